From an optimization exercise on the open Yosys and OpenROAD flow, aimed at small area; shortcuts taken in it are not production practice. At most, simulation tests tie the RTL to the original design; equivalence was not proved. Order is by start time. A run may have started before the one above it ended, and the first run may already hold edits. The series may have gaps, and a smaller design here may also do less where the tests do not look. Only the layout flow was run in runs 3 and 11; the RTL was not checked for function there. In runs 15 and 16 the design's own scripts or RTL, not TritonCTS, make the clock network. The clock port is modelled as an ideal driver, which makes a skipped or thinned clock tree look cheaper than it is; a real chip needs a root buffer or a tree. No activity file was given, so power comes from the tool's default toggle rates.

**config.mk**
```make
export PLATFORM = sky130hd
export DESIGN_NAME = top_control
export DESIGN_NICKNAME = top_control
export VERILOG_FILES = /design/flow/design.v
export SDC_FILE = /design/flow/constraint.sdc
export NUM_CORES = 4
export LEC_CHECK = 0
export CAP_MARGIN = 20
export CORE_MARGIN = 2
export CORE_UTILIZATION = 40
export SLEW_MARGIN = 20
```
**constraint.sdc**
```tcl
create_clock -name core_clock -period 10.0 [get_ports {clk}]
set_input_delay 2.0000 -clock core_clock [delete_from_list [all_inputs] [get_ports {clk}]]
set_output_delay 2.0000 -clock core_clock [all_outputs]
set_load 0.01 [all_outputs]
```
**run.sh**
```bash
#!/bin/bash
# synth_recipe.tcl (not shown) runs the flow's synth.tcl, then flattens the netlist and writes it again
# the make line also repeats each setting of config.mk as NAME=value (left out here)
make -C /OpenROAD-flow-scripts/flow DESIGN_CONFIG=/design/flow/config.mk WORK_HOME=/design/flow/orfs CLKGATE_MAP_FILE= SYNTH_SCRIPT=/design/flow/synth_recipe.tcl finish
```
**design.v**
```verilog
`timescale 1ns / 1ps
module clkdiv(
    input wire clk,
    input wire clr,
    output wire ce25
    );
	 reg [24:0] count;
	 always @(posedge clk or posedge clr)
		begin
			if(clr == 1)
				count <= 0;
			else
				count <= count + 1;
		end
	assign ce25 = ~count[0];
endmodule
`timescale 1ns / 1ps
module key_ctrl(
    input wire clk,
    input wire ce25,
    input wire clr,
    input wire kbClk,
    input wire kbData,
    output reg [7:0] val1,
    output reg [7:0] val2
		);
	 reg kbClkF, kbDataF;
	 reg [3:0] kbClk_filter, kbData_filter;
	 reg [10:0] sh1, sh2, sh3;
	 reg [3:0] bCount;
	 reg [4:0] state;
	 reg [7:0]  val3;
	 parameter 	start = 	4'b0000,		 
					clk1Lo = 4'b0001,
					clk1Hi = 4'b0010,
					clk2Lo = 4'b0100,
					clk2Hi = 4'b0101,
					clk3Lo = 4'b1000,
					clk3Hi = 4'b1001,
					getK1  = 4'b0011,
					getK2  = 4'b0110,
					getK3  = 4'b1010,
					upKey  = 4'b0111,
					bitMax = 4'b1011;
	 always @(posedge clk or posedge clr)
		begin 
			if(clr == 1)
				begin
					kbClk_filter <= 1;
					kbData_filter <= 1;
					kbClkF <= 1;
					kbDataF <= 1;
				end
			else if (ce25)
				begin
					kbClk_filter[3] <= kbClk;	 
					kbClk_filter[2:0] <= kbClk_filter[3:1];
					kbData_filter[3] <= kbData; 
					kbData_filter[2:0] <= kbData_filter[3:1];
					if(kbClk_filter == 4'b1111)	 
						kbClkF <= 1;
					else
						if(kbClk_filter == 4'b0000)
							kbClkF <= 0;
					if(kbData_filter == 4'b1111)  
						kbDataF <= 1;
					else
						if(kbData_filter == 4'b0000)
							kbDataF <= 0;
		end
	end
always @(posedge clk or posedge clr)
	begin
		if(clr == 1)	 
			begin
				state <= start;
				bCount <= 0;
				sh1 <= 0;
				sh2 <= 0;
				sh3 <= 0;
				val1 <= 0;
				val2 <= 0;
				val3 <= 0;
			end
		else if (ce25)
			case(state)
				start:
					if (kbDataF == 1) 
						state <= start;
					else
						state <= clk1Lo;
				clk1Lo: 
					if (bCount < bitMax)
						if (kbClkF == 1)	 
							state <= clk1Lo;
						else
							begin
								state <= clk1Hi;
								sh1 <= {kbDataF, sh1[10:1]};	 
							end
					else
						state <= getK1;
				clk1Hi:
					if (kbClkF == 0)	 
						state <= clk1Hi;
					else
						begin
							state <= clk1Lo;
							bCount <= bCount + 1;
						end
				getK1:
					begin
						val1 <= sh1[8:1];	 
						state <= clk2Lo;	 
						bCount <= 0;
					end
				clk2Lo:
					if (bCount < bitMax)
						if (kbClkF == 1)	 
							state <= clk2Lo;
						else
							begin
								state <= clk2Hi;
								sh2 <= {kbDataF, sh2[10:1]};	 
							end
					else
						state <= getK2;
				clk2Hi:
					if (kbClkF == 0)	 
						state <= clk2Hi;
					else
						begin
							state <= clk2Lo;
							bCount <= bCount + 1;
						end
				getK2:
					begin
						val2 <= sh2[8:1];	 
						state <= upKey;	 
						bCount <= 0;
					end
				upKey:
					if (val2 == 8'hF0)	 
						state <= clk3Lo;	 
					else
						if(val1 == 8'hE0)
							state <= clk1Lo;
						else
							state <= clk2Lo;
				clk3Lo:
					if (bCount < bitMax)
						if (kbClkF == 1)	 
							state <= clk3Lo;
						else
							begin
								state <= clk3Hi;
								sh3 <= {kbDataF, sh3[10:1]};	 
							end 
					else
						state <= getK3;
				clk3Hi:
					if ( kbClkF == 0)	  
						state <= clk3Hi;
					else
						begin 
							state <= clk3Lo;
							bCount <= bCount + 1;
						end
				getK3:
					begin
						val3 <= sh3[8:1];	 
						state <= clk1Lo;	 
						bCount <= 0;
					end
				default ;
			endcase
		end
endmodule
`timescale 1ns / 1ps
module sev_seg(
    input clock,
    input reset,
    input [3:0] digit3,
    input [3:0] digit2,
    input [3:0] digit1,
    input [3:0] digit0,
    output [7:0] s,
    output dp,
    output [3:0] an
    );
localparam N = 18;
reg [N-1:0]count;  
always @ (posedge clock or posedge reset)	 
 begin
  if (reset)
   count <= 0;
  else
   count <= count + 1;
 end
reg [3:0]seg;  
reg [3:0]tempAnode;  
reg dec;	 
always @ (*)
 begin
  case(count[N-1:N-2])
   2'b00 :	 
    begin
     seg = digit0;
     tempAnode = 4'b1110;
     dec = 1'b1;
    end
   2'b01:	 
    begin
     seg = digit1;
     tempAnode = 4'b1101;
     dec = 1'b1;
    end
   2'b10:	 
    begin
     seg = digit2;
     tempAnode = 4'b1011;
     dec = 1'b1;
    end
   2'b11:	 
    begin
     seg = digit3;
     tempAnode = 4'b0111;
     dec = 1'b0;
    end
  endcase
 end
assign an = tempAnode;	 
reg [6:0] temp;
always @ (*)
 begin
  case(seg)
   4'd0 : temp = 7'b1000000;  
   4'd1 : temp = 7'b1111001;  
   4'd2 : temp = 7'b0100100;  
   4'd3 : temp = 7'b0110000;  
   4'd4 : temp = 7'b0011001;  
   4'd5 : temp = 7'b0010010;  
   4'd6 : temp = 7'b0000010;  
   4'd7 : temp = 7'b1111000;  
   4'd8 : temp = 7'b0000000;  
   4'd9 : temp = 7'b0010000;  
   default : temp = 7'b0111111; 
  endcase
 end
assign s = temp;
assign dp = dec;
endmodule
`timescale 1ns / 1ps
module top_control(
    input kbClk,
    input kbData,
    input clk,
    input clr,
    output [7:0] seg,
    output [3:0] anode,
    output dec
    );
wire [7:0] key,key2;
wire keyCe;
reg [3:0] d3, d2, d1, d0;
clkdiv U1 (.clk(clk),
		.clr(clr),
		.ce25(keyCe)
		);
key_ctrl U2 (.clk(clk),
		.ce25(keyCe),
		.clr(clr),
		.kbClk(kbClk),
		.kbData(kbData),
		.val1(key),
		.val2(key2)
	 );
sev_seg U3 (.clock(clk),
		.reset(clr),
		.digit0(d0),
		.digit1(d1),
		.digit2(d2),
		.digit3(d3),
		.s(seg),
		.dp(dec),
		.an(anode)
		);
	reg [3:0] count0, count1, count2, count3;  
	reg [1:0] sel, selNext;
	localparam [1:0] idle = 2'b00;			
	localparam [1:0] incrementing = 2'b01;	
   localparam [1:0] timeStart = 2'b10;		
   localparam [1:0] done = 2'b11;	
	reg [1:0] current, next;
	reg [28:0] currentCount, nextCount;
	always @ (posedge clk or posedge clr)
	begin
		if(clr)
		begin
			current <= idle;
			currentCount <= 0;
			sel <=0;
		end
		else if(key == 8'h1D)	 
		begin
			current <= idle;
			currentCount <= 0;
			sel <=0;
		end		
		else	 
		begin
			current <= next;
			currentCount <= nextCount;
			sel <= selNext;
		end
	end
	reg startTimer;
	always @ (*)
	begin
		next = current; 
		nextCount = currentCount;
		selNext = sel;
	case(current)
		idle:
		begin
		selNext = 2'b00;		 
			if(key == 8'h1C)	 
			begin
				next = timeStart;  
			end
			if(key == 8'h23 && key2 == 8'hF0)	 
			begin
				selNext = 2'b11;
				next = incrementing;  
			end
		end
		incrementing:			 
		begin
				selNext = 2'b11; 
				next = done;
		end
		timeStart:
		begin
			selNext = 2'b01;  
			next = done;    
		end
		done:		 
		begin
			if(key == 8'h1B)
			begin
				selNext = 2'b10; 
			end
			else if (key == 8'h1C)
			begin
				selNext = 2'b01;
			end
		end
	endcase
    end
	reg [18:0] ticker;  
	wire click;
	always @ (posedge clk or posedge clr)
	begin
		if(clr)
			ticker <= 0;
		else if(key == 8'h1D)
			ticker <= 0;
 		else if(ticker == 100000)
			ticker <= 0;
		else if(startTimer)
			ticker <= ticker + 1;
	end
	assign click = ((ticker == 100000) ? 1'b1 : 1'b0);  
	always @ (posedge clk or posedge clr)
	begin
		if (clr)
		begin
			count0 <= 0;
			count1 <= 0;
			count2 <= 0;
			count3 <= 0;
		end
		else if (key == 8'h1D)
		begin
			count0 <= 0;
			count1 <= 0;
			count2 <= 0;
			count3 <= 0;
		end
		else if (key == 8'h23 && key2 == 8'hF0)  
		begin
			if(count0 == 9)
			begin  
				count0 <= 0;
				if (count1 == 9)
				begin  
					count1 <= 0;
					if (count2 == 9)
					begin  
						count2 <= 0;
						if(count3 == 9 && count2 == 9 && d1 == 9 && d0 == 9)
						begin
							count3 <= 0;
						end
						else	 
							count3 <= count3 + 1;
					end
					else  
						count2 <= count2 + 1;
				end
				else  
					count1 <= count1 + 1;
			end
			else  
				count0 <= count0 + 1;
		end
		else if (click)  
		begin
			if(count0 == 9)
			begin  
				count0 <= 0;
				if (count1 == 9)
				begin  
					count1 <= 0;
					if (count2 == 9)
					begin  
						count2 <= 0;
						if(count3 == 9 && count2 == 9 && d1 == 9 && d0 == 9)
						begin
							count3 <= 0;
						end
						else	 
							count3 <= count3 + 1;
					end
					else  
						count2 <= count2 + 1;
				end
				else  
					count1 <= count1 + 1;
			end
			else  
				count0 <= count0 + 1;
		end
	end
	always@ (*)
	begin
	case(selNext) 
		2'b00:
		begin
			startTimer = 0;  
			d0 = 4'd0;	
			d1 = 4'd0;
			d2 = 4'd0;
			d3 = 4'd0;
		end
		2'b01:  
		begin
			startTimer = 1'b1;  
			d0 = count0;
			d1 = count1;
			d2 = count2;
			d3 = count3;
		end
		2'b10:  
		begin
			startTimer = 1'b0;
			d0 = count0;
			d1 = count1;
			d2 = count2;
			d3 = count3;
		end
		2'b11: 	 
		begin
			startTimer = 1'b0;
			d0 = count0;
			d1 = count1;
			d2 = count2;
			d3 = count3;
		end
		default:
		begin
			d0 = 4'd0;
			d1 = 4'd0;
			d2 = 4'd0;
			d3 = 4'd0;
			startTimer = 1'b0;
		end
	endcase  
	end
endmodule
```
==> qor_table.md, run 1 <==
| Item | Value |
|---|---|
| Status | no timing/DRC/antenna violations |
| Highest attainable clock frequency | 172 MHz |
| Area of all sequential standard cells | 0.00281 mm2 |
| Worst-case register-to-register setup slack | 7.13 ns |
| Total number of yosys warnings | 4 |
| Antenna violations before repair | 0 |
| Post-Route Skew | 0.00863 ns |
| Relative slew margins | 0.303 |
| Number of levels in the clock H-tree | 3 |
| Cell area after synthesis | 0.00583 mm2 |
| Flip-flop cell with the highest count after synthesis | sky130_fd_sc_hd__dfrtp_1 |
| Delay of the slowest critical-path stage | 0.91 ns |
| Number of nets in the layout | 587 |
| Hold_ws | 0.468 ns |
| DR vias | 4,110 |
| Initial cell density of the core | 0.406 |
| N_diodes | 0 |
| Most frequent cells after synthesis | 108 x sky130_fd_sc_hd__dfrtp_1, 45 x sky130_fd_sc_hd__nor2_1, 44 x sky130_fd_sc_hd__mux2_2, 42 x sky130_fd_sc_hd__nand2_1, 31 x sky130_fd_sc_hd__xnor2_1 |
| Crit. End Element | output port |
| Setup TNS after final layout | 0 ns |
| Static leakage | 2.87 nW |
| CP Launch Point | U2.val2[1] |
| Clock slew at reported path FFs | 0.08 ns |
| Pre-antenna DRT Iters | 4 |
| Vias/cell | 5.43 |
| Clock latency reported for the late side of the worst-skew pair | 0.36 ns |
| Reg-to-reg endpoint | ticker[18] |
| Share of cells above drive strength 1 | 0.147 |
| Worst IR Drop VDD | 0.113 mV |
| Final standard cell area without fillers | 0.00647 mm2 |
| Post-place instance area | 0.00615 mm2 |
| Area taken by multi-input logic gates | 0.00285 mm2 |
| Final setup violation count | 0 |
| Remaining number of nets flagged by the antenna check after routing | 0 |
| Cts-stage hold buffer count | 0 |
| Clock buffer depth | 2 |
| CTS tree | done |
| CTS Buf Count | 9 |
| Worst Tran Pin Value | 1.03 ns |
| Max-capacitance violation count | 0 |
| First-pass GRT wire length | 19,300 um |
| Horiz. Die Dim | 125 um |
| Num Clock Sinks | 112 |
| Num ports | 17 |
| Arrival time at the worst endpoint | 3.80 ns |
| Post-route DRC | 0 |
| Cell-by-cell listing of the critical path | nor4_1 -> nand4_1 -> o22ai_1 -> nor3_1 -> nor2_1 -> a2bb2oi_1 -> clkdlybuf4s50_1 |
| Count of pins over their slew limit | 0 |
| Worst r2r path cells | 6 |
| Number of buffer cells added on primary ports | 15 |
| Placeable core area | 0.0144 mm2 |
| DIE AREA | 0.0155 mm2 |
| Flip-flop and latch count after synthesis | 112 |
| First-iteration detailed-routing DRC count | 269 |
| Worst path slowest cell | sky130_fd_sc_hd__o22ai_1 |
| Unrepaired setup endpoints after global routing | false |
| Share of async-settable or async-resettable flops after synthesis | 1.00 |
| Critical Setup Path Class | reg -> out |
| Post-CTS setup-driven buffer insertion count | 0 |
| Library cell used as clock root buffer | sky130_fd_sc_hd__clkbuf_16 |
| Avg Synthesized Cell Area | 10.5 um2 |
| Final total power | 0.968 mW |
| Largest net degree at the start of global routing | 72 |
| Standard-cell row count | 44 |
| Number of synthesized flops with an enable pin | 0 |
| Number of instances resized during post-cts repair | 0 |
| Number of global-route vias before repair | 4,149 |
| Layout overhead on the synthesized area | 11.1% |
| Final hold vios | 0 |
| Maximum fanout along the worst path | 11 |
| Post-route fraction of the period consumed by the critical path | 0.580 |
| Post-Synthesis Net Count | 575 |
| Required time at the worst-slack endpoint | 8.00 ns |
| Sum of routed wire length over all layers | 10,900 um |
| Routability congestion estimate from global placement | 0.772 |
| Global route total overflow | 0 |
| Class of the worst hold path | reg -> reg |
| Filler cells | 1,340 |
| Vertical extent of the die | 125 um |
| Part of the Yosys area used for sequential elements | 0.482 |
| Post-Place Cells | 741 |
| Largest cells by area after synthesis | sky130_fd_sc_hd__dfrtp_1 46%, sky130_fd_sc_hd__mux2_2 8.5%, sky130_fd_sc_hd__xnor2_1 4.7%, sky130_fd_sc_hd__ha_1 3.2%, sky130_fd_sc_hd__nor2_1 2.9% |
| Post-route insts no fill | 757 |
| Average detailed-routed wire length per instance | 14.4 um |
| Final critical delay including setup and external delays | 5.80 ns |
| Cell taking the most area after synthesis | sky130_fd_sc_hd__dfrtp_1 |
| GRT Overall Usage | 0.148 |
| Pwr Density | 150 mW/mm2 |
| Cell count after synthesis | 556 |
| Last element of the critical path | seg[5] |
| Cell with the most instances after synthesis | sky130_fd_sc_hd__dfrtp_1 |
| Post-DP HPWL | 7460 um |
| Count of cell types in the netlist | 65 |
| Fraction of post-synthesis cell area in the top cell type by area | 0.464 |
| Crit path launch type | flip-flop |
| Start of the worst register-to-register path | U2.val2[1] |
[registers in the layout (all words and copies together) (netlist names), 2 cells and up]
signal	count
ticker	19
U3.count	18
U2.sh1	10
U2.sh2	10
U2.val1	8
U2.val2	8
U2.bCount	4
U2.kbClk_filter	4
U2.kbData_filter	4
U2.state	4
count0	4
count1	4
count2	4
count3	4
current	2
sel	2
[critical path: cells and delay by family (launching register included)]
kind / cells / cell delay [ns]
and+or+nand+nor: 4 / 1.37
AOI/OAI and AO/OA: 2 / 1.11
buffers and inverters: 1 / 0.56
DFF: 1 / 0.39
[worst min-delay path by stage]
stage | startpoint | to | slack, ns | depth (start not counted)
global placement | U3.count[4] | U3.count[4] | 0.45 | 1
floorplan | U3.count[4] | U3.count[4] | 0.44 | 1
finish | U3.count[4] | U3.count[4] | 0.47 | 1
global route | U3.count[4] | U3.count[4] | 0.48 | 1
detailed placement | U3.count[4] | U3.count[4] | 0.46 | 1
CTS | U3.count[4] | U3.count[4] | 0.47 | 1
[power by group]
| group | internal (mW) | leakage, nW | switching, mW |
|---|---|---|---|
| sequential | 0.471 | 1.50 | 0.0325 |
| combinational | 0.0346 | 1.21 | 0.0452 |
| clock | 0.203 | 0.157 | 0.183 |
| total | 0.708 | 2.87 | 0.260 |
[layout make-up]
cell class	instances	share of cell area
sequential	112	0.434
inverter	25	0.0149
tap	184	0.0356
clock buffer	9	0.0348
clock inverter	7	0.0147
multi-input combinational	402	0.440
timing repair buffer	18	0.0267
[cells by family (layout without fill, tap and decap cells)]
logic type,Yosys count,after routing,synth area share
and+or+nand+nor,210,210,0.198
DFF,112,112,0.482
AOI/OAI and AO/OA,87,87,0.0960
muxes,49,49,0.102
buffers and inverters,42,59,0.0294
xor gates and xnor gates,40,40,0.0601
adders and majority gates,15,15,0.0322
other,1,1,0.000644
[stage by stage]
| step | utilization | setup WS (ns) |
|---|---|---|
| 6_report | 0.451 | 4.20 |
| 2_1_floorplan | - | 5.05 |
| 3_3_place_gp | 0.428 | 4.75 |
| 5_1_grt | 0.451 | 3.88 |
| 3_5_place_dp | 0.428 | 4.59 |
| 4_1_cts | 0.451 | 4.17 |
[layout by cell type (no fill, tap or decap), types with 5 or more instances in the layout]
| master | count |
|---|---|
| sky130_fd_sc_hd__clkdlybuf4s50_1 | 15 |
| sky130_fd_sc_hd__inv_1 | 24 |
| sky130_fd_sc_hd__ha_1 | 15 |
| sky130_fd_sc_hd__nor3_1 | 8 |
| sky130_fd_sc_hd__nor2b_1 | 12 |
| sky130_fd_sc_hd__nand2b_1 | 5 |
| sky130_fd_sc_hd__a21oi_1 | 22 |
| sky130_fd_sc_hd__xor2_1 | 9 |
| sky130_fd_sc_hd__nor2_1 | 45 |
| sky130_fd_sc_hd__mux2_2 | 44 |
| sky130_fd_sc_hd__or3_1 | 5 |
| sky130_fd_sc_hd__nor4_1 | 18 |
| sky130_fd_sc_hd__xnor2_1 | 31 |
| sky130_fd_sc_hd__and4b_1 | 5 |
| sky130_fd_sc_hd__nand3_1 | 24 |
| sky130_fd_sc_hd__a31oi_1 | 6 |
| sky130_fd_sc_hd__nand2_1 | 42 |
| sky130_fd_sc_hd__nand4_1 | 12 |
| sky130_fd_sc_hd__o21ai_0 | 28 |
| sky130_fd_sc_hd__and3_1 | 5 |
| sky130_fd_sc_hd__dfrtp_1 | 108 |
| sky130_fd_sc_hd__clkbuf_16 | 9 |
[metal layers]
layer  GRT usage  vias to the layer above  share of wire
met5           0                        -              0
met4      0.0344                        0         0.0077
met3      0.0442                        6          0.029
met2       0.245                       47           0.48
met1       0.193                     2034           0.48
li1            -                     2023              -
==> run 2: changes to the inputs <==
==> design.v (replaced) <==
`timescale 1ns / 1ps
module clkdiv(
    input wire clk,
    input wire clr,
    output wire ce25
    );
	reg t;
	always @(posedge clk or posedge clr)
		if (clr)
			t <= 1'b0;
		else
			t <= ~t;
	assign ce25 = ~t;
endmodule
`timescale 1ns / 1ps
module key_ctrl(
    input wire clk,
    input wire ce25,
    input wire clr,
    input wire kbClk,
    input wire kbData,
    output reg [2:0] k1,
    output reg k2f0
    );
	reg [3:0] cfl, dfl;
	reg cF, dF;
	always @(posedge clk or posedge clr)
		if (clr) begin
			cfl <= 4'b0001;
			dfl <= 4'b0001;
			cF <= 1'b1;
			dF <= 1'b1;
		end else if (ce25) begin
			cfl <= {kbClk, cfl[3:1]};
			dfl <= {kbData, dfl[3:1]};
			if (cfl == 4'b1111) cF <= 1'b1;
			else if (cfl == 4'b0000) cF <= 1'b0;
			if (dfl == 4'b1111) dF <= 1'b1;
			else if (dfl == 4'b0000) dF <= 1'b0;
		end
	reg [1:0] fr;
	reg hi;
	reg [3:0] bc;
	reg [7:0] sh;
	always @(posedge clk)
		if (ce25 && fr != 2'd0 && !hi && !cF && bc <= 4'd8)
			sh <= {dF, sh[7:1]};
	reg [2:0] cls;
	always @(*)
		case (sh)
			8'h1D: cls = 3'd1;
			8'h1C: cls = 3'd2;
			8'h1B: cls = 3'd3;
			8'h23: cls = 3'd4;
			8'hE0: cls = 3'd5;
			default: cls = 3'd0;
		endcase
	always @(posedge clk or posedge clr)
		if (clr) begin
			fr <= 2'd0;
			hi <= 1'b0;
			bc <= 4'd0;
			k1 <= 3'd0;
			k2f0 <= 1'b0;
		end else if (ce25) begin
			if (fr == 2'd0) begin
				if (!dF) fr <= 2'd1;
			end else if (hi) begin
				if (cF) begin
					hi <= 1'b0;
					bc <= bc + 4'd1;
				end
			end else if (bc < 4'd11) begin
				if (!cF) hi <= 1'b1;
			end else if (bc == 4'd11) begin
				bc <= 4'd12;
			end else if (bc == 4'd12) begin
				if (fr == 2'd2) begin
					k2f0 <= (sh == 8'hF0);
					bc <= 4'd13;
				end else begin
					if (fr == 2'd1) k1 <= cls;
					fr <= (fr == 2'd1) ? 2'd2 : 2'd1;
					bc <= 4'd0;
				end
			end else begin
				bc <= 4'd0;
				if (k2f0) fr <= 2'd3;
				else if (k1 == 3'd5) fr <= 2'd1;
				else fr <= 2'd2;
			end
		end
endmodule
`timescale 1ns / 1ps
module sev_seg(
    input clock,
    input reset,
    input [3:0] digit3,
    input [3:0] digit2,
    input [3:0] digit1,
    input [3:0] digit0,
    input blank,             
    output [7:0] s,
    output dp,
    output [3:0] an
    );
	reg [15:0] lf;
	reg [1:0] q;
	wire z = ~|lf[14:0];
	wire fb = lf[15] ^ lf[13] ^ lf[12] ^ lf[10] ^ z;
	wire wrap = lf[15] & z;
	always @(posedge clock or posedge reset)
		if (reset) begin
			lf <= 16'd0;
			q <= 2'd0;
		end else begin
			lf <= {lf[14:0], fb};
			if (wrap) q <= q + 2'd1;
		end
	reg [3:0] dg;
	always @(*)
		case (q)
			2'd0: dg = digit0;
			2'd1: dg = digit1;
			2'd2: dg = digit2;
			default: dg = digit3;
		endcase
	wire [3:0] v = blank ? 4'd0 : dg;
	reg [6:0] temp;
	always @(*)
		case (v)
			4'd0 : temp = 7'b1000000;
			4'd1 : temp = 7'b1111001;
			4'd2 : temp = 7'b0100100;
			4'd3 : temp = 7'b0110000;
			4'd4 : temp = 7'b0011001;
			4'd5 : temp = 7'b0010010;
			4'd6 : temp = 7'b0000010;
			4'd7 : temp = 7'b1111000;
			4'd8 : temp = 7'b0000000;
			4'd9 : temp = 7'b0010000;
			default : temp = 7'b0111111;
		endcase
	assign s = {1'b0, temp};
	assign an = ~(4'b0001 << q);
	assign dp = ~(q == 2'd3);
endmodule
`timescale 1ns / 1ps
module top_control(
    input kbClk,
    input kbData,
    input clk,
    input clr,
    output [7:0] seg,
    output [3:0] anode,
    output dec
    );
wire keyCe;
wire [2:0] k1;
wire k2f0;
clkdiv U1 (.clk(clk), .clr(clr), .ce25(keyCe));
key_ctrl U2 (.clk(clk), .ce25(keyCe), .clr(clr), .kbClk(kbClk), .kbData(kbData),
		.k1(k1), .k2f0(k2f0));
	wire kW = (k1 == 3'd1);		 
	wire kA = (k1 == 3'd2);		 
	wire kS = (k1 == 3'd3);		 
	wire kD = (k1 == 3'd4) & k2f0;	 
	localparam [2:0] IDLE = 3'd0, INC = 3'd1, TSTART = 3'd2, RUN = 3'd3, STOP = 3'd4;
	reg [2:0] st, stn;
	always @(*)
		case (st)
			IDLE:    stn = kD ? INC : (kA ? TSTART : IDLE);
			INC:     stn = STOP;
			TSTART:  stn = RUN;
			RUN:     stn = kS ? STOP : RUN;
			default: stn = kA ? RUN : STOP;
		endcase
	always @(posedge clk or posedge clr)
		if (clr)
			st <= IDLE;
		else if (kW)
			st <= IDLE;
		else
			st <= stn;
	wire blank = (st == IDLE) & ~kD;
	wire run = (st == TSTART) | ((st == RUN) & ~kS) | ((st == STOP) & kA);
	localparam [16:0] TEND = 17'd43223;
	reg [16:0] tk;
	wire click = (tk == TEND);
	always @(posedge clk or posedge clr)
		if (clr)
			tk <= 17'd0;
		else if (kW | click)
			tk <= 17'd0;
		else if (run)
			tk <= {tk[15:0], ~(tk[16] ^ tk[13])};
	reg [3:0] c0, c1, c2, c3;
	wire n0 = (c0 == 4'd9);
	wire n1 = (c1 == 4'd9);
	wire n2 = (c2 == 4'd9);
	wire n3 = (c3 == 4'd9);
	always @(posedge clk or posedge clr)
		if (clr) begin
			c0 <= 4'd0; c1 <= 4'd0; c2 <= 4'd0; c3 <= 4'd0;
		end else if (kW) begin
			c0 <= 4'd0; c1 <= 4'd0; c2 <= 4'd0; c3 <= 4'd0;
		end else if (kD | click) begin
			c0 <= n0 ? 4'd0 : c0 + 4'd1;
			if (n0) begin
				c1 <= n1 ? 4'd0 : c1 + 4'd1;
				if (n1) begin
					c2 <= n2 ? 4'd0 : c2 + 4'd1;
					if (n2)
						c3 <= n3 ? 4'd0 : c3 + 4'd1;
				end
			end
		end
sev_seg U3 (.clock(clk), .reset(clr), .digit0(c0), .digit1(c1), .digit2(c2), .digit3(c3),
		.blank(blank), .s(seg), .dp(dec), .an(anode));
endmodule
==> qor_table.md, run 2 <==
| Item | Value | Change |
|---|---|---|
| Antenna violations before repair | 0 | unchanged |
| Final standard cell area without fillers | 0.00477 mm2 | -26% |
| Post-Place Cells | 547 | -26% |
| Number of nets in the layout | 447 | -24% |
| CP Buf/Inv Count | 1 | unchanged |
| Total number of yosys warnings | 4 | unchanged |
| Worst path slowest cell | sky130_fd_sc_hd__clkdlybuf4s50_1 |  |
| Clock latency reported for the late side of the worst-skew pair | 0.36 ns | about the same |
| Post-place instance area | 0.00455 mm2 | -26% |
| Unrepaired setup endpoints after global routing | false |  |
| Remaining number of nets flagged by the antenna check after routing | 0 | unchanged |
| Share of cells above drive strength 1 | 0.105 | -0.0415 |
| Maximum fanout along the worst path | 9 | -2 |
| Cts-stage hold buffer count | 0 | unchanged |
| Sum of routed wire length over all layers | 7660 um | -30% |
| Final setup violation count | 0 | unchanged |
| Flip-flop count of the largest register, all copies and words added | 17 | -2 |
| Crit path launch type | flip-flop |  |
| Arrival time at the worst endpoint | 3.00 ns | -0.80 ns |
| Worst Tran Pin Value | 0.920 ns | -0.110 ns |
| Clock buffer depth | 2 | unchanged |
| Fraction of post-synthesis cell area in the top cell type by area | 0.420 | -0.0434 |
| Max-capacitance violation count | 0 | unchanged |
| Pre-antenna DRT Iters | 4 | unchanged |
| First-iteration detailed-routing DRC count | 106 | -61% |
| DR vias | 2,995 | -27% |
| Final core utilization | 0.460 | +0.00968 |
| Reg with most FFs | tk |  |
| Most frequent cells after synthesis | 72 x sky130_fd_sc_hd__dfrtp_1, 35 x sky130_fd_sc_hd__nand2_1, 34 x sky130_fd_sc_hd__nor2_1, 25 x sky130_fd_sc_hd__mux2i_1, 24 x sky130_fd_sc_hd__o21ai_1 |  |
| Placeable core area | 0.0104 mm2 | -28% |
| Final hold vios | 0 | unchanged |
| Required time at the worst-slack endpoint | 8.00 ns | about the same |
| Standard-cell row count | 37 | -16% |
| Part of the Yosys area used for sequential elements | 0.501 | +0.0192 |
| Average detailed-routed wire length per instance | 13.6 um | -5.5% |
| Layout overhead on the synthesized area | 11.4% |  |
| Post-route insts no fill | 564 | -25% |
| Post-Synthesis Net Count | 432 | -25% |
| Leading cell types in the layout, fill and taps excluded | 72 x sky130_fd_sc_hd__dfrtp_1, 35 x sky130_fd_sc_hd__nand2_1, 34 x sky130_fd_sc_hd__nor2_1 |  |
| N_diodes | 0 | unchanged |
| Hold_ws | 0.385 ns | -0.0832 ns |
| Leading cell type in the layout, fill and taps excluded | sky130_fd_sc_hd__dfrtp_1 |  |
| Count of pins over their slew limit | 0 | unchanged |
| Top flop regs | tk x17, U3.lf x16, U2.sh x8 |  |
| Post-CTS setup-driven buffer insertion count | 0 | unchanged |
| Final total power | 0.656 mW | -32% |
| First-pass GRT wire length | 13,300 um | -31% |
| DIE AREA | 0.0116 mm2 | -26% |
| GRT Overall Usage | 0.144 | -0.00442 |
| Post-DP HPWL | 5270 um | -29% |
| Status | no timing/DRC/antenna violations |  |
| Num ports | 17 | unchanged |
| Delay of the slowest critical-path stage | 0.56 ns | -0.35 ns |
| Critical Setup Path Class | reg -> out |  |
| Routability congestion estimate from global placement | 0.798 | +3.4% |
| Number of global-route vias before repair | 2,865 | -31% |
| Clock slew at reported path FFs | 0.09 ns | about the same |
| Post-route fraction of the period consumed by the critical path | 0.500 | -0.0802 |
| Class of the worst hold path | reg -> reg |  |
| Static leakage | 2.03 nW | -29% |
| Crit. End Element | output port |  |
| Number of synthesized flops with an enable pin | 8 | +8 |
| Cell with the most instances after synthesis | sky130_fd_sc_hd__dfrtp_1 |  |
| Number of instances resized during post-cts repair | 0 | unchanged |
| Flip-flop cell with the highest count after synthesis | sky130_fd_sc_hd__dfrtp_1 |  |
| Setup slack after placement | 5.37 ns | +0.778 ns |
| Avg Synthesized Cell Area | 10.5 um2 | +0.22% |
| Number of levels in the clock H-tree | 3 | unchanged |
| Cell-by-cell listing of the critical path | and4bb_1 -> or4_1 -> nor2b_1 -> ha_1 -> or2_1 -> a32oi_1 -> clkdlybuf4s50_1 |  |
| Global route total overflow | 0 | unchanged |
| Post-route DRC | 0 | unchanged |
| Post-Route Skew | 0.0125 ns | +0.00391 ns |
| Vertical extent of the die | 108 um | -14% |
| Worst IR Drop VDD | 0.125 mV | +10% |
| Vias/cell | 5.31 | -2.2% |
| Library cell used as clock root buffer | sky130_fd_sc_hd__clkbuf_8 |  |
| Cell count after synthesis | 408 | -27% |
| Relative slew margins | 0.387 | +0.0840 |
| Flip-flop and latch count after synthesis | 84 | -25% |
| Filler cells | 983 | -27% |
| Cell family with the largest share of critical-path delay | simple AND/OR/NAND/NOR gates |  |
| Num Clock Sinks | 84 | -25% |
| Number of buffer cells added on primary ports | 15 | unchanged |
| Area of all sequential standard cells | 0.00215 mm2 | -24% |
| Final critical delay including setup and external delays | 5.00 ns | -0.802 ns |
| Final worst setup slack | 5.00 ns | +0.802 ns |
| Count of cell types in the netlist | 58 | -11% |
| Horiz. Die Dim | 108 um | -14% |
| Initial cell density of the core | 0.413 | +0.00773 |
| Largest net degree at the start of global routing | 77 | +6.9% |
| Setup TNS after final layout | 0 ns | unchanged |
| Highest attainable clock frequency | 200 MHz | +16% |
| CTS tree | done |  |
| Cell taking the most area after synthesis | sky130_fd_sc_hd__dfrtp_1 |  |
| CTS Buf Count | 9 | unchanged |
| Area taken by multi-input logic gates | 0.00198 mm2 | -30% |
| Share of async-settable or async-resettable flops after synthesis | 0.905 | -0.0952 |
| Cell area after synthesis | 0.00429 mm2 | -26% |
| Largest cells by area after synthesis | sky130_fd_sc_hd__dfrtp_1 42%, sky130_fd_sc_hd__ha_1 5.8%, sky130_fd_sc_hd__mux2i_1 5.8%, sky130_fd_sc_hd__edfxtp_1 5.6%, sky130_fd_sc_hd__nand2_1 3.1% |  |
| Pwr Density | 137 mW/mm2 | -8.1% |
run 2: cell types whose count changed after synthesis, sizes merged, moves of 6 or more:
cell,change
mux2,-33
o21ai,+6
nand3,-13
nand2,-7
dfrtp,-36
nor2,-11
a21oi,-7
edfxtp,+8
mux2i,+24
xnor2,-29
xor2,-7
nor2b,-7
nor4,-12
nand4,-13
run 2: cell type report:
class	instances	share of cell area
flip-flops and latches	84	0.450
clock buffers	10	0.0288
well taps	136	0.0356
clock inverters	6	0.0152
inverters	23	0.0181
repair buffers	18	0.0370
multi-input cells	287	0.415
run 2: final timing paths:
path                           from        end  slack (ns)  cells after the start
hold / removal             U3.lf[8]   U3.lf[9]        0.38                      0
setup / recovery           U2.k1[1]     seg[4]        5.00                      7
min in group asynchronous       clr  U2.dfl[1]        2.25                      3
hold reg to reg            U3.lf[8]   U3.lf[9]        0.38                      0
max in group asynchronous       clr      tk[1]        7.16                      3
setup reg to reg              tk[8]      c3[3]        7.61                      6
run 2: worst reg2reg max path, delay by kind of cell, from the launching register on:
family,cells,cell delay (ns)
AOI/OAI and AO/OA,2,0.34
buffers and inverters,1,0.22
DFF,1,0.40
and+or+nand+nor,3,1.34
run 2: cell families (layout without fill, tap and decap cells):
kind of cell               count (synthesis)  count (layout)  synth area share
buffers and inverters                     37              57            0.0371
DFF                                       84              84             0.501
and+or+nand+nor                          142             142             0.180
muxes                                     36              36            0.0873
adders and majority gates                 20              20            0.0584
other                                      1               1          0.000875
AOI/OAI and AO/OA                         84              84             0.127
xor gates and xnor gates                   4               4           0.00818
run 2: metal layers:
| layer | vias up | track usage | share of wire |
|---|---|---|---|
| met2 | 36 | 0.217 | 0.45 |
| met3 | 7 | 0.0387 | 0.027 |
| met1 | 1459 | 0.203 | 0.51 |
| met4 | 0 | 0.0440 | 0.010 |
| li1 | 1493 | - | - |
| met5 | - | 0 | 0 |
run 2: report_power, final:
group / internal [mW] / total, mW / leakage (nW) / switching [mW]
clock: 0.125 / 0.252 / 0.108 / 0.128
sequential: 0.353 / 0.365 / 1.04 / 0.0122
combinational: 0.0168 / 0.0383 / 0.876 / 0.0215
==> run 3: changes to the inputs <==
--- a/design.v
+++ b/design.v
@@ -187,33 +187,38 @@
 	localparam [16:0] TEND = 17'd43223;
 	reg [16:0] tk;
 	wire click = (tk == TEND);
+	wire tkeep = ~kW & ~click;
+	wire tstep = tkeep & run;
+	wire thold = tkeep & ~run;
+	wire [16:0] tnx = {tk[15:0], ~(tk[16] ^ tk[13])};
 	always @(posedge clk or posedge clr)
 		if (clr)
 			tk <= 17'd0;
-		else if (kW | click)
-			tk <= 17'd0;
-		else if (run)
-			tk <= {tk[15:0], ~(tk[16] ^ tk[13])};
+		else
+			tk <= ({17{tstep}} & tnx) | ({17{thold}} & tk);
+	function [3:0] bcdnext(input [3:0] d, input ci, input w);
+		reg [3:0] t;
+		begin
+			t[0] = ci;
+			t[1] = ci & d[0] & ~d[3];
+			t[2] = ci & d[0] & d[1];
+			t[3] = ci & d[0] & (d[3] | (d[2] & d[1]));
+			bcdnext = (d ^ t) & {4{~w}};
+		end
+	endfunction
 	reg [3:0] c0, c1, c2, c3;
-	wire n0 = (c0 == 4'd9);
-	wire n1 = (c1 == 4'd9);
-	wire n2 = (c2 == 4'd9);
-	wire n3 = (c3 == 4'd9);
+	wire i0 = kD | click;
+	wire i1 = i0 & c0[3] & c0[0];
+	wire i2 = i1 & c1[3] & c1[0];
+	wire i3 = i2 & c2[3] & c2[0];
 	always @(posedge clk or posedge clr)
 		if (clr) begin
 			c0 <= 4'd0; c1 <= 4'd0; c2 <= 4'd0; c3 <= 4'd0;
-		end else if (kW) begin
-			c0 <= 4'd0; c1 <= 4'd0; c2 <= 4'd0; c3 <= 4'd0;
-		end else if (kD | click) begin
-			c0 <= n0 ? 4'd0 : c0 + 4'd1;
-			if (n0) begin
-				c1 <= n1 ? 4'd0 : c1 + 4'd1;
-				if (n1) begin
-					c2 <= n2 ? 4'd0 : c2 + 4'd1;
-					if (n2)
-						c3 <= n3 ? 4'd0 : c3 + 4'd1;
-				end
-			end
+		end else begin
+			c0 <= bcdnext(c0, i0, kW);
+			c1 <= bcdnext(c1, i1, kW);
+			c2 <= bcdnext(c2, i2, kW);
+			c3 <= bcdnext(c3, i3, kW);
 		end
 sev_seg U3 (.clock(clk), .reset(clr), .digit0(c0), .digit1(c1), .digit2(c2), .digit3(c3),
 		.blank(blank), .s(seg), .dp(dec), .an(anode));
==> flow/run.sh (new file) <==
#!/bin/bash
# Standard ORFS flow with an area-oriented synthesis: no adder extraction,
# and an ABC script of our own (flow/abc_area.script). Port buffers use buf_1.
set -euo pipefail
W=$(pwd)
rm -rf "$W/scripts_mod"
cp -r "$FLOW_HOME/scripts" "$W/scripts_mod"
cp "$W/flow/abc_area.script" "$W/scripts_mod/abc_area.script"
bash standard.sh ADDER_MAP_FILE= ABC_AREA=1 SCRIPTS_DIR="$W/scripts_mod" \
  "BUFFER_PORTS_ARGS=-buffer_cell sky130_fd_sc_hd__buf_1" finish > "$W/flow_make.log" 2>&1
==> flow/abc_area.script (new file) <==
&get -n
&st
&dch -f
&nf -R 1000
&put
topo
==> standard.sh (new file) <==
#!/bin/bash
# synth_recipe.tcl (not shown) runs the flow's synth.tcl, then flattens the netlist and writes it again
# the make line also repeats each setting of config.mk as NAME=value (left out here)
make -C /OpenROAD-flow-scripts/flow DESIGN_CONFIG=/design/flow/config.mk WORK_HOME=/design/flow/orfs CLKGATE_MAP_FILE= SYNTH_SCRIPT=/design/flow/synth_recipe.tcl "${@:-finish}"
removed: run.sh
==> qor_table.md, run 3 <==
| Item | Value | Change |
|---|---|---|
| Status | no timing/DRC/antenna violations |  |
| Top flop regs | tk x17, U3.lf x16, U2.sh x8 |  |
| Antenna violations before repair | 0 | unchanged |
| Highest attainable clock frequency | 229 MHz | +15% |
| Number of levels in the clock H-tree | 3 | unchanged |
| Final core utilization | 0.457 | -0.00363 |
| Xor and xnor fraction of the mapped netlist area | 0.0243 | +0.0162 |
| Num Clock Sinks | 84 | unchanged |
| CTS tree | done |  |
| Critical Path Most Common Cell | sky130_fd_sc_hd__nand2_1 |  |
| Pre-antenna DRT Iters | 4 | unchanged |
| Count of pins over their slew limit | 0 | unchanged |
| Post-place instance area | 0.00379 mm2 | -17% |
| Flip-flop cell with the highest count after synthesis | sky130_fd_sc_hd__dfrtp_1 |  |
| Total number of yosys warnings | 4 | unchanged |
| Maximum fanout along the worst path | 6 | -3 |
| Cell area after synthesis | 0.00360 mm2 | -16% |
| Flip-flop count of the largest register, all copies and words added | 17 | unchanged |
| CP Launch Point | U2.k1[1] |  |
| Post-route fraction of the period consumed by the critical path | 0.437 | -0.0634 |
| Required time at the worst-slack endpoint | 8.00 ns | about the same |
| Vias/cell | 5.35 | +0.78% |
| Remaining number of nets flagged by the antenna check after routing | 0 | unchanged |
| Clock slew at reported path FFs | 0.09 ns | about the same |
| Worst r2r path cells | 10 | +4 |
| Number of nets in the layout | 357 | -20% |
| Num ports | 17 | unchanged |
| Most frequent cells after synthesis | 72 x sky130_fd_sc_hd__dfrtp_1, 34 x sky130_fd_sc_hd__nor2_1, 31 x sky130_fd_sc_hd__nand2_1, 24 x sky130_fd_sc_hd__a21oi_1, 17 x sky130_fd_sc_hd__a22o_1 |  |
| Leading cell type in the layout, fill and taps excluded | sky130_fd_sc_hd__dfrtp_1 |  |
| Switching power share of the total | 0.308 | +0.0619 |
| Flip-flop and latch count after synthesis | 84 | unchanged |
| Worst path slowest cell | sky130_fd_sc_hd__dfrtp_1 |  |
| Share of synthesized area spent on multiplexers | 0.0376 | -0.0497 |
| CTS Buf Count | 9 | unchanged |
| First-pass GRT wire length | 11,300 um | -16% |
| Post-Synthesis Net Count | 331 | -23% |
| Average detailed-routed wire length per instance | 13.5 um | -0.29% |
| Worst IR Drop VDD | 0.0816 mV | -35% |
| Cell taking the most area after synthesis | sky130_fd_sc_hd__dfrtp_1 |  |
| Standard-cell row count | 34 | -8.1% |
| Static leakage | 1.68 nW | -17% |
| Post-CTS setup-driven buffer insertion count | 0 | unchanged |
| Pwr Density | 189 mW/mm2 | +37% |
| Cts-stage hold buffer count | 0 | unchanged |
| Clock network fraction of design power | 0.298 | -0.087 |
| Clock buffer depth | 2 | unchanged |
| Number of synthesized flops with an enable pin | 8 | unchanged |
| Final critical delay including setup and external delays | 4.37 ns | -0.634 ns |
| Final hold vios | 0 | unchanged |
| Relative slew margins | 0.315 | -0.0718 |
| DR vias | 2,494 | -17% |
| Largest cells by area after synthesis | sky130_fd_sc_hd__dfrtp_1 50%, sky130_fd_sc_hd__edfxtp_1 6.7%, sky130_fd_sc_hd__a22o_1 4.1%, sky130_fd_sc_hd__mux2_1 3.8%, sky130_fd_sc_hd__nor2_1 3.5% |  |
| Worst Tran Pin Value | 1.02 ns | +0.104 ns |
| Last element of the critical path | seg[4] |  |
| Internal power contribution | 0.520 mW | +5.2% |
| Largest family of logic cells by synthesized area | simple AND/OR/NAND/NOR gates |  |
| Number of instances resized during post-cts repair | 0 | unchanged |
| Critical Setup Path Class | reg -> out |  |
| Number of global-route vias before repair | 2,425 | -15% |
| Cell count after synthesis | 327 | -20% |
| Crit path launch type | flip-flop |  |
| Post-synthesis adder-cell area fraction | 0 | -0.0584 |
| Post-DP HPWL | 4180 um | -21% |
| Synthesized-area fraction occupied by ao, oa, aoi and oai cells | 0.141 | +0.0138 |
| Avg Synthesized Cell Area | 11.0 um2 | +4.8% |
| Final setup violation count | 0 | unchanged |
| Routability congestion estimate from global placement | 0.816 | +2.2% |
| Unrepaired setup endpoints after global routing | false |  |
| Worst-case register-to-register setup slack | 7.44 ns | -0.17 ns |
| Placeable core area | 0.00872 mm2 | -16% |
| Start of the worst register-to-register path | tk[8] |  |
| Filler cells | 826 | -16% |
| Post-Route Skew | 0.0129 ns | +0.000325 ns |
| Count of cell types in the netlist | 37 | -36% |
| Leading cell types in the layout, fill and taps excluded | 72 x sky130_fd_sc_hd__dfrtp_1, 34 x sky130_fd_sc_hd__nor2_1, 31 x sky130_fd_sc_hd__nand2_1 |  |
| Initial cell density of the core | 0.413 | -0.000623 |
| Layout overhead on the synthesized area | 10.7% |  |
| Post-route DRC | 0 | unchanged |
| Class of the worst hold path | reg -> reg |  |
| Library cell used as clock root buffer | sky130_fd_sc_hd__clkbuf_8 |  |
| Setup TNS after final layout | 0 ns | unchanged |
| Cell with the most instances after synthesis | sky130_fd_sc_hd__dfrtp_1 |  |
| Cell-by-cell listing of the critical path | nor2_1 -> nand3_1 -> nand2_1 -> o21ai_0 -> a21oi_1 -> clkinv_1 -> nand2_1 -> nand2b_1 -> o211ai_1 -> buf_1 |  |
| GRT Overall Usage | 0.142 | -0.00197 |
| Final standard cell area without fillers | 0.00398 mm2 | -17% |
| Switching power total | 0.232 mW | +43% |
| Arrival time at the worst endpoint | 2.37 ns | -0.63 ns |
| Share of async-settable or async-resettable flops after synthesis | 0.905 | unchanged |
| Fraction of post-synthesis cell area in the top cell type by area | 0.501 | +0.0803 |
| Sum of routed wire length over all layers | 6310 um | -18% |
| Horiz. Die Dim | 98.8 um | -8.1% |
| Part of the Yosys area used for sequential elements | 0.597 | +0.0956 |
| Crit. End Element | output port |  |
| First-iteration detailed-routing DRC count | 131 | +24% |
| Delay of the slowest critical-path stage | 0.44 ns | -0.12 ns |
| DIE AREA | 0.00977 mm2 | -15% |
| Portion of total power attributed to sequential cells | 0.543 | -0.014 |
| Largest net degree at the start of global routing | 77 | unchanged |
| Global route total overflow | 0 | unchanged |
| Max-capacitance violation count | 0 | unchanged |
| Number of buffer cells added on primary ports | 15 | unchanged |
| Reg with most FFs | tk |  |
| Synthesized-area fraction occupied by and/or/nand/nor cells | 0.188 | +0.00796 |
| Clock latency reported for the late side of the worst-skew pair | 0.36 ns | about the same |
| Combinational share of power | 0.159 | +0.101 |
| Vertical extent of the die | 98.8 um | -8.1% |
| Reg-to-reg endpoint | c3[3] |  |
| Share of cells above drive strength 1 | 0.0698 | -0.0353 |
| N_diodes | 0 | unchanged |
-- run 3: cell types whose count changed after synthesis, moves of 10 or more --
cell                      change
sky130_fd_sc_hd__mux2_1      +10
sky130_fd_sc_hd__nor3_1      +10
sky130_fd_sc_hd__o21ai_1     -24
sky130_fd_sc_hd__ha_1        -20
sky130_fd_sc_hd__inv_1       -20
sky130_fd_sc_hd__a22o_1      +16
sky130_fd_sc_hd__mux2i_1     -25
-- run 3: worst min path at each step --
stage               startpoint         to  slack, ns  depth (start not counted)
floorplan             U3.lf[9]  U3.lf[10]       0.35                          0
global placement      U3.lf[9]  U3.lf[10]       0.36                          0
detailed placement    U3.lf[6]   U3.lf[7]       0.36                          0
CTS                   U3.lf[6]   U3.lf[7]       0.38                          0
global route          U3.lf[6]   U3.lf[7]       0.39                          0
finish                U3.lf[6]   U3.lf[7]       0.38                          0
-- run 3: layout make-up --
type / instances / area (um2) / share of cell area
flip-flops and latches: 84 / 2150 / 0.539
clock buffers: 10 / 138 / 0.0346
repair buffers: 17 / 71.3 / 0.0179
clock inverters: 6 / 47.5 / 0.0119
inverters: 7 / 26.3 / 0.00660
well taps: 108 / 135 / 0.0339
multi-input cells: 234 / 1420 / 0.356
-- run 3: critical path, delay by kind of cell (launching register included) --
kind,cells,cell delay (ns)
AND/OR/NAND/NOR,5,0.73
AO/OA/AOI/OAI,3,0.52
flip-flops,1,0.44
buffers and inverters,2,0.33
-- run 3: cells by family after synthesis --
| kind of cell | Yosys count |
|---|---|
| xor gates and xnor gates | 10 |
| other | 1 |
| AOI/OAI and AO/OA | 75 |
| buffers and inverters | 9 |
| and+or+nand+nor | 136 |
| DFF | 84 |
| muxes | 12 |
-- run 3: power groups by stage --
stage / clock network [mW] / logic, mW / registers (mW)
finish: 0.224 / 0.120 / 0.408
global route: 0.245 / 0.137 / 0.415
CTS: 0.232 / 0.119 / 0.408
detailed placement: 0 / 0.119 / 0.415
global placement: 0 / 0.116 / 0.415
floorplan: 0 / 0.0954 / 0.407
-- run 3: metal layers --
metal | wire length, um | GRT usage | up-vias | share of wire
met5 | 0 | 0 | - | 0
met4 | 144 | 0.0759 | 0 | 0.023
met3 | 147 | 0.0255 | 11 | 0.023
met2 | 2710 | 0.205 | 30 | 0.43
met1 | 3320 | 0.204 | 1203 | 0.53
li1 | - | - | 1250 | -
-- run 3: stage by stage --
| stage | power (mW) | worst slack (ns) | std cells | hold WS (ns) |
|---|---|---|---|---|
| 6_report | 0.752 | 5.63 | 466 | 0.381 |
| 5_1_grt | 0.796 | 5.39 | 466 | 0.386 |
| 4_1_cts | 0.759 | 5.64 | 466 | 0.382 |
| 3_5_place_dp | 0.533 | 6.04 | 450 | 0.364 |
| 3_3_place_gp | 0.531 | 6.21 | 450 | 0.358 |
| 2_1_floorplan | 0.502 | 6.37 | 327 | 0.354 |
==> run 4: changes to the inputs <==
--- a/design.v
+++ b/design.v
@@ -182,20 +182,18 @@
 			st <= IDLE;
 		else
 			st <= stn;
-	wire blank = (st == IDLE) & ~kD;
+	wire idle = (st == IDLE);
+	wire blank = idle & ~kD;
 	wire run = (st == TSTART) | ((st == RUN) & ~kS) | ((st == STOP) & kA);
 	localparam [16:0] TEND = 17'd43223;
 	reg [16:0] tk;
 	wire click = (tk == TEND);
-	wire tkeep = ~kW & ~click;
+	wire tkeep = ~kW & ~click & ~idle;
 	wire tstep = tkeep & run;
 	wire thold = tkeep & ~run;
 	wire [16:0] tnx = {tk[15:0], ~(tk[16] ^ tk[13])};
-	always @(posedge clk or posedge clr)
-		if (clr)
-			tk <= 17'd0;
-		else
-			tk <= ({17{tstep}} & tnx) | ({17{thold}} & tk);
+	always @(posedge clk)
+		tk <= ({17{tstep}} & tnx) | ({17{thold}} & tk);
 	function [3:0] bcdnext(input [3:0] d, input ci, input w);
 		reg [3:0] t;
 		begin
@@ -211,15 +209,13 @@
 	wire i1 = i0 & c0[3] & c0[0];
 	wire i2 = i1 & c1[3] & c1[0];
 	wire i3 = i2 & c2[3] & c2[0];
-	always @(posedge clk or posedge clr)
-		if (clr) begin
-			c0 <= 4'd0; c1 <= 4'd0; c2 <= 4'd0; c3 <= 4'd0;
-		end else begin
-			c0 <= bcdnext(c0, i0, kW);
-			c1 <= bcdnext(c1, i1, kW);
-			c2 <= bcdnext(c2, i2, kW);
-			c3 <= bcdnext(c3, i3, kW);
-		end
+	wire cw = kW | blank;
+	always @(posedge clk) begin
+		c0 <= bcdnext(c0, i0, cw);
+		c1 <= bcdnext(c1, i1, cw);
+		c2 <= bcdnext(c2, i2, cw);
+		c3 <= bcdnext(c3, i3, cw);
+	end
 sev_seg U3 (.clock(clk), .reset(clr), .digit0(c0), .digit1(c1), .digit2(c2), .digit3(c3),
 		.blank(blank), .s(seg), .dp(dec), .an(anode));
 endmodule
--- a/flow/run.sh
+++ b/flow/run.sh
@@ -7,4 +7,4 @@
 cp -r "$FLOW_HOME/scripts" "$W/scripts_mod"
 cp "$W/flow/abc_area.script" "$W/scripts_mod/abc_area.script"
 bash standard.sh ADDER_MAP_FILE= ABC_AREA=1 SCRIPTS_DIR="$W/scripts_mod" \
-  "BUFFER_PORTS_ARGS=-buffer_cell sky130_fd_sc_hd__buf_1" finish > "$W/flow_make.log" 2>&1
+  "BUFFER_PORTS_ARGS=-buffer_cell sky130_fd_sc_hd__buf_1"  finish > "$W/flow_make.log" 2>&1
==> qor_table.md, run 4 <==
| Item | Value | Change |
|---|---|---|
| Count of cell types in the netlist | 46 | +24% |
| Clock latency reported for the late side of the worst-skew pair | 0.34 ns | -0.02 ns |
| Cell-by-cell listing of the critical path | nor4b_1 -> nand2b_1 -> o211ai_1 -> nor2b_1 -> or2_0 -> o211ai_1 -> buf_1 |  |
| Post-Place Cells | 443 | -1.6% |
| Setup slack after placement | 5.77 ns | -0.278 ns |
| Critical Path Most Common Cell | sky130_fd_sc_hd__o211ai_1 |  |
| Final total power | 0.831 mW | +11% |
| Arrival time at the worst endpoint | 2.58 ns | +0.21 ns |
| Global route total overflow | 0 | unchanged |
| Post-DP HPWL | 4000 um | -4.3% |
| Layout overhead on the synthesized area | 12.6% |  |
| Number of levels in the clock H-tree | 3 | unchanged |
| Critical Setup Path Class | reg -> out |  |
| Worst IR Drop VDD | 0.102 mV | +25% |
| Flip-flop and latch count after synthesis | 84 | unchanged |
| Status | no timing/DRC/antenna violations |  |
| First-iteration detailed-routing DRC count | 97 | -26% |
| Class of the worst hold path | reg -> reg |  |
| Part of the Yosys area used for sequential elements | 0.576 | -0.0207 |
| Clock network fraction of design power | 0.341 | +0.043 |
| Avg Synthesized Cell Area | 10.6 um2 | -3.5% |
| CP Launch Point | U2.k1[1] |  |
| Number of synthesized flops with an enable pin | 8 | unchanged |
| Number of instances resized during post-cts repair | 0 | unchanged |
| Start of the worst register-to-register path | tk[13] |  |
| Most frequent cells after synthesis | 39 x sky130_fd_sc_hd__dfrtp_1, 33 x sky130_fd_sc_hd__dfxtp_1, 33 x sky130_fd_sc_hd__nand2_1, 27 x sky130_fd_sc_hd__nor2_1, 26 x sky130_fd_sc_hd__a21oi_1 |  |
| Share of async-settable or async-resettable flops after synthesis | 0.512 | -0.393 |
| Count of pins over their slew limit | 0 | unchanged |
| Combinational share of power | 0.171 | +0.012 |
| First-pass GRT wire length | 10,800 um | -3.9% |
| Relative slew margins | 0.573 | +0.258 |
| CTS Buf Count | 9 | unchanged |
| Final worst setup slack | 5.42 ns | -0.218 ns |
| Required time at the worst-slack endpoint | 8.00 ns | about the same |
| CTS tree | done |  |
| Fraction of post-synthesis cell area in the top cell type by area | 0.284 | -0.217 |
| Post-route DRC | 0 | unchanged |
| N_diodes | 0 | unchanged |
| Crit. End Element | output port |  |
| Total number of yosys warnings | 4 | unchanged |
| Vertical extent of the die | 96.7 um | -2.1% |
| Final critical delay including setup and external delays | 4.58 ns | +0.218 ns |
| Sum of routed wire length over all layers | 5840 um | -7.5% |
| DR vias | 2,462 | -1.3% |
| Num Clock Sinks | 84 | unchanged |
| Reg with most FFs | tk |  |
| Flip-flop cell with the highest count after synthesis | sky130_fd_sc_hd__dfrtp_1 |  |
| Top flop regs | tk x17, U3.lf x16, U2.sh x8 |  |
| Library cell used as clock root buffer | sky130_fd_sc_hd__clkbuf_8 |  |
| Num ports | 17 | unchanged |
| Post-route insts no fill | 460 | -1.3% |
| Highest attainable clock frequency | 218 MHz | -4.8% |
| Antenna violations before repair | 0 | unchanged |
| DIE AREA | 0.00936 mm2 | -4.2% |
| Leading cell type in the layout, fill and taps excluded | sky130_fd_sc_hd__dfrtp_1 |  |
| Switching power total | 0.249 mW | +7.6% |
| Leading cell types in the layout, fill and taps excluded | 39 x sky130_fd_sc_hd__dfrtp_1, 33 x sky130_fd_sc_hd__nand2_1, 33 x sky130_fd_sc_hd__dfxtp_1 |  |
| Post-Route Skew | 0.0130 ns | +0.000145 ns |
| Reg-to-reg endpoint | c3[3] |  |
| Worst-case register-to-register setup slack | 6.71 ns | -0.73 ns |
| Pwr Density | 214 mW/mm2 | +14% |
| Crit path launch type | flip-flop |  |
| Clock slew at reported path FFs | 0.08 ns | about the same |
| Clock buffer depth | 2 | unchanged |
| Cell taking the most area after synthesis | sky130_fd_sc_hd__dfrtp_1 |  |
| Final setup violation count | 0 | unchanged |
| Cell area after synthesis | 0.00344 mm2 | -4.4% |
| Flip-flop count of the largest register, all copies and words added | 17 | unchanged |
| Cts-stage hold buffer count | 0 | unchanged |
| Horiz. Die Dim | 96.7 um | -2.1% |
| Largest net degree at the start of global routing | 44 | -43% |
| Post-CTS setup-driven buffer insertion count | 0 | unchanged |
| Placeable core area | 0.00826 mm2 | -5.3% |
| Worst path slowest cell | sky130_fd_sc_hd__nor4b_1 |  |
| Max-capacitance violation count | 0 | unchanged |
| Initial cell density of the core | 0.417 | +0.00404 |
| Number of buffer cells added on primary ports | 15 | unchanged |
| Cell with the most instances after synthesis | sky130_fd_sc_hd__dfrtp_1 |  |
| CP Buf/Inv Count | 1 | -1 |
| Switching power share of the total | 0.300 | -0.00802 |
| GRT Overall Usage | 0.135 | -0.00666 |
| Cell count after synthesis | 324 | -0.92% |
| Final hold vios | 0 | unchanged |
| Static leakage | 1.51 nW | -10% |
| Worst Tran Pin Value | 0.637 ns | -0.386 ns |
| Routability congestion estimate from global placement | 0.786 | -3.6% |
| Largest cells by area after synthesis | sky130_fd_sc_hd__dfrtp_1 28%, sky130_fd_sc_hd__dfxtp_1 19%, sky130_fd_sc_hd__edfxtp_1 7.0%, sky130_fd_sc_hd__a22o_1 4.3%, sky130_fd_sc_hd__mux2_1 4.3% |  |
| Stages on the worst setup path | 7 | -3 |
| Worst r2r path cells | 12 | +2 |
| Delay of the slowest critical-path stage | 0.57 ns | +0.13 ns |
| Number of nets in the layout | 354 | -0.84% |
| Cell family with the largest share of critical-path delay | simple AND/OR/NAND/NOR gates |  |
| Remaining number of nets flagged by the antenna check after routing | 0 | unchanged |
| Internal power contribution | 0.582 mW | +12% |
| Pre-antenna DRT Iters | 6 | +2 |
| Average detailed-routed wire length per instance | 12.7 um | -6.3% |
| Number of global-route vias before repair | 2,383 | -1.7% |
| Setup TNS after final layout | 0 ns | unchanged |
| Last element of the critical path | seg[4] |  |
| Final core utilization | 0.469 | +0.0126 |
| Portion of total power attributed to sequential cells | 0.488 | -0.055 |
| Share of cells above drive strength 1 | 0.0620 | -0.00786 |
| Unrepaired setup endpoints after global routing | false |  |
| Vias/cell | 5.35 | about the same |
| Maximum fanout along the worst path | 6 | unchanged |
| Standard-cell row count | 33 | -2.9% |
| Post-Synthesis Net Count | 328 | -0.91% |
| Post-route fraction of the period consumed by the critical path | 0.458 | +0.0218 |
run 4: routing by layer:
layer,vias to the layer above,global-route usage,wire length [um]
met1,1162,0.188,3080
met4,0,0.0379,50
met5,-,0,0
li1,1263,-,-
met2,32,0.209,2520
met3,5,0.0383,190
run 4: how the worst min path moves through the flow:
stage,start,to,cells after the start
2_1_floorplan,U3.lf[9],U3.lf[10],0
3_5_place_dp,U3.lf[1],U3.lf[2],0
3_3_place_gp,U3.lf[9],U3.lf[10],0
6_report,U3.lf[0],U3.lf[1],0
5_1_grt,U3.lf[0],U3.lf[1],0
4_1_cts,U3.lf[0],U3.lf[1],0
run 4: cells by family (layout without fill, tap and decap cells):
kind of cell,after synthesis,after routing,share of synthesized area
simple gates,120,120,0.175
compound gates,85,85,0.169
flops,84,84,0.576
mux,13,13,0.0425
buf+inv,13,44,0.0164
xor+xnor,8,8,0.0204
other cells,1,1,0.00109
run 4: worst reg2reg max path: cells and delay by family (launching register included):
family | cells | cell delay [ns]
and+or+nand+nor | 10 | 2.37
DFF | 1 | 0.39
AOI/OAI and AO/OA | 2 | 0.46
run 4: metrics by stage:
step           instance area, um2  hold slack, ns
6_report                     3870           0.377
2_1_floorplan                3440           0.354
3_5_place_dp                 3620           0.362
5_1_grt                      3870           0.386
3_3_place_gp                 3620           0.356
4_1_cts                      3860           0.380
run 4: area by class of cell:
type	instances	area, um2
Fill cell	783	4380
Sequential cell	84	1980
Multi-Input combinational cell	227	1410
Clock buffer	12	166
Tap cell	105	131
Clock inverter	4	77.6
Timing Repair Buffer	17	71.3
Inverter	11	41.3
run 4: power by group through the flow:
stage	sequential [mW]	combinational [mW]	clock, mW
final	0.406	0.142	0.283
after floorplan	0.403	0.108	0
after global routing	0.412	0.164	0.305
after global placement	0.411	0.134	0
after CTS	0.405	0.135	0.290
after detailed placement	0.412	0.135	0
==> run 5: changes to the inputs <==
--- a/flow/run.sh
+++ b/flow/run.sh
@@ -7,4 +7,4 @@
 cp -r "$FLOW_HOME/scripts" "$W/scripts_mod"
 cp "$W/flow/abc_area.script" "$W/scripts_mod/abc_area.script"
 bash standard.sh ADDER_MAP_FILE= ABC_AREA=1 SCRIPTS_DIR="$W/scripts_mod" \
-  "BUFFER_PORTS_ARGS=-buffer_cell sky130_fd_sc_hd__buf_1"  finish > "$W/flow_make.log" 2>&1
+  "BUFFER_PORTS_ARGS=-buffer_cell sky130_fd_sc_hd__buf_1" "CTS_ARGS=-sink_clustering_enable -repair_clock_nets -dont_use_dummy_load -root_buf sky130_fd_sc_hd__clkbuf_8 -buf_list sky130_fd_sc_hd__clkbuf_4" finish > "$W/flow_make.log" 2>&1
==> qor_table.md, run 5 <==
| Item | Value | Change |
|---|---|---|
| Worst IR Drop VDD | 0.0824 mV | -19% |
| Number of nets in the layout | 354 | unchanged |
| Post-Route Skew | 0.0203 ns | +0.00731 ns |
| Count of cell types in the netlist | 46 | unchanged |
| Share of cells above drive strength 1 | 0.0460 | -0.0160 |
| Flip-flop cell with the highest count after synthesis | sky130_fd_sc_hd__dfrtp_1 |  |
| Clock buffer depth | 2 | unchanged |
| Average detailed-routed wire length per instance | 12.9 um | +1.5% |
| Clock latency reported for the late side of the worst-skew pair | 0.34 ns | about the same |
| Largest cells by area after synthesis | sky130_fd_sc_hd__dfrtp_1 28%, sky130_fd_sc_hd__dfxtp_1 19%, sky130_fd_sc_hd__edfxtp_1 7.0%, sky130_fd_sc_hd__a22o_1 4.3%, sky130_fd_sc_hd__mux2_1 4.3% |  |
| Largest net degree at the start of global routing | 44 | unchanged |
| Required time at the worst-slack endpoint | 8.00 ns | about the same |
| Maximum fanout along the worst path | 6 | unchanged |
| N_diodes | 0 | unchanged |
| Vertical extent of the die | 96.7 um | unchanged |
| Arrival time at the worst endpoint | 2.56 ns | -0.02 ns |
| Routability congestion estimate from global placement | 0.786 | unchanged |
| First-iteration detailed-routing DRC count | 121 | +25% |
| Antenna violations before repair | 0 | unchanged |
| Cell area after synthesis | 0.00344 mm2 | unchanged |
| Global route total overflow | 0 | unchanged |
| Area of all sequential standard cells | 0.00198 mm2 | unchanged |
| Critical Setup Path Class | reg -> out |  |
| Flip-flop and latch count after synthesis | 84 | unchanged |
| Cell count after synthesis | 324 | unchanged |
| Number of global-route vias before repair | 2,370 | -0.55% |
| Most frequent cells after synthesis | 39 x sky130_fd_sc_hd__dfrtp_1, 33 x sky130_fd_sc_hd__dfxtp_1, 33 x sky130_fd_sc_hd__nand2_1, 27 x sky130_fd_sc_hd__nor2_1, 26 x sky130_fd_sc_hd__a21oi_1 |  |
| Part of the Yosys area used for sequential elements | 0.576 | unchanged |
| Fraction of post-synthesis cell area in the top cell type by area | 0.284 | unchanged |
| GRT Overall Usage | 0.137 | +0.00156 |
| Max-capacitance violation count | 0 | unchanged |
| Relative slew margins | 0.584 | +0.0102 |
| Initial cell density of the core | 0.417 | unchanged |
| Static leakage | 1.45 nW | -3.8% |
| Layout overhead on the synthesized area | 9.13% |  |
| Post-route DRC | 0 | unchanged |
| Share of async-settable or async-resettable flops after synthesis | 0.512 | unchanged |
| Setup TNS after final layout | 0 ns | unchanged |
| Num Clock Sinks | 84 | unchanged |
| Filler cells | 793 | +1.3% |
| Flip-flop count of the largest register, all copies and words added | 17 | unchanged |
| Class of the worst hold path | reg -> reg |  |
| Final total power | 0.731 mW | -12% |
| Number of instances resized during post-cts repair | 0 | unchanged |
| Unrepaired setup endpoints after global routing | false |  |
| First-pass GRT wire length | 10,800 um | unchanged |
| Highest attainable clock frequency | 220 MHz | +0.64% |
| Crit path launch type | flip-flop |  |
| Reg with most FFs | tk |  |
| DIE AREA | 0.00936 mm2 | unchanged |
| Crit. End Element | output port |  |
| Remaining number of nets flagged by the antenna check after routing | 0 | unchanged |
| Total number of yosys warnings | 4 | unchanged |
| Count of pins over their slew limit | 0 | unchanged |
| Number of synthesized flops with an enable pin | 8 | unchanged |
| Number of levels in the clock H-tree | 3 | unchanged |
| Final hold vios | 0 | unchanged |
| Leading cell types in the layout, fill and taps excluded | 39 x sky130_fd_sc_hd__dfrtp_1, 33 x sky130_fd_sc_hd__nand2_1, 33 x sky130_fd_sc_hd__dfxtp_1 |  |
| Placeable core area | 0.00826 mm2 | unchanged |
| Post-DP HPWL | 4000 um | unchanged |
| Post-CTS setup-driven buffer insertion count | 0 | unchanged |
| Number of buffer cells added on primary ports | 15 | unchanged |
| Library cell used as clock root buffer | sky130_fd_sc_hd__clkbuf_8 |  |
| DR vias | 2,461 | -0.041% |
| CTS Buf Count | 9 | unchanged |
| Sum of routed wire length over all layers | 5840 um | about the same |
| Final setup violation count | 0 | unchanged |
| Pre-antenna DRT Iters | 4 | -2 |
| Top flop regs | tk x17, U3.lf x16, U2.sh x8 |  |
| Cell with the most instances after synthesis | sky130_fd_sc_hd__dfrtp_1 |  |
| Post-Synthesis Net Count | 328 | unchanged |
| Avg Synthesized Cell Area | 10.6 um2 | unchanged |
| Pwr Density | 195 mW/mm2 | -9.3% |
| Horiz. Die Dim | 96.7 um | unchanged |
| Post-route fraction of the period consumed by the critical path | 0.456 | -0.00289 |
| Final critical delay including setup and external delays | 4.56 ns | -0.0289 ns |
| Cts-stage hold buffer count | 0 | unchanged |
| Num ports | 17 | unchanged |
| Area taken by multi-input logic gates | 0.00141 mm2 | unchanged |
| Worst Tran Pin Value | 0.622 ns | -0.0152 ns |
| CTS tree | done |  |
| Vias/cell | 5.43 | +1.5% |
| Standard-cell row count | 33 | unchanged |
| Status | no timing/DRC/antenna violations |  |
| Cell taking the most area after synthesis | sky130_fd_sc_hd__dfrtp_1 |  |
| Leading cell type in the layout, fill and taps excluded | sky130_fd_sc_hd__dfrtp_1 |  |
| Clock slew at reported path FFs | 0.08 ns | about the same |
## run 5: logic make-up (layout without fill, tap and decap cells)
group                  Yosys count  after routing  share of synthesized area
AND/OR/NAND/NOR                120            120                      0.175
AO/OA/AOI/OAI                   85             85                      0.169
flip-flops                      84             84                      0.576
multiplexers                    13             13                     0.0425
buffers and inverters           13             37                     0.0164
XOR/XNOR                         8              8                     0.0204
other                            1              1                    0.00109
## run 5: power breakdown
group | switching (mW) | internal (mW) | leakage, nW
combinational | 0.0935 | 0.0492 | 0.544
clock | 0.102 | 0.0806 | 0.0647
sequential | 0.0371 | 0.368 | 0.839
total | 0.232 | 0.498 | 1.45
## run 5: metrics by stage
step | cells | hold slack (ns) | worst slack [ns] | cell area [um2] | util
2_1_floorplan | 324 | 0.354 | 6.15 | 3440 | -
3_3_place_gp | 443 | 0.356 | 5.84 | 3620 | 0.438
3_5_place_dp | 443 | 0.362 | 5.77 | 3620 | 0.438
4_1_cts | 452 | 0.380 | 5.40 | 3740 | 0.453
5_1_grt | 453 | 0.386 | 5.12 | 3750 | 0.455
6_report | 453 | 0.377 | 5.44 | 3750 | 0.455
## run 5: worst paths after layout
kind,startpoint,to,slack (ns),cells past startpoint
setup reg to reg,tk[13],c3[3],6.69,12
hold / removal,U3.lf[0],U3.lf[1],0.38,0
setup / recovery,U2.k1[1],seg[4],5.44,7
max in group asynchronous,clr,U2.dF,7.85,3
min in group asynchronous,clr,U3.q[0],1.75,3
hold reg to reg,U3.lf[0],U3.lf[1],0.38,0
## run 5: metal layers
metal  global-route usage  part of all wire  vias to the layer above
met5                    0                 0                        -
met2                0.207              0.43                       27
met1                0.188              0.53                     1170
li1                     -                 -                     1254
met4               0.0379             0.012                        0
met3               0.0470             0.034                       10
## run 5: critical path: stages, from the launching register on
cell and delay [ns]:
sky130_fd_sc_hd__dfrtp_1 0.42, sky130_fd_sc_hd__nor4b_1 0.56, sky130_fd_sc_hd__nand2b_1 0.27, sky130_fd_sc_hd__o211ai_1 0.19, sky130_fd_sc_hd__nor2b_1 0.20, sky130_fd_sc_hd__or2_0 0.28, sky130_fd_sc_hd__o211ai_1 0.13, sky130_fd_sc_hd__buf_1 0.17
## run 5: area by class of cell
cell class                 instances  area share
timing repair buffer              17      0.0190
clock buffer                       9      0.0330
sequential                        84       0.528
inverter                          11      0.0110
multi-input combinational        227       0.374
tap                              105      0.0350
==> run 6: changes to the inputs <==
==> flow/run.sh (replaced) <==
#!/bin/bash
# Standard ORFS flow with an area-oriented synthesis: no adder extraction,
# and an ABC script of our own (flow/abc_area.script). Port buffers use buf_1.
set -euo pipefail
W=$(pwd)
rm -rf "$W/scripts_mod"
cp -r "$FLOW_HOME/scripts" "$W/scripts_mod"
cp "$W/flow/abc_area.script" "$W/scripts_mod/abc_area.script"
bash standard.sh ADDER_MAP_FILE= ABC_AREA=1 SCRIPTS_DIR="$W/scripts_mod" \
  "BUFFER_PORTS_ARGS=-buffer_cell sky130_fd_sc_hd__buf_1" "CTS_ARGS=-sink_clustering_enable -repair_clock_nets -dont_use_dummy_load -buf_list sky130_fd_sc_hd__clkbuf_2 sky130_fd_sc_hd__clkbuf_4 sky130_fd_sc_hd__clkbuf_8" finish > "$W/flow_make.log" 2>&1
==> qor_table.md, run 6 <==
| Item | Value | Change |
|---|---|---|
| Status | aborted with a tool error |  |
| Stage where the flow stopped | clock tree synthesis (4_1_cts) |  |
| Run Error | [ERROR STA-0564] clock_tree_synthesis positional arguments not supported. |  |
| Standard-cell row count | 33 | unchanged |
| Vertical extent of the die | 96.7 um | unchanged |
| Initial cell density of the core | 0.417 | unchanged |
| Flip-flop cell with the highest count after synthesis | sky130_fd_sc_hd__dfrtp_1 |  |
| Cell count after synthesis | 324 | unchanged |
| Horiz. Die Dim | 96.7 um | unchanged |
| Number of buffer cells added on primary ports | 15 | unchanged |
| Part of the Yosys area used for sequential elements | 0.576 | unchanged |
| Cell area after synthesis | 0.00344 mm2 | unchanged |
| Post-DP HPWL | 4000 um | unchanged |
| Share of async-settable or async-resettable flops after synthesis | 0.512 | unchanged |
| Flip-flop and latch count after synthesis | 84 | unchanged |
| Post-Synthesis Net Count | 328 | unchanged |
| Routability congestion estimate from global placement | 0.786 | unchanged |
| Cell taking the most area after synthesis | sky130_fd_sc_hd__dfrtp_1 |  |
| Total number of yosys warnings | 4 | unchanged |
| Largest cells by area after synthesis | sky130_fd_sc_hd__dfrtp_1 28%, sky130_fd_sc_hd__dfxtp_1 19%, sky130_fd_sc_hd__edfxtp_1 7.0%, sky130_fd_sc_hd__a22o_1 4.3%, sky130_fd_sc_hd__mux2_1 4.3% |  |
| Count of cell types in the netlist | 46 | unchanged |
| Cell with the most instances after synthesis | sky130_fd_sc_hd__dfrtp_1 |  |
| Fraction of post-synthesis cell area in the top cell type by area | 0.284 | unchanged |
| Num ports | 17 | unchanged |
| Post-Place Cells | 443 | unchanged |
| Number of synthesized flops with an enable pin | 8 | unchanged |
| Most frequent cells after synthesis | 39 x sky130_fd_sc_hd__dfrtp_1, 33 x sky130_fd_sc_hd__dfxtp_1, 33 x sky130_fd_sc_hd__nand2_1, 27 x sky130_fd_sc_hd__nor2_1, 26 x sky130_fd_sc_hd__a21oi_1 |  |
| Avg Synthesized Cell Area | 10.6 um2 | unchanged |
==> run 6: cell counts after synthesis <==
No cell type changed its count.
==> run 6: power groups by stage <==
stage | clock network (mW) | logic (mW) | registers [mW]
detailed placement | 0 | 0.135 | 0.412
global placement | 0 | 0.134 | 0.411
floorplan | 0 | 0.108 | 0.403
==> run 6: kinds of logic after synthesis <==
family          Yosys count  synth area share
compound gates           85             0.169
xor+xnor                  8            0.0204
buf+inv                  13            0.0164
flops                    84             0.576
mux                      13            0.0425
other cells               1           0.00109
simple gates            120             0.175
==> run 6: worst min-delay path by stage <==
stage | startpoint | end | cells past startpoint | slack [ns]
after floorplan | U3.lf[9] | U3.lf[10] | 0 | 0.35
after global placement | U3.lf[9] | U3.lf[10] | 0 | 0.36
after detailed placement | U3.lf[1] | U3.lf[2] | 0 | 0.36
==> run 6: stage by stage <==
stage          setup slack [ns]  hold slack (ns)  instance area (um2)  utilization
3_5_place_dp               5.77            0.362                 3620        0.438
3_3_place_gp               5.84            0.356                 3620        0.438
2_1_floorplan              6.15            0.354                 3440            -
==> run 7: changes to the inputs <==
==> flow/run.sh (replaced) <==
#!/bin/bash
# Standard ORFS flow with an area-oriented synthesis: no adder extraction,
# and an ABC script of our own (flow/abc_area.script). Port buffers use buf_1.
set -euo pipefail
W=$(pwd)
rm -rf "$W/scripts_mod"
cp -r "$FLOW_HOME/scripts" "$W/scripts_mod"
cp "$W/flow/abc_area.script" "$W/scripts_mod/abc_area.script"
bash standard.sh ADDER_MAP_FILE= ABC_AREA=1 SCRIPTS_DIR="$W/scripts_mod" \
  "BUFFER_PORTS_ARGS=-buffer_cell sky130_fd_sc_hd__buf_1" "CTS_ARGS=-sink_clustering_enable -repair_clock_nets -dont_use_dummy_load -buf_list {sky130_fd_sc_hd__clkbuf_4 sky130_fd_sc_hd__clkbuf_8} -sink_clustering_size 20" finish > "$W/flow_make.log" 2>&1
==> flow/abc_area.script (replaced) <==
&get -n
&st
&deepsyn -T 20
&dch -f
&nf -R 1000
&put
topo
==> qor_table.md, run 7 <==
| Item | Value | Change |
|---|---|---|
| Critical Setup Path Class | reg -> out |  |
| Pre-antenna DRT Iters | 4 |  |
| Post-route fraction of the period consumed by the critical path | 0.437 |  |
| Routability congestion estimate from global placement | 0.779 | -0.90% |
| Relative slew margins | 0.609 |  |
| Clock buffer depth | 2 |  |
| DIE AREA | 0.00901 mm2 |  |
| Global route total overflow | 0 |  |
| Crit. End Element | output port |  |
| GRT Overall Usage | 0.139 |  |
| Total number of yosys warnings | 4 | unchanged |
| Post-Route Skew | 0.0319 ns |  |
| Avg Synthesized Cell Area | 10.6 um2 | -0.48% |
| Reg with most FFs | tk |  |
| Cell area after synthesis | 0.00331 mm2 | -3.9% |
| Number of instances resized during post-cts repair | 0 |  |
| Average detailed-routed wire length per instance | 13.0 um |  |
| CTS tree | done |  |
| Count of cell types in the netlist | 40 | -13% |
| Post-Synthesis Net Count | 317 | -3.4% |
| Arrival time at the worst endpoint | 2.37 ns |  |
| Placeable core area | 0.00813 mm2 |  |
| Leading cell types in the layout, fill and taps excluded | 39 x sky130_fd_sc_hd__dfrtp_1, 33 x sky130_fd_sc_hd__dfxtp_1, 32 x sky130_fd_sc_hd__nor2_1 |  |
| Highest attainable clock frequency | 229 MHz |  |
| Worst min-delay path endpoint | U3.lf[9] |  |
| Fraction of post-synthesis cell area in the top cell type by area | 0.295 | +0.0114 |
| Setup TNS after final layout | 0 ns |  |
| Flip-flop and latch count after synthesis | 84 | unchanged |
| Cell taking the most area after synthesis | sky130_fd_sc_hd__dfrtp_1 |  |
| Most frequent cells after synthesis | 39 x sky130_fd_sc_hd__dfrtp_1, 33 x sky130_fd_sc_hd__dfxtp_1, 32 x sky130_fd_sc_hd__nor2_1, 31 x sky130_fd_sc_hd__nand2_1, 23 x sky130_fd_sc_hd__a21oi_1 |  |
| Top flop regs | tk x17, U3.lf x16, U2.sh x8 |  |
| Num ports | 17 | unchanged |
| Final critical delay including setup and external delays | 4.37 ns |  |
| Start of the worst register-to-register path | tk[8] |  |
| Largest net degree at the start of global routing | 44 |  |
| Vias/cell | 5.21 |  |
| N_diodes | 0 |  |
| DR vias | 2,305 |  |
| Library cell used as clock root buffer | sky130_fd_sc_hd__clkbuf_8 |  |
| Final setup violation count | 0 |  |
| Class of the worst hold path | reg -> reg |  |
| Worst IR Drop VDD | 0.0724 mV |  |
| Layout overhead on the synthesized area | 9.42% |  |
| Setup slack after placement | 6.01 ns | +0.248 ns |
| Vertical extent of the die | 94.9 um | -1.9% |
| Max-capacitance violation count | 0 |  |
| Horiz. Die Dim | 94.9 um | -1.9% |
| Standard-cell row count | 33 | unchanged |
| Sum of routed wire length over all layers | 5770 um |  |
| First-pass GRT wire length | 9640 um |  |
| Antenna violations before repair | 0 |  |
| Number of synthesized flops with an enable pin | 8 | unchanged |
| First-iteration detailed-routing DRC count | 99 |  |
| Largest cells by area after synthesis | sky130_fd_sc_hd__dfrtp_1 30%, sky130_fd_sc_hd__dfxtp_1 20%, sky130_fd_sc_hd__edfxtp_1 7.3%, sky130_fd_sc_hd__a22o_1 4.8%, sky130_fd_sc_hd__nor2_1 3.6% |  |
| Number of global-route vias before repair | 2,112 |  |
| Unrepaired setup endpoints after global routing | false |  |
| Crit path launch type | flip-flop |  |
| Required time at the worst-slack endpoint | 8.00 ns |  |
| Flip-flop cell with the highest count after synthesis | sky130_fd_sc_hd__dfrtp_1 |  |
| Part of the Yosys area used for sequential elements | 0.599 | +0.0231 |
| Post-DP HPWL | 3900 um | -2.5% |
| Reg-to-reg endpoint | c3[3] |  |
| Final hold vios | 0 |  |
| Number of buffer cells added on primary ports | 15 | unchanged |
| Clock latency reported for the late side of the worst-skew pair | 0.36 ns |  |
| Worst Tran Pin Value | 0.586 ns |  |
| Share of async-settable or async-resettable flops after synthesis | 0.512 | unchanged |
| Count of pins over their slew limit | 0 |  |
| Post-route DRC | 0 |  |
| Worst r2r path cells | 12 |  |
| Number of levels in the clock H-tree | 3 |  |
| Status | no timing/DRC/antenna violations |  |
| Initial cell density of the core | 0.407 | -0.00996 |
| Maximum fanout along the worst path | 8 |  |
| Cts-stage hold buffer count | 0 |  |
| Leading cell type in the layout, fill and taps excluded | sky130_fd_sc_hd__dfrtp_1 |  |
| Remaining number of nets flagged by the antenna check after routing | 0 |  |
| CTS Buf Count | 9 |  |
| Hold path startpoint | U3.lf[8] |  |
| Number of nets in the layout | 343 |  |
| Num Clock Sinks | 84 |  |
| Clock slew at reported path FFs | 0.09 ns |  |
| Static leakage | 1.43 nW |  |
| Final total power | 0.736 mW |  |
| Cell with the most instances after synthesis | sky130_fd_sc_hd__dfrtp_1 |  |
| Cell count after synthesis | 313 | -3.4% |
| Post-CTS setup-driven buffer insertion count | 0 |  |
| Worst-case register-to-register setup slack | 6.89 ns |  |
| Pwr Density | 203 mW/mm2 |  |
| Share of cells above drive strength 1 | 0.0475 |  |
| Final core utilization | 0.445 |  |
| Final worst setup slack | 5.63 ns |  |
| Flip-flop count of the largest register, all copies and words added | 17 |  |
| Cells on Worst Hold Path | 0 |  |
-- run 7: cell count changes after synthesis, sizes merged, moves of 4 or more --
cell / change
mux2: -7
nor3: +6
a311oi: -5
nor2: +5
o211ai: -5
and3: +4
clkinv: -4
nor2b: +4
-- run 7: how the worst max path moves through the flow --
stage	cells after the start	to	startpoint	slack, ns
final	7	seg[2]	U3.q[0]	5.63
after global routing	7	seg[2]	U3.q[0]	5.41
after CTS	7	seg[2]	U3.q[0]	5.61
after detailed placement	7	seg[2]	U3.q[0]	6.01
after global placement	7	seg[2]	U3.q[0]	6.10
after floorplan	6	seg[2]	U3.q[0]	6.10
-- run 7: cells by family after synthesis --
family / count (synthesis) / share of synthesized area
compound gates: 77 / 0.152
mux: 7 / 0.0272
simple gates: 130 / 0.195
flops: 84 / 0.599
other cells: 1 / 0.00113
xor+xnor: 5 / 0.0132
buf+inv: 9 / 0.0125
-- run 7: per-layer routing --
metal / global-route usage / up-vias / part of all wire
li1: - / 1187 / -
met5: 0 / - / 0
met3: 0.0455 / 9 / 0.032
met1: 0.184 / 1075 / 0.51
met2: 0.202 / 34 / 0.44
met4: 0.0761 / 0 / 0.021
-- run 7: final cells by class --
class                      instances  area [um2]
fill                             770        4510
sequential                        84        1980
multi-input combinational        220        1280
tap                              105         131
timing repair buffer              17        71.3
inverter                           7        26.3
clock buffer                       9         124
-- run 7: metrics by stage --
step	std cells	hold WS (ns)	cell area [um2]
after global placement	432	0.360	3490
after CTS	441	0.386	3610
after detailed placement	432	0.362	3490
after floorplan	313	0.354	3310
after global routing	442	0.394	3620
final	442	0.384	3620
-- run 7: critical path, cell delays in order, from the launching register on --
cell                      delay (ns)
sky130_fd_sc_hd__dfrtp_1        0.47
sky130_fd_sc_hd__or2_0          0.32
sky130_fd_sc_hd__o21ai_0        0.46
sky130_fd_sc_hd__and3_1         0.25
sky130_fd_sc_hd__a21oi_1        0.06
sky130_fd_sc_hd__a21oi_1        0.16
sky130_fd_sc_hd__nor2b_1        0.15
sky130_fd_sc_hd__buf_1          0.15
-- run 7: where the power goes --
group | internal, mW | switching (mW) | total [mW]
Combinational | 0.0466 | 0.0804 | 0.127
Clock | 0.0805 | 0.104 | 0.185
Sequential | 0.385 | 0.0400 | 0.425
Total | 0.512 | 0.225 | 0.736
==> run 8: changes to the inputs <==
==> flow/run.sh (replaced) <==
#!/bin/bash
# Standard ORFS flow with an area-oriented synthesis: no adder extraction,
# and an ABC script of our own (flow/abc_area.script). Port buffers use buf_1.
set -euo pipefail
W=$(pwd)
rm -rf "$W/scripts_mod"
cp -r "$FLOW_HOME/scripts" "$W/scripts_mod"
cp "$W/flow/abc_area.script" "$W/scripts_mod/abc_area.script"
bash standard.sh ADDER_MAP_FILE= ABC_AREA=1 SCRIPTS_DIR="$W/scripts_mod" \
  "BUFFER_PORTS_ARGS=-buffer_cell sky130_fd_sc_hd__buf_1" "CTS_ARGS=-sink_clustering_enable -repair_clock_nets -dont_use_dummy_load -buf_list {sky130_fd_sc_hd__clkbuf_8} -sink_clustering_size 40 -sink_clustering_max_diameter 200" finish > "$W/flow_make.log" 2>&1
==> qor_table.md, run 8 <==
| Item | Value | Change |
|---|---|---|
| Remaining number of nets flagged by the antenna check after routing | 0 | unchanged |
| Maximum fanout along the worst path | 8 | unchanged |
| Vertical extent of the die | 94.9 um | unchanged |
| Vias/cell | 5.21 | unchanged |
| Post-place instance area | 0.00349 mm2 | unchanged |
| Most frequent cells after synthesis | 39 x sky130_fd_sc_hd__dfrtp_1, 33 x sky130_fd_sc_hd__dfxtp_1, 32 x sky130_fd_sc_hd__nor2_1, 31 x sky130_fd_sc_hd__nand2_1, 23 x sky130_fd_sc_hd__a21oi_1 |  |
| Number of instances resized during post-cts repair | 0 | unchanged |
| Number of global-route vias before repair | 2,112 | unchanged |
| Flip-flop count of the largest register, all copies and words added | 17 | unchanged |
| Xor and xnor fraction of the mapped netlist area | 0.0132 | unchanged |
| Placeable core area | 0.00813 mm2 | unchanged |
| Post-route fraction of the period consumed by the critical path | 0.437 | unchanged |
| Number of synthesized flops with an enable pin | 8 | unchanged |
| CTS tree | done |  |
| Worst min-delay path endpoint | U3.lf[9] |  |
| Number of buffer cells added on primary ports | 15 | unchanged |
| Cell count after synthesis | 313 | unchanged |
| Largest cells by area after synthesis | sky130_fd_sc_hd__dfrtp_1 30%, sky130_fd_sc_hd__dfxtp_1 20%, sky130_fd_sc_hd__edfxtp_1 7.3%, sky130_fd_sc_hd__a22o_1 4.8%, sky130_fd_sc_hd__nor2_1 3.6% |  |
| Standard-cell row count | 33 | unchanged |
| Leading cell type in the layout, fill and taps excluded | sky130_fd_sc_hd__dfrtp_1 |  |
| Crit path launch type | flip-flop |  |
| Part of the Yosys area used for sequential elements | 0.599 | unchanged |
| Sum of routed wire length over all layers | 5770 um | unchanged |
| Count of pins over their slew limit | 0 | unchanged |
| Clock buffer depth | 2 | unchanged |
| Global route total overflow | 0 | unchanged |
| Static leakage | 1.43 nW | unchanged |
| Num ports | 17 | unchanged |
| First-pass GRT wire length | 9640 um | unchanged |
| N_diodes | 0 | unchanged |
| Total number of yosys warnings | 4 | unchanged |
| Initial cell density of the core | 0.407 | unchanged |
| Post-DP HPWL | 3900 um | unchanged |
| Pre-antenna DRT Iters | 4 | unchanged |
| Final critical delay including setup and external delays | 4.37 ns | unchanged |
| Top flop regs | tk x17, U3.lf x16, U2.sh x8 |  |
| Highest attainable clock frequency | 229 MHz | unchanged |
| Post-CTS setup-driven buffer insertion count | 0 | unchanged |
| Post-Place Cells | 432 | unchanged |
| Pwr Density | 203 mW/mm2 | unchanged |
| Post-Synthesis Net Count | 317 | unchanged |
| Fraction of post-synthesis cell area in the top cell type by area | 0.295 | unchanged |
| Post-route DRC | 0 | unchanged |
| Share of async-settable or async-resettable flops after synthesis | 0.512 | unchanged |
| Share of cells above drive strength 1 | 0.0475 | unchanged |
| Reg with most FFs | tk |  |
| Final hold vios | 0 | unchanged |
| Max-capacitance violation count | 0 | unchanged |
| Setup slack after placement | 6.01 ns | unchanged |
| Cell with the most instances after synthesis | sky130_fd_sc_hd__dfrtp_1 |  |
| Clock latency reported for the late side of the worst-skew pair | 0.36 ns | about the same |
| Start of the worst register-to-register path | tk[8] |  |
| Avg Synthesized Cell Area | 10.6 um2 | unchanged |
| Share of synthesized area spent on multiplexers | 0.0272 | unchanged |
| Cells on Worst Hold Path | 0 | unchanged |
| GRT Overall Usage | 0.139 | unchanged |
| Critical Setup Path Class | reg -> out |  |
| Largest net degree at the start of global routing | 44 | unchanged |
| Average detailed-routed wire length per instance | 13.0 um | unchanged |
| Flip-flop and latch count after synthesis | 84 | unchanged |
| Largest family of logic cells by synthesized area | simple AND/OR/NAND/NOR gates |  |
| Status | no timing/DRC/antenna violations |  |
| Count of cell types in the netlist | 40 | unchanged |
| Relative slew margins | 0.609 | unchanged |
| Layout overhead on the synthesized area | 9.42% | unchanged |
| Horiz. Die Dim | 94.9 um | unchanged |
| Clock slew at reported path FFs | 0.09 ns | about the same |
| First-iteration detailed-routing DRC count | 99 | unchanged |
| Flip-flop cell with the highest count after synthesis | sky130_fd_sc_hd__dfrtp_1 |  |
| Hold path startpoint | U3.lf[8] |  |
| Synthesized-area fraction occupied by ao, oa, aoi and oai cells | 0.152 | unchanged |
| Final standard cell area without fillers | 0.00362 mm2 | unchanged |
| Class of the worst hold path | reg -> reg |  |
| Antenna violations before repair | 0 | unchanged |
| Num Clock Sinks | 84 | unchanged |
| Synthesized-area fraction occupied by and/or/nand/nor cells | 0.195 | unchanged |
| Worst-case register-to-register setup slack | 6.89 ns | about the same |
| Cell taking the most area after synthesis | sky130_fd_sc_hd__dfrtp_1 |  |
| Worst IR Drop VDD | 0.0724 mV | unchanged |
| CP Launch Point | U3.q[0] |  |
| Number of nets in the layout | 343 | unchanged |
| Routability congestion estimate from global placement | 0.779 | unchanged |
| Post-Route Skew | 0.0319 ns | unchanged |
| Arrival time at the worst endpoint | 2.37 ns | about the same |
| CTS Buf Count | 9 | unchanged |
| Unrepaired setup endpoints after global routing | false |  |
| Worst r2r path cells | 12 | unchanged |
| Worst Tran Pin Value | 0.586 ns | unchanged |
| Required time at the worst-slack endpoint | 8.00 ns | about the same |
| Setup TNS after final layout | 0 ns | unchanged |
| Number of levels in the clock H-tree | 3 | unchanged |
| DIE AREA | 0.00901 mm2 | unchanged |
| Leading cell types in the layout, fill and taps excluded | 39 x sky130_fd_sc_hd__dfrtp_1, 33 x sky130_fd_sc_hd__dfxtp_1, 32 x sky130_fd_sc_hd__nor2_1 |  |
| Cell area after synthesis | 0.00331 mm2 | unchanged |
| Reg-to-reg endpoint | c3[3] |  |
| Crit. End Element | output port |  |
| Post-route insts no fill | 442 | unchanged |
| Final worst setup slack | 5.63 ns | unchanged |
| Post-synthesis adder-cell area fraction | 0 | unchanged |
| Cts-stage hold buffer count | 0 | unchanged |
| DR vias | 2,305 | unchanged |
| Library cell used as clock root buffer | sky130_fd_sc_hd__clkbuf_8 |  |
| Final setup violation count | 0 | unchanged |
[run 8: cell counts after synthesis]
No cell type changed its count.
[run 8: how the worst max path moves through the flow]
stage             end  slack (ns)  cells after the start
2_1_floorplan  seg[2]        6.10                      6
3_3_place_gp   seg[2]        6.10                      7
3_5_place_dp   seg[2]        6.01                      7
4_1_cts        seg[2]        5.61                      7
5_1_grt        seg[2]        5.41                      7
6_report       seg[2]        5.63                      7
[run 8: power by group]
group | switching, mW | internal [mW] | leakage (nW)
sequential | 0.0400 | 0.385 | 0.832
combinational | 0.0804 | 0.0466 | 0.534
clock | 0.104 | 0.0805 | 0.0647
[run 8: per-layer routing]
layer	global-route usage	up-vias	share of wire
met4	0.0761	0	0.021
li1	-	1187	-
met5	0	-	0
met2	0.202	34	0.44
met3	0.0455	9	0.032
met1	0.184	1075	0.51
[run 8: kinds of logic after synthesis]
kind of cell,count (synthesis)
and+or+nand+nor,130
DFF,84
AOI/OAI and AO/OA,77
buffers and inverters,9
muxes,7
xor gates and xnor gates,5
other,1
[run 8: layout make-up]
class | instances | area [um2]
flip-flops and latches | 84 | 1980
multi-input cells | 220 | 1280
inverters | 7 | 26.3
repair buffers | 17 | 71.3
clock buffers | 9 | 124
well taps | 105 | 131
fillers | 770 | 4510
[run 8: worst max-delay path, stage by stage, from the launching register on]
cell and delay (ns):
sky130_fd_sc_hd__dfrtp_1 0.47, sky130_fd_sc_hd__or2_0 0.32, sky130_fd_sc_hd__o21ai_0 0.46, sky130_fd_sc_hd__and3_1 0.25, sky130_fd_sc_hd__a21oi_1 0.06, sky130_fd_sc_hd__a21oi_1 0.16
sky130_fd_sc_hd__nor2b_1 0.15, sky130_fd_sc_hd__buf_1 0.15
[run 8: through the flow]
stage / utilization / power, mW / hold WS (ns)
5_1_grt: 0.445 / 0.780 / 0.394
4_1_cts: 0.444 / 0.740 / 0.386
3_3_place_gp: 0.429 / 0.550 / 0.360
6_report: 0.445 / 0.736 / 0.384
3_5_place_dp: 0.429 / 0.553 / 0.362
2_1_floorplan: - / 0.518 / 0.354
==> run 9: changes to the inputs <==
--- a/design.v
+++ b/design.v
@@ -22,21 +22,24 @@
     output reg [2:0] k1,
     output reg k2f0
     );
-	reg [3:0] cfl, dfl;
+	reg cv, dv;
+	reg [1:0] cc, dc;
 	reg cF, dF;
 	always @(posedge clk or posedge clr)
 		if (clr) begin
-			cfl <= 4'b0001;
-			dfl <= 4'b0001;
+			cv <= 1'b0;
+			dv <= 1'b0;
+			cc <= 2'd2;
+			dc <= 2'd2;
 			cF <= 1'b1;
 			dF <= 1'b1;
 		end else if (ce25) begin
-			cfl <= {kbClk, cfl[3:1]};
-			dfl <= {kbData, dfl[3:1]};
-			if (cfl == 4'b1111) cF <= 1'b1;
-			else if (cfl == 4'b0000) cF <= 1'b0;
-			if (dfl == 4'b1111) dF <= 1'b1;
-			else if (dfl == 4'b0000) dF <= 1'b0;
+			cv <= kbClk;
+			dv <= kbData;
+			cc <= (kbClk != cv) ? 2'd0 : (cc == 2'd3) ? 2'd3 : cc + 2'd1;
+			dc <= (kbData != dv) ? 2'd0 : (dc == 2'd3) ? 2'd3 : dc + 2'd1;
+			if (cc == 2'd3) cF <= cv;
+			if (dc == 2'd3) dF <= dv;
 		end
 	reg [1:0] fr;
 	reg hi;
==> qor_table.md, run 9 <==
| Item | Value | Change |
|---|---|---|
| Met2 wirelength from detailed routing | 2420 um | -3.6% |
| Post-Route Skew | 0.0107 ns | -0.0212 ns |
| Largest cells by area after synthesis | sky130_fd_sc_hd__dfrtp_1 28%, sky130_fd_sc_hd__dfxtp_1 20%, sky130_fd_sc_hd__edfxtp_1 7.4%, sky130_fd_sc_hd__a22o_1 4.8%, sky130_fd_sc_hd__nor2_1 4.1% |  |
| Routability congestion estimate from global placement | 0.774 | -0.68% |
| Reg with most FFs | tk |  |
| Unrepaired setup endpoints after global routing | false |  |
| Num Clock Sinks | 82 | -2.4% |
| Worst Tran Pin Value | 0.624 ns | +0.0376 ns |
| Post-DP HPWL | 3880 um | -0.59% |
| Share of cells above drive strength 1 | 0.0504 | +0.00297 |
| Static leakage | 1.42 nW | -1.0% |
| Worst r2r path cells | 12 | unchanged |
| Largest family of logic cells by synthesized area | simple AND/OR/NAND/NOR gates |  |
| Num ports | 17 | unchanged |
| Remaining number of nets flagged by the antenna check after routing | 0 | unchanged |
| Initial cell density of the core | 0.418 | +0.0114 |
| Largest net degree at the start of global routing | 42 | -4.5% |
| Post-place instance area | 0.00345 mm2 | -1.1% |
| Final hold vios | 0 | unchanged |
| Synthesized-area fraction occupied by ao, oa, aoi and oai cells | 0.155 | +0.00318 |
| Cts-stage hold buffer count | 0 | unchanged |
| Count of cell types in the netlist | 42 | +5.0% |
| Cell taking the most area after synthesis | sky130_fd_sc_hd__dfrtp_1 |  |
| Final critical delay including setup and external delays | 4.58 ns | +0.212 ns |
| Number of nets in the layout | 343 | unchanged |
| Leading cell type in the layout, fill and taps excluded | sky130_fd_sc_hd__dfrtp_1 |  |
| Post-synthesis adder-cell area fraction | 0 | unchanged |
| Most frequent cells after synthesis | 37 x sky130_fd_sc_hd__dfrtp_1, 36 x sky130_fd_sc_hd__nor2_1, 33 x sky130_fd_sc_hd__dfxtp_1, 27 x sky130_fd_sc_hd__nand2_1, 22 x sky130_fd_sc_hd__a21oi_1 |  |
| First-iteration detailed-routing DRC count | 104 | +5.1% |
| Global route total overflow | 0 | unchanged |
| Cell with the most instances after synthesis | sky130_fd_sc_hd__dfrtp_1 |  |
| Clock latency reported for the late side of the worst-skew pair | 0.34 ns | -0.02 ns |
| Max-capacitance violation count | 0 | unchanged |
| Cell count after synthesis | 312 | -0.32% |
| Number of instances resized during post-cts repair | 0 | unchanged |
| DIE AREA | 0.00890 mm2 | -1.3% |
| DR vias | 2,333 | +1.2% |
| Number of synthesized flops with an enable pin | 8 | unchanged |
| Number of levels in the clock H-tree | 3 | unchanged |
| Avg Synthesized Cell Area | 10.5 um2 | -1.0% |
| Library cell used as clock root buffer | sky130_fd_sc_hd__clkbuf_8 |  |
| Number of global-route vias before repair | 2,248 | +6.4% |
| Topmost layer with routed signal wires | met4 |  |
| Clock buffer depth | 2 | unchanged |
| Final worst setup slack | 5.42 ns | -0.212 ns |
| Count of pins over their slew limit | 0 | unchanged |
| Pwr Density | 203 mW/mm2 | about the same |
| Post-route fraction of the period consumed by the critical path | 0.458 | +0.0212 |
| Pre-antenna DRT Iters | 5 | +1 |
| Sum of routed wire length over all layers | 5640 um | -2.3% |
| Flip-flop and latch count after synthesis | 82 | -2.4% |
| GRT Overall Usage | 0.140 | +0.000914 |
| CTS tree | done |  |
| Setup TNS after final layout | 0 ns | unchanged |
| Class of the worst hold path | reg -> reg |  |
| N_diodes | 0 | unchanged |
| Worst IR Drop VDD | 0.0617 mV | -15% |
| Crit. End Element | output port |  |
| Horiz. Die Dim | 94.3 um | -0.64% |
| Post-route DRC | 0 | unchanged |
| Layout overhead on the synthesized area | 9.66% |  |
| Top flop regs | tk x17, U3.lf x16, U2.sh x8 |  |
| Vias/cell | 5.31 | +1.9% |
| CTS Buf Count | 9 | unchanged |
| Flip-flop count of the largest register, all copies and words added | 17 | unchanged |
| Share of synthesized area spent on multiplexers | 0.0238 | -0.00347 |
| Clock slew at reported path FFs | 0.07 ns | -0.02 ns |
| Status | no timing/DRC/antenna violations |  |
| Required time at the worst-slack endpoint | 8.00 ns | about the same |
| Crit path launch type | flip-flop |  |
| Xor and xnor fraction of the mapped netlist area | 0.0215 | +0.00823 |
| Part of the Yosys area used for sequential elements | 0.592 | -0.00729 |
| Standard-cell row count | 32 | -3.0% |
| Synthesized-area fraction occupied by and/or/nand/nor cells | 0.186 | -0.00888 |
| Leading cell types in the layout, fill and taps excluded | 37 x sky130_fd_sc_hd__dfrtp_1, 36 x sky130_fd_sc_hd__nor2_1, 33 x sky130_fd_sc_hd__dfxtp_1 |  |
| Highest attainable clock frequency | 218 MHz | -4.6% |
| Cells on Worst Hold Path | 0 | unchanged |
| Maximum fanout along the worst path | 9 | +1 |
| Relative slew margins | 0.580 | -0.0295 |
| Post-Synthesis Net Count | 316 | -0.32% |
| Setup slack after placement | 5.82 ns | -0.194 ns |
| Total number of yosys warnings | 4 | unchanged |
| Number of buffer cells added on primary ports | 15 | unchanged |
| Cell area after synthesis | 0.00326 mm2 | -1.3% |
| Flip-flop cell with the highest count after synthesis | sky130_fd_sc_hd__dfrtp_1 |  |
| Critical Setup Path Class | reg -> out |  |
| Average detailed-routed wire length per instance | 12.8 um | -1.6% |
| Antenna violations before repair | 0 | unchanged |
| Placeable core area | 0.00781 mm2 | -4.0% |
| Detailed-routing wirelength on met1 | 2840 um | -3.5% |
| Share of async-settable or async-resettable flops after synthesis | 0.500 | -0.0119 |
| Fraction of post-synthesis cell area in the top cell type by area | 0.284 | -0.0114 |
| Arrival time at the worst endpoint | 2.58 ns | +0.21 ns |
| Final standard cell area without fillers | 0.00358 mm2 | -1.1% |
| Final setup violation count | 0 | unchanged |
| First-pass GRT wire length | 9780 um | +1.4% |
| Vertical extent of the die | 94.3 um | -0.64% |
| Post-CTS setup-driven buffer insertion count | 0 | unchanged |
| WL met3 | 253 um | +37% |
## run 9: per-layer routing
| layer | vias to the layer above | track usage |
|---|---|---|
| met4 | 0 | 0.0664 |
| met2 | 51 | 0.222 |
| met3 | 13 | 0.0431 |
| met1 | 1104 | 0.176 |
| li1 | 1165 | - |
| met5 | - | 0 |
## run 9: stage by stage
| step | total power [mW] | hold slack (ns) | utilization | instances |
|---|---|---|---|---|
| detailed placement | 0.552 | 0.362 | 0.442 | 429 |
| finish | 0.728 | 0.378 | 0.458 | 439 |
| global route | 0.774 | 0.396 | 0.458 | 439 |
| CTS | 0.732 | 0.379 | 0.458 | 438 |
| floorplan | 0.519 | 0.354 | - | 312 |
| global placement | 0.549 | 0.361 | 0.442 | 429 |
## run 9: cells by family (layout without fill, tap and decap cells)
| group | count (synthesis) | count (layout) |
|---|---|---|
| simple gates | 123 | 123 |
| mux | 6 | 6 |
| xor+xnor | 8 | 8 |
| compound gates | 76 | 76 |
| flops | 82 | 82 |
| other cells | 1 | 1 |
| buf+inv | 16 | 41 |
## run 9: where the power goes
group          switching, mW  internal (mW)  leakage, nW  total (mW)
Sequential            0.0439          0.394        0.814       0.438
Combinational         0.0637         0.0470        0.537       0.111
Clock                 0.0986         0.0804       0.0647       0.179
Total                  0.206          0.521         1.42       0.728
## run 9: cell type report
type / count / area (um2)
Timing Repair Buffer: 18 / 78.8
Clock buffer: 9 / 124
Tap cell: 102 / 128
Fill cell: 762 / 4230
Sequential cell: 82 / 1930
Multi-Input combinational cell: 214 / 1260
Inverter: 14 / 52.6
## run 9: critical path: stages (launching register included)
cell	delay [ns]
sky130_fd_sc_hd__dfrtp_1	0.48
sky130_fd_sc_hd__nor2b_1	0.24
sky130_fd_sc_hd__clkinv_1	0.12
sky130_fd_sc_hd__o22ai_1	0.14
sky130_fd_sc_hd__nor2_1	0.05
sky130_fd_sc_hd__o21ai_0	0.17
sky130_fd_sc_hd__nor2_1	0.13
sky130_fd_sc_hd__nor3_1	0.16
sky130_fd_sc_hd__nor2_1	0.06
sky130_fd_sc_hd__nand2_1	0.07
sky130_fd_sc_hd__nand2_1	0.07
sky130_fd_sc_hd__o21ai_0	0.11
sky130_fd_sc_hd__o21a_1	0.20
sky130_fd_sc_hd__o21ai_0	0.08
sky130_fd_sc_hd__buf_1	0.14
## run 9: final timing paths
path	start	to	slack, ns
setup / recovery	U3.q[0]	seg[4]	5.42
hold / removal	U3.lf[8]	U3.lf[9]	0.38
setup reg to reg	tk[8]	c3[3]	6.78
hold reg to reg	U3.lf[8]	U3.lf[9]	0.38
max in group asynchronous	clr	U2.cc[1]	7.89
min in group asynchronous	clr	U3.lf[6]	1.73
==> run 10: changes to the inputs <==
--- a/design.v
+++ b/design.v
@@ -51,11 +51,11 @@
 	reg [2:0] cls;
 	always @(*)
 		case (sh)
-			8'h1D: cls = 3'd1;
-			8'h1C: cls = 3'd2;
-			8'h1B: cls = 3'd3;
-			8'h23: cls = 3'd4;
-			8'hE0: cls = 3'd5;
+			8'h1D: cls = 3'b001;
+			8'h1C: cls = 3'b010;
+			8'h1B: cls = 3'b100;
+			8'h23: cls = 3'b110;
+			8'hE0: cls = 3'b111;
 			default: cls = 3'd0;
 		endcase
 	always @(posedge clk or posedge clr)
@@ -89,7 +89,7 @@
 			end else begin
 				bc <= 4'd0;
 				if (k2f0) fr <= 2'd3;
-				else if (k1 == 3'd5) fr <= 2'd1;
+				else if (k1[1] & k1[0]) fr <= 2'd1;	 
 				else fr <= 2'd2;
 			end
 		end
@@ -164,11 +164,11 @@
 clkdiv U1 (.clk(clk), .clr(clr), .ce25(keyCe));
 key_ctrl U2 (.clk(clk), .ce25(keyCe), .clr(clr), .kbClk(kbClk), .kbData(kbData),
 		.k1(k1), .k2f0(k2f0));
-	wire kW = (k1 == 3'd1);		 
-	wire kA = (k1 == 3'd2);		 
-	wire kS = (k1 == 3'd3);		 
-	wire kD = (k1 == 3'd4) & k2f0;	 
-	localparam [2:0] IDLE = 3'd0, INC = 3'd1, TSTART = 3'd2, RUN = 3'd3, STOP = 3'd4;
+	wire kW = k1[0] & ~k1[2];		 
+	wire kA = k1[1] & ~k1[2];		 
+	wire kS = k1[2] & ~k1[1];		 
+	wire kD = k1[2] & k1[1] & ~k1[0] & k2f0;	 
+	localparam [2:0] IDLE = 3'd0, INC = 3'd4, TSTART = 3'd2, RUN = 3'd3, STOP = 3'd1;
 	reg [2:0] st, stn;
 	always @(*)
 		case (st)
@@ -176,7 +176,8 @@
 			INC:     stn = STOP;
 			TSTART:  stn = RUN;
 			RUN:     stn = kS ? STOP : RUN;
-			default: stn = kA ? RUN : STOP;
+			STOP:    stn = kA ? RUN : STOP;
+			default: stn = IDLE;
 		endcase
 	always @(posedge clk or posedge clr)
 		if (clr)
==> qor_table.md, run 10 <==
| Item | Value | Change |
|---|---|---|
| Hold path startpoint | U3.lf[8] |  |
| Count of pins over their slew limit | 0 | unchanged |
| Routability congestion estimate from global placement | 0.758 | -2.0% |
| Max-capacitance violation count | 0 | unchanged |
| Antenna violations before repair | 0 | unchanged |
| Num ports | 17 | unchanged |
| Number of levels in the clock H-tree | 3 | unchanged |
| Reg-to-reg endpoint | c3[3] |  |
| Cts-stage hold buffer count | 0 | unchanged |
| Cell taking the most area after synthesis | sky130_fd_sc_hd__dfrtp_1 |  |
| Worst path slowest cell | sky130_fd_sc_hd__dfrtp_1 |  |
| Highest attainable clock frequency | 213 MHz | -2.3% |
| Remaining number of nets flagged by the antenna check after routing | 0 | unchanged |
| Critical Setup Path Class | reg -> out |  |
| Global route total overflow | 0 | unchanged |
| Arrival time at the worst endpoint | 2.69 ns | +0.11 ns |
| Fraction of post-synthesis cell area in the top cell type by area | 0.287 | +0.00330 |
| Worst IR Drop VDD | 0.0776 mV | +26% |
| Sum of routed wire length over all layers | 5570 um | -1.2% |
| Number of instances resized during post-cts repair | 0 | unchanged |
| Pre-antenna DRT Iters | 4 | -1 |
| Cells on Worst Hold Path | 0 | unchanged |
| Clock slew at reported path FFs | 0.09 ns | +0.02 ns |
| Setup TNS after final layout | 0 ns | unchanged |
| Post-CTS setup-driven buffer insertion count | 0 | unchanged |
| Placeable core area | 0.00777 mm2 | -0.51% |
| Number of nets in the layout | 331 | -3.5% |
| Part of the Yosys area used for sequential elements | 0.599 | +0.00688 |
| Leading cell type in the layout, fill and taps excluded | sky130_fd_sc_hd__dfrtp_1 |  |
| Post-Route Skew | 0.0217 ns | +0.0110 ns |
| Post-DP HPWL | 3920 um | +1.1% |
| Post-route DRC | 0 | unchanged |
| Unrepaired setup endpoints after global routing | false |  |
| Count of cell types in the netlist | 40 | -4.8% |
| Internal power contribution | 0.514 mW | -1.5% |
| Cell count after synthesis | 302 | -3.2% |
| Final total power | 0.740 mW | +1.7% |
| Num Clock Sinks | 82 | unchanged |
| Number of synthesized flops with an enable pin | 8 | unchanged |
| Largest net degree at the start of global routing | 42 | unchanged |
| Worst r2r path cells | 13 | +1 |
| Post-Synthesis Net Count | 306 | -3.2% |
| First-iteration detailed-routing DRC count | 90 | -13% |
| CP Launch Point | U3.q[0] |  |
| N_diodes | 0 | unchanged |
| Number of global-route vias before repair | 2,211 | -1.6% |
| Relative slew margins | 0.344 | -0.236 |
| Required time at the worst-slack endpoint | 8.00 ns | about the same |
| Worst-case register-to-register setup slack | 6.63 ns | -0.15 ns |
| Status | no timing/DRC/antenna violations |  |
| DIE AREA | 0.00880 mm2 | -1.1% |
| Cell area after synthesis | 0.00323 mm2 | -1.1% |
| Number of buffer cells added on primary ports | 15 | unchanged |
| Flip-flop cell with the highest count after synthesis | sky130_fd_sc_hd__dfrtp_1 |  |
| Flip-flop and latch count after synthesis | 82 | unchanged |
| CTS Buf Count | 9 | unchanged |
| Vias/cell | 5.32 | +0.17% |
| Switching power share of the total | 0.306 | +0.0222 |
| Class of the worst hold path | reg -> reg |  |
| DR vias | 2,273 | -2.6% |
| Most frequent cells after synthesis | 37 x sky130_fd_sc_hd__dfrtp_1, 33 x sky130_fd_sc_hd__dfxtp_1, 32 x sky130_fd_sc_hd__nor2_1, 25 x sky130_fd_sc_hd__nor3_1, 21 x sky130_fd_sc_hd__a21oi_1 |  |
| Share of cells above drive strength 1 | 0.0492 | -0.00121 |
| Crit. End Element | output port |  |
| Library cell used as clock root buffer | sky130_fd_sc_hd__clkbuf_8 |  |
| Final critical delay including setup and external delays | 4.69 ns | +0.109 ns |
| Initial cell density of the core | 0.415 | -0.00268 |
| Layout overhead on the synthesized area | 9.46% |  |
| Post-route fraction of the period consumed by the critical path | 0.469 | +0.0109 |
| Maximum fanout along the worst path | 7 | -2 |
| Final hold vios | 0 | unchanged |
| Crit path launch type | flip-flop |  |
| Start of the worst register-to-register path | tk[6] |  |
| GRT Overall Usage | 0.143 | +0.00260 |
| Vertical extent of the die | 93.8 um | -0.55% |
| Reg with most FFs | tk |  |
| Share of async-settable or async-resettable flops after synthesis | 0.500 | unchanged |
| Total number of yosys warnings | 4 | unchanged |
| Average detailed-routed wire length per instance | 13.0 um | +1.6% |
| Filler cells | 766 | +0.52% |
| Largest cells by area after synthesis | sky130_fd_sc_hd__dfrtp_1 29%, sky130_fd_sc_hd__dfxtp_1 20%, sky130_fd_sc_hd__edfxtp_1 7.4%, sky130_fd_sc_hd__a22o_1 4.6%, sky130_fd_sc_hd__nor3_1 3.9% |  |
| First-pass GRT wire length | 9890 um | +1.2% |
| Clock buffer depth | 2 | unchanged |
| Worst Tran Pin Value | 0.982 ns | +0.358 ns |
| Portion of total power attributed to sequential cells | 0.584 | -0.018 |
| Switching power total | 0.226 mW | +9.6% |
| Combinational share of power | 0.174 | +0.022 |
| Clock network fraction of design power | 0.242 | -0.004 |
| CTS tree | done |  |
| Static leakage | 1.34 nW | -5.3% |
| Leading cell types in the layout, fill and taps excluded | 37 x sky130_fd_sc_hd__dfrtp_1, 33 x sky130_fd_sc_hd__dfxtp_1, 32 x sky130_fd_sc_hd__nor2_1 |  |
| Final setup violation count | 0 | unchanged |
| Top flop regs | tk x17, U3.lf x16, U2.sh x8 |  |
| Horiz. Die Dim | 93.8 um | -0.55% |
| Cell with the most instances after synthesis | sky130_fd_sc_hd__dfrtp_1 |  |
| Cell-by-cell listing of the critical path | or2_0 -> o22ai_1 -> or3_1 -> o21a_1 -> nor2b_1 -> a21oi_1 -> nor2_1 -> or2_0 -> nor2_1 -> o22ai_1 -> buf_1 |  |
| Flip-flop count of the largest register, all copies and words added | 17 | unchanged |
| Clock latency reported for the late side of the worst-skew pair | 0.36 ns | +0.02 ns |
| Hold_ws | 0.385 ns | +0.00655 ns |
| Standard-cell row count | 32 | unchanged |
| Pwr Density | 209 mW/mm2 | +3.0% |
| Avg Synthesized Cell Area | 10.7 um2 | +2.1% |
| Delay of the slowest critical-path stage | 0.48 ns | about the same |
| Worst min-delay path endpoint | U3.lf[9] |  |
-- run 10: cell count changes in the layout (fill, tap and decap cells not counted), sizes merged, moves of 3 or more --
cell,previous run,this run
or2,0,7
a21o,4,1
nand2,27,20
nor3,15,25
o21ai,14,8
nor2,36,32
o22ai,1,6
clkinv,14,6
-- run 10: logic make-up (layout without fill, tap and decap cells) --
group                  after synthesis  count (layout)  synth area share
other                                1               1           0.00116
XOR/XNOR                             5               5            0.0136
AO/OA/AOI/OAI                       70              70             0.145
buffers and inverters                8              31            0.0116
AND/OR/NAND/NOR                    130             130             0.206
multiplexers                         6               6            0.0244
flip-flops                          82              82             0.599
-- run 10: critical path, delay by kind of cell (launching register included) --
family,cells,cell delay (ns)
and+or+nand+nor,6,1.19
buffers and inverters,1,0.18
AOI/OAI and AO/OA,4,0.51
DFF,1,0.48
-- run 10: per-layer routing --
layer / vias to the layer above / wire [um] / GRT usage / share of wire
met4: 0 / 73 / 0.0580 / 0.013
met2: 34 / 2600 / 0.225 / 0.47
met3: 7 / 203 / 0.0457 / 0.036
met5: - / 0 / 0 / 0
li1: 1144 / - / - / -
met1: 1088 / 2700 / 0.182 / 0.48
-- run 10: final cells by class --
cell class              count  area [um2]  area share
flip-flops and latches     82        1930       0.547
inverters                   6        22.5     0.00638
clock buffers               9         124      0.0351
well taps                 102         128      0.0361
multi-input cells         212        1260       0.357
repair buffers             16        63.8      0.0181
-- run 10: how the worst max path moves through the flow --
stage          endpoint  slack (ns)  depth (start not counted)
2_1_floorplan    seg[1]        5.68                         10
3_3_place_gp     seg[1]        5.80                         11
3_5_place_dp     seg[1]        5.69                         11
4_1_cts          seg[1]        5.30                         11
5_1_grt          seg[5]        5.08                         10
6_report         seg[5]        5.31                         11
-- run 10: stage by stage --
step | utilization | std cells | worst slack, ns | area (um2)
finish | 0.455 | 427 | 5.31 | 3530
global route | 0.455 | 427 | 5.08 | 3530
CTS | 0.455 | 427 | 5.30 | 3530
detailed placement | 0.439 | 418 | 5.69 | 3410
global placement | 0.439 | 418 | 5.80 | 3410
floorplan | - | 302 | 5.68 | 3230
-- run 10: power by group through the flow --
stage	logic [mW]	registers, mW	clock network (mW)
floorplan	0.103	0.425	0
global placement	0.128	0.436	0
detailed placement	0.131	0.438	0
CTS	0.131	0.432	0.187
global route	0.150	0.440	0.198
finish	0.129	0.432	0.179
==> run 11: changes to the inputs <==
--- a/design.v
+++ b/design.v
@@ -142,7 +142,12 @@
 			4'd7 : temp = 7'b1111000;
 			4'd8 : temp = 7'b0000000;
 			4'd9 : temp = 7'b0010000;
-			default : temp = 7'b0111111;
+			4'd10 : temp = 7'b0001100;
+			4'd11 : temp = 7'b0111000;
+			4'd12 : temp = 7'b0010000;
+			4'd13 : temp = 7'b0010010;
+			4'd14 : temp = 7'b0001010;
+			default : temp = 7'b1111000;
 		endcase
 	assign s = {1'b0, temp};
 	assign an = ~(4'b0001 << q);
==> flow/run.sh (replaced) <==
#!/bin/bash
# Standard ORFS flow with an area-oriented synthesis: no adder extraction,
# and an ABC script of our own (flow/abc_area.script). Port buffers use buf_1.
# CTS without dummy loads; afterwards flow/post_cts.tcl downsizes clock
# buffers that have slew to spare.
set -euo pipefail
W=$(pwd)
rm -rf "$W/scripts_mod"
cp -r "$FLOW_HOME/scripts" "$W/scripts_mod"
cp "$W/flow/abc_area.script" "$W/scripts_mod/abc_area.script"
bash standard.sh ADDER_MAP_FILE= ABC_AREA=1 SCRIPTS_DIR="$W/scripts_mod" \
  "BUFFER_PORTS_ARGS=-buffer_cell sky130_fd_sc_hd__buf_1" POST_CTS_TCL="$W/flow/post_cts.tcl" "CTS_ARGS=-sink_clustering_enable -repair_clock_nets -dont_use_dummy_load -buf_list {sky130_fd_sc_hd__clkbuf_8} -sink_clustering_size 40 -sink_clustering_max_diameter 200" finish > "$W/flow_make.log" 2>&1
==> flow/post_cts.tcl (new file) <==
# Downsize clock-tree buffers where the flip-flop clock pins still see a
# small slew. Each buffer is tried with smaller clkbuf cells and kept at the
# smallest one that leaves every clock-pin slew under the limit.
set pc_limit 0.110
proc pc_max_clk_slew {} {
  set a 0
  foreach p [get_pins -hierarchical */CLK] {
    set s [get_property $p slew_max]
    if {$s > $a} { set a $s }
  }
  return $a
}
estimate_parasitics -placement
puts "post_cts: max clock-pin slew before [pc_max_clk_slew]"
foreach inst [get_cells clkbuf_*] {
  set orig [get_property [get_property $inst liberty_cell] name]
  foreach c {sky130_fd_sc_hd__clkbuf_2 sky130_fd_sc_hd__clkbuf_4} {
    if {$c == $orig} { break }
    replace_cell $inst $c
    estimate_parasitics -placement
    set s [pc_max_clk_slew]
    if {$s <= $pc_limit} {
      puts "post_cts: [get_full_name $inst] $orig -> $c (max clock-pin slew $s)"
      set orig ""
      break
    }
    replace_cell $inst $orig
  }
  if {$orig != ""} { estimate_parasitics -placement }
}
puts "post_cts: max clock-pin slew after [pc_max_clk_slew]"
==> qor_table.md, run 11 <==
| Item | Value | Change |
|---|---|---|
| Static leakage | 1.34 nW | about the same |
| CTS tree | done |  |
| N_diodes | 0 | unchanged |
| Worst r2r path cells | 12 | -1 |
| Horiz. Die Dim | 93.6 um | -0.20% |
| Class of the worst hold path | reg -> reg |  |
| Num Clock Sinks | 82 | unchanged |
| Placeable core area | 0.00777 mm2 | unchanged |
| Cell taking the most area after synthesis | sky130_fd_sc_hd__dfrtp_1 |  |
| Start of the worst register-to-register path | tk[8] |  |
| Flip-flop cell with the highest count after synthesis | sky130_fd_sc_hd__dfrtp_1 |  |
| Reg with most FFs | tk |  |
| Initial cell density of the core | 0.414 | -0.00177 |
| Leading cell type in the layout, fill and taps excluded | sky130_fd_sc_hd__nor2_1 |  |
| Internal power contribution | 0.459 mW | -11% |
| Last element of the critical path | seg[3] |  |
| Total number of yosys warnings | 4 | unchanged |
| CP Launch Point | U3.q[0] |  |
| Share of cells above drive strength 1 | 0.0453 | -0.00391 |
| Count of pins over their slew limit | 0 | unchanged |
| Worst IR Drop VDD | 0.100 mV | +29% |
| Vias/cell | 5.30 | -0.47% |
| Final critical delay including setup and external delays | 4.40 ns | -0.290 ns |
| Standard-cell row count | 32 | unchanged |
| Pre-antenna DRT Iters | 4 | unchanged |
| Worst-case register-to-register setup slack | 6.83 ns | +0.20 ns |
| Final setup violation count | 0 | unchanged |
| Status | no timing/DRC/antenna violations |  |
| Post-route DRC | 0 | unchanged |
| Arrival time at the worst endpoint | 2.40 ns | -0.29 ns |
| Clock network fraction of design power | 0.253 | +0.011 |
| Setup TNS after final layout | 0 ns | unchanged |
| Post-route fraction of the period consumed by the critical path | 0.440 | -0.0290 |
| Filler cells | 741 | -3.3% |
| Hold path startpoint | U3.lf[9] |  |
| Most frequent cells after synthesis | 41 x sky130_fd_sc_hd__nor2_1, 37 x sky130_fd_sc_hd__dfrtp_1, 33 x sky130_fd_sc_hd__dfxtp_1, 25 x sky130_fd_sc_hd__nand2_1, 24 x sky130_fd_sc_hd__a21oi_1 |  |
| Worst Tran Pin Value | 0.929 ns | -0.0531 ns |
| Number of global-route vias before repair | 2,260 | +2.2% |
| Top flop regs | tk x17, U3.lf x16, U2.sh x8 |  |
| Share of async-settable or async-resettable flops after synthesis | 0.500 | unchanged |
| Layout overhead on the synthesized area | 8.64% |  |
| Maximum fanout along the worst path | 7 | unchanged |
| Count of cell types in the netlist | 43 | +7.5% |
| Post-DP HPWL | 3900 um | -0.50% |
| Clock latency reported for the late side of the worst-skew pair | 0.52 ns | +0.16 ns |
| Number of nets in the layout | 337 | +1.8% |
| Clock slew at reported path FFs | 0.10 ns | about the same |
| Sum of routed wire length over all layers | 5690 um | +2.2% |
| Area of all sequential standard cells | 0.00193 mm2 | unchanged |
| Cell area after synthesis | 0.00321 mm2 | -0.43% |
| Global route total overflow | 0 | unchanged |
| Flip-flop count of the largest register, all copies and words added | 17 | unchanged |
| Relative slew margins | 0.378 | +0.0334 |
| Portion of total power attributed to sequential cells | 0.637 | +0.053 |
| Remaining number of nets flagged by the antenna check after routing | 0 | unchanged |
| Area taken by multi-input logic gates | 0.00122 mm2 | -3.2% |
| Part of the Yosys area used for sequential elements | 0.601 | +0.00256 |
| Critical Setup Path Class | reg -> out |  |
| Leading cell types in the layout, fill and taps excluded | 41 x sky130_fd_sc_hd__nor2_1, 37 x sky130_fd_sc_hd__dfrtp_1, 33 x sky130_fd_sc_hd__dfxtp_1 |  |
| Largest net degree at the start of global routing | 42 | unchanged |
| Avg Synthesized Cell Area | 10.4 um2 | -2.4% |
| Max-capacitance violation count | 0 | unchanged |
| Number of synthesized flops with an enable pin | 8 | unchanged |
| Post-Route Skew | 0.0372 ns | +0.0155 ns |
| Post-Synthesis Net Count | 312 | +2.0% |
| DR vias | 2,294 | +0.92% |
| Largest cells by area after synthesis | sky130_fd_sc_hd__dfrtp_1 29%, sky130_fd_sc_hd__dfxtp_1 21%, sky130_fd_sc_hd__edfxtp_1 7.5%, sky130_fd_sc_hd__nor2_1 4.8%, sky130_fd_sc_hd__a22o_1 4.6% |  |
| Num ports | 17 | unchanged |
| Fraction of post-synthesis cell area in the top cell type by area | 0.288 | +0.00123 |
| Pwr Density | 182 mW/mm2 | -13% |
| Unrepaired setup endpoints after global routing | false |  |
| Reg-to-reg endpoint | c3[3] |  |
| Crit path launch type | flip-flop |  |
| Number of buffer cells added on primary ports | 15 | unchanged |
| Antenna violations before repair | 0 | unchanged |
| Crit. End Element | output port |  |
| First-iteration detailed-routing DRC count | 80 | -11% |
| Required time at the worst-slack endpoint | 8.00 ns | about the same |
| Cell count after synthesis | 308 | +2.0% |
| Highest attainable clock frequency | 227 MHz | +6.6% |
| GRT Overall Usage | 0.147 | +0.00430 |
| Vertical extent of the die | 93.6 um | -0.20% |
| Combinational share of power | 0.110 | -0.064 |
| Switching power total | 0.177 mW | -22% |
| Routability congestion estimate from global placement | 0.780 | +2.9% |
| Average detailed-routed wire length per instance | 13.1 um | +0.77% |
| Final hold vios | 0 | unchanged |
| Cell with the most instances after synthesis | sky130_fd_sc_hd__nor2_1 |  |
| DIE AREA | 0.00877 mm2 | -0.40% |
| Switching power share of the total | 0.278 | -0.0278 |
| First-pass GRT wire length | 10,200 um | +3.3% |
| Final core utilization | 0.449 | -0.00532 |
| Flip-flop and latch count after synthesis | 82 | unchanged |
run 11: cell families (layout without fill, tap and decap cells):
group / Yosys count / in the layout / share of synthesized area
simple gates: 128 / 128 / 0.195
flops: 82 / 82 / 0.601
compound gates: 71 / 71 / 0.149
buf+inv: 15 / 38 / 0.0199
xor+xnor: 7 / 7 / 0.0191
mux: 4 / 4 / 0.0140
other cells: 1 / 1 / 0.00117
run 11: metal layers:
metal  GRT usage  vias to the layer above  wire length, um
met5           0                        -                0
met1       0.201                     1092             2880
met3      0.0532                        8              197
met4      0.0435                        0               70
met2       0.221                       29             2550
li1            -                     1165                -
run 11: layout make-up:
type	count	share of cell area
Sequential cell	82	0.553
Multi-Input combinational cell	211	0.350
Tap cell	102	0.0366
Clock buffer	9	0.0276
Timing Repair Buffer	16	0.0183
Inverter	13	0.0140
run 11: how the worst min path moves through the flow:
| stage | end | cells after the start |
|---|---|---|
| final | U3.lf[10] | 0 |
| after global routing | U3.lf[10] | 0 |
| after detailed placement | U3.lf[6] | 0 |
| after global placement | U3.lf[9] | 0 |
| after floorplan | U3.lf[2] | 0 |
run 11: critical path, stage by stage (launching register included):
cell	delay, ns
sky130_fd_sc_hd__dfrtp_1	0.46
sky130_fd_sc_hd__nor2_1	0.16
sky130_fd_sc_hd__clkinv_1	0.14
sky130_fd_sc_hd__o21ai_0	0.42
sky130_fd_sc_hd__o21ai_0	0.21
sky130_fd_sc_hd__nor2_1	0.16
sky130_fd_sc_hd__a31o_1	0.16
sky130_fd_sc_hd__buf_1	0.16
run 11: through the flow:
| stage | worst slack (ns) | area, um2 | std cells | power (mW) | hold WS, ns |
|---|---|---|---|---|---|
| floorplan | 6.36 | 3210 | 308 | 0.460 | 0.354 |
| global placement | 6.26 | 3390 | 424 | 0.481 | 0.358 |
| detailed placement | 6.15 | 3390 | 424 | 0.482 | 0.362 |
| global route | 5.35 | 3490 | 433 | 0.674 | 0.397 |
| finish | 5.60 | 3490 | 433 | 0.636 | 0.380 |
run 11: power by group through the flow:
| stage | sequential (mW) | combinational [mW] | clock [mW] |
|---|---|---|---|
| 3_3_place_gp | 0.412 | 0.0689 | 0 |
| 2_1_floorplan | 0.403 | 0.0565 | 0 |
| 6_report | 0.405 | 0.0700 | 0.161 |
| 3_5_place_dp | 0.412 | 0.0703 | 0 |
| 5_1_grt | 0.413 | 0.0811 | 0.180 |
==> run 12: changes to the inputs <==
--- a/design.v
+++ b/design.v
@@ -44,20 +44,29 @@
 	reg [1:0] fr;
 	reg hi;
 	reg [3:0] bc;
-	reg [7:0] sh;
+	reg [3:0] r;
+	function [2:0] lowcls(input [3:0] lo, input d4);
+		case ({lo, d4})
+			5'b1101_1: lowcls = 3'b001;	 
+			5'b1100_1: lowcls = 3'b010;	 
+			5'b1011_1: lowcls = 3'b100;	 
+			5'b0011_0: lowcls = 3'b110;	 
+			5'b0000_0: lowcls = 3'b111;	 
+			5'b0000_1: lowcls = 3'b011;	 
+			default:   lowcls = 3'b000;
+		endcase
+	endfunction
+	wire ehi = (r[1] & r[0]) | (r[2] & r[1] & ~r[0] & (bc == 4'd6));
 	always @(posedge clk)
-		if (ce25 && fr != 2'd0 && !hi && !cF && bc <= 4'd8)
-			sh <= {dF, sh[7:1]};
-	reg [2:0] cls;
-	always @(*)
-		case (sh)
-			8'h1D: cls = 3'b001;
-			8'h1C: cls = 3'b010;
-			8'h1B: cls = 3'b100;
-			8'h23: cls = 3'b110;
-			8'hE0: cls = 3'b111;
-			default: cls = 3'd0;
-		endcase
+		if (ce25 && fr != 2'd0 && !hi && !cF && bc != 4'd0 && bc <= 4'd8) begin
+			if (bc <= 4'd4)
+				r <= {dF, r[3:1]};
+			else if (bc == 4'd5)
+				r <= {1'b0, lowcls(r, dF)};
+			else if (dF != ehi)
+				r <= 4'd0;
+		end
+	wire isF0 = (r[2:0] == 3'b011);
 	always @(posedge clk or posedge clr)
 		if (clr) begin
 			fr <= 2'd0;
@@ -79,10 +88,10 @@
 				bc <= 4'd12;
 			end else if (bc == 4'd12) begin
 				if (fr == 2'd2) begin
-					k2f0 <= (sh == 8'hF0);
+					k2f0 <= isF0;
 					bc <= 4'd13;
 				end else begin
-					if (fr == 2'd1) k1 <= cls;
+					if (fr == 2'd1) k1 <= isF0 ? 3'b000 : r[2:0];
 					fr <= (fr == 2'd1) ? 2'd2 : 2'd1;
 					bc <= 4'd0;
 				end
==> qor_table.md, run 12 <==
| Item | Value | Change |
|---|---|---|
| Clock slew at reported path FFs | 0.09 ns | about the same |
| Average detailed-routed wire length per instance | 13.0 um | -1.5% |
| Final standard cell area without fillers | 0.00343 mm2 | -1.6% |
| Unrepaired setup endpoints after global routing | false |  |
| Crit. End Element | output port |  |
| N_diodes | 0 | unchanged |
| Worst IR Drop VDD | 0.0815 mV | -19% |
| Maximum fanout along the worst path | 8 | +1 |
| Class of the worst hold path | reg -> reg |  |
| Placeable core area | 0.00769 mm2 | -1.0% |
| Static leakage | 1.33 nW | -0.72% |
| Post-place instance area | 0.00334 mm2 | -1.6% |
| Number of nets in the layout | 346 | +2.7% |
| DR vias | 2,352 | +2.5% |
| Cell family with the largest share of critical-path delay | compound AO/OA/AOI/OAI gates |  |
| Worst Tran Pin Value | 0.658 ns | -0.270 ns |
| GRT Overall Usage | 0.149 | +0.00150 |
| Worst path slowest cell | sky130_fd_sc_hd__dfrtp_1 |  |
| Final setup violation count | 0 | unchanged |
| Top flop regs | tk x17, U3.lf x16 |  |
| Number of synthesized flops with an enable pin | 4 | -4 |
| Largest cells by area after synthesis | sky130_fd_sc_hd__dfrtp_1 29%, sky130_fd_sc_hd__dfxtp_1 21%, sky130_fd_sc_hd__a22o_1 5.0%, sky130_fd_sc_hd__nor2_1 4.5%, sky130_fd_sc_hd__a21oi_1 4.0% |  |
| Cell with the most instances after synthesis | sky130_fd_sc_hd__nor2_1 |  |
| Fraction of post-synthesis cell area in the top cell type by area | 0.293 | +0.00456 |
| Count of pins over their slew limit | 0 | unchanged |
| Count of cell types in the netlist | 39 | -9.3% |
| Cell area after synthesis | 0.00316 mm2 | -1.6% |
| Flip-flop count of the largest register, all copies and words added | 17 | unchanged |
| Critical Path Most Common Cell | sky130_fd_sc_hd__o21ai_0 |  |
| Vias/cell | 5.32 | +0.44% |
| Reg with most FFs | tk |  |
| First-pass GRT wire length | 10,300 um | +0.34% |
| Relative slew margins | 0.559 | +0.182 |
| Flip-flop cell with the highest count after synthesis | sky130_fd_sc_hd__dfrtp_1 |  |
| Initial cell density of the core | 0.411 | -0.00220 |
| Antenna violations before repair | 0 | unchanged |
| Delay of the slowest critical-path stage | 0.47 ns | about the same |
| Highest attainable clock frequency | 230 MHz | +1.2% |
| Avg Synthesized Cell Area | 10.0 um2 | -4.0% |
| DIE AREA | 0.00864 mm2 | -1.5% |
| Clock latency reported for the late side of the worst-skew pair | 0.47 ns | -0.05 ns |
| Flip-flop and latch count after synthesis | 78 | -4.9% |
| First-iteration detailed-routing DRC count | 110 | +38% |
| Routability congestion estimate from global placement | 0.849 | +8.9% |
| Total number of yosys warnings | 4 | unchanged |
| Most frequent cells after synthesis | 38 x sky130_fd_sc_hd__nor2_1, 37 x sky130_fd_sc_hd__dfrtp_1, 33 x sky130_fd_sc_hd__dfxtp_1, 25 x sky130_fd_sc_hd__a21oi_1, 21 x sky130_fd_sc_hd__nor3_1 |  |
| Global route total overflow | 0 | unchanged |
| Layout overhead on the synthesized area | 8.54% | about the same |
| Crit path launch type | flip-flop |  |
| CTS tree | done |  |
| Num ports | 17 | unchanged |
| Post-DP HPWL | 3980 um | +2.0% |
| Leading cell types in the layout, fill and taps excluded | 38 x sky130_fd_sc_hd__nor2_1, 37 x sky130_fd_sc_hd__dfrtp_1, 33 x sky130_fd_sc_hd__dfxtp_1 |  |
| CP Buf/Inv Count | 1 | -1 |
| Horiz. Die Dim | 92.9 um | -0.75% |
| Max-capacitance violation count | 0 | unchanged |
| Critical Setup Path Class | reg -> out |  |
| Share of cells above drive strength 1 | 0.0500 | +0.00468 |
| Cell-by-cell listing of the critical path | or2_0 -> o21ai_0 -> o21ai_0 -> nor2_1 -> a31o_1 -> buf_1 |  |
| Filler cells | 764 | +3.1% |
| Final hold vios | 0 | unchanged |
| Post-route DRC | 0 | unchanged |
| Post-Route Skew | 0.0329 ns | -0.00426 ns |
| Vertical extent of the die | 92.9 um | -0.75% |
| Setup TNS after final layout | 0 ns | unchanged |
| Largest net degree at the start of global routing | 42 | unchanged |
| Final core utilization | 0.447 | -0.00281 |
| Cell taking the most area after synthesis | sky130_fd_sc_hd__dfrtp_1 |  |
| Part of the Yosys area used for sequential elements | 0.573 | -0.0285 |
| Remaining number of nets flagged by the antenna check after routing | 0 | unchanged |
| Post-route fraction of the period consumed by the critical path | 0.435 | -0.00505 |
| Status | no timing/DRC/antenna violations |  |
| Pwr Density | 206 mW/mm2 | +13% |
| Leading cell type in the layout, fill and taps excluded | sky130_fd_sc_hd__nor2_1 |  |
| Share of async-settable or async-resettable flops after synthesis | 0.526 | +0.0256 |
| Standard-cell row count | 32 | unchanged |
| Pre-antenna DRT Iters | 5 | +1 |
| Cell count after synthesis | 316 | +2.6% |
| Arrival time at the worst endpoint | 2.35 ns | -0.05 ns |
| Post-Synthesis Net Count | 320 | +2.6% |
| Final critical delay including setup and external delays | 4.35 ns | -0.0505 ns |
| Required time at the worst-slack endpoint | 8.00 ns | about the same |
| Number of buffer cells added on primary ports | 15 | unchanged |
| Num Clock Sinks | 78 | -4.9% |
| Number of global-route vias before repair | 2,235 | -1.1% |
| Sum of routed wire length over all layers | 5720 um | +0.56% |
[run 12: routing by layer]
metal / vias to the layer above / wire length, um / GRT usage
li1: 1194 / - / -
met1: 1119 / 2950 / 0.208
met2: 35 / 2550 / 0.222
met3: 4 / 190 / 0.0439
met4: 0 / 38 / 0.0478
met5: - / 0 / 0
[run 12: worst paths after layout]
kind | startpoint | end | slack (ns) | cells past startpoint
max in group asynchronous | clr | U2.dF | 7.99 | 3
worst max-delay path | U3.q[0] | seg[3] | 5.65 | 6
worst min register to register | U3.lf[11] | U3.lf[12] | 0.37 | 0
min in group asynchronous | clr | U2.k2f0 | 1.61 | 3
worst min-delay path | U3.lf[11] | U3.lf[12] | 0.37 | 0
worst max register to register | tk[8] | c3[3] | 7.18 | 12
[run 12: final cells by class]
class | instances | area [um2] | area share
inverter | 14 | 52.6 | 0.0153
multi-input combinational | 222 | 1290 | 0.375
clock buffer | 9 | 83.8 | 0.0244
tap | 102 | 128 | 0.0372
timing repair buffer | 17 | 71.3 | 0.0208
sequential | 78 | 1810 | 0.528
[run 12: cells by family (layout without fill, tap and decap cells)]
group,Yosys count,in the layout,share of synthesized area
AND/OR/NAND/NOR,126,126,0.195
flip-flops,78,78,0.573
XOR/XNOR,6,6,0.0166
multiplexers,6,6,0.0249
other,1,1,0.00119
AO/OA/AOI/OAI,83,83,0.169
buffers and inverters,16,40,0.0214
[run 12: stage by stage]
| step | power, mW | worst slack (ns) | instances | hold slack, ns |
|---|---|---|---|---|
| 2_1_floorplan | 0.524 | 6.24 | 316 | 0.354 |
| 3_3_place_gp | 0.564 | 6.17 | 432 | 0.360 |
| 3_5_place_dp | 0.566 | 6.13 | 432 | 0.361 |
| 5_1_grt | 0.761 | 5.34 | 442 | 0.384 |
| 6_report | 0.708 | 5.65 | 442 | 0.370 |
[run 12: power breakdown]
group	internal, mW	leakage, nW	switching [mW]
clock network	0.0519	0.0487	0.0895
registers	0.359	0.778	0.0480
logic	0.0587	0.505	0.101
==> run 13: changes to the inputs <==
==> flow/abc_area.script (replaced) <==
&get -n
&st
&deepsyn -J 200 -T 300
&dch -f
&nf -R 1000
&put
topo
--- a/config.mk
+++ b/config.mk
@@ -7,5 +7,5 @@
 export LEC_CHECK = 0
 export CAP_MARGIN = 20
 export CORE_MARGIN = 2
-export CORE_UTILIZATION = 40
+export CORE_UTILIZATION = 75
 export SLEW_MARGIN = 20
==> qor_table.md, run 13 <==
| Item | Value | Change |
|---|---|---|
| Area taken by multi-input logic gates | 0.00129 mm2 | unchanged |
| Class of the worst hold path | reg -> reg |  |
| Vias/cell | 6.52 | +23% |
| Number of buffer cells added on primary ports | 15 | unchanged |
| Crit. End Element | output port |  |
| Cell area after synthesis | 0.00316 mm2 | unchanged |
| Hold_ws | 0.359 ns | -0.0119 ns |
| First-pass GRT wire length | 10,100 um | -1.3% |
| CTS tree | done |  |
| Filler cells | 244 | -68% |
| Num ports | 17 | unchanged |
| Final core utilization | 0.834 | +0.387 |
| Post-route DRC | 0 | unchanged |
| Share of async-settable or async-resettable flops after synthesis | 0.526 | unchanged |
| Flip-flop and latch count after synthesis | 78 | unchanged |
| Hold path startpoint | U3.lf[1] |  |
| Vertical extent of the die | 68.9 um | -26% |
| Final critical delay including setup and external delays | 4.35 ns | -0.00449 ns |
| Flip-flop count of the largest register, all copies and words added | 17 | unchanged |
| Fraction of post-synthesis cell area in the top cell type by area | 0.293 | unchanged |
| Worst IR Drop VDD | 0.180 mV | +120% |
| Avg Synthesized Cell Area | 10.0 um2 | unchanged |
| Initial cell density of the core | 0.785 | +0.374 |
| Status | no timing/DRC/antenna violations |  |
| Arrival time at the worst endpoint | 2.35 ns | about the same |
| GRT Overall Usage | 0.296 | +0.147 |
| Required time at the worst-slack endpoint | 8.00 ns | about the same |
| Area of all sequential standard cells | 0.00181 mm2 | unchanged |
| Number of global-route vias before repair | 2,326 | +4.1% |
| Critical Setup Path Class | reg -> out |  |
| Routability congestion estimate from global placement | 0.898 | +5.7% |
| Count of pins over their slew limit | 0 | unchanged |
| Unrepaired setup endpoints after global routing | false |  |
| Part of the Yosys area used for sequential elements | 0.573 | unchanged |
| Remaining number of nets flagged by the antenna check after routing | 0 | unchanged |
| Clock latency reported for the late side of the worst-skew pair | 0.50 ns | +0.03 ns |
| Setup TNS after final layout | 0 ns | unchanged |
| Final setup violation count | 0 | unchanged |
| Highest attainable clock frequency | 230 MHz | +0.10% |
| Share of cells above drive strength 1 | 0.0472 | -0.00280 |
| Total number of yosys warnings | 4 | unchanged |
| Standard-cell row count | 23 | -28% |
| Final hold vios | 0 | unchanged |
| Worst r2r path cells | 12 | unchanged |
| Relative slew margins | 0.298 | -0.261 |
| Most frequent cells after synthesis | 38 x sky130_fd_sc_hd__nor2_1, 37 x sky130_fd_sc_hd__dfrtp_1, 33 x sky130_fd_sc_hd__dfxtp_1, 25 x sky130_fd_sc_hd__a21oi_1, 21 x sky130_fd_sc_hd__nor3_1 |  |
| Count of cell types in the netlist | 39 | unchanged |
| Setup slack after placement | 6.18 ns | +0.0501 ns |
| Cell count after synthesis | 316 | unchanged |
| DR vias | 2,537 | +7.9% |
| Cell taking the most area after synthesis | sky130_fd_sc_hd__dfrtp_1 |  |
| Antenna violations before repair | 0 | unchanged |
| Top flop regs | tk x17, U3.lf x16 |  |
| Global route total overflow | 0 | unchanged |
| Cells on Worst Hold Path | 0 | unchanged |
| Horiz. Die Dim | 68.9 um | -26% |
| Cell with the most instances after synthesis | sky130_fd_sc_hd__nor2_1 |  |
| Reg with most FFs | tk |  |
| Leading cell types in the layout, fill and taps excluded | 38 x sky130_fd_sc_hd__nor2_1, 37 x sky130_fd_sc_hd__dfrtp_1, 33 x sky130_fd_sc_hd__dfxtp_1 |  |
| Clock slew at reported path FFs | 0.10 ns | about the same |
| N_diodes | 0 | unchanged |
| Pwr Density | 212 mW/mm2 | +3.1% |
| Number of synthesized flops with an enable pin | 4 | unchanged |
| First-iteration detailed-routing DRC count | 192 | +75% |
| Crit path launch type | flip-flop |  |
| DIE AREA | 0.00475 mm2 | -45% |
| Largest cells by area after synthesis | sky130_fd_sc_hd__dfrtp_1 29%, sky130_fd_sc_hd__dfxtp_1 21%, sky130_fd_sc_hd__a22o_1 5.0%, sky130_fd_sc_hd__nor2_1 4.5%, sky130_fd_sc_hd__a21oi_1 4.0% |  |
| Placeable core area | 0.00403 mm2 | -48% |
| Leading cell type in the layout, fill and taps excluded | sky130_fd_sc_hd__nor2_1 |  |
| Maximum fanout along the worst path | 8 | unchanged |
| Post-Synthesis Net Count | 320 | unchanged |
| Worst Tran Pin Value | 1.05 ns | +0.390 ns |
| Layout overhead on the synthesized area | 6.17% |  |
| Post-route fraction of the period consumed by the critical path | 0.435 | -0.000449 |
| CP Launch Point | U3.q[0] |  |
| Post-Route Skew | 0.0424 ns | +0.00950 ns |
| Sum of routed wire length over all layers | 6240 um | +9.0% |
| Start of the worst register-to-register path | tk[8] |  |
| Average detailed-routed wire length per instance | 16.0 um | +24% |
| Max-capacitance violation count | 0 | unchanged |
| Final worst setup slack | 5.65 ns | +0.00449 ns |
| Post-DP HPWL | 4000 um | +0.42% |
| Largest net degree at the start of global routing | 42 | unchanged |
| Static leakage | 1.33 nW | -0.43% |
| Flip-flop cell with the highest count after synthesis | sky130_fd_sc_hd__dfrtp_1 |  |
| Num Clock Sinks | 78 | unchanged |
| Pre-antenna DRT Iters | 5 | unchanged |
| Number of nets in the layout | 345 | -0.29% |
[run 13: cell counts after synthesis]
Identical to the previous run, type by type.
[run 13: worst paths after layout]
| check | slack, ns | to |
|---|---|---|
| min | 0.36 | U3.lf[2] |
| max reg2reg | 7.20 | c3[3] |
| max | 5.65 | seg[3] |
| min reg2reg | 0.36 | U3.lf[2] |
| max in group asynchronous | 8.04 | U2.dc[1] |
| min in group asynchronous | 1.57 | U3.q[1] |
[run 13: report_power, final]
part	internal [mW]	total (mW)	switching, mW
logic	0.0562	0.163	0.107
registers	0.359	0.409	0.0501
clock network	0.0498	0.141	0.0915
total	0.465	0.714	0.249
[run 13: layer usage]
| layer | routed length [um] | track usage | vias to the layer above | part of all wire |
|---|---|---|---|---|
| met5 | 0 | 0 | - | 0 |
| met4 | 142 | 0.120 | 0 | 0.023 |
| met3 | 409 | 0.106 | 24 | 0.066 |
| met2 | 3060 | 0.488 | 124 | 0.49 |
| met1 | 2630 | 0.353 | 1203 | 0.42 |
| li1 | - | - | 1186 | - |
[run 13: cell type report]
cell class	count	area share
Multi-Input combinational cell	222	0.383
Tap cell	50	0.0186
Clock buffer	9	0.0242
Sequential cell	78	0.539
Inverter	14	0.0156
Timing Repair Buffer	16	0.0190
[run 13: through the flow]
step                      power [mW]  area (um2)  cells
after floorplan                0.524        3160    316
after global placement         0.559        3270    380
after detailed placement       0.566        3270    380
after global routing           0.754        3360    389
final                          0.714        3360    389
[run 13: logic make-up after synthesis]
logic type / after synthesis / synth area share
AO/OA/AOI/OAI: 83 / 0.169
XOR/XNOR: 6 / 0.0166
buffers and inverters: 16 / 0.0214
flip-flops: 78 / 0.573
multiplexers: 6 / 0.0249
other: 1 / 0.00119
AND/OR/NAND/NOR: 126 / 0.195
[run 13: worst max-delay path, cell delays in order, from the launching register on]
cell and delay (ns):
sky130_fd_sc_hd__dfrtp_1 0.48, sky130_fd_sc_hd__or2_0 0.31, sky130_fd_sc_hd__o21ai_0 0.44, sky130_fd_sc_hd__o21ai_0 0.23
sky130_fd_sc_hd__nor2_1 0.17, sky130_fd_sc_hd__a31o_1 0.11, sky130_fd_sc_hd__buf_1 0.14
==> run 14: changes to the inputs <==
--- a/config.mk
+++ b/config.mk
@@ -7,5 +7,5 @@
 export LEC_CHECK = 0
 export CAP_MARGIN = 20
 export CORE_MARGIN = 2
-export CORE_UTILIZATION = 75
+export CORE_UTILIZATION = 60
 export SLEW_MARGIN = 20
==> qor_table.md, run 14 <==
| Item | Value | Change |
|---|---|---|
| Status | no timing/DRC/antenna violations |  |
| Post-route DRC | 0 | unchanged |
| Max-capacitance violation count | 0 | unchanged |
| Setup TNS after final layout | 0 ns | unchanged |
| Largest cells by area after synthesis | sky130_fd_sc_hd__dfrtp_1 29%, sky130_fd_sc_hd__dfxtp_1 21%, sky130_fd_sc_hd__a22o_1 5.0%, sky130_fd_sc_hd__nor2_1 4.5%, sky130_fd_sc_hd__a21oi_1 4.0% |  |
| Flip-flop cell with the highest count after synthesis | sky130_fd_sc_hd__dfrtp_1 |  |
| Routability congestion estimate from global placement | 0.836 | -6.9% |
| Flip-flop and latch count after synthesis | 78 | unchanged |
| Clock slew at reported path FFs | 0.08 ns | -0.02 ns |
| Worst path slowest cell | sky130_fd_sc_hd__dfrtp_1 |  |
| DR vias | 2,374 | -6.4% |
| Cell count after synthesis | 316 | unchanged |
| Setup slack after placement | 6.12 ns | -0.0599 ns |
| CTS tree | done |  |
| Share of cells above drive strength 1 | 0.0472 | unchanged |
| Worst IR Drop VDD | 0.145 mV | -20% |
| Initial cell density of the core | 0.619 | -0.166 |
| Reg with most FFs | tk |  |
| Cell family with the largest share of critical-path delay | compound AO/OA/AOI/OAI gates |  |
| Remaining number of nets flagged by the antenna check after routing | 0 | unchanged |
| Pwr Density | 210 mW/mm2 | -1.3% |
| Number of synthesized flops with an enable pin | 4 | unchanged |
| Final setup violation count | 0 | unchanged |
| Cell with the most instances after synthesis | sky130_fd_sc_hd__nor2_1 |  |
| Final total power | 0.710 mW | -0.50% |
| Cell-by-cell listing of the critical path | or2_0 -> o221ai_1 -> a31oi_1 -> o21ai_0 -> nor2_1 -> a31o_1 -> buf_1 |  |
| Avg Synthesized Cell Area | 10.0 um2 | unchanged |
| Standard-cell row count | 26 | +13% |
| Post-route fraction of the period consumed by the critical path | 0.440 | +0.00585 |
| Num ports | 17 | unchanged |
| Share of async-settable or async-resettable flops after synthesis | 0.526 | unchanged |
| Post-Route Skew | 0.0341 ns | -0.00835 ns |
| Largest net degree at the start of global routing | 42 | unchanged |
| First-pass GRT wire length | 10,300 um | +1.8% |
| Num Clock Sinks | 78 | unchanged |
| Crit. End Element | output port |  |
| Cell taking the most area after synthesis | sky130_fd_sc_hd__dfrtp_1 |  |
| Top flop regs | tk x17, U3.lf x16 |  |
| Antenna violations before repair | 0 | unchanged |
| Final hold vios | 0 | unchanged |
| Placeable core area | 0.00511 mm2 | +27% |
| Critical Setup Path Class | reg -> out |  |
| Horiz. Die Dim | 76.6 um | +11% |
| Post-DP HPWL | 3940 um | -1.3% |
| N_diodes | 0 | unchanged |
| Delay of the slowest critical-path stage | 0.51 ns | +0.03 ns |
| Vertical extent of the die | 76.6 um | +11% |
| DIE AREA | 0.00587 mm2 | +23% |
| Number of nets in the layout | 345 | unchanged |
| Count of pins over their slew limit | 0 | unchanged |
| Final core utilization | 0.663 | -0.171 |
| Final critical delay including setup and external delays | 4.40 ns | +0.0585 ns |
| Vias/cell | 5.80 | -11% |
| Leading cell types in the layout, fill and taps excluded | 38 x sky130_fd_sc_hd__nor2_1, 37 x sky130_fd_sc_hd__dfrtp_1, 33 x sky130_fd_sc_hd__dfxtp_1 |  |
| Final worst setup slack | 5.60 ns | -0.0585 ns |
| Number of buffer cells added on primary ports | 15 | unchanged |
| Cell area after synthesis | 0.00316 mm2 | unchanged |
| Clock latency reported for the late side of the worst-skew pair | 0.50 ns | about the same |
| Part of the Yosys area used for sequential elements | 0.573 | unchanged |
| CP Buf/Inv Count | 1 | unchanged |
| Maximum fanout along the worst path | 8 | unchanged |
| First-iteration detailed-routing DRC count | 104 | -46% |
| GRT Overall Usage | 0.219 | -0.0764 |
| Required time at the worst-slack endpoint | 8.00 ns | about the same |
| Most frequent cells after synthesis | 38 x sky130_fd_sc_hd__nor2_1, 37 x sky130_fd_sc_hd__dfrtp_1, 33 x sky130_fd_sc_hd__dfxtp_1, 25 x sky130_fd_sc_hd__a21oi_1, 21 x sky130_fd_sc_hd__nor3_1 |  |
| Highest attainable clock frequency | 227 MHz | -1.3% |
| Sum of routed wire length over all layers | 5670 um | -9.1% |
| Worst Tran Pin Value | 1.02 ns | -0.0314 ns |
| Static leakage | 1.33 nW | about the same |
| Leading cell type in the layout, fill and taps excluded | sky130_fd_sc_hd__nor2_1 |  |
| Class of the worst hold path | reg -> reg |  |
| Post-Synthesis Net Count | 320 | unchanged |
| Count of cell types in the netlist | 39 | unchanged |
| Pre-antenna DRT Iters | 4 | -1 |
| Average detailed-routed wire length per instance | 13.9 um | -14% |
| Crit path launch type | flip-flop |  |
| Arrival time at the worst endpoint | 2.40 ns | +0.05 ns |
| Total number of yosys warnings | 4 | unchanged |
| Relative slew margins | 0.319 | +0.0210 |
| Global route total overflow | 0 | unchanged |
| Flip-flop count of the largest register, all copies and words added | 17 | unchanged |
| Fraction of post-synthesis cell area in the top cell type by area | 0.293 | unchanged |
| Number of global-route vias before repair | 2,245 | -3.5% |
| Layout overhead on the synthesized area | 7.04% |  |
| Unrepaired setup endpoints after global routing | false |  |
[run 14: cell counts after synthesis]
Identical to the previous run, type by type.
[run 14: power breakdown]
| part | internal [mW] | leakage [nW] | total, mW | switching [mW] |
|---|---|---|---|---|
| Clock | 0.0518 | 0.0487 | 0.146 | 0.0946 |
| Sequential | 0.359 | 0.778 | 0.406 | 0.0474 |
| Combinational | 0.0562 | 0.500 | 0.157 | 0.101 |
| Total | 0.467 | 1.33 | 0.710 | 0.243 |
[run 14: layout make-up]
cell class              instances  area, um2
fillers                       422       1720
inverters                      14       52.6
well taps                      70       87.6
clock buffers                   9       83.8
multi-input cells             222       1290
repair buffers                 16       63.8
flip-flops and latches         78       1810
[run 14: stage by stage]
| stage | instances | hold slack (ns) | cell area [um2] |
|---|---|---|---|
| final | 409 | 0.383 | 3390 |
| after global routing | 409 | 0.397 | 3390 |
| after detailed placement | 400 | 0.364 | 3300 |
| after global placement | 400 | 0.357 | 3300 |
| after floorplan | 316 | 0.354 | 3160 |
[run 14: cell families after synthesis]
group | Yosys count | share of synthesized area
compound gates | 83 | 0.169
xor+xnor | 6 | 0.0166
buf+inv | 16 | 0.0214
flops | 78 | 0.573
mux | 6 | 0.0249
other cells | 1 | 0.00119
simple gates | 126 | 0.195
[run 14: final timing paths]
check	cells past startpoint	slack (ns)	endpoint	start
hold / removal	0	0.38	U3.lf[7]	U3.lf[6]
max in group asynchronous	3	8.03	U2.dc[1]	clr
setup reg to reg	12	7.27	c3[3]	tk[8]
min in group asynchronous	3	1.57	U3.lf[11]	clr
hold reg to reg	0	0.38	U3.lf[7]	U3.lf[6]
setup / recovery	7	5.60	seg[3]	U3.q[0]
[run 14: worst register-to-register path, cell delays in order (launching register included)]
cell	delay, ns
sky130_fd_sc_hd__dfxtp_1	0.33
sky130_fd_sc_hd__nor2_1	0.10
sky130_fd_sc_hd__nand3_1	0.09
sky130_fd_sc_hd__nor4b_1	0.27
sky130_fd_sc_hd__nand3_1	0.14
sky130_fd_sc_hd__nand2_1	0.13
sky130_fd_sc_hd__and3_1	0.21
sky130_fd_sc_hd__and2_0	0.30
sky130_fd_sc_hd__and3_1	0.37
sky130_fd_sc_hd__and3_1	0.31
sky130_fd_sc_hd__and3_1	0.21
sky130_fd_sc_hd__nor2_1	0.04
sky130_fd_sc_hd__a211oi_1	0.15
[run 14: layer usage]
layer,share of wire,track usage
met1,0.50,0.299
met2,0.44,0.332
met3,0.041,0.0711
met4,0.013,0.0782
met5,0,0
==> run 15: changes to the inputs <==
==> flow/run.sh (replaced) <==
#!/bin/bash
# Standard ORFS flow with an area-oriented synthesis: no adder extraction,
# and an ABC script of our own (flow/abc_area.script). Port buffers use buf_1.
# The clock tree is flow/clock_tree.tcl (four clkbuf_8 fed by the clock
# port) in place of clock_tree_synthesis; the rest of the CTS step is ORFS's.
set -euo pipefail
W=$(pwd)
rm -rf "$W/scripts_mod"
cp -r "$FLOW_HOME/scripts" "$W/scripts_mod"
cp "$W/flow/abc_area.script" "$W/scripts_mod/abc_area.script"
grep -q '^log_cmd clock_tree_synthesis {\*}\$cts_args$' "$W/scripts_mod/cts.tcl"
sed -i "s#^log_cmd clock_tree_synthesis {\*}\$cts_args\$#source $W/flow/clock_tree.tcl#" "$W/scripts_mod/cts.tcl"
grep -q "^source $W/flow/clock_tree.tcl\$" "$W/scripts_mod/cts.tcl"
bash standard.sh ADDER_MAP_FILE= ABC_AREA=1 SCRIPTS_DIR="$W/scripts_mod" \
  "BUFFER_PORTS_ARGS=-buffer_cell sky130_fd_sc_hd__buf_1" finish > "$W/flow_make.log" 2>&1
==> flow/clock_tree.tcl (new file) <==
# Clock tree of our own, in place of clock_tree_synthesis: the clock port
# drives four clkbuf_8, each driving the flip-flops of one quarter of the
# placed design (split in two by x, then each half in two by y).
set ct_buf sky130_fd_sc_hd__clkbuf_8
set ct_block [ord::get_db_block]
set ct_sinks {}
foreach it [[$ct_block findNet clk] getITerms] {
  set inst [$it getInst]
  set bb [$inst getBBox]
  lappend ct_sinks [list [expr {([$bb xMin] + [$bb xMax]) / 2}] [expr {([$bb yMin] + [$bb yMax]) / 2}] \
    "[$inst getName]/[[$it getMTerm] getName]"]
}
puts "clock_tree: [llength $ct_sinks] sinks"
set ct_sinks [lsort -integer -index 0 $ct_sinks]
set ct_n [llength $ct_sinks]
set ct_g 0
for {set i 0} {$i < 2} {incr i} {
  set col [lsort -integer -index 1 [lrange $ct_sinks [expr {$i * $ct_n / 2}] [expr {($i + 1) * $ct_n / 2 - 1}]]]
  set m [llength $col]
  for {set j 0} {$j < 2} {incr j} {
    set grp [lrange $col [expr {$j * $m / 2}] [expr {($j + 1) * $m / 2 - 1}]]
    set sx 0
    set sy 0
    set pins {}
    foreach s $grp {
      set sx [expr {$sx + [lindex $s 0]}]
      set sy [expr {$sy + [lindex $s 1]}]
      lappend pins [get_pins [lindex $s 2]]
    }
    set cx [expr {$sx / [llength $grp] / 1000.0}]
    set cy [expr {$sy / [llength $grp] / 1000.0}]
    puts "clock_tree: clkbuf_m$ct_g drives [llength $grp] sinks at ($cx, $cy)"
    insert_buffer -buffer_cell $ct_buf -net clk -load_pins $pins -location [list $cx $cy] \
      -buffer_name clkbuf_m$ct_g -net_name clknet_m$ct_g
    incr ct_g
  }
}
set_propagated_clock [all_clocks]
--- a/config.mk
+++ b/config.mk
@@ -7,5 +7,5 @@
 export LEC_CHECK = 0
 export CAP_MARGIN = 20
 export CORE_MARGIN = 2
-export CORE_UTILIZATION = 60
+export CORE_UTILIZATION = 40
 export SLEW_MARGIN = 20
removed: flow/post_cts.tcl
==> qor_table.md, run 15 <==
| Item | Value | Change |
|---|---|---|
| Post-Place Cells | 432 | +8.0% |
| Layout overhead on the synthesized area | 7.63% |  |
| Reg with most FFs | tk |  |
| Final setup violation count | 0 | unchanged |
| Standard-cell row count | 32 | +23% |
| Total number of yosys warnings | 4 | unchanged |
| Flip-flop cell with the highest count after synthesis | sky130_fd_sc_hd__dfrtp_1 |  |
| Flip-flop count of the largest register, all copies and words added | 17 | unchanged |
| Crit path launch type | flip-flop |  |
| Pwr Density | 200 mW/mm2 | -4.8% |
| Post-route DRC | 0 | unchanged |
| Post-place instance area | 0.00334 mm2 | +1.2% |
| Count of cell types in the netlist | 39 | unchanged |
| Vertical extent of the die | 92.9 um | +21% |
| Number of nets in the layout | 341 | -1.2% |
| Crit. End Element | output port |  |
| Share of async-settable or async-resettable flops after synthesis | 0.526 | unchanged |
| Worst path slowest cell | sky130_fd_sc_hd__dfrtp_1 |  |
| Relative slew margins | 0.554 | +0.234 |
| Horiz. Die Dim | 92.9 um | +21% |
| Number of synthesized flops with an enable pin | 4 | unchanged |
| Last element of the critical path | seg[3] |  |
| Fraction of post-synthesis cell area in the top cell type by area | 0.293 | unchanged |
| Antenna violations before repair | 0 | unchanged |
| Critical Setup Path Class | reg -> out |  |
| Top flop regs | tk x17, U3.lf x16 |  |
| Post-route fraction of the period consumed by the critical path | 0.413 | -0.0275 |
| Required time at the worst-slack endpoint | 8.00 ns | about the same |
| Remaining number of nets flagged by the antenna check after routing | 0 | unchanged |
| Stages on the worst setup path | 6 | -1 |
| Number of global-route vias before repair | 2,191 | -2.4% |
| Highest attainable clock frequency | 242 MHz | +6.6% |
| Count of pins over their slew limit | 0 | unchanged |
| Final critical delay including setup and external delays | 4.13 ns | -0.275 ns |
| Global route total overflow | 0 | unchanged |
| Share of cells above drive strength 1 | 0.0358 | -0.0114 |
| Post-Synthesis Net Count | 320 | unchanged |
| Unrepaired setup endpoints after global routing | false |  |
| Pre-antenna DRT Iters | 4 | unchanged |
| Routability congestion estimate from global placement | 0.849 | +1.6% |
| Num ports | 17 | unchanged |
| CP Buf/Inv Count | 1 | unchanged |
| Worst Tran Pin Value | 0.667 ns | -0.351 ns |
| Post-route insts no fill | 437 | +6.8% |
| Clock latency reported for the late side of the worst-skew pair | 0.18 ns | -0.32 ns |
| Cell-by-cell listing of the critical path | or2_0 -> o21ai_0 -> o21ai_0 -> nor2_1 -> a31o_1 -> buf_1 |  |
| Most frequent cells after synthesis | 38 x sky130_fd_sc_hd__nor2_1, 37 x sky130_fd_sc_hd__dfrtp_1, 33 x sky130_fd_sc_hd__dfxtp_1, 25 x sky130_fd_sc_hd__a21oi_1, 21 x sky130_fd_sc_hd__nor3_1 |  |
| Sum of routed wire length over all layers | 5620 um | -0.88% |
| Number of instances resized during post-cts repair | 0 |  |
| N_diodes | 0 | unchanged |
| Initial cell density of the core | 0.411 | -0.208 |
| Start of the worst register-to-register path | tk[8] |  |
| Cell taking the most area after synthesis | sky130_fd_sc_hd__dfrtp_1 |  |
| Flip-flop and latch count after synthesis | 78 | unchanged |
| Leading cell types in the layout, fill and taps excluded | 38 x sky130_fd_sc_hd__nor2_1, 37 x sky130_fd_sc_hd__dfrtp_1, 33 x sky130_fd_sc_hd__dfxtp_1 |  |
| Worst r2r path cells | 12 | unchanged |
| Final hold vios | 0 | unchanged |
| Delay of the slowest critical-path stage | 0.50 ns | about the same |
| Post-DP HPWL | 3980 um | +0.92% |
| First-iteration detailed-routing DRC count | 111 | +6.7% |
| Worst IR Drop VDD | 0.0799 mV | -45% |
| DR vias | 2,340 | -1.4% |
| GRT Overall Usage | 0.135 | -0.0845 |
| Leading cell type in the layout, fill and taps excluded | sky130_fd_sc_hd__nor2_1 |  |
| Setup TNS after final layout | 0 ns | unchanged |
| Max-capacitance violation count | 0 | unchanged |
| Vias/cell | 5.35 | -7.7% |
| Status | no timing/DRC/antenna violations |  |
| Avg Synthesized Cell Area | 10.0 um2 | unchanged |
| Final worst setup slack | 5.87 ns | +0.275 ns |
| First-pass GRT wire length | 10,100 um | -2.0% |
| Critical Path Most Common Cell | sky130_fd_sc_hd__o21ai_0 |  |
| DIE AREA | 0.00864 mm2 | +47% |
| Maximum fanout along the worst path | 8 | unchanged |
| Post-Route Skew | 0.0172 ns | -0.0168 ns |
| Static leakage | 1.31 nW | -1.1% |
| Final standard cell area without fillers | 0.00340 mm2 | +0.55% |
| Placeable core area | 0.00769 mm2 | +51% |
| Part of the Yosys area used for sequential elements | 0.573 | unchanged |
| Cell area after synthesis | 0.00316 mm2 | unchanged |
| Average detailed-routed wire length per instance | 12.9 um | -7.2% |
| Class of the worst hold path | reg -> reg |  |
| Post-CTS setup-driven buffer insertion count | 0 |  |
| Reg-to-reg endpoint | c3[3] |  |
| Clock slew at reported path FFs | 0.12 ns | +0.04 ns |
| Arrival time at the worst endpoint | 2.13 ns | -0.27 ns |
| Setup slack after placement | 6.13 ns | +0.00984 ns |
| Number of buffer cells added on primary ports | 15 | unchanged |
| Cell family with the largest share of critical-path delay | compound AO/OA/AOI/OAI gates |  |
| Largest cells by area after synthesis | sky130_fd_sc_hd__dfrtp_1 29%, sky130_fd_sc_hd__dfxtp_1 21%, sky130_fd_sc_hd__a22o_1 5.0%, sky130_fd_sc_hd__nor2_1 4.5%, sky130_fd_sc_hd__a21oi_1 4.0% |  |
| Cts-stage hold buffer count | 0 |  |
| CP Launch Point | U3.q[0] |  |
| Largest net degree at the start of global routing | 42 | unchanged |
| Cell count after synthesis | 316 | unchanged |
| Cell with the most instances after synthesis | sky130_fd_sc_hd__nor2_1 |  |
| Worst-case register-to-register setup slack | 7.19 ns | -0.08 ns |
==> run 15: how the worst min path moves through the flow <==
stage | slack [ns] | end | cells after the start | from
finish | 0.39 | U3.lf[8] | 0 | U3.lf[7]
global route | 0.41 | U3.lf[3] | 0 | U3.lf[2]
CTS | 0.39 | U3.lf[8] | 0 | U3.lf[7]
detailed placement | 0.36 | U3.lf[8] | 0 | U3.lf[7]
global placement | 0.36 | U3.lf[10] | 0 | U3.lf[9]
floorplan | 0.35 | U3.lf[2] | 0 | U3.lf[1]
==> run 15: cells by family (layout without fill, tap and decap cells) <==
| kind of cell | after synthesis | count (layout) | synth area share |
|---|---|---|---|
| xor gates and xnor gates | 6 | 6 | 0.0166 |
| other | 1 | 1 | 0.00119 |
| DFF | 78 | 78 | 0.573 |
| muxes | 6 | 6 | 0.0249 |
| buffers and inverters | 16 | 35 | 0.0214 |
| and+or+nand+nor | 126 | 126 | 0.195 |
| AOI/OAI and AO/OA | 83 | 83 | 0.169 |
==> run 15: final cells by class, without the clock buffers <==
type,count,area (um2)
flip-flops and latches,78,1810
repair buffers,17,71.3
well taps,102,128
inverters,14,52.6
multi-input cells,222,1290
fillers,768,4280
==> run 15: power breakdown <==
group	switching [mW]	total, mW	internal, mW
logic	0.101	0.160	0.0588
clock network	0.0754	0.113	0.0374
registers	0.0479	0.407	0.359
total	0.224	0.679	0.455
==> run 15: per-layer routing <==
layer | wire (um) | up-vias | GRT usage
met2 | 2510 | 39 | 0.222
li1 | - | 1180 | -
met5 | 0 | - | 0
met4 | 40 | 0 | 0.0110
met1 | 2890 | 1119 | 0.205
met3 | 185 | 2 | 0.00814
==> run 15: metrics by stage <==
stage                util  total power [mW]  hold slack, ns
floorplan               -             0.524           0.354
global placement    0.434             0.564           0.360
detailed placement  0.434             0.566           0.361
CTS                 0.442             0.678           0.393
global route        0.443             0.727           0.413
finish              0.443             0.679           0.390
==> run 15: worst register-to-register path, stage by stage (launching register included) <==
cell	delay, ns
sky130_fd_sc_hd__dfxtp_1	0.34
sky130_fd_sc_hd__nor2_1	0.10
sky130_fd_sc_hd__nand3_1	0.09
sky130_fd_sc_hd__nor4b_1	0.30
sky130_fd_sc_hd__nand3_1	0.17
sky130_fd_sc_hd__nand2_1	0.12
sky130_fd_sc_hd__and3_1	0.21
sky130_fd_sc_hd__and2_0	0.30
sky130_fd_sc_hd__and3_1	0.37
sky130_fd_sc_hd__and3_1	0.31
sky130_fd_sc_hd__and3_1	0.21
sky130_fd_sc_hd__nor2_1	0.04
sky130_fd_sc_hd__a211oi_1	0.16
==> run 16: changes to the inputs <==
--- a/config.mk
+++ b/config.mk
@@ -7,5 +7,5 @@
 export LEC_CHECK = 0
 export CAP_MARGIN = 20
 export CORE_MARGIN = 2
-export CORE_UTILIZATION = 40
+export CORE_UTILIZATION = 65
 export SLEW_MARGIN = 20
==> qor_table.md, run 16 <==
| Item | Value | Change |
|---|---|---|
| Num ports | 17 | unchanged |
| Total number of yosys warnings | 4 | unchanged |
| Number of nets in the layout | 340 | -0.29% |
| Layout overhead on the synthesized area | 5.93% |  |
| Count of cell types in the netlist | 39 | unchanged |
| Post-place instance area | 0.00330 mm2 | -1.3% |
| Highest attainable clock frequency | 242 MHz | -0.12% |
| Unrepaired setup endpoints after global routing | false |  |
| Reg-to-reg endpoint | c3[3] |  |
| Final worst setup slack | 5.86 ns | -0.00494 ns |
| Worst r2r path cells | 12 | unchanged |
| Final core utilization | 0.709 | +0.267 |
| Horiz. Die Dim | 73.8 um | -21% |
| Crit. End Element | output port |  |
| GRT Overall Usage | 0.204 | +0.0694 |
| Maximum fanout along the worst path | 8 | unchanged |
| Clock slew at reported path FFs | 0.12 ns | about the same |
| Final total power | 0.671 mW | -1.2% |
| Post-route fraction of the period consumed by the critical path | 0.414 | +0.000494 |
| Cell with the most instances after synthesis | sky130_fd_sc_hd__nor2_1 |  |
| First-iteration detailed-routing DRC count | 151 | +36% |
| Post-DP HPWL | 3840 um | -3.6% |
| Status | no timing/DRC/antenna violations |  |
| Largest net degree at the start of global routing | 42 | unchanged |
| Static leakage | 1.30 nW | -0.52% |
| Worst IR Drop VDD | 0.150 mV | +87% |
| Flip-flop count of the largest register, all copies and words added | 17 | unchanged |
| Cell count after synthesis | 316 | unchanged |
| Crit path launch type | flip-flop |  |
| Hold path startpoint | U3.lf[9] |  |
| Antenna violations before repair | 0 | unchanged |
| Hold_ws | 0.387 ns | -0.00260 ns |
| Final standard cell area without fillers | 0.00335 mm2 | -1.6% |
| Max-capacitance violation count | 0 | unchanged |
| Worst-case register-to-register setup slack | 7.28 ns | +0.09 ns |
| Post-Synthesis Net Count | 320 | unchanged |
| Worst Tran Pin Value | 1.08 ns | +0.415 ns |
| Critical Setup Path Class | reg -> out |  |
| Leading cell types in the layout, fill and taps excluded | 38 x sky130_fd_sc_hd__nor2_1, 37 x sky130_fd_sc_hd__dfrtp_1, 33 x sky130_fd_sc_hd__dfxtp_1 |  |
| Start of the worst register-to-register path | tk[8] |  |
| N_diodes | 0 | unchanged |
| Flip-flop cell with the highest count after synthesis | sky130_fd_sc_hd__dfrtp_1 |  |
| Share of cells above drive strength 1 | 0.0299 | -0.00588 |
| Arrival time at the worst endpoint | 2.14 ns | about the same |
| Top flop regs | tk x17, U3.lf x16 |  |
| DIE AREA | 0.00544 mm2 | -37% |
| Final setup violation count | 0 | unchanged |
| Average detailed-routed wire length per instance | 13.2 um | +2.5% |
| Avg Synthesized Cell Area | 10.0 um2 | unchanged |
| Post-Place Cells | 397 | -8.1% |
| Count of pins over their slew limit | 0 | unchanged |
| Share of async-settable or async-resettable flops after synthesis | 0.526 | unchanged |
| Required time at the worst-slack endpoint | 8.00 ns | about the same |
| Number of global-route vias before repair | 2,071 | -5.5% |
| Most frequent cells after synthesis | 38 x sky130_fd_sc_hd__nor2_1, 37 x sky130_fd_sc_hd__dfrtp_1, 33 x sky130_fd_sc_hd__dfxtp_1, 25 x sky130_fd_sc_hd__a21oi_1, 21 x sky130_fd_sc_hd__nor3_1 |  |
| Number of buffer cells added on primary ports | 15 | unchanged |
| Routability congestion estimate from global placement | 0.839 | -1.2% |
| Vertical extent of the die | 73.8 um | -21% |
| Cells on Worst Hold Path | 0 | unchanged |
| Final critical delay including setup and external delays | 4.14 ns | +0.00494 ns |
| Relative slew margins | 0.277 | -0.276 |
| Setup slack after placement | 6.13 ns | +0.00180 ns |
| Sum of routed wire length over all layers | 5290 um | -6.0% |
| Cell taking the most area after synthesis | sky130_fd_sc_hd__dfrtp_1 |  |
| Final hold vios | 0 | unchanged |
| DR vias | 2,315 | -1.1% |
| Cell area after synthesis | 0.00316 mm2 | unchanged |
| Cts-stage hold buffer count | 0 | unchanged |
| Placeable core area | 0.00472 mm2 | -39% |
| Vias/cell | 5.77 | +7.8% |
| Flip-flop and latch count after synthesis | 78 | unchanged |
| Global route total overflow | 0 | unchanged |
| Leading cell type in the layout, fill and taps excluded | sky130_fd_sc_hd__nor2_1 |  |
| Reg with most FFs | tk |  |
| Number of instances resized during post-cts repair | 0 | unchanged |
| Worst min-delay path endpoint | U3.lf[10] |  |
| Part of the Yosys area used for sequential elements | 0.573 | unchanged |
| Pre-antenna DRT Iters | 4 | unchanged |
| Largest cells by area after synthesis | sky130_fd_sc_hd__dfrtp_1 29%, sky130_fd_sc_hd__dfxtp_1 21%, sky130_fd_sc_hd__a22o_1 5.0%, sky130_fd_sc_hd__nor2_1 4.5%, sky130_fd_sc_hd__a21oi_1 4.0% |  |
| Standard-cell row count | 25 | -22% |
| Setup TNS after final layout | 0 ns | unchanged |
| First-pass GRT wire length | 9180 um | -9.1% |
| Remaining number of nets flagged by the antenna check after routing | 0 | unchanged |
| Post-CTS setup-driven buffer insertion count | 0 | unchanged |
| Post-route insts no fill | 401 | -8.2% |
| Number of synthesized flops with an enable pin | 4 | unchanged |
| Pwr Density | 200 mW/mm2 | +0.34% |
| Clock latency reported for the late side of the worst-skew pair | 0.17 ns | about the same |
| Post-Route Skew | 0.0182 ns | +0.000948 ns |
| Initial cell density of the core | 0.670 | +0.258 |
| Post-route DRC | 0 | unchanged |
| Fraction of post-synthesis cell area in the top cell type by area | 0.293 | unchanged |
| Class of the worst hold path | reg -> reg |  |
## run 16: cell types whose count changed in the layout (fill, tap and decap cells not counted), sizes merged
cell,delta
buf,-1
## run 16: layout make-up, without the clock buffers
class                           instances  area [um2]
Tap cell                               67        83.8
Timing Repair Buffer                   16        63.8
Fill cell                             371        1370
Multi-Input combinational cell        222        1280
Inverter                               14        52.6
Sequential cell                        78        1810
## run 16: cells by family (layout without fill, tap and decap cells)
family,Yosys count,count (layout),share of synthesized area
flip-flops,78,78,0.573
XOR/XNOR,6,6,0.0166
AO/OA/AOI/OAI,83,83,0.169
AND/OR/NAND/NOR,126,126,0.195
other,1,1,0.00119
multiplexers,6,6,0.0249
buffers and inverters,16,34,0.0214
## run 16: worst max-delay path, stage by stage, from the launching register on
cell and delay [ns]:
sky130_fd_sc_hd__dfrtp_1 0.50, sky130_fd_sc_hd__or2_0 0.26, sky130_fd_sc_hd__o221ai_1 0.14, sky130_fd_sc_hd__a31oi_1 0.38, sky130_fd_sc_hd__o21ai_0 0.20, sky130_fd_sc_hd__nor2_1 0.19
sky130_fd_sc_hd__a31o_1 0.12, sky130_fd_sc_hd__buf_1 0.16
## run 16: routing by layer
layer	share of wire	wire length, um	GRT usage	vias up
met4	0.013	70	0.0263	0
met5	0	0	0	-
met1	0.51	2670	0.309	1099
met2	0.46	2430	0.336	26
li1	-	-	-	1181
met3	0.023	119	0.0123	9
## run 16: worst max-delay path by stage
stage                       start     end
after detailed placement  U3.q[0]  seg[3]
final                     U3.q[0]  seg[3]
after global placement    U3.q[0]  seg[3]
after floorplan           U3.q[0]  seg[3]
after CTS                 U3.q[0]  seg[3]
after global routing      U3.q[0]  seg[5]
## run 16: power breakdown
part / switching [mW] / internal [mW] / total [mW]
registers: 0.0472 / 0.359 / 0.406
clock network: 0.0737 / 0.0374 / 0.111
logic: 0.0986 / 0.0552 / 0.154
==> run 17: changes to the inputs <==
--- a/design.v
+++ b/design.v
@@ -24,22 +24,24 @@
     );
 	reg cv, dv;
 	reg [1:0] cc, dc;
-	reg cF, dF;
+	reg cFn, dFn;		 
+	wire cF = ~cFn;
+	wire dF = ~dFn;
 	always @(posedge clk or posedge clr)
 		if (clr) begin
 			cv <= 1'b0;
 			dv <= 1'b0;
 			cc <= 2'd2;
 			dc <= 2'd2;
-			cF <= 1'b1;
-			dF <= 1'b1;
+			cFn <= 1'b0;
+			dFn <= 1'b0;
 		end else if (ce25) begin
 			cv <= kbClk;
 			dv <= kbData;
 			cc <= (kbClk != cv) ? 2'd0 : (cc == 2'd3) ? 2'd3 : cc + 2'd1;
 			dc <= (kbData != dv) ? 2'd0 : (dc == 2'd3) ? 2'd3 : dc + 2'd1;
-			if (cc == 2'd3) cF <= cv;
-			if (dc == 2'd3) dF <= dv;
+			if (cc == 2'd3) cFn <= ~cv;
+			if (dc == 2'd3) dFn <= ~dv;
 		end
 	reg [1:0] fr;
 	reg hi;
==> flow/run.sh (replaced) <==
#!/bin/bash
# Standard ORFS flow with an area-oriented synthesis: no adder extraction,
# and an ABC script of our own (flow/abc_area.script). Port buffers use buf_1.
# CTS without dummy loads; afterwards flow/post_cts.tcl downsizes clock
# buffers that have slew to spare.
set -euo pipefail
W=$(pwd)
rm -rf "$W/scripts_mod"
cp -r "$FLOW_HOME/scripts" "$W/scripts_mod"
cp "$W/flow/abc_area.script" "$W/scripts_mod/abc_area.script"
bash standard.sh ADDER_MAP_FILE= ABC_AREA=1 SCRIPTS_DIR="$W/scripts_mod" \
  "BUFFER_PORTS_ARGS=-buffer_cell sky130_fd_sc_hd__buf_1" POST_CTS_TCL="$W/flow/post_cts.tcl" "CTS_ARGS=-sink_clustering_enable -repair_clock_nets -dont_use_dummy_load -buf_list {sky130_fd_sc_hd__clkbuf_8} -sink_clustering_size 40 -sink_clustering_max_diameter 200" finish > "$W/flow_make.log" 2>&1
==> flow/post_cts.tcl (new file) <==
# Downsize clock-tree buffers where the flip-flop clock pins still see a
# small slew. Each buffer is tried with smaller clkbuf cells and kept at the
# smallest one that leaves every clock-pin slew under the limit.
set pc_limit 0.110
proc pc_max_clk_slew {} {
  set a 0
  foreach p [get_pins -hierarchical */CLK] {
    set s [get_property $p slew_max]
    if {$s > $a} { set a $s }
  }
  return $a
}
estimate_parasitics -placement
puts "post_cts: max clock-pin slew before [pc_max_clk_slew]"
foreach inst [get_cells clkbuf_*] {
  set orig [get_property [get_property $inst liberty_cell] name]
  foreach c {sky130_fd_sc_hd__clkbuf_2 sky130_fd_sc_hd__clkbuf_4} {
    if {$c == $orig} { break }
    replace_cell $inst $c
    estimate_parasitics -placement
    set s [pc_max_clk_slew]
    if {$s <= $pc_limit} {
      puts "post_cts: [get_full_name $inst] $orig -> $c (max clock-pin slew $s)"
      set orig ""
      break
    }
    replace_cell $inst $orig
  }
  if {$orig != ""} { estimate_parasitics -placement }
}
puts "post_cts: max clock-pin slew after [pc_max_clk_slew]"
--- a/config.mk
+++ b/config.mk
@@ -7,5 +7,5 @@
 export LEC_CHECK = 0
 export CAP_MARGIN = 20
 export CORE_MARGIN = 2
-export CORE_UTILIZATION = 65
+export CORE_UTILIZATION = 60
 export SLEW_MARGIN = 20
removed: flow/clock_tree.tcl
==> qor_table.md, run 17 <==
| Item | Value | Change |
|---|---|---|
| Final total power | 0.713 mW | +6.4% |
| Part of the Yosys area used for sequential elements | 0.573 | about the same |
| Crit. End Element | output port |  |
| Arrival time at the worst endpoint | 2.31 ns | +0.17 ns |
| Number of buffer cells added on primary ports | 15 | unchanged |
| Hold_ws | 0.383 ns | -0.00374 ns |
| Required time at the worst-slack endpoint | 8.00 ns | about the same |
| Post-Route Skew | 0.0237 ns | +0.00549 ns |
| CP Launch Point | U3.q[0] |  |
| Flip-flop cell with the highest count after synthesis | sky130_fd_sc_hd__dfrtp_1 |  |
| Switching power share of the total | 0.335 | +0.00747 |
| Top flop regs | tk x17, U3.lf x16 |  |
| Final critical delay including setup and external delays | 4.31 ns | +0.170 ns |
| Pre-antenna DRT Iters | 4 | unchanged |
| Cell family with the largest share of critical-path delay | compound AO/OA/AOI/OAI gates |  |
| Standard-cell row count | 26 | +4.0% |
| GRT Overall Usage | 0.209 | +0.00505 |
| CP Buf/Inv Count | 2 | +1 |
| Status | no timing/DRC/antenna violations |  |
| Antenna violations before repair | 0 | unchanged |
| DR vias | 2,318 | +0.13% |
| Share of cells above drive strength 1 | 0.0411 | +0.0111 |
| Internal power contribution | 0.475 mW | +5.2% |
| Vertical extent of the die | 76.6 um | +3.8% |
| Placeable core area | 0.00511 mm2 | +8.1% |
| Delay of the slowest critical-path stage | 0.49 ns | about the same |
| Post-Synthesis Net Count | 321 | +0.31% |
| Global route total overflow | 0 | unchanged |
| Final hold vios | 0 | unchanged |
| Relative slew margins | 0.337 | +0.0603 |
| Avg Synthesized Cell Area | 9.97 um2 | -0.43% |
| Filler cells | 427 | +15% |
| Cell area after synthesis | 0.00316 mm2 | -0.12% |
| Post-route DRC | 0 | unchanged |
| Clock latency reported for the late side of the worst-skew pair | 0.48 ns | +0.31 ns |
| DIE AREA | 0.00586 mm2 | +7.8% |
| Critical Setup Path Class | reg -> out |  |
| Initial cell density of the core | 0.619 | -0.0511 |
| Leading cell type in the layout, fill and taps excluded | sky130_fd_sc_hd__dfrtp_1 |  |
| Reg with most FFs | tk |  |
| Switching power total | 0.239 mW | +8.8% |
| Layout overhead on the synthesized area | 7.41% |  |
| Horiz. Die Dim | 76.6 um | +3.8% |
| Highest attainable clock frequency | 232 MHz | -4.0% |
| Share of async-settable or async-resettable flops after synthesis | 0.526 | unchanged |
| Worst Tran Pin Value | 0.990 ns | -0.0919 ns |
| Number of synthesized flops with an enable pin | 4 | unchanged |
| Clock slew at reported path FFs | 0.08 ns | -0.04 ns |
| Flip-flop and latch count after synthesis | 78 | unchanged |
| Worst path slowest cell | sky130_fd_sc_hd__dfrtp_1 |  |
| Portion of total power attributed to sequential cells | 0.567 | -0.038 |
| Count of pins over their slew limit | 0 | unchanged |
| Maximum fanout along the worst path | 7 | -1 |
| Crit path launch type | flip-flop |  |
| Flip-flop count of the largest register, all copies and words added | 17 | unchanged |
| Hold path startpoint | U3.lf[6] |  |
| Fraction of post-synthesis cell area in the top cell type by area | 0.309 | +0.0162 |
| Combinational share of power | 0.228 | about the same |
| Setup TNS after final layout | 0 ns | unchanged |
| Num ports | 17 | unchanged |
| Post-route fraction of the period consumed by the critical path | 0.431 | +0.0170 |
| Sum of routed wire length over all layers | 5520 um | +4.4% |
| First-iteration detailed-routing DRC count | 162 | +7.3% |
| Routability congestion estimate from global placement | 0.796 | -5.1% |
| CTS tree | done |  |
| Largest cells by area after synthesis | sky130_fd_sc_hd__dfrtp_1 31%, sky130_fd_sc_hd__dfxtp_1 21%, sky130_fd_sc_hd__a22o_1 4.7%, sky130_fd_sc_hd__a21oi_1 4.3%, sky130_fd_sc_hd__nor2_1 4.2% |  |
| Average detailed-routed wire length per instance | 13.4 um | +1.8% |
| Static leakage | 1.34 nW | +2.4% |
| Remaining number of nets flagged by the antenna check after routing | 0 | unchanged |
| Cell-by-cell listing of the critical path | clkinv_1 -> nand2_1 -> o221ai_1 -> a31oi_1 -> nand2b_1 -> nand2_1 -> nor2_1 -> a21o_1 -> buf_1 |  |
| Cell taking the most area after synthesis | sky130_fd_sc_hd__dfrtp_1 |  |
| Post-DP HPWL | 3890 um | +1.3% |
| Leading cell types in the layout, fill and taps excluded | 39 x sky130_fd_sc_hd__dfrtp_1, 35 x sky130_fd_sc_hd__nor2_1, 33 x sky130_fd_sc_hd__dfxtp_1 |  |
| Cell with the most instances after synthesis | sky130_fd_sc_hd__dfrtp_1 |  |
| Most frequent cells after synthesis | 39 x sky130_fd_sc_hd__dfrtp_1, 35 x sky130_fd_sc_hd__nor2_1, 33 x sky130_fd_sc_hd__dfxtp_1, 27 x sky130_fd_sc_hd__a21oi_1, 22 x sky130_fd_sc_hd__nand2_1 |  |
| Count of cell types in the netlist | 38 | -2.6% |
| N_diodes | 0 | unchanged |
| Largest net degree at the start of global routing | 42 | unchanged |
| Cell count after synthesis | 317 | +0.32% |
| Pwr Density | 210 mW/mm2 | +5.0% |
| Start of the worst register-to-register path | tk[8] |  |
| Number of global-route vias before repair | 2,165 | +4.5% |
| Clock network fraction of design power | 0.205 | +0.039 |
| First-pass GRT wire length | 9690 um | +5.6% |
| Number of nets in the layout | 347 | +2.1% |
| Unrepaired setup endpoints after global routing | false |  |
| Critical Path Most Common Cell | sky130_fd_sc_hd__nand2_1 |  |
| Max-capacitance violation count | 0 | unchanged |
| Total number of yosys warnings | 4 | unchanged |
| Final setup violation count | 0 | unchanged |
| Worst IR Drop VDD | 0.189 mV | +27% |
| Vias/cell | 5.64 | -2.3% |
| Class of the worst hold path | reg -> reg |  |
| Num Clock Sinks | 78 |  |
## run 17: power by group through the flow
stage | logic, mW | clock network [mW] | registers (mW)
floorplan | 0.127 | 0 | 0.397
global placement | 0.156 | 0 | 0.409
detailed placement | 0.158 | 0 | 0.411
global route | 0.186 | 0.164 | 0.413
finish | 0.163 | 0.146 | 0.404
## run 17: worst paths after layout
path                             to  slack [ns]  depth (start not counted)
max                          seg[3]        5.69                          9
min                        U3.lf[7]        0.38                          0
max reg2reg                   c3[3]        7.30                         12
min reg2reg                U3.lf[7]        0.38                          0
max in group asynchronous  U2.dc[1]        8.03                          3
min in group asynchronous  U2.fr[1]        1.60                          3
## run 17: per-stage QoR
step | cell area, um2 | utilization | instances | worst slack, ns
global placement | 3300 | 0.645 | 401 | 6.33
detailed placement | 3300 | 0.645 | 401 | 6.22
floorplan | 3160 | - | 317 | 6.36
finish | 3390 | 0.664 | 411 | 5.69
global route | 3390 | 0.664 | 411 | 5.47
## run 17: logic make-up (layout without fill, tap and decap cells)
group                  after synthesis  in the layout  synth area share
AND/OR/NAND/NOR                    120            120             0.187
AO/OA/AOI/OAI                       84             84             0.170
flip-flops                          78             78             0.573
buffers and inverters               21             45            0.0273
XOR/XNOR                             9              9            0.0250
multiplexers                         4              4            0.0174
other                                1              1           0.00119
## run 17: area by class of cell
class / instances / area (um2) / area share
inverter: 19 / 71.3 / 0.0210
sequential: 78 / 1810 / 0.533
clock buffer: 9 / 90.1 / 0.0265
multi-input combinational: 218 / 1260 / 0.372
tap: 70 / 87.6 / 0.0258
timing repair buffer: 17 / 71.3 / 0.0210
## run 17: metal layers
layer | vias up | GRT usage | part of all wire
met5 | - | 0 | 0
met4 | 0 | 0.0764 | 0.012
met3 | 5 | 0.0664 | 0.035
met2 | 39 | 0.324 | 0.45
met1 | 1089 | 0.279 | 0.51
li1 | 1185 | - | -

==> static timing again, ports no longer ideal <==
No port has a modelled driver above. Below, the same layouts with a new extraction and two added sets of constraints.
Step 1, drivers: a clkbuf_16 drives clk and a buf_2 each remaining input, both assumed.
Step 2, shift: input delay + t, output delay - t, t = (earliest + latest rising clock arrival at the registers) / 2. This alone moves slack from input paths to output paths.
a / b / c = no drivers / after step 1 / after step 2; a / b = the first two.
run	shift t [ns]	setup WS [ns]	worst data-port slew with drivers (ns)
run 1	0.394	4.198 / 4.159 / 4.553	0.03
run 2	0.382	5.000 / 4.970 / 5.351	0.03
run 3	0.380	5.634 / 5.604 / 5.984	0.03
run 4	0.368	5.416 / 5.384 / 5.753	0.03
run 5	0.360	5.445 / 5.413 / 5.773	0.03
run 7	0.372	5.630 / 5.598 / 5.970	0.03
run 8	0.372	5.630 / 5.598 / 5.970	0.03
run 9	0.366	5.418 / 5.387 / 5.753	0.03
run 10	0.372	5.309 / 5.279 / 5.652	0.03
run 11	0.532	5.599 / 5.572 / 6.104	0.03
run 12	0.481	5.649 / 5.622 / 6.102	0.03
run 13	0.507	5.654 / 5.627 / 6.134	0.03
run 14	0.512	5.595 / 5.569 / 6.081	0.03
run 15	0.221	5.870 / 5.815 / 6.036	0.03
run 16	0.217	5.865 / 5.811 / 6.028	0.04
run 17	0.499	5.695 / 5.666 / 6.165	0.03
After both steps every run listed still meets setup and hold.
